This design comes from an exercise in tuning for small area on the open sky130 flow, not from production work.
At most, simulation tests tie the RTL to the original design; equivalence was not proved.
Order is by start time. A run may have started before the one above it ended, and the first run may already hold edits.
Some runs may be left out. An edit can pass the tests and still lose a function that they never use.
Only the layout flow was run in runs 6 to 9; the RTL was not checked for function there.

**run.sh**
```bash
#!/bin/bash
# synth_recipe.tcl (not shown) runs the flow's synth.tcl, then flattens the netlist and writes it again
# the make line also repeats each setting of config.mk as NAME=value (left out here)
make -C /OpenROAD-flow-scripts/flow DESIGN_CONFIG=/design/flow/config.mk WORK_HOME=/design/flow/orfs CLKGATE_MAP_FILE= SYNTH_SCRIPT=/design/flow/synth_recipe.tcl finish
```
**config.mk**
```make
export PLATFORM = sky130hd
export DESIGN_NAME = board
export DESIGN_NICKNAME = board
export VERILOG_FILES = /design/flow/design.v
export SDC_FILE = /design/flow/constraint.sdc
export NUM_CORES = 4
export LEC_CHECK = 0
export CAP_MARGIN = 20
export CORE_MARGIN = 2
export CORE_UTILIZATION = 40
export SLEW_MARGIN = 20
```
**constraint.sdc**
```tcl
create_clock -name core_clock -period 10.0 [get_ports {clk}]
set_input_delay 2.0000 -clock core_clock [delete_from_list [all_inputs] [get_ports {clk}]]
set_output_delay 2.0000 -clock core_clock [all_outputs]
set_load 0.01 [all_outputs]
```
**design.v**
```verilog
`timescale 1ns / 1ps
module board(
    input clk,
    input rst,
    input [11:0] passSW,
    input T1btn,
    input T0btn,
    input Cbtn,
    output bnkLED,
    output t1LED,
    output t0LED,
    input counterSW,
    input bankSW,
    input chPASS,
    output a,
    output b,
    output c,
    output d,
    output e,
    output f,
    output g,
    output an0,
    output an1,
    output an2,
    output an3,
    output Wait
    );
    wire [4:0] ssd0_pre, ssd1_pre, ssd2_pre, ssd3_pre;
    wire [6:0] ssd0, ssd1, ssd3, ssd2;
    wire  T1btn_c, T0btn_c,  Cbtn_c;
    bankSystem core(.ssd0(ssd0_pre), .ssd1(ssd1_pre), .ssd2(ssd2_pre), .ssd3(ssd3_pre), .passSW(passSW), 
    .Teller1btn(T1btn_c), .Teller0btn(T0btn_c), .bankLed(bnkLED), .Teller1led(t1LED), .Teller0led(t0LED), 
    .rst(rst), .clk(clk), .customerBTN(Cbtn_c),  .counterSW(counterSW), .bankSW(bankSW), .chPASS(chPASS), .Wait(Wait));
    int5bitToHexSSD_bankVer ssd0M(.in(ssd0_pre), .out(ssd0));
    int5bitToHexSSD_bankVer ssd1M(.in(ssd1_pre), .out(ssd1));
    int5bitToHexSSD_bankVer ssd2M(.in(ssd2_pre), .out(ssd2));
    int5bitToHexSSD_bankVer ssd3M(.in(ssd3_pre), .out(ssd3));
    ssd ssdControl(.clk(clk), .rst(rst), .a0(ssd0[0]), .a1(ssd1[0]), .a2(ssd2[0]), .a3(ssd3[0]),
    .b0(ssd0[1]), .b1(ssd1[1]), .b2(ssd2[1]), .b3(ssd3[1]), .c0(ssd0[2]), .c1(ssd1[2]), .c2(ssd2[2]), .c3(ssd3[2]),
    .d0(ssd0[3]), .d1(ssd1[3]), .d2(ssd2[3]), .d3(ssd3[3]), .e0(ssd0[4]), .e1(ssd1[4]), .e2(ssd2[4]), .e3(ssd3[4]),
    .f0(ssd0[5]), .f1(ssd1[5]), .f2(ssd2[5]), .f3(ssd3[5]), .g0(ssd0[6]), .g1(ssd1[6]), .g2(ssd2[6]), .g3(ssd3[6]),
    .a(a), .b(b), .c(c), .d(d), .e(e), .f(f), .g(g), .an0(an0), .an1(an1), .an2(an2), .an3(an3));
    debouncer t0BUT(.clk(clk), .rst(rst), .noisy_in(T0btn), .clean_out(T0btn_c));
    debouncer t1BUT(.clk(clk), .rst(rst), .noisy_in(T1btn), .clean_out(T1btn_c));
    debouncer cBUT(.clk(clk), .rst(rst), .noisy_in(Cbtn), .clean_out(Cbtn_c));
endmodule
`timescale 1ns / 1ps
module bankSystem(ssd0, ssd1, ssd2, ssd3, passSW, Teller1btn, Teller0btn,
  bankLed, Teller1led, Teller0led, rst, clk, customerBTN, counterSW, bankSW, chPASS, Wait);
  input clk, rst;  
  output [4:0] ssd1, ssd2, ssd3, ssd0;  
  input [11:0] passSW;  
  input Teller1btn, Teller0btn;  
  input customerBTN;  
  input counterSW;  
  input bankSW;  
  input chPASS;  
  output reg bankLed, Teller1led, Teller0led;  
  reg [7:0] callingCus, totalCus, teller1call, teller0call;
  reg [11:0] passT1, passT0;  
  reg trigQueNumTake;  
  output reg Wait;  
  reg waitswho;  
  wire blinkOff, queueActive;
  wire [7:0] waitingCus;  
  wire readyForClose;  
  wire [2:0] operation;  
  wire notRdyCls;
  assign notRdyCls = ~readyForClose & bankSW;
  assign operation = {bankSW, counterSW, chPASS};  
  assign readyForClose = (~(Teller1led | Teller0led) & (callingCus == totalCus)) | ~bankLed;
  assign waitingCus = totalCus - callingCus;
  always@(posedge clk or posedge rst)  
    begin
      if(rst)
        begin
          teller1call <= 8'b0;
          teller0call <= 8'b0;
          callingCus <= 8'b0;
        end
      else if((operation == 3'b0) & (waitingCus != 8'b0))
        begin
 if(Teller0btn & Teller0led)
            begin
              teller0call <= callingCus + 8'b1;
              callingCus <= callingCus + 8'b1;
            end
          else if(Teller1btn & Teller1led)
            begin
              teller1call <= callingCus + 8'b1;
              callingCus <= callingCus + 8'b1;
            end
        end
    end
  always@(posedge clk or posedge rst)  
    begin
      if(rst)
        begin
          bankLed <= 0;
          Teller0led <= 0;
          Teller1led <= 0;
          Wait <= 0;
          passT0 <= 12'd0;
          passT1 <= 12'd0;
        end
      else
        case (operation)
          3'b100:  
            begin  
              if(readyForClose)
                begin  
                  if (Wait)  
                      case(waitswho)
                        0: if((passSW == passT0) & Teller0btn)
                            begin  
                              bankLed <= ~bankLed;
                              Wait <= 0;
                            end  
                        1: if((passSW == passT1) & Teller1btn)
                            begin  
                              bankLed <= ~bankLed;
                              Wait <= 0;
                            end  
                      endcase
                  else
                    begin  
                      if((passSW == passT0) & Teller0btn)
                        begin  
                          Wait <= 1;
                          waitswho <= 1;
                        end  
                      else if((passSW == passT1) & Teller1btn)
                        begin  
                          Wait <= 1;
                          waitswho <= 0;
                        end  
                    end  
                  end  
            end  
          3'b010:  
            begin
              if((passSW == passT0) & Teller0btn)
                  Teller0led <= ~Teller0led;
              else if((passSW == passT1) & Teller1btn)
                  Teller1led <= ~Teller1led;
            end
          3'b001:  
            begin
              if (Wait)  
                  case(waitswho)
                    0: if(Teller0btn)
                        passT0 <= passSW;
                    1: if(Teller1btn)
                        passT1 <= passSW;
                  endcase
              else
                begin  
                  if((passSW == passT0) & Teller0btn)
                    begin  
                      Wait <= 1;
                      waitswho <= 0;
                    end  
                  else if((passSW == passT1) & Teller1btn)
                    begin  
                      Wait <= 1;
                      waitswho <= 1;
                    end  
                end  
            end
          default: Wait <= 0;
        endcase
    end
  always@(posedge clk or posedge rst)  
    begin
      if (rst)
        begin
          trigQueNumTake <= 0;
          totalCus <= 8'd0;
        end
      else if(bankLed)
        begin
          if(customerBTN)
            begin
              trigQueNumTake <= 1;
              totalCus <= totalCus + 8'b1;
            end
          else
            begin
              trigQueNumTake <= 0;
            end
        end
      else
        begin
          totalCus <= 8'd0;
          trigQueNumTake <= 0;
        end
    end
  displaySelection ssdSelector(.dig0(ssd0), .dig1(ssd1), .dig2(ssd2), .dig3(ssd3),
      .bankClosed(bankLed), .queueNum(queueActive), .totalCus(totalCus),
      .teller1call(teller1call), .teller0call(teller0call),
      .notRdyCls(notRdyCls), .waitingCus(waitingCus), .blinkOff(blinkOff));
  queueNumTakeProces queuemng(.trigQueNumTake(trigQueNumTake), .clk(clk), .rst(rst),
                                .queueActive(queueActive), .blinkOff(blinkOff));
endmodule
module displaySelection(dig0, dig1, dig2, dig3, bankClosed, queueNum, totalCus,
  teller1call, teller0call, notRdyCls, waitingCus, blinkOff );
  parameter a = 5'd10, b = 5'd11, c = 5'd12, d = 5'd13, h = 5'd19;
  parameter e = 5'd14, f = 5'd15, o = 5'd16, L = 5'd17, p = 5'd18, r = 5'd20;
  output reg [4:0] dig0, dig1, dig2, dig3;
  input bankClosed, notRdyCls;
  input blinkOff, queueNum ;
  input [7:0] totalCus, teller1call, teller0call, waitingCus;
  always@(*)
    if(!bankClosed)  
      begin
        dig3 = c;
        dig2 = L;
        dig1 = 5'd5;  
        dig0 = d;
      end
    else if(blinkOff)  
      begin
        dig3 = 5'b11111;
        dig2 = 5'b11111;
        dig1 = 5'b11111;
        dig0 = 5'b11111;
      end
    else if(queueNum)  
      begin
        dig3 = 5'b11111;
        dig2 = 5'b11111;
        dig1 = {1'b0 ,totalCus[7:4]};
        dig0 = {1'b0 ,totalCus[3:0]};
      end
    else if(notRdyCls)  
      begin
        dig3 = r;
        dig2 = 5'd12;  
        dig1 = {1'b0 ,waitingCus[7:4]};
        dig0 = {1'b0 ,waitingCus[3:0]};
      end
    else
      begin  
        dig3 = {1'b0 ,teller1call[7:4]};
        dig2 = {1'b0 ,teller1call[3:0]};
        dig1 = {1'b0 ,teller0call[7:4]};
        dig0 = {1'b0 ,teller0call[3:0]};
      end
endmodule
module queueNumTakeProces(trigQueNumTake, clk, rst, queueActive, blinkOff);
  input trigQueNumTake, clk, rst;
  output reg queueActive;
  output blinkOff;
  reg [1:0] state;
  wire oneSecSig, quarSecSig, quaTrig, quaTrigRep;
  reg quarSecSig_s;
  quarSecWait quaCount(.start(quaTrig), .rst(rst), .clk(clk), .lastCycle(quarSecSig));
  oneSecWait oneCount(.start(trigQueNumTake), .rst(rst), .clk(clk), .lastCycle(oneSecSig));
  assign quaTrig = trigQueNumTake | quaTrigRep;
  assign blinkOff = state[0];
  always@(posedge clk or posedge rst)  
    begin
      if (rst)
        begin
          state <= 2'b0;
        end
      else
        case (state)
          2'b11: state <= 2'b0;
          default: state <= state + {1'b0, quarSecSig};
        endcase
    end
  always@(posedge clk or posedge rst) 
    if (rst)
        queueActive <= 0;
    else if (oneSecSig)
        queueActive <= 0;
    else if (trigQueNumTake)
        queueActive <= 1;
    assign quaTrigRep = quarSecSig_s & (state != 2'd3);
    always@(posedge clk)
        begin
            quarSecSig_s <= quarSecSig;   
        end
endmodule
`timescale 1ns / 1ps
module oneSecWait(start, rst, clk, lastCycle);
  parameter oneSec = 17'd100000;  
  parameter counterSize = 17;  
  input start, rst, clk;
  output lastCycle;
  reg [(counterSize - 1):0] count;
  assign lastCycle = (count == oneSec);
  always@(posedge clk or posedge rst)
    begin
      if(rst)
        count <= 0;
      else if(count == oneSec)
        count <= 0;
      else if(start)
        count <= 1;
      else if(count != 0)
        count <= count + 1;
      else
        count <= count;
    end
endmodule  
module halfSecWait(start, rst, clk, lastCycle);
  parameter oneSec = (17'd100000 >> 1);  
  parameter counterSize = (17 - 1);  
  input start, rst, clk;
  output lastCycle;
  reg [(counterSize - 1):0] count;
  assign lastCycle = (count == oneSec);
  always@(posedge clk or posedge rst)
    begin
      if(rst)
        count <= 0;
      else if(count == oneSec)
        count <= 0;
      else if(start)
        count <= 1;
      else if(count != 0)
        count <= count + 1;
      else
        count <= count;
    end
endmodule  
module quarSecWait(start, rst, clk, lastCycle);
  parameter oneSec = (17'd100000 >> 2);  
  parameter counterSize = (17 - 2);  
  input start, rst, clk;
  output lastCycle;
  reg [(counterSize - 1):0] count;
  always@(posedge clk or posedge rst)
    begin
      if(rst)
        count <= 0;
      else if(count == oneSec)
        count <= 0;
      else if(start)
        count <= 1;
      else if(count != 0)
        count <= count + 1;
      else
        count <= count;
    end
  assign lastCycle = (count == oneSec);
endmodule  
 `timescale 1ns / 1ps
module int4bitToHexSSD(in, out);
  parameter zero = 7'b0000001, one = 7'b1001111, two = 7'b0010010;
  parameter thr = 7'b0000110, four = 7'b1001100, five = 7'b0100100;
  parameter six = 7'b0100000, svn = 7'b0001111, eght = 7'b0000000;
  parameter nine = 7'b0000100, A = 7'b0001000, B = 7'b1100000;
   parameter C = 7'b0110001, D = 7'b1000010, E = 7'b0110000, F = 7'b0111000;
  input [3:0] in;
  output reg [6:0] out;
  always@(*)
        case (in)
          4'b0: out = zero;
          4'b1: out = one;
          4'b10: out = two;
          4'b11: out = thr;
          4'b100: out = four;
          4'b101: out = five;
          4'b110: out = six;
          4'b111: out = svn;
          4'b1000: out = eght;
          4'b1001: out = nine;
          4'b1010: out = A;
          4'b1011: out = B;
          4'b1100: out = C;
          4'b1101: out = D;
          4'b1110: out = E;
          4'b1111: out = F;
        endcase
endmodule
module int5bitToHexSSD_bankVer(in, out);
  parameter zero = 7'b0000001, one = 7'b1001111, two = 7'b0010010;  
  parameter thr = 7'b0000110, four = 7'b1001100, five = 7'b0100100;  
  parameter six = 7'b0100000, svn = 7'b0001111, eght = 7'b0000000;  
  parameter nine = 7'b0000100, A = 7'b0001000, B = 7'b1100000;  
  parameter C = 7'b0110001, D = 7'b1000010, E = 7'b0110000, F = 7'b0111000;  
  parameter  o = 7'b1100010, L = 7'b1110001, empty = 7'b1111111;  
  parameter  p = 7'b0011000, h = 7'b1101000, r = 7'b1111010;  
  input [4:0] in;
  output reg [6:0] out;
  always@(*)
        case (in)
          5'b0: out = zero;
          5'b1: out = one;
          5'b10: out = two;
          5'b11: out = thr;
          5'b100: out = four;
          5'b101: out = five;
          5'b110: out = six;
          5'b111: out = svn;
          5'b1000: out = eght;
          5'b1001: out = nine;
          5'b1010: out = A;
          5'b1011: out = B;
          5'b1100: out = C;
          5'b1101: out = D;
          5'b1110: out = E;
          5'b1111: out = F;
          5'b10000: out = o;
          5'b10001: out = L;
          5'b10010: out = p;
          5'b10011: out = h;
          5'b10100: out = r;
          default: out = empty;
        endcase
endmodule
`timescale 1ns / 1ps
module debouncer(
	input 		clk,
	input 		rst,
	input 		noisy_in,  
	output reg 	clean_out  
    );
reg noisy_in_reg;
reg clean_out_tmp1;  
reg clean_out_tmp2;  
always@(posedge clk or posedge rst)
begin
	if (rst) 
        begin
            noisy_in_reg <= 0;
            clean_out_tmp1 <= 0;
            clean_out_tmp2 <= 0;   
            clean_out <= 0;
        end
	else 
	   begin
		noisy_in_reg <= noisy_in;  
		clean_out_tmp1 <= noisy_in_reg;
		clean_out_tmp2 <= clean_out_tmp1;
		clean_out <= ~clean_out_tmp2 & clean_out_tmp1;  
	end
end
endmodule
`timescale 1ns / 1ps
module ssd( clk, rst, a0,a1,a2,a3,b0,b1,b2,b3,c0,c1,c2,c3,d0,d1,d2,d3,e0,e1,e2,e3,
f0,f1,f2,f3,g0,g1,g2,g3,a,b,c,d,e,f,g,an0,an1,an2,an3
    );
input clk, rst; 
input a0,a1,a2,a3,b0,b1,b2,b3,c0,c1,c2,c3,d0,d1,d2,d3,e0,e1,e2,e3,f0,f1,f2,f3,g0,g1,g2,g3; 
output reg a,b,c,d,e,f,g,an0,an1,an2,an3; 
reg [2:0] state; 
reg [4:0] counter; 
always @ (posedge clk) begin  
	if(rst) begin	 
		state <= 0;		 
		counter <= 0;
	end else begin  
		if(counter == 5'd24)  
		begin                
			if (state == 3'b100)  
			state <= 1;
			else 						 
			state <= state + 1;
		counter <= 0;		 
		end
		else
		counter <= counter + 1;  
	end
end
always@(posedge clk)
begin
	if(rst) 
	begin
	an0 <= 1;
	an1 <= 1;
	an2 <= 1;
	an3 <= 1;
	a <= 1;
	b <= 1;
	c <= 1;
	d <= 1;
	e <= 1;
	f <= 1;
	g <= 1;
	end
	else if(state == 3'b001)  
	begin
	an0 <= 0;
	an1 <= 1;
	an2 <= 1;
	an3 <= 1;
	a <= a0;
	b <= b0;
	c <= c0;
	d <= d0;
	e <= e0;
	f <= f0;
	g <= g0;
	end
	else if(state == 3'b010)  
	begin
	an0 <= 1;
	an1 <= 0;
	an2 <= 1;
	an3 <= 1;
	a <= a1;
	b <= b1;
	c <= c1;
	d <= d1;
	e <= e1;
	f <= f1;
	g <= g1;
	end
	else if(state == 3'b011)  
	begin
	an0 <= 1;
	an1 <= 1;
	an2 <= 0;
	an3 <= 1;
	a <= a2;
	b <= b2;
	c <= c2;
	d <= d2;
	e <= e2;
	f <= f2;
	g <= g2;
	end
	else if(state == 3'b100)	 
	begin
	an0 <= 1;
	an1 <= 1;
	an2 <= 1;
	an3 <= 0;
	a <= a3;
	b <= b3;
	c <= c3;
	d <= d3;
	e <= e3;
	f <= f3;
	g <= g3;
	end
	else  
	begin
	an0 <= 1;
	an1 <= 1;
	an2 <= 1;
	an3 <= 1;
	a <= 1;
	b <= 1;
	c <= 1;
	d <= 1;
	e <= 1;
	f <= 1;
	g <= 1;
	end
end
endmodule
```
==> results.tsv, run 1 <==
stage	metric	value	unit
finish	top flop regs	core.queuemng.oneCount.count (17), core.queuemng.quaCount.count (15)	
clocking	CTS tree	built	
critical_path	CP peak stage delay	0.70	ns
timing	fmax	196	MHz
global_route	gr busiest metal	met2	
synthesis	Synth Net Count	902	
timing	fin. max-slew vios	0	
critical_path	crit path buf inv count	3	
timing	Fin. Hold Viols	0	
clocking	clock latency (worst-skew pair)	0.42	ns
global_route	vias in the first global route	6035	
timing	Slew headroom	31.7	%
timing	Fin Setup TNS	0	ns
synthesis	Synth Flop Type	dfrtp_1	
critical_path	Critical Path AT	5.41	ns
finish	FILL cells	1849	
die	die extent in y	144	microns
routing	post-route ant nets	0	
synthesis	synthesized cell area	0.00783	sq mm
synthesis	#FFs+latches synth	129	
finish	Finished Cell Area	0.00900	sq mm
finish	layout cells sized above 1	11.1	%
routing	per-cell routed wire length	15.6	microns
synthesis	top cells by area, synth	dfrtp_1 (35%), ha_1 (7.0%), mux2_2 (6.0%)	
critical_path	Worst setup EP type	flip-flop	
critical_path	critical path startpoint category	primary input	
placement	Port Buffers	34	
global_route	grt met2 use	29.1	%
worst_hold_path	HP Class	flip-flop to flip-flop	
synthesis	Mapped Avg Cell Area	9.35	sq um
synthesis	most area-hungry cell type in the Yosys netlist	dfrtp_1	
synthesis	fraction of registers with async set or reset after synthesis	83.7	%
clocking	clk sinks	129	
synthesis	most common library cells after synthesis	dfrtp_1 (108), nor2_1 (87), nand2_1 (76)	
clocking	post_cts resized	0	
die	I/O pins	35	
placement	GPL Wtd Cong	0.858	
critical_path	peak fanout along the critical path	15	
timing	RSZ-0062 raised after global routing	no	
finish	Top reg by flops	core.queuemng.oneCount.count	
finish	number of diodes	0	
synthesis	Ys Warns	8	
finish	Area growth, synth to finish	15.0	%
global_route	first-pass GRT wire length	30000	microns
timing	Tcrit/Tclk final	51.1	%
synthesis	Yosys top cell area share	34.5	%
timing	post-layout minimum cycle time	5.11	ns
timing	Worst Skew	0.0101	ns
finish	Final #Nets	928	
job	Max Cap Viol	0	
synthesis	Seq/Total Area, Yosys	40.0	%
status	status	finished clean	
die	row count	51	
critical_path	Slowest-stage cell, CP	nor2_1	
die	Core ar.	0.0193	sq mm
critical_path	CP top delay family	compound AO/OA/AOI/OAI gates	
timing	fin worst setup slack	4.89	ns
routing	Vias	6158	
critical_path	critical path type	primary input to flip-flop	
synthesis	EDFF count, synth	1	
clocking	clock-pin slew on the worst setup and hold paths	0.06	ns
routing	DRC	0	
timing	setup violators final	0	
synthesis	count leader, synth	dfrtp_1	
synthesis	Mapped Cells	837	
placement	post-place setup slack	4.56	ns
routing	DRT Wirelength	17800	microns
die	Starting Density	40.5	%
global_route	grt met3 use	3.37	%
clocking	Root Buffer	clkbuf_16	
die	Die Span X	144	microns
critical_path	crit-path cells	clkdlybuf4s50_1, o41ai_2, buf_4, nor2_1, nor3b_1, a211o_1, o21ai_0, inv_1, ha_1, mux2_2, a21oi_1, o2bb2ai_1	
global_route	antenna violations before repair	0	
placement	Area after DPL	0.00840	sq mm
routing	vias per cell	5.40	
routing	Initial DRC Count	303	
synthesis	post-synthesis cell type count	76	
clocking	setup repair bufs after CTS	0	
global_route	largest net degree at the start of global routing	79	
global_route	grt total ovfl	0	
clocking	CTS buffer count	17	
finish	Largest register FFs	17	
clocking	maximum clock path buffer count	2	
global_route	GRT Overall Usage	18.2	%
timing	Slew @ Worst Pin	1.02	ns
timing	hold_ws	0.347	ns
clocking	CTS H-tree depth	4	
die	Die Footprint	0.0207	sq mm
placement	DPL Wire Length	12800	microns
global_route	GR Util met1	24.8	%
clocking	# hold bufs at CTS	0	
routing	drt pass-1 iters	5	
critical_path	Required @ worst endpoint	10.30	ns
[through the flow]
stage,std cells,util (%)
finish,1141,46.5
global route,1141,46.5
CTS,1141,46.5
detailed placement,1109,43.4
global placement,1109,43.4
floorplan,837,-
[kinds of logic after synthesis]
kind of cell    share of synthesized area, %
fa+ha+maj                               7.29
buf+inv                                 3.34
xor+xnor                                8.60
mux                                     7.32
compound gates                          14.1
simple gates                            19.3
flops                                   40.0
[metal layers]
metal / vias to the layer above / share of wire [%] / wire (microns)
met5: - / 0 / 0
met4: 0 / 2.1 / 374
met3: 26 / 3.6 / 636
met2: 131 / 46 / 8130
met1: 2960 / 49 / 8630
li1: 3041 / - / -
[layout by cell type (no fill, tap or decap), types with 7 or more instances in the layout]
master             n
dfrtp_1          108
o21ai_0           35
nand4_1           21
nand2_1           76
mux2i_1           10
xor2_1            32
and3_1             8
dfxtp_1           20
a31oi_1            9
inv_1             36
nor2b_1            9
o22ai_1            7
nor3_1            25
clkbuf_16         17
mux2_2            42
nand3_1           33
ha_1              44
nor4_1            10
clkdlybuf4s50_1   34
xnor2_1           43
a21oi_1           35
nor2_1            87
nand2b_1          10
o211ai_1           7
[cell type report]
cell class	instances	area [sq um]	share of cell area, %
Multi-Input combinational cell	641	4430	49.3
Clock buffer	19	443	4.92
Tap cell	265	332	3.69
Sequential cell	129	3130	34.8
Timing Repair Buffer	37	367	4.07
Clock inverter	13	150	1.67
Inverter	37	141	1.57
[worst reg2reg max path: cells and delay by family, from the launching register on]
| family | cells | cell delay (ns) |
|---|---|---|
| AOI/OAI and AO/OA | 5 | 1.35 |
| adders and majority gates | 2 | 0.63 |
| buffers and inverters | 3 | 0.33 |
| DFF | 1 | 0.40 |
| and+or+nand+nor | 6 | 1.32 |
[worst paths after layout]
| path | slack, ns | startpoint | endpoint | cells past startpoint |
|---|---|---|---|---|
| worst min register to register | 0.35 | t0BUT.noisy_in_reg | t0BUT.clean_out_tmp1 | 0 |
| worst max-delay path | 4.89 | bankSW | ssdControl.a | 12 |
| min in group asynchronous | 2.18 | rst | core.bankLed | 2 |
| worst max register to register | 5.91 | core.callingCus[4] | ssdControl.g | 16 |
| worst min-delay path | 0.35 | t0BUT.noisy_in_reg | t0BUT.clean_out_tmp1 | 0 |
| max in group asynchronous | 6.75 | rst | core.totalCus[0] | 3 |
Power of run 1 is not shown: the default activity estimate is doubtful for this run.
==> run 2, diff against run 1 <==
==> design.v (replaced) <==
`timescale 1ns / 1ps
module board(
    input clk,
    input rst,
    input [11:0] passSW,
    input T1btn,
    input T0btn,
    input Cbtn,
    output bnkLED,
    output t1LED,
    output t0LED,
    input counterSW,
    input bankSW,
    input chPASS,
    output a,
    output b,
    output c,
    output d,
    output e,
    output f,
    output g,
    output an0,
    output an1,
    output an2,
    output an3,
    output Wait
    );
  reg n0, n1, nc, T0btn_c, T1btn_c, Cbtn_c;
  reg s0, s1, sc, p0, p1, pc;
  always @(posedge clk or posedge rst)
    if (rst) begin
      n0 <= 1'b0; n1 <= 1'b0; nc <= 1'b0;
      T0btn_c <= 1'b0; T1btn_c <= 1'b0; Cbtn_c <= 1'b0;
    end else begin
      n0 <= T0btn; n1 <= T1btn; nc <= Cbtn;
      T0btn_c <= s0 & ~p0; T1btn_c <= s1 & ~p1; Cbtn_c <= sc & ~pc;
    end
  always @(posedge clk) begin
    s0 <= n0; s1 <= n1; sc <= nc;
    p0 <= s0; p1 <= s1; pc <= sc;
  end
  reg bankLed, T0led, T1led, WaitR, waitswho;
  reg [11:0] passT0, passT1;
  reg [7:0] t0call, t1call, totalCus;
  reg last1, trig;
  assign bnkLED = bankLed;
  assign t0LED = T0led;
  assign t1LED = T1led;
  assign Wait = WaitR;
  wire [2:0] operation = {bankSW, counterSW, chPASS};
  wire [7:0] callingCus = last1 ? t1call : t0call;
  wire [7:0] nextCall = callingCus + 8'd1;
  wire [7:0] waitingCus = totalCus - callingCus;
  wire anyWaiting = (totalCus != callingCus);
  wire readyForClose = (~(T1led | T0led) & ~anyWaiting) | ~bankLed;
  wire notRdyCls = ~readyForClose & bankSW;
  wire eq0 = (passSW == passT0);
  wire eq1 = (passSW == passT1);
  always @(posedge clk or posedge rst)
    if (rst) begin
      t0call <= 8'd0;
      t1call <= 8'd0;
    end else if ((operation == 3'b000) & anyWaiting) begin
      if (T0btn_c & T0led) t0call <= nextCall;
      else if (T1btn_c & T1led) t1call <= nextCall;
    end
  always @(posedge clk)
    if ((operation == 3'b000) & anyWaiting) begin
      if (T0btn_c & T0led) last1 <= 1'b0;
      else if (T1btn_c & T1led) last1 <= 1'b1;
    end
  always @(posedge clk or posedge rst)
    if (rst) begin
      bankLed <= 1'b0;
      T0led <= 1'b0;
      T1led <= 1'b0;
      WaitR <= 1'b0;
      passT0 <= 12'd0;
      passT1 <= 12'd0;
    end else
      case (operation)
        3'b100:
          if (readyForClose) begin
            if (WaitR) begin
              if (waitswho ? (eq1 & T1btn_c) : (eq0 & T0btn_c)) begin
                bankLed <= ~bankLed;
                WaitR <= 1'b0;
              end
            end else if (eq0 & T0btn_c) WaitR <= 1'b1;
            else if (eq1 & T1btn_c) WaitR <= 1'b1;
          end
        3'b010:
          if (eq0 & T0btn_c) T0led <= ~T0led;
          else if (eq1 & T1btn_c) T1led <= ~T1led;
        3'b001:
          if (WaitR) begin
            if (~waitswho & T0btn_c) passT0 <= passSW;
            if (waitswho & T1btn_c) passT1 <= passSW;
          end else if ((eq0 & T0btn_c) | (eq1 & T1btn_c)) WaitR <= 1'b1;
        default: WaitR <= 1'b0;
      endcase
  always @(posedge clk)
    if (~WaitR) begin
      if (operation == 3'b100 & readyForClose) begin
        if (eq0 & T0btn_c) waitswho <= 1'b1;
        else if (eq1 & T1btn_c) waitswho <= 1'b0;
      end else if (operation == 3'b001) begin
        if (eq0 & T0btn_c) waitswho <= 1'b0;
        else if (eq1 & T1btn_c) waitswho <= 1'b1;
      end
    end
  always @(posedge clk) begin
    totalCus <= bankLed ? totalCus + {7'd0, Cbtn_c} : 8'd0;
    trig <= bankLed & Cbtn_c;
  end
  wire queueActive, blinkOff;
  queueTimer qt(.clk(clk), .rst(rst), .trig(trig), .queueActive(queueActive), .blinkOff(blinkOff));
  ssdDrive disp(.clk(clk), .rst(rst), .bankLed(bankLed), .blinkOff(blinkOff),
    .queueActive(queueActive), .notRdyCls(notRdyCls), .totalCus(totalCus),
    .waitingCus(waitingCus), .t0call(t0call), .t1call(t1call),
    .a(a), .b(b), .c(c), .d(d), .e(e), .f(f), .g(g),
    .an0(an0), .an1(an1), .an2(an2), .an3(an3));
endmodule
module queueTimer(clk, rst, trig, queueActive, blinkOff);
  parameter Q = 25000;           
  parameter W = 15;              
  input clk, rst, trig;
  output queueActive, blinkOff;
  reg [W-1:0] B;
  reg [1:0] P, st;
  reg L, cR, qR;
  assign queueActive = cR;
  assign blinkOff = st[0];
  wire bQ = (B == Q);
  wire qsig = qR & bQ;                                      
  wire csig = cR & (P == 2'd3) & (B == (L ? Q - 4 : Q - 3));  
  wire bZ = (B == 0);
  always @(posedge clk or posedge rst)
    if (rst) begin
      st <= 2'd0;
      cR <= 1'b0;
      qR <= 1'b0;
    end else begin
      st <= (st == 2'd3) ? 2'd0 : st + {1'b0, qsig};
      if (csig) cR <= 1'b0;
      else if (trig) cR <= 1'b1;
      if (qsig) qR <= (st != 2'd2);
      else if (trig) qR <= 1'b1;
    end
  always @(posedge clk) begin
    if (trig) begin
      B <= qsig ? {W{1'b0}} : {{(W-1){1'b0}}, 1'b1};
      P <= 2'd0;
      L <= qsig;
    end else if (bQ) begin
      B <= {W{1'b0}};
      P <= P + 2'd1;
    end else if (csig) begin
      B <= {W{1'b0}};
    end else if (bZ) begin
      B <= {{(W-1){1'b0}}, qR | cR};
    end else begin
      B <= B + 1'b1;
    end
  end
endmodule
module ssdDrive(clk, rst, bankLed, blinkOff, queueActive, notRdyCls, totalCus,
  waitingCus, t0call, t1call, a, b, c, d, e, f, g, an0, an1, an2, an3);
  input clk, rst, bankLed, blinkOff, queueActive, notRdyCls;
  input [7:0] totalCus, waitingCus, t0call, t1call;
  output a, b, c, d, e, f, g, an0, an1, an2, an3;
  localparam BL = 5'd31, LL = 5'd17, RR = 5'd20;
  reg [4:0] k;
  reg [3:0] h;       
  reg [4:0] code;
  wire adv = (k == 5'd24);
  wire [3:0] hn = {h[2], h[1], h[0], ~(h[0] | h[1] | h[2])};
  wire [3:0] S = rst ? 4'd0 : (adv ? hn : h);    
  reg [4:0] d0, d1, d2, d3;
  always @(*) begin
    if (!bankLed) begin
      d3 = 5'd12; d2 = LL; d1 = 5'd5; d0 = 5'd13;
    end else if (blinkOff) begin
      d3 = BL; d2 = BL; d1 = BL; d0 = BL;
    end else if (queueActive) begin
      d3 = BL; d2 = BL; d1 = {1'b0, totalCus[7:4]}; d0 = {1'b0, totalCus[3:0]};
    end else if (notRdyCls) begin
      d3 = RR; d2 = 5'd12; d1 = {1'b0, waitingCus[7:4]}; d0 = {1'b0, waitingCus[3:0]};
    end else begin
      d3 = {1'b0, t1call[7:4]}; d2 = {1'b0, t1call[3:0]};
      d1 = {1'b0, t0call[7:4]}; d0 = {1'b0, t0call[3:0]};
    end
  end
  wire [4:0] sel = S[0] ? d0 : S[1] ? d1 : S[2] ? d2 : S[3] ? d3 : BL;
  always @(posedge clk) begin
    k <= rst ? 5'd31 : (adv ? 5'd0 : k + 5'd1);
    h <= S;
    code <= sel;
  end
  assign {an3, an2, an1, an0} = ~h;
  wire [6:0] seg;
  int5bitToHexSSD_bankVer dec(.in(code), .out(seg));
  assign {g, f, e, d, c, b, a} = seg;
endmodule
module int5bitToHexSSD_bankVer(in, out);
  input [4:0] in;
  output reg [6:0] out;
  always @(*)
    case (in)
      5'd0:  out = 7'b0000001;
      5'd1:  out = 7'b1001111;
      5'd2:  out = 7'b0010010;
      5'd3:  out = 7'b0000110;
      5'd4:  out = 7'b1001100;
      5'd5:  out = 7'b0100100;
      5'd6:  out = 7'b0100000;
      5'd7:  out = 7'b0001111;
      5'd8:  out = 7'b0000000;
      5'd9:  out = 7'b0000100;
      5'd10: out = 7'b0001000;
      5'd11: out = 7'b1100000;
      5'd12: out = 7'b0110001;
      5'd13: out = 7'b1000010;
      5'd14: out = 7'b0110000;
      5'd15: out = 7'b0111000;
      5'd17: out = 7'b1110001;
      5'd20: out = 7'b1111010;
      default: out = 7'b1111111;
    endcase
endmodule
--- a/config.mk
+++ b/config.mk
@@ -5,6 +5,7 @@
 export SDC_FILE = /design/flow/constraint.sdc
 export NUM_CORES = 4
 export LEC_CHECK = 0
+export ABC_AREA = 1
 export CAP_MARGIN = 20
 export CORE_MARGIN = 2
 export CORE_UTILIZATION = 40
==> run 2 against run 1 <==
  * Global-route usage decreased by 1.2 points
  * Clock skew about the same
  * Maximum frequency up 16%
  * Hold slack worse by 0.0034 ns
  * Wire length is 28% lower
  * Register-to-register slack better by 0.46 ns
  * Synthesized cell count fell by 7.6%
  * Area after synthesis is 26% lower
==> results.tsv, run 2 <==
stage	metric	value	unit
die	row count	43	
critical_path	Slowest-stage cell, CP	buf_4	
global_route	grt total ovfl	0	
synthesis	Ys Warns	4	
critical_path	Worst setup EP type	flip-flop	
critical_path	CP top delay family	buffers and inverters	
finish	top flop regs	qt.B (15), passT0 (12), passT1 (12)	
finish	Final #Nets	848	
global_route	vias in the first global route	4541	
critical_path	critical path type	primary input to flip-flop	
status	status	finished clean	
critical_path	peak fanout along the critical path	54	
critical_path	Critical Path Stages	19	
synthesis	adder-cell share of the synthesized area	4.45	%
die	Die Span X	124	microns
critical_path	CP peak stage delay	0.59	ns
clocking	# hold bufs at CTS	0	
critical_path	capture point of the worst reg-to-reg path	disp.dec.out[1]	
routing	post-route ant nets	0	
critical_path	crit-path cells	clkdlybuf4s50_1, inv_2, buf_4, nand2_2, o21ai_1, nand2_1, inv_1, nand2_1, nand2_1, nand2_1, nand2_2, nand2_4, ha_1, nand2_1, nand2_1, inv_1, nand2_1, nand3_1, nand2_1	
synthesis	most area-hungry cell type in the Yosys netlist	dfrtp_1	
synthesis	EDFF count, synth	3	
synthesis	Synth Area in Simple Gates	30.6	%
critical_path	critical path startpoint category	primary input	
timing	fin worst setup slack	5.58	ns
synthesis	Synth Flop Type	dfrtp_1	
finish	Largest register FFs	15	
clocking	post_cts resized	0	
critical_path	worst setup path end	disp.dec.out[1]	
synthesis	Synth Net Count	813	
routing	DRC	0	
critical_path	critical path launch point	rst	
synthesis	#FFs+latches synth	105	
global_route	largest net degree at the start of global routing	55	
timing	Worst Skew	0.00983	ns
synthesis	Yosys top cell area share	23.3	%
synthesis	Synth Area in Compound Gates	10.6	%
die	I/O pins	35	
timing	setup violators final	0	
synthesis	multiplexer share of the synthesized area	0	%
critical_path	worst r2r src	last1	
routing	vias per cell	5.00	
placement	DPL Wire Length	9700	microns
finish	layout cells sized above 1	7.63	%
critical_path	crit path buf inv count	5	
timing	post-layout minimum cycle time	4.42	ns
routing	drt pass-1 iters	5	
synthesis	main combinational cell family by area after synthesis	simple AND/OR/NAND/NOR gates	
routing	Vias	4962	
synthesis	fraction of registers with async set or reset after synthesis	51.4	%
timing	fin. max-slew vios	0	
placement	post-place setup slack	5.15	ns
finish	number of diodes	0	
die	Core ar.	0.0140	sq mm
placement	dpl cells	977	
synthesis	top cells by area, synth	dfrtp_1 (23%), dfxtp_1 (17%), nand2_1 (12%)	
finish	Top reg by flops	qt.B	
job	Max Cap Viol	0	
timing	RSZ-0062 raised after global routing	no	
synthesis	count leader, synth	nand2_1	
finish	Area growth, synth to finish	13.7	%
global_route	first-pass GRT wire length	21700	microns
clocking	CTS buffer count	9	
routing	DRT Wirelength	12800	microns
timing	Slew @ Worst Pin	0.952	ns
clocking	Root Buffer	clkbuf_16	
synthesis	Seq/Total Area, Yosys	41.4	%
clocking	clock latency (worst-skew pair)	0.36	ns
critical_path	most numerous cell on the critical path	nand2_1	
die	Die Footprint	0.0155	sq mm
timing	Fin Setup TNS	0	ns
critical_path	Critical Path AT	4.67	ns
timing	Tcrit/Tclk final	44.2	%
routing	per-cell routed wire length	12.9	microns
placement	GPL Wtd Cong	0.883	
clocking	setup repair bufs after CTS	0	
routing	Initial DRC Count	331	
clocking	clock-pin slew on the worst setup and hold paths	0.07	ns
timing	Slew headroom	36.5	%
clocking	clk sinks	105	
global_route	antenna violations before repair	0	
die	Starting Density	41.3	%
critical_path	reg2reg path depth	23	
finish	most frequent cells in the layout	nand2_1 (180), inv_1 (110), nor2_1 (69)	
global_route	GRT Overall Usage	17.1	%
timing	Fin. Hold Viols	0	
critical_path	R2R setup slack	6.37	ns
timing	fmax	226	MHz
finish	most common cell after layout, fill and taps aside	nand2_1	
worst_hold_path	HP Class	flip-flop to flip-flop	
clocking	maximum clock path buffer count	2	
synthesis	synthesized cell area	0.00580	sq mm
synthesis	Synth Area in XOR/XNOR	4.08	%
critical_path	Required @ worst endpoint	10.25	ns
synthesis	Mapped Cells	773	
clocking	CTS tree	built	
worst_hold_path	WHS Path Cells	0	
synthesis	Mapped Avg Cell Area	7.50	sq um
synthesis	most common library cells after synthesis	nand2_1 (180), inv_1 (110), nor2_1 (69)	
finish	non-filler instance count after layout	993	
synthesis	post-synthesis cell type count	49	
placement	Port Buffers	34	
die	die extent in y	124	microns
clocking	CTS H-tree depth	3	
## run 2: cell count changes after synthesis, sizes merged, moves of 10 or more
cell    before  now
dfrtp      108   54
clkbuf      20    9
nand3       33   50
mux2i       10    0
nor2        87   74
inv         36  119
nand2       76  194
xnor2       43    8
nand2b      10    0
dfxtp       20   48
ha          44   19
mux2        42    0
o21ai       36   67
xor2        33   19
## run 2: routing by layer
layer | routed length, microns | global-route usage (%)
met5 | 0 | 0
met4 | 176 | 4.76
met3 | 641 | 4.51
met2 | 5800 | 27.1
met1 | 6220 | 23.0
## run 2: logic make-up after synthesis
group,Yosys count
flip-flops,105
AO/OA/AOI/OAI,109
adder cells (fa/ha/maj),20
buffers and inverters,132
AND/OR/NAND/NOR,380
XOR/XNOR,27
## run 2: final cells by class
| class | count | area [sq um] |
|---|---|---|
| fill | 1408 | 7450 |
| multi-input combinational | 536 | 2880 |
| sequential | 105 | 2400 |
| inverter | 120 | 453 |
| timing repair buffer | 36 | 355 |
| clock buffer | 12 | 246 |
| tap | 180 | 225 |
| clock inverter | 4 | 27.5 |
## run 2: how the worst min path moves through the flow
stage               startpoint  to
CTS                         n1  s1
global route                nc  sc
detailed placement          n0  s0
finish                      nc  sc
floorplan                   n0  s0
global placement            nc  sc
## run 2: stage by stage
stage / util, % / instance area, sq um / hold slack, ns
2_1_floorplan: - / 5800 / 0.324
5_1_grt: 47.0 / 6590 / 0.349
4_1_cts: 47.0 / 6590 / 0.347
6_report: 47.0 / 6590 / 0.344
3_5_place_dp: 45.0 / 6320 / 0.333
3_3_place_gp: 45.0 / 6320 / 0.328
Power of run 2 is not shown: the default activity estimate is doubtful for this run.
==> run 3, diff against run 2 <==
==> design.v (replaced) <==
`timescale 1ns / 1ps
module board(
    input clk,
    input rst,
    input [11:0] passSW,
    input T1btn,
    input T0btn,
    input Cbtn,
    output bnkLED,
    output t1LED,
    output t0LED,
    input counterSW,
    input bankSW,
    input chPASS,
    output a,
    output b,
    output c,
    output d,
    output e,
    output f,
    output g,
    output an0,
    output an1,
    output an2,
    output an3,
    output Wait
    );
  reg n0, n1, nc, T0btn_c, T1btn_c, Cbtn_c;
  reg s0, s1, sc, p0, p1, pc;
  always @(posedge clk or posedge rst)
    if (rst) begin
      n0 <= 1'b0; n1 <= 1'b0; nc <= 1'b0;
      T0btn_c <= 1'b0; T1btn_c <= 1'b0; Cbtn_c <= 1'b0;
    end else begin
      n0 <= T0btn; n1 <= T1btn; nc <= Cbtn;
      T0btn_c <= s0 & ~p0; T1btn_c <= s1 & ~p1; Cbtn_c <= sc & ~pc;
    end
  always @(posedge clk) begin
    s0 <= n0; s1 <= n1; sc <= nc;
    p0 <= s0; p1 <= s1; pc <= sc;
  end
  reg bankLed, T0led, T1led, WaitR, waitswho;
  reg [11:0] passT0, passT1;
  reg [7:0] C, O, totalCus;
  reg last1, trig;
  assign bnkLED = bankLed;
  assign t0LED = T0led;
  assign t1LED = T1led;
  assign Wait = WaitR;
  wire [2:0] operation = {bankSW, counterSW, chPASS};
  wire anyWaiting = (totalCus != C);
  wire readyForClose = (~(T1led | T0led) & ~anyWaiting) | ~bankLed;
  wire notRdyCls = ~readyForClose & bankSW;
  wire eq0 = (passSW == passT0);
  wire eq1 = (passSW == passT1);
  wire callEn = (operation == 3'b000) & anyWaiting;
  wire call0 = callEn & T0btn_c & T0led;
  wire call1 = callEn & ~(T0btn_c & T0led) & T1btn_c & T1led;
  wire callAny = call0 | call1;
  wire swap = call1 ? ~last1 : last1;    
  always @(posedge clk or posedge rst)
    if (rst) begin
      C <= 8'd0;
      O <= 8'd0;
    end else if (callAny) begin
      C <= C + 8'd1;
      if (swap) O <= C;
    end
  always @(posedge clk)
    if (callAny) last1 <= call1;
  always @(posedge clk or posedge rst)
    if (rst) begin
      bankLed <= 1'b0;
      T0led <= 1'b0;
      T1led <= 1'b0;
      WaitR <= 1'b0;
      passT0 <= 12'd0;
      passT1 <= 12'd0;
    end else
      case (operation)
        3'b100:
          if (readyForClose) begin
            if (WaitR) begin
              if (waitswho ? (eq1 & T1btn_c) : (eq0 & T0btn_c)) begin
                bankLed <= ~bankLed;
                WaitR <= 1'b0;
              end
            end else if ((eq0 & T0btn_c) | (eq1 & T1btn_c)) WaitR <= 1'b1;
          end
        3'b010:
          if (eq0 & T0btn_c) T0led <= ~T0led;
          else if (eq1 & T1btn_c) T1led <= ~T1led;
        3'b001:
          if (WaitR) begin
            if (~waitswho & T0btn_c) passT0 <= passSW;
            if (waitswho & T1btn_c) passT1 <= passSW;
          end else if ((eq0 & T0btn_c) | (eq1 & T1btn_c)) WaitR <= 1'b1;
        default: WaitR <= 1'b0;
      endcase
  always @(posedge clk)
    if (~WaitR) begin
      if (operation == 3'b100 & readyForClose) begin
        if (eq0 & T0btn_c) waitswho <= 1'b1;
        else if (eq1 & T1btn_c) waitswho <= 1'b0;
      end else if (operation == 3'b001) begin
        if (eq0 & T0btn_c) waitswho <= 1'b0;
        else if (eq1 & T1btn_c) waitswho <= 1'b1;
      end
    end
  always @(posedge clk) begin
    totalCus <= bankLed ? totalCus + {7'd0, Cbtn_c} : 8'd0;
    trig <= bankLed & Cbtn_c;
  end
  wire queueActive, blinkOff;
  queueTimer qt(.clk(clk), .rst(rst), .trig(trig), .queueActive(queueActive), .blinkOff(blinkOff));
  ssdDrive disp(.clk(clk), .rst(rst), .bankLed(bankLed), .blinkOff(blinkOff),
    .queueActive(queueActive), .notRdyCls(notRdyCls), .totalCus(totalCus),
    .C(C), .O(O), .last1(last1),
    .a(a), .b(b), .c(c), .d(d), .e(e), .f(f), .g(g),
    .an0(an0), .an1(an1), .an2(an2), .an3(an3));
endmodule
module queueTimer(clk, rst, trig, queueActive, blinkOff);
  parameter Q = 25000;           
  parameter W = 15;              
  input clk, rst, trig;
  output queueActive, blinkOff;
  localparam [W-1:0] QM = Q;         
  localparam [W-1:0] EM = Q - 4;     
  localparam [W-1:0] EM1 = Q - 3;    
  reg [W-1:0] B;
  reg [1:0] P, st;
  reg L, cR, qR;
  assign queueActive = cR;
  assign blinkOff = st[0];
  wire bQ = ((B & QM) == QM);
  wire qsig = qR & bQ;                                              
  wire csig = cR & (P == 2'd3) & ((B & EM) == EM) & (B[0] | L);     
  wire run = qR | cR;
  always @(posedge clk or posedge rst)
    if (rst) begin
      st <= 2'd0;
      cR <= 1'b0;
      qR <= 1'b0;
    end else begin
      st <= (st == 2'd3) ? 2'd0 : st + {1'b0, qsig};
      if (csig) cR <= 1'b0;
      else if (trig) cR <= 1'b1;
      if (qsig) qR <= (st != 2'd2);
      else if (trig) qR <= 1'b1;
    end
  always @(posedge clk) begin
    if (trig) begin
      B <= {{(W-1){1'b0}}, ~qsig};
      P <= 2'd0;
      L <= qsig;
    end else if (bQ | csig) begin
      B <= {W{1'b0}};
      P <= P + 2'd1;
    end else begin
      B <= B + {{(W-1){1'b0}}, run};
    end
  end
endmodule
module ssdDrive(clk, rst, bankLed, blinkOff, queueActive, notRdyCls, totalCus,
  C, O, last1, a, b, c, d, e, f, g, an0, an1, an2, an3);
  input clk, rst, bankLed, blinkOff, queueActive, notRdyCls, last1;
  input [7:0] totalCus, C, O;
  output a, b, c, d, e, f, g, an0, an1, an2, an3;
  localparam BL = 5'b11111, LL = 5'b10001, RR = 5'b11010;
  reg [4:0] k;
  reg [3:0] h;       
  reg [4:0] code;
  wire adv = k[4] & k[3] & ~k[0];
  wire [3:0] hn = {h[2], h[1], h[0], ~(h[0] | h[1] | h[2])};
  wire [3:0] S = rst ? 4'd0 : (adv ? hn : h);    
  wire lo = S[0] | S[2];
  wire right = S[0] | S[1];
  wire [3:0] tN = lo ? totalCus[3:0] : totalCus[7:4];
  wire [3:0] cN = lo ? C[3:0] : C[7:4];
  wire [3:0] oN = lo ? O[3:0] : O[7:4];
  wire useO = ~right ^ last1;
  wire showTot = right & (queueActive | notRdyCls);
  wire subC = right & ~queueActive & notRdyCls;
  wire bin = subC & ~lo & (totalCus[3:0] < C[3:0]);
  wire [3:0] p1 = showTot ? tN : (useO ? oN : cN);
  wire [3:0] p2 = subC ? cN : 4'd0;
  wire [3:0] numv = p1 - p2 - {3'd0, bin};
  wire [4:0] num = {1'b0, numv};
  reg [4:0] sel;
  always @(*) begin
    if (S == 4'd0) sel = BL;
    else if (!bankLed) sel = S[0] ? 5'd13 : S[1] ? 5'd5 : S[2] ? LL : 5'd12;
    else if (blinkOff) sel = BL;
    else if (queueActive) sel = right ? num : BL;
    else if (notRdyCls) sel = right ? num : S[2] ? 5'd12 : RR;
    else sel = num;
  end
  always @(posedge clk) begin
    k <= rst ? 5'd31 : (adv ? 5'd0 : k + 5'd1);
    h <= S;
    code <= sel;
  end
  assign {an3, an2, an1, an0} = ~h;
  localparam [111:0] HEX = 112'b0111000011000010000100110001110000000010000000100000000000011110100000010010010011000000110001001010011110000001;
  wire [6:0] hx = HEX[code[3:0]*7 +: 7];
  wire [6:0] seg = code[4] ? {3'b111, code[3:0]} : hx;
  assign {g, f, e, d, c, b, a} = seg;
endmodule
==> run 3 against run 2 <==
  * Critical path depth is 4 lower
  * Die area shrank 4.9%
  * Worst setup slack got worse by 0.80 ns
  * Sequential share of layout area rose by 1.0 points
  * First-iteration DRC count down 41%
  * Wire length is 11% lower
  * Cell area fell by 4.4%
  * Area after synthesis is 5.0% lower
==> results.tsv, run 3 <==
stage	metric	value	unit
routing	per-cell routed wire length	12.3	microns
die	die extent in y	121	microns
routing	vias per cell	4.94	
timing	Tcrit/Tclk final	52.2	%
routing	post-route ant nets	0	
clocking	Root Buffer	clkbuf_16	
critical_path	critical path launch point	rst	
critical_path	Worst setup EP type	flip-flop	
finish	Area growth, synth to finish	14.5	%
die	Die Span X	121	microns
synthesis	fraction of registers with async set or reset after synthesis	52.4	%
timing	Slew headroom	39.0	%
clocking	clock latency (worst-skew pair)	0.35	ns
finish	register area	0.00236	sq mm
placement	GPL Wtd Cong	0.891	
die	Core ar.	0.0133	sq mm
routing	Initial DRC Count	195	
clocking	CTS H-tree depth	3	
die	row count	42	
finish	layout cells sized above 1	6.87	%
finish	top flop regs	qt.B (15), passT0 (12), passT1 (12)	
clocking	CTS buffer count	9	
finish	Largest register FFs	15	
die	Die Footprint	0.0147	sq mm
timing	Worst Skew	0.00923	ns
status	status	finished clean	
finish	Top reg by flops	qt.B	
synthesis	Synth Net Count	760	
global_route	vias in the first global route	4426	
timing	fin. max-slew vios	0	
clocking	# hold bufs at CTS	0	
finish	Final #Nets	794	
worst_hold_path	HP Class	flip-flop to flip-flop	
placement	DPL Wire Length	8610	microns
die	I/O pins	35	
critical_path	worst r2r src	C[3]	
clocking	clk sinks	103	
global_route	GRT Overall Usage	17.3	%
die	Starting Density	41.2	%
routing	met1 WL	5340	microns
routing	drt pass-1 iters	5	
synthesis	count leader, synth	nand2_1	
synthesis	most common library cells after synthesis	nand2_1 (159), inv_1 (103), nor2_1 (77)	
synthesis	Seq/Total Area, Yosys	42.9	%
global_route	grt total ovfl	0	
synthesis	top cells by area, synth	dfrtp_1 (25%), dfxtp_1 (17%), nand2_1 (11%)	
synthesis	Mapped Cells	718	
critical_path	reg2reg path depth	20	
critical_path	capture point of the worst reg-to-reg path	disp.code[2]	
clocking	post_cts resized	0	
timing	setup violators final	0	
timing	Slew @ Worst Pin	0.912	ns
critical_path	worst setup path end	disp.code[2]	
synthesis	Mapped Avg Cell Area	7.67	sq um
finish	most frequent cells in the layout	nand2_1 (159), inv_1 (103), nor2_1 (77)	
finish	FILL cells	1335	
synthesis	Yosys top cell area share	24.5	%
synthesis	post-synthesis cell type count	51	
placement	Port Buffers	34	
routing	DRT Wirelength	11400	microns
timing	Fin Setup TNS	0	ns
clocking	setup repair bufs after CTS	0	
timing	RSZ-0062 raised after global routing	no	
timing	post-layout minimum cycle time	5.22	ns
finish	area of the multi-input gates	0.00267	sq mm
synthesis	EDFF count, synth	3	
global_route	antenna violations before repair	0	
routing	DRC	0	
clocking	maximum clock path buffer count	2	
critical_path	Critical Path AT	5.46	ns
synthesis	#FFs+latches synth	103	
finish	most common cell after layout, fill and taps aside	nand2_1	
synthesis	Ys Warns	3	
routing	Vias	4606	
routing	DR top layer	met4	
job	Max Cap Viol	0	
synthesis	Synth Flop Type	dfrtp_1	
timing	fmax	191	MHz
global_route	largest net degree at the start of global routing	64	
routing	WL met2	5360	microns
clocking	CTS tree	built	
finish	Layout Utilization	47.2	%
clocking	clock-pin slew on the worst setup and hold paths	0.07	ns
routing	met3 wire len	514	microns
synthesis	synthesized cell area	0.00551	sq mm
critical_path	critical path type	primary input to flip-flop	
timing	Fin. Hold Viols	0	
synthesis	most area-hungry cell type in the Yosys netlist	dfrtp_1	
critical_path	critical path startpoint category	primary input	
critical_path	peak fanout along the critical path	63	
finish	number of diodes	0	
global_route	first-pass GRT wire length	20500	microns
critical_path	Required @ worst endpoint	10.24	ns
critical_path	R2R setup slack	6.44	ns
[run 3: metal layers]
metal / up-vias / global-route usage [%]
li1: 2398 / -
met1: 2086 / 21.9
met2: 103 / 28.6
met3: 19 / 3.99
met4: 0 / 6.75
met5: - / 0
[run 3: area by class of cell]
class,count,area share (%)
flip-flops and latches,103,37.5
multi-input cells,495,42.3
well taps,176,3.49
repair buffers,35,5.52
inverters,108,6.43
clock buffers,11,3.85
clock inverters,5,0.913
[run 3: worst min path at each step]
| stage | cells after the start | slack [ns] | endpoint | start |
|---|---|---|---|---|
| 3_5_place_dp | 0 | 0.33 | s0 | n0 |
| 4_1_cts | 0 | 0.34 | s0 | n0 |
| 3_3_place_gp | 0 | 0.32 | s0 | n0 |
| 2_1_floorplan | 0 | 0.32 | s0 | n0 |
| 5_1_grt | 0 | 0.36 | s0 | n0 |
| 6_report | 0 | 0.34 | s0 | n0 |
[run 3: cells by family (layout without fill, tap and decap cells)]
group	after synthesis	after routing	share of synthesized area, %
AND/OR/NAND/NOR	341	341	28.5
flip-flops	103	103	42.9
XOR/XNOR	19	19	3.02
adder cells (fa/ha/maj)	22	22	5.27
AO/OA/AOI/OAI	113	113	11.7
buffers and inverters	120	159	8.59
[run 3: worst max-delay path, stage by stage]
cell and delay [ns]:
clkdlybuf4s50_1 0.41, inv_2 0.05, buf_4 0.63, nand3_4 0.32, nand2_4 0.28, nor2_1 0.07, a211oi_1 0.22, a21oi_1 0.08
fa_1 0.42, fa_1 0.42, xnor2_1 0.14, nor3_1 0.16, nor2_1 0.06, o21ai_1 0.11, nand2_1 0.05
[run 3: per-stage QoR]
stage          std cells  hold slack [ns]  cell area (sq um)  setup WS [ns]
5_1_grt              933            0.357               6310           4.22
4_1_cts              933            0.345               6310           4.71
3_3_place_gp         917            0.324               6010           4.39
6_report             933            0.343               6310           4.78
3_5_place_dp         917            0.328               6010           4.34
2_1_floorplan        718            0.324               5510           4.90
Power of run 3 is not shown: the default activity estimate is doubtful for this run.
==> run 4, diff against run 3 <==
--- a/config.mk
+++ b/config.mk
@@ -8,5 +8,8 @@
 export ABC_AREA = 1
 export CAP_MARGIN = 20
 export CORE_MARGIN = 2
-export CORE_UTILIZATION = 40
+export CORE_UTILIZATION = 60
+export CTS_BUF_LIST = sky130_fd_sc_hd__clkbuf_8
+export CTS_CLUSTER_DIAMETER = 100
+export CTS_CLUSTER_SIZE = 30
 export SLEW_MARGIN = 20
==> run 4 against run 3 <==
  * Core utilization rose by 22 points
  * Global-route usage rose by 7.4 points
  * Maximum frequency rose by 0.29%
  * Worst setup slack improved by 0.015 ns
  * Clock skew is 0.0050 ns higher
  * Clock-buffer cell count down 2
  * Still clean
==> results.tsv, run 4 <==
stage	metric	value	unit
worst_hold_path	Min-Delay Endpoint	sc	
job	Max Cap Viol	0	
routing	post-route ant nets	0	
critical_path	Critical Path AT	5.48	ns
critical_path	reg2reg path depth	20	
clocking	clock latency (worst-skew pair)	0.37	ns
clocking	maximum clock path buffer count	2	
routing	per-cell routed wire length	13.1	microns
clocking	post_cts resized	0	
synthesis	Synth Net Count	760	
routing	drt pass-1 iters	5	
critical_path	Worst setup EP type	flip-flop	
synthesis	post-synthesis cell type count	51	
global_route	grt total ovfl	0	
clocking	CTS H-tree depth	3	
global_route	GR Util met1	30.3	%
critical_path	CP peak stage delay	0.64	ns
critical_path	critical path launch point	rst	
finish	Final #Nets	794	
clocking	clock-pin slew on the worst setup and hold paths	0.10	ns
timing	Slew headroom	40.5	%
synthesis	fraction of registers with async set or reset after synthesis	52.4	%
synthesis	count leader, synth	nand2_1	
critical_path	critical path type	primary input to flip-flop	
timing	fmax	192	MHz
worst_hold_path	Hold Path Origin	nc	
timing	Fin. Hold Viols	0	
placement	Area after DPL	0.00592	sq mm
synthesis	most common library cells after synthesis	nand2_1 (159), inv_1 (103), nor2_1 (77)	
finish	Area growth, synth to finish	10.9	%
finish	top flop regs	qt.B (15), passT0 (12), passT1 (12)	
finish	register area	0.00236	sq mm
timing	fin worst setup slack	4.79	ns
synthesis	Mapped Cells	718	
clocking	Root Buffer	clkbuf_8	
clocking	setup repair bufs after CTS	0	
critical_path	crit-path cells	clkdlybuf4s50_1, inv_2, buf_4, nand3_4, nand2_4, nand2_1, a31oi_1, a21oi_1, fa_1, fa_1, xnor2_1, nor3_1, nor2_1, o21ai_1, nand2_1	
die	row count	34	
critical_path	crit path buf inv count	3	
critical_path	Slowest-stage cell, CP	buf_4	
die	I/O pins	35	
synthesis	most area-hungry cell type in the Yosys netlist	dfrtp_1	
global_route	GRT Overall Usage	24.7	%
timing	post-layout minimum cycle time	5.21	ns
placement	DPL Wire Length	8550	microns
critical_path	Required @ worst endpoint	10.27	ns
finish	most common cell after layout, fill and taps aside	nand2_1	
routing	DRT Wirelength	11400	microns
synthesis	Yosys top cell area share	24.5	%
global_route	grt met3 use	3.41	%
finish	most frequent cells in the layout	nand2_1 (159), inv_1 (103), nor2_1 (77)	
clocking	CTS buffer count	9	
critical_path	critical path startpoint category	primary input	
synthesis	top cells by area, synth	dfrtp_1 (25%), dfxtp_1 (17%), nand2_1 (11%)	
worst_hold_path	HP Class	flip-flop to flip-flop	
global_route	largest net degree at the start of global routing	64	
die	Die Span X	99.8	microns
timing	setup violators final	0	
critical_path	peak fanout along the critical path	63	
timing	RSZ-0062 raised after global routing	no	
finish	layout cells sized above 1	7.00	%
critical_path	worst r2r src	C[3]	
clocking	clk sinks	103	
global_route	antenna violations before repair	0	
synthesis	Mapped Avg Cell Area	7.67	sq um
die	die extent in y	99.8	microns
worst_hold_path	WHS Path Cells	0	
timing	Fin Setup TNS	0	ns
global_route	gr busiest metal	met2	
critical_path	R2R setup slack	6.48	ns
finish	FILL cells	756	
finish	area of the multi-input gates	0.00267	sq mm
synthesis	Ys Warns	3	
timing	fin. max-slew vios	0	
global_route	first-pass GRT wire length	20000	microns
status	status	finished clean	
finish	number of diodes	0	
critical_path	CP top delay family	buffers and inverters	
die	Die Footprint	0.00996	sq mm
synthesis	#FFs+latches synth	103	
synthesis	synthesized cell area	0.00551	sq mm
routing	DRC	0	
critical_path	capture point of the worst reg-to-reg path	disp.code[2]	
placement	GPL Wtd Cong	0.927	
timing	Worst Skew	0.0143	ns
die	Core ar.	0.00881	sq mm
routing	vias per cell	5.40	
routing	Vias	4669	
finish	Largest register FFs	15	
timing	Tcrit/Tclk final	52.1	%
synthesis	Synth Flop Type	dfrtp_1	
finish	Finished Cell Area	0.00611	sq mm
synthesis	EDFF count, synth	3	
clocking	# hold bufs at CTS	0	
timing	Slew @ Worst Pin	0.889	ns
finish	Top reg by flops	qt.B	
placement	post-place setup slack	4.38	ns
global_route	vias in the first global route	4503	
synthesis	Seq/Total Area, Yosys	42.9	%
clocking	CTS tree	built	
global_route	grt met2 use	44.3	%
routing	Initial DRC Count	224	
placement	Port Buffers	34	
die	Starting Density	62.5	%
## run 4: worst max-delay path by stage
| stage | endpoint | slack [ns] | depth (start not counted) |
|---|---|---|---|
| 2_1_floorplan | disp.code[2] | 4.90 | 15 |
| 3_3_place_gp | disp.code[2] | 4.45 | 15 |
| 3_5_place_dp | disp.code[2] | 4.38 | 15 |
| 4_1_cts | disp.code[2] | 4.78 | 15 |
| 5_1_grt | disp.code[2] | 4.48 | 15 |
| 6_report | disp.code[2] | 4.79 | 15 |
## run 4: metrics by stage
stage          std cells  utilization (%)  hold WS (ns)
6_report             865             69.3         0.357
4_1_cts              865             69.3         0.359
2_1_floorplan        718                -         0.324
5_1_grt              865             69.3         0.371
3_3_place_gp         849             67.2         0.325
3_5_place_dp         849             67.2         0.334
## run 4: cell type report
| type | count | share of cell area, % |
|---|---|---|
| multi-input combinational | 495 | 43.7 |
| tap | 108 | 2.21 |
| clock buffer | 9 | 2.03 |
| sequential | 103 | 38.7 |
| inverter | 108 | 6.64 |
| timing repair buffer | 35 | 5.70 |
| clock inverter | 7 | 1.00 |
## run 4: logic make-up after synthesis
logic type	share of synthesized area (%)
xor gates and xnor gates	3.02
and+or+nand+nor	28.5
AOI/OAI and AO/OA	11.7
DFF	42.9
adders and majority gates	5.27
buffers and inverters	8.59
## run 4: layer usage
metal  routed length, microns  vias to the layer above
met5                        0                        -
met4                      186                        0
met3                      309                       16
met2                     5740                       77
met1                     5120                     2178
li1                         -                     2398
Power of run 4 is not shown: the default activity estimate is doubtful for this run.
==> run 5, diff against run 4 <==
--- a/design.v
+++ b/design.v
@@ -66,8 +66,9 @@
       C <= C + 8'd1;
       if (swap) O <= C;
     end
-  always @(posedge clk)
-    if (callAny) last1 <= call1;
+  always @(posedge clk or posedge rst)
+    if (rst) last1 <= 1'b0;
+    else if (callAny) last1 <= call1;
   always @(posedge clk or posedge rst)
     if (rst) begin
       bankLed <= 1'b0;
==> flow/run.sh (new file) <==
#!/bin/bash
# Layout flow: the standard synthesis, then the combinational logic is
# re-mapped for area (registers kept as they are), then the standard ORFS
# layout with small port buffers and a clock tree without dummy loads.
set -euo pipefail
W=$(pwd)
F=$W/flow
R=$W/orfs/results/$FLOW_PLATFORM/board/base
L=$W/orfs/logs/$FLOW_PLATFORM/board/base

# 1. standard synthesis
bash standard.sh synth > $W/1_standard_synth.log 2>&1

# 2. area re-mapping of the combinational logic
cp $R/1_2_yosys.v $W/1_2_yosys_standard.v
DU=$(grep -o -- "-dont_use [A-Za-z0-9_]*" $L/1_2_yosys.log | awk '{print $2}' | sort -u | tr '\n' ' ')
REMAP_IN=$W/1_2_yosys_standard.v REMAP_OUT=$W/1_2_yosys_remap.v \
REMAP_LIB=$FLOW_HOME/platforms/$FLOW_PLATFORM/lib/sky130_fd_sc_hd__tt_025C_1v80.lib \
REMAP_ABC=$F/remap.abc REMAP_DONTUSE="$DU" \
  yosys -c $F/remap.tcl > $W/2_remap.log 2>&1
cp $W/1_2_yosys_remap.v $R/1_2_yosys.v
rm -f $R/1_synth.odb $R/1_synth.sdc
bash standard.sh synth > $W/3_synth_odb.log 2>&1

# 3. the rest of the standard layout
export BUFFER_PORTS_ARGS="-buffer_cell sky130_fd_sc_hd__buf_1"
export CTS_ARGS="-sink_clustering_enable -repair_clock_nets -dont_use_dummy_load -buf_list sky130_fd_sc_hd__clkbuf_8 -sink_clustering_size 30 -sink_clustering_max_diameter 100"
bash standard.sh > $W/4_standard_layout.log 2>&1
==> flow/remap.abc (new file) <==
strash
balance
rewrite
refactor
balance
rewrite -z
refactor -z
rewrite -z
balance
dch
amap
topo
==> flow/remap.tcl (new file) <==
# Re-map the combinational logic of the standard synthesis netlist for area.
# Registers (and tie cells) stay the same instances, with the same names and cells.
# env: REMAP_IN, REMAP_OUT, REMAP_LIB, REMAP_ABC, REMAP_DONTUSE
yosys -import
set lib $::env(REMAP_LIB)
read_liberty -ignore_miss_func $lib
read_verilog $::env(REMAP_IN)
hierarchy -top $::env(FLOW_TOP)
# keep every sequential and tie cell as an instance
foreach m [split [string trim [tee -q -s result.string select -list-mod sky130_fd_sc_hd__*]] "\n"] {
  if {[regexp {__(df|edf|sdf|sedf|dl|conb)} $m]} {
    setattr -mod -set keep_hierarchy 1 $m
  }
}
flatten
opt_clean -purge
set du {}
foreach c $::env(REMAP_DONTUSE) { lappend du -dont_use $c }
abc -liberty $lib {*}$du -script $::env(REMAP_ABC)
opt_clean -purge
hilomap -singleton -hicell sky130_fd_sc_hd__conb_1 HI -locell sky130_fd_sc_hd__conb_1 LO
opt_clean -purge
tee -o $::env(REMAP_OUT).stat stat -liberty $lib
# write only the top module; cells stay references to the library
foreach m [split [string trim [tee -q -s result.string select -list-mod sky130_fd_sc_hd__*]] "\n"] {
  delete $m
}
write_verilog -noattr -noexpr -nohex -nodec $::env(REMAP_OUT)
==> standard.sh (new file) <==
#!/bin/bash
# synth_recipe.tcl (not shown) runs the flow's synth.tcl, then flattens the netlist and writes it again
# the make line also repeats each setting of config.mk as NAME=value (left out here)
make -C /OpenROAD-flow-scripts/flow DESIGN_CONFIG=/design/flow/config.mk WORK_HOME=/design/flow/orfs CLKGATE_MAP_FILE= SYNTH_SCRIPT=/design/flow/synth_recipe.tcl "${@:-finish}"
==> config.mk (replaced) <==
export PLATFORM = sky130hd
export DESIGN_NAME = board
export DESIGN_NICKNAME = board
export VERILOG_FILES = /design/flow/design.v
export SDC_FILE = /design/flow/constraint.sdc
export NUM_CORES = 4
export LEC_CHECK = 0
export CAP_MARGIN = 20
export CORE_MARGIN = 2
export CORE_UTILIZATION = 60
export SLEW_MARGIN = 20
removed: run.sh
==> run 5 against run 4 <==
  * Flip-flop and latch count unchanged
  * Largest cell class is now sequential cells
  * Die area down 14%
  * Hold slack worse by 0.021 ns
  * Clock-buffer cell count unchanged
  * Highest routed layer unchanged
==> results.tsv, run 5 <==
stage	metric	value	unit
status	status	finished clean	
placement	Area after DPL	0.00498	sq mm
timing	Fin. Hold Viols	0	
routing	met3 wire len	418	microns
timing	Fin Setup TNS	0	ns
clocking	clock latency (worst-skew pair)	0.37	ns
finish	Final #Nets	636	
clocking	setup repair bufs after CTS	0	
critical_path	Required @ worst endpoint	10.22	ns
global_route	vias in the first global route	3815	
clocking	clock-pin slew on the worst setup and hold paths	0.11	ns
timing	Slew headroom	37.4	%
routing	DR top layer	met4	
synthesis	Mapped Cells	568	
placement	Port Buffers	34	
synthesis	Mapped Avg Cell Area	8.27	sq um
clocking	# hold bufs at CTS	0	
placement	DPL Wire Length	7650	microns
global_route	grt total ovfl	0	
global_route	antenna violations before repair	0	
routing	met1 WL	4720	microns
clocking	Root Buffer	clkbuf_8	
routing	DRT Wirelength	10200	microns
critical_path	Slowest-stage cell, CP	o22ai_1	
finish	Largest register FFs	15	
timing	fmax	212	MHz
die	I/O pins	35	
finish	layout cells sized above 1	2.12	%
routing	vias per cell	5.78	
critical_path	CP peak stage delay	0.34	ns
clocking	CTS H-tree depth	3	
worst_hold_path	HP Class	flip-flop to flip-flop	
global_route	GRT Overall Usage	25.6	%
critical_path	worst r2r src	disp.k[4]	
critical_path	capture point of the worst reg-to-reg path	disp.code[3]	
die	row count	32	
clocking	CTS tree	built	
critical_path	R2R setup slack	5.68	ns
finish	Top reg by flops	qt.B	
die	Core ar.	0.00765	sq mm
worst_hold_path	Min-Delay Endpoint	s0	
timing	fin. max-slew vios	0	
timing	Worst Skew	0.0433	ns
placement	GPL Wtd Cong	0.891	
finish	top flop regs	qt.B (15), passT0 (12), passT1 (12)	
finish	Area growth, synth to finish	8.55	%
critical_path	crit-path cells	buf_1, a211oi_1, buf_4, clkinv_1, o22ai_1, nand2_1, o21ai_0, o22ai_1, nor3_1, nor2_1, nor2_1, and3_1, o22ai_1, or2_0, nor2_1, a21oi_1, o32a_1	
synthesis	Ys Warns	3	
worst_hold_path	WHS Path Cells	0	
routing	Vias	4138	
worst_hold_path	Hold Path Origin	n0	
critical_path	peak fanout along the critical path	14	
timing	post-layout minimum cycle time	4.71	ns
timing	Tcrit/Tclk final	47.1	%
critical_path	Critical Path AT	4.93	ns
clocking	clk sinks	103	
clocking	post_cts resized	0	
routing	WL met2	4930	microns
global_route	first-pass GRT wire length	17500	microns
die	die extent in y	92.5	microns
critical_path	reg2reg path depth	19	
critical_path	critical path startpoint category	primary input	
routing	Initial DRC Count	273	
synthesis	synthesized cell area	0.00470	sq mm
finish	most common cell after layout, fill and taps aside	clkinv_1	
clocking	CTS buffer count	9	
die	Die Footprint	0.00856	sq mm
global_route	largest net degree at the start of global routing	61	
finish	most frequent cells in the layout	clkinv_1 (85), nor2_1 (80), nand2_1 (61)	
timing	RSZ-0062 raised after global routing	no	
routing	DRC	0	
finish	number of diodes	0	
routing	drt pass-1 iters	4	
finish	Finished Cell Area	0.00510	sq mm
synthesis	Synth Net Count	588	
timing	setup violators final	0	
critical_path	critical path type	primary input to flip-flop	
timing	Slew @ Worst Pin	0.932	ns
die	Die Span X	92.5	microns
job	Max Cap Viol	0	
clocking	maximum clock path buffer count	2	
routing	post-route ant nets	0	
critical_path	Worst setup EP type	flip-flop	
die	Starting Density	61.5	%
routing	per-cell routed wire length	14.3	microns
-- run 5: metal layers --
| layer | vias to the layer above | GRT usage (%) |
|---|---|---|
| li1 | 2114 | - |
| met4 | 0 | 8.08 |
| met3 | 16 | 5.21 |
| met5 | - | 0 |
| met1 | 1894 | 33.7 |
| met2 | 114 | 42.6 |
-- run 5: worst max-delay path by stage --
stage,startpoint,to,slack (ns),cells after the start
floorplan,rst,disp.code[3],4.17,16
finish,rst,disp.code[3],5.29,17
global route,rst,disp.code[3],4.91,17
detailed placement,rst,disp.code[3],4.97,17
global placement,rst,disp.code[3],5.10,17
CTS,rst,disp.code[3],5.32,17
-- run 5: per-stage QoR --
step | hold slack (ns) | setup WS, ns | util [%] | instances
2_1_floorplan | 0.324 | 4.17 | - | 568
3_3_place_gp | 0.325 | 5.10 | 65.1 | 707
3_5_place_dp | 0.331 | 4.97 | 65.1 | 707
4_1_cts | 0.341 | 5.32 | 66.7 | 716
5_1_grt | 0.351 | 4.91 | 66.7 | 716
6_report | 0.336 | 5.29 | 66.7 | 716
-- run 5: cell type report --
type                    count  area (sq um)
repair buffers             37           150
flip-flops and latches    103          2360
clock buffers               9           124
well taps                 102           128
multi-input cells         379          2020
inverters                  86           323
fillers                   663          2550
-- run 5: critical path, delay by kind of cell --
| family | cells | cell delay, ns |
|---|---|---|
| simple gates | 7 | 1.15 |
| compound gates | 7 | 1.07 |
| buf+inv | 3 | 0.71 |
Power of run 5 is not shown: the default activity estimate is doubtful for this run.
==> run 6, diff against run 5 <==
--- a/design.v
+++ b/design.v
@@ -58,14 +58,10 @@
   wire call1 = callEn & ~(T0btn_c & T0led) & T1btn_c & T1led;
   wire callAny = call0 | call1;
   wire swap = call1 ? ~last1 : last1;    
-  always @(posedge clk or posedge rst)
-    if (rst) begin
-      C <= 8'd0;
-      O <= 8'd0;
-    end else if (callAny) begin
-      C <= C + 8'd1;
-      if (swap) O <= C;
-    end
+  always @(posedge clk) begin
+    if (rst | callAny) C <= rst ? 8'd0 : C + 8'd1;
+    if (rst | (callAny & swap)) O <= C;
+  end
   always @(posedge clk or posedge rst)
     if (rst) last1 <= 1'b0;
     else if (callAny) last1 <= call1;
@@ -75,8 +71,6 @@
       T0led <= 1'b0;
       T1led <= 1'b0;
       WaitR <= 1'b0;
-      passT0 <= 12'd0;
-      passT1 <= 12'd0;
     end else
       case (operation)
         3'b100:
@@ -93,11 +87,15 @@
           else if (eq1 & T1btn_c) T1led <= ~T1led;
         3'b001:
           if (WaitR) begin
-            if (~waitswho & T0btn_c) passT0 <= passSW;
-            if (waitswho & T1btn_c) passT1 <= passSW;
           end else if ((eq0 & T0btn_c) | (eq1 & T1btn_c)) WaitR <= 1'b1;
         default: WaitR <= 1'b0;
       endcase
+  wire chWait = (operation == 3'b001) & WaitR;
+  wire [11:0] passIn = passSW & {12{~rst}};
+  always @(posedge clk) begin
+    if (rst | (chWait & ~waitswho & T0btn_c)) passT0 <= passIn;
+    if (rst | (chWait & waitswho & T1btn_c)) passT1 <= passIn;
+  end
   always @(posedge clk)
     if (~WaitR) begin
       if (operation == 3'b100 & readyForClose) begin
--- a/flow/run.sh
+++ b/flow/run.sh
@@ -24,5 +24,5 @@
 
 # 3. the rest of the standard layout
 export BUFFER_PORTS_ARGS="-buffer_cell sky130_fd_sc_hd__buf_1"
-export CTS_ARGS="-sink_clustering_enable -repair_clock_nets -dont_use_dummy_load -buf_list sky130_fd_sc_hd__clkbuf_8 -sink_clustering_size 30 -sink_clustering_max_diameter 100"
+export CTS_ARGS="-sink_clustering_enable -repair_clock_nets -dont_use_dummy_load -buf_list {sky130_fd_sc_hd__clkbuf_4 sky130_fd_sc_hd__clkbuf_8 sky130_fd_sc_hd__clkbuf_16}"
 bash standard.sh > $W/4_standard_layout.log 2>&1
==> run 6 against run 5 <==
  * Still clean on timing, DRC and antenna
  * Clock-buffer cell count unchanged
  * First-iteration DRC count shrank 14%
  * Area after synthesis up 3.5%
  * Wire length grew 4.5%
  * Largest cell class unchanged
==> results.tsv, run 6 <==
stage	metric	value	unit
routing	DRT Wirelength	10700	microns
finish	most common cell after layout, fill and taps aside	nor2_1	
clocking	Root Buffer	clkbuf_8	
finish	Top reg by flops	qt.B	
clocking	post_cts resized	0	
synthesis	Mapped Cells	564	
critical_path	capture point of the worst reg-to-reg path	disp.code[3]	
finish	FILL cells	662	
routing	Initial DRC Count	235	
status	status	finished clean	
global_route	antenna violations before repair	0	
global_route	GRT Overall Usage	26.2	%
finish	Area growth, synth to finish	8.25	%
placement	GPL Wtd Cong	0.880	
finish	layout cells sized above 1	1.97	%
routing	per-cell routed wire length	15.0	microns
die	Die Footprint	0.00885	sq mm
clocking	clock latency (worst-skew pair)	0.38	ns
critical_path	critical path launch point	rst	
critical_path	critical path startpoint category	primary input	
timing	post-layout minimum cycle time	4.62	ns
finish	top flop regs	qt.B (15), passT0 (12), passT1 (12)	
critical_path	worst setup path end	disp.code[3]	
finish	Layout Utilization	67.5	%
routing	vias per cell	5.74	
die	die extent in y	94.1	microns
critical_path	worst r2r src	totalCus[1]	
global_route	first-pass GRT wire length	18200	microns
die	Core ar.	0.00781	sq mm
timing	RSZ-0062 raised after global routing	no	
global_route	largest net degree at the start of global routing	28	
timing	Tcrit/Tclk final	46.2	%
finish	non-filler instance count after layout	712	
routing	drt pass-1 iters	5	
placement	Area after DPL	0.00514	sq mm
routing	DRC	0	
clocking	CTS H-tree depth	3	
timing	Slew headroom	56.9	%
routing	Vias	4085	
clocking	clk sinks	103	
synthesis	Ys Warns	3	
synthesis	Mapped Avg Cell Area	8.63	sq um
clocking	setup repair bufs after CTS	0	
critical_path	peak fanout along the critical path	25	
placement	DPL Wire Length	7970	microns
clocking	CTS buffer count	9	
placement	dpl cells	703	
critical_path	critical path type	primary input to flip-flop	
critical_path	Required @ worst endpoint	10.27	ns
timing	fmax	217	MHz
timing	Worst Skew	0.0452	ns
die	row count	32	
timing	Fin Setup TNS	0	ns
synthesis	Synth Net Count	584	
die	I/O pins	35	
job	Max Cap Viol	0	
clocking	# hold bufs at CTS	0	
critical_path	Worst setup EP type	flip-flop	
finish	number of diodes	0	
finish	most frequent cells in the layout	nor2_1 (129), clkinv_1 (63), nand2_1 (47)	
finish	Largest register FFs	15	
timing	Fin. Hold Viols	0	
clocking	maximum clock path buffer count	2	
worst_hold_path	HP Class	flip-flop to flip-flop	
synthesis	synthesized cell area	0.00487	sq mm
timing	setup violators final	0	
clocking	clock-pin slew on the worst setup and hold paths	0.12	ns
finish	Final #Nets	632	
clocking	CTS tree	built	
critical_path	Critical Path AT	4.89	ns
routing	post-route ant nets	0	
critical_path	R2R setup slack	5.99	ns
finish	register area	0.00256	sq mm
critical_path	reg2reg path depth	16	
die	Starting Density	62.3	%
global_route	grt total ovfl	0	
timing	Slew @ Worst Pin	0.639	ns
finish	area of the multi-input gates	0.00207	sq mm
die	Die Span X	94.1	microns
timing	fin. max-slew vios	0	
global_route	vias in the first global route	3980	
finish	Finished Cell Area	0.00527	sq mm
placement	Port Buffers	34	
## run 6: changes by cell type in the layout (fill, tap and decap cells not counted), sizes merged, moves of 4 or more
cell,before,now
nor2,80,129
dfrtp,55,15
edfxtp,2,42
o21ai,54,31
clkinv,85,63
nand2,61,47
nor2b,6,19
o22ai,29,17
a22oi,11,2
or4,1,10
nand3,3,9
o221ai,7,1
a31oi,6,2
nor3b,0,4
## run 6: area by class of cell
| class | instances | share of cell area (%) |
|---|---|---|
| tap | 102 | 2.42 |
| timing repair buffer | 37 | 2.85 |
| inverter | 63 | 4.49 |
| sequential | 103 | 48.6 |
| multi-input combinational | 398 | 39.3 |
| clock buffer | 9 | 2.35 |
## run 6: worst min path at each step
stage | from | end | slack, ns | cells past startpoint
2_1_floorplan | s0 | p0 | 0.32 | 0
3_3_place_gp | n0 | s0 | 0.33 | 0
3_5_place_dp | n0 | s0 | 0.33 | 0
4_1_cts | n0 | s0 | 0.32 | 0
5_1_grt | n0 | s0 | 0.32 | 0
6_report | n0 | s0 | 0.31 | 0
## run 6: critical path: stages
cell      delay [ns]
buf_1           0.07
buf_4           0.22
a311oi_1        0.28
buf_4           0.23
clkinv_1        0.31
o22a_1          0.26
nor2_1          0.08
a21oi_1         0.05
a22o_1          0.22
o21ai_0         0.36
clkinv_1        0.12
o21ai_0         0.20
nand2_1         0.10
or2_0           0.22
a31oi_1         0.16
## run 6: per-layer routing
layer,vias up,track usage (%),part of all wire (%)
li1,2107,-,-
met1,1860,34.3,45
met2,98,44.8,49
met3,20,3.45,4.3
met4,0,9.30,1.7
met5,-,0,0
## run 6: through the flow
step / hold slack, ns / worst slack [ns]
floorplan: 0.324 / 4.85
global placement: 0.325 / 5.16
detailed placement: 0.329 / 5.06
CTS: 0.319 / 5.41
global route: 0.322 / 4.94
finish: 0.311 / 5.38
Power of run 6 is not shown: the default activity estimate is doubtful for this run.
==> run 7, diff against run 6 <==
--- a/flow/run.sh
+++ b/flow/run.sh
@@ -24,5 +24,5 @@
 
 # 3. the rest of the standard layout
 export BUFFER_PORTS_ARGS="-buffer_cell sky130_fd_sc_hd__buf_1"
-export CTS_ARGS="-sink_clustering_enable -repair_clock_nets -dont_use_dummy_load -buf_list {sky130_fd_sc_hd__clkbuf_4 sky130_fd_sc_hd__clkbuf_8 sky130_fd_sc_hd__clkbuf_16}"
+export CTS_ARGS="-sink_clustering_enable -repair_clock_nets -dont_use_dummy_load -buf_list sky130_fd_sc_hd__clkbuf_16 -sink_clustering_size 50 -sink_clustering_max_diameter 200"
 bash standard.sh > $W/4_standard_layout.log 2>&1
==> run 7 against run 6 <==
  * Critical path depth unchanged
  * Sequential share of layout area is 0.92 points lower
  * Synthesized cell count stayed put
  * Cell area grew 1.9%
  * Flip-flop and latch count unchanged
  * Area after synthesis stayed put
==> results.tsv, run 7 <==
stage	metric	value	unit
timing	RSZ-0062 raised after global routing	no	
job	Max Cap Viol	0	
critical_path	R2R setup slack	6.00	ns
routing	DRC	0	
critical_path	crit-path cells	buf_1, buf_4, a311oi_1, buf_4, clkinv_1, o22a_1, nor2_1, a21oi_1, a22o_1, o21ai_0, clkinv_1, o21ai_0, nand2_1, or2_0, a31oi_1	
worst_hold_path	Min-Delay Endpoint	s0	
routing	Initial DRC Count	217	
timing	fmax	217	MHz
critical_path	Slowest-stage cell, CP	o21ai_0	
finish	number of diodes	0	
timing	Fin Setup TNS	0	ns
die	Die Footprint	0.00885	sq mm
routing	WL met2	5340	microns
routing	per-cell routed wire length	15.2	microns
critical_path	worst r2r src	C[7]	
die	die extent in y	94.1	microns
critical_path	capture point of the worst reg-to-reg path	disp.code[3]	
clocking	CTS tree	built	
status	status	finished clean	
global_route	GRT Overall Usage	26.9	%
placement	GPL Wtd Cong	0.880	
critical_path	CP peak stage delay	0.36	ns
clocking	CTS buffer count	9	
synthesis	Mapped Cells	564	
timing	fin. max-slew vios	0	
placement	DPL Wire Length	7970	microns
routing	Vias	4157	
timing	post-layout minimum cycle time	4.62	ns
placement	Area after DPL	0.00514	sq mm
routing	post-route ant nets	0	
synthesis	Mapped Avg Cell Area	8.63	sq um
finish	Final #Nets	632	
finish	most frequent cells in the layout	nor2_1 (129), clkinv_1 (63), nand2_1 (47)	
timing	Tcrit/Tclk final	46.2	%
synthesis	synthesized cell area	0.00487	sq mm
placement	Port Buffers	34	
finish	Area growth, synth to finish	10.3	%
finish	top flop regs	qt.B (15), passT0 (12), passT1 (12)	
clocking	clock-pin slew on the worst setup and hold paths	0.08	ns
synthesis	Synth Net Count	584	
clocking	clk sinks	103	
timing	Fin. Hold Viols	0	
critical_path	reg2reg path depth	16	
die	I/O pins	35	
timing	Slew @ Worst Pin	0.643	ns
routing	DR top layer	met4	
critical_path	Required @ worst endpoint	10.26	ns
clocking	clock latency (worst-skew pair)	0.35	ns
critical_path	critical path startpoint category	primary input	
worst_hold_path	WHS Path Cells	0	
timing	setup violators final	0	
worst_hold_path	HP Class	flip-flop to flip-flop	
routing	vias per cell	5.84	
global_route	grt total ovfl	0	
finish	Largest register FFs	15	
routing	DRT Wirelength	10800	microns
die	Core ar.	0.00781	sq mm
global_route	antenna violations before repair	0	
global_route	vias in the first global route	4037	
timing	Worst Skew	0.0273	ns
routing	drt pass-1 iters	4	
global_route	first-pass GRT wire length	18500	microns
global_route	largest net degree at the start of global routing	28	
timing	Slew headroom	56.6	%
critical_path	peak fanout along the critical path	25	
clocking	CTS H-tree depth	3	
clocking	post_cts resized	0	
die	Die Span X	94.1	microns
finish	Finished Cell Area	0.00537	sq mm
finish	layout cells sized above 1	1.97	%
finish	FILL cells	644	
routing	met1 WL	4660	microns
critical_path	critical path launch point	rst	
critical_path	Worst setup EP type	flip-flop	
clocking	Root Buffer	clkbuf_16	
worst_hold_path	Hold Path Origin	n0	
routing	met3 wire len	492	microns
clocking	maximum clock path buffer count	2	
die	Starting Density	62.3	%
clocking	setup repair bufs after CTS	0	
critical_path	critical path type	primary input to flip-flop	
finish	most common cell after layout, fill and taps aside	nor2_1	
die	row count	32	
clocking	# hold bufs at CTS	0	
synthesis	Ys Warns	3	
finish	Top reg by flops	qt.B	
critical_path	Critical Path AT	4.88	ns
## run 7: worst max-delay path by stage
stage               depth (start not counted)           end  slack (ns)
floorplan                                  12  disp.code[3]        4.85
global placement                           15  disp.code[3]        5.16
detailed placement                         15  disp.code[3]        5.06
CTS                                        15  disp.code[3]        5.40
global route                               15  disp.code[3]        4.93
finish                                     15  disp.code[3]        5.38
## run 7: per-stage QoR
step                hold slack (ns)  setup WS [ns]  std cells  util (%)
floorplan                     0.324           4.85        564         -
detailed placement            0.329           5.06        703      65.9
global route                  0.329           4.93        712      68.8
global placement              0.325           5.16        703      65.9
CTS                           0.324           5.40        712      68.8
finish                        0.323           5.38        712      68.8
## run 7: worst max-delay path, delay by kind of cell
family / cells / cell delay [ns]
buf+inv: 5 / 0.94
compound gates: 7 / 1.52
simple gates: 3 / 0.40
## run 7: per-layer routing
layer	up-vias	track usage, %
met3	27	4.41
li1	2119	-
met1	1899	34.0
met5	-	0
met4	0	12.2
met2	112	45.5
## run 7: layout make-up
cell class                      instances  area (sq um)  area share [%]
Clock buffer                            9           225            4.19
Inverter                               63           236            4.40
Multi-Input combinational cell        398          2070            38.6
Sequential cell                       103          2560            47.6
Tap cell                              102           128            2.38
Timing Repair Buffer                   37           150            2.80
Power of run 7 is not shown: the default activity estimate is doubtful for this run.
==> run 8, diff against run 7 <==
--- a/design.v
+++ b/design.v
@@ -58,10 +58,11 @@
   wire call1 = callEn & ~(T0btn_c & T0led) & T1btn_c & T1led;
   wire callAny = call0 | call1;
   wire swap = call1 ? ~last1 : last1;    
-  always @(posedge clk) begin
-    if (rst | callAny) C <= rst ? 8'd0 : C + 8'd1;
+  always @(posedge clk or posedge rst)
+    if (rst) C <= 8'd0;
+    else C <= C + {7'd0, callAny};
+  always @(posedge clk)
     if (rst | (callAny & swap)) O <= C;
-  end
   always @(posedge clk or posedge rst)
     if (rst) last1 <= 1'b0;
     else if (callAny) last1 <= call1;
--- a/flow/run.sh
+++ b/flow/run.sh
@@ -16,7 +16,7 @@
 DU=$(grep -o -- "-dont_use [A-Za-z0-9_]*" $L/1_2_yosys.log | awk '{print $2}' | sort -u | tr '\n' ' ')
 REMAP_IN=$W/1_2_yosys_standard.v REMAP_OUT=$W/1_2_yosys_remap.v \
 REMAP_LIB=$FLOW_HOME/platforms/$FLOW_PLATFORM/lib/sky130_fd_sc_hd__tt_025C_1v80.lib \
-REMAP_ABC=$F/remap.abc REMAP_DONTUSE="$DU" \
+REMAP_ABC=$F/abc REMAP_DONTUSE="$DU" \
   yosys -c $F/remap.tcl > $W/2_remap.log 2>&1
 cp $W/1_2_yosys_remap.v $R/1_2_yosys.v
 rm -f $R/1_synth.odb $R/1_synth.sdc
@@ -24,5 +24,5 @@
 
 # 3. the rest of the standard layout
 export BUFFER_PORTS_ARGS="-buffer_cell sky130_fd_sc_hd__buf_1"
-export CTS_ARGS="-sink_clustering_enable -repair_clock_nets -dont_use_dummy_load -buf_list sky130_fd_sc_hd__clkbuf_16 -sink_clustering_size 50 -sink_clustering_max_diameter 200"
+export CTS_ARGS="-sink_clustering_enable -repair_clock_nets -dont_use_dummy_load -buf_list sky130_fd_sc_hd__clkbuf_8 -sink_clustering_size 30 -sink_clustering_max_diameter 100"
 bash standard.sh > $W/4_standard_layout.log 2>&1
==> flow/abc/d0.abc (new file) <==
strash
balance
rewrite
refactor
balance
rewrite -z
refactor -z
rewrite -z
balance
dch
amap
topo
==> flow/abc/d5.abc (new file) <==
strash
dc2
dc2
dch
amap
topo
==> flow/abc/e1.abc (new file) <==
strash
dch
amap
topo
==> flow/abc/e2.abc (new file) <==
strash
dc2
dch
amap
topo
==> flow/abc/e3.abc (new file) <==
strash
balance
rewrite
refactor
balance
rewrite -z
refactor -z
rewrite -z
balance
dch
amap
strash
dch
amap
topo
==> flow/abc/e6.abc (new file) <==
strash
if -K 6
mfs2
strash
dch
amap
topo
==> flow/abc/e7.abc (new file) <==
strash
renode
strash
dch
amap
topo
==> flow/remap.tcl (replaced) <==
# Re-map the combinational logic of the standard synthesis netlist for area:
# several ABC scripts, two rounds, keep the smallest result. Registers (and tie
# cells) stay the same instances, with the same names and cells.
# env: REMAP_IN, REMAP_OUT, REMAP_LIB, REMAP_ABC (folder of *.abc), REMAP_DONTUSE
yosys -import
set lib $::env(REMAP_LIB)
set top $::env(FLOW_TOP)
set du {}
foreach c $::env(REMAP_DONTUSE) { lappend du -dont_use $c }

# read a netlist with the library cells as logic, registers and ties kept as cells
proc load_netlist {file} {
  global lib top
  design -reset
  read_liberty -ignore_miss_func $lib
  read_verilog $file
  hierarchy -top $top
  foreach m [split [string trim [tee -q -s result.string select -list-mod sky130_fd_sc_hd__*]] "\n"] {
    if {[regexp {__(df|edf|sdf|sedf|dl|conb)} $m]} {
      setattr -mod -set keep_hierarchy 1 $m
    }
  }
  flatten
  opt_clean -purge
}
proc top_area {} {
  global lib top
  set s [tee -q -s result.string stat -liberty $lib]
  regexp "Chip area for module '\\\\$top': (\[0-9.\]+)" $s -> a
  return $a
}
proc write_netlist {file} {
  global top
  design -push-copy
  foreach m [split [string trim [tee -q -s result.string select -list-mod sky130_fd_sc_hd__*]] "\n"] {
    delete $m
  }
  write_verilog -noattr -noexpr -nohex -nodec $file
  design -pop
}

set best 1e30
set scripts [lsort [glob $::env(REMAP_ABC)/*.abc]]
set cur $::env(REMAP_IN)
for {set round 1} {$round <= 3} {incr round} {
  set improved 0
  foreach sc $scripts {
    load_netlist $cur
    abc -liberty $lib {*}$du -script $sc
    opt_clean -purge
    set a [top_area]
    puts "REMAP round $round [file tail $sc] area $a"
    if {$a < $best - 0.001} {
      set best $a
      set improved 1
      write_netlist $::env(REMAP_OUT).best.v
    }
  }
  set cur $::env(REMAP_OUT).best.v
  if {!$improved} break
}
puts "REMAP best area $best"
design -reset
read_liberty -lib $lib
read_verilog $cur
hierarchy -top $top
hilomap -singleton -hicell sky130_fd_sc_hd__conb_1 HI -locell sky130_fd_sc_hd__conb_1 LO
opt_clean -purge
tee -o $::env(REMAP_OUT).stat stat -liberty $lib
write_verilog -noattr -noexpr -nohex -nodec $::env(REMAP_OUT)
--- a/config.mk
+++ b/config.mk
@@ -5,6 +5,7 @@
 export SDC_FILE = /design/flow/constraint.sdc
 export NUM_CORES = 4
 export LEC_CHECK = 0
+export ABC_AREA = 1
 export CAP_MARGIN = 20
 export CORE_MARGIN = 2
 export CORE_UTILIZATION = 60
removed: flow/remap.abc
==> run 8 against run 7 <==
  * Die area shrank 6.1%
  * Flip-flop and latch count did not move
  * Worst setup slack worse by 1.3 ns
  * Hold slack gained 0.027 ns
  * Area after synthesis is 6.3% lower
  * Clock-buffer cell count is the same
  * Non-clock buffer count unchanged
  * Wire length down 15%
  * Highest routed layer unchanged
==> results.tsv, run 8 <==
stage	metric	value	unit
timing	setup violators final	0	
clocking	post_cts resized	0	
die	Core ar.	0.00729	sq mm
clocking	clock-pin slew on the worst setup and hold paths	0.09	ns
clocking	clk sinks	103	
critical_path	crit-path cells	buf_1, buf_4, clkinv_1, buf_4, o221ai_1, clkinv_1, nor2_1, clkinv_1, a221o_1, a31oi_1, o21bai_1, nor2_1, nor2_1, nor2_1, nand2_1, nor2_1, a211oi_1, or4_1	
die	die extent in y	91.2	microns
finish	top flop regs	qt.B (15), passT0 (12), passT1 (12)	
finish	layout cells sized above 1	2.16	%
timing	Slew headroom	36.8	%
routing	post-route ant nets	0	
clocking	maximum clock path buffer count	2	
routing	per-cell routed wire length	14.0	microns
finish	Area growth, synth to finish	8.73	%
job	Max Cap Viol	0	
routing	Initial DRC Count	193	
finish	FILL cells	637	
timing	Slew @ Worst Pin	0.940	ns
synthesis	Mapped Cells	510	
routing	DRC	0	
global_route	grt met2 use	38.3	%
global_route	vias in the first global route	3396	
clocking	clock latency (worst-skew pair)	0.36	ns
clocking	CTS buffer count	9	
routing	drt pass-1 iters	4	
critical_path	critical path startpoint category	primary input	
clocking	CTS H-tree depth	3	
routing	vias per cell	5.62	
global_route	first-pass GRT wire length	15200	microns
synthesis	Ys Warns	3	
global_route	grt met3 use	5.31	%
critical_path	reg2reg path depth	17	
critical_path	Required @ worst endpoint	10.22	ns
clocking	CTS tree	built	
timing	RSZ-0062 raised after global routing	no	
critical_path	Worst setup EP type	flip-flop	
clocking	setup repair bufs after CTS	0	
global_route	antenna violations before repair	0	
timing	Tcrit/Tclk final	59.1	%
critical_path	Critical Path AT	6.13	ns
finish	Largest register FFs	15	
die	Die Footprint	0.00831	sq mm
placement	GPL Wtd Cong	0.928	
timing	Fin Setup TNS	0	ns
critical_path	critical path type	primary input to flip-flop	
critical_path	CP peak stage delay	0.75	ns
placement	post-place setup slack	3.86	ns
status	status	finished clean	
finish	Top reg by flops	qt.B	
die	Die Span X	91.2	microns
critical_path	crit path buf inv count	6	
routing	Vias	3683	
finish	most common cell after layout, fill and taps aside	nor2_1	
global_route	gr busiest metal	met2	
timing	Fin. Hold Viols	0	
clocking	Root Buffer	clkbuf_8	
worst_hold_path	WHS Path Cells	0	
worst_hold_path	HP Class	flip-flop to flip-flop	
synthesis	Synth Net Count	530	
timing	post-layout minimum cycle time	5.91	ns
finish	Final #Nets	578	
die	I/O pins	35	
global_route	GRT Overall Usage	22.9	%
critical_path	Slowest-stage cell, CP	nor2_1	
placement	Port Buffers	34	
critical_path	CP top delay family	simple AND/OR/NAND/NOR gates	
timing	fmax	169	MHz
placement	DPL Wire Length	6890	microns
global_route	grt total ovfl	0	
global_route	largest net degree at the start of global routing	33	
synthesis	Mapped Avg Cell Area	8.94	sq um
critical_path	peak fanout along the critical path	32	
die	row count	31	
timing	Worst Skew	0.0195	ns
timing	fin worst setup slack	4.09	ns
timing	fin. max-slew vios	0	
routing	DRT Wirelength	9190	microns
finish	number of diodes	0	
critical_path	Critical Path Stages	18	
finish	most frequent cells in the layout	nor2_1 (104), clkinv_1 (70), dfxtp_1 (46)	
die	Starting Density	62.5	%
synthesis	synthesized cell area	0.00456	sq mm
global_route	GR Util met1	29.2	%
critical_path	most numerous cell on the critical path	nor2_1	
clocking	# hold bufs at CTS	0	
[run 8: changes by cell type in the layout (fill, tap and decap cells not counted), sizes merged, moves of 7 or more]
cell	previous run	this run
nor2	129	104
nor2b	19	6
nand2	47	35
o22ai	17	26
dfrtp	15	23
edfxtp	42	34
clkinv	63	70
or4	10	3
[run 8: area by class of cell]
class	count	area, sq um	share of cell area (%)
sequential	103	2520	50.8
tap	99	124	2.50
clock buffer	9	124	2.50
multi-input combinational	337	1780	35.9
timing repair buffer	37	150	3.03
inverter	70	263	5.30
[run 8: worst reg2reg max path: stages (launching register included)]
cell and delay (ns):
dfxtp_1 0.38, nand2_1 0.11, nor2_1 0.31, clkinv_1 0.27
o221ai_1 0.28, clkinv_1 0.21, nor2_1 0.75, clkinv_1 0.54
a221o_1 0.45, a31oi_1 0.28, o21bai_1 0.12, nor2_1 0.16
nor2_1 0.07, nor2_1 0.11, nand2_1 0.09, nor2_1 0.11
a211oi_1 0.05, or4_1 0.39
[run 8: layer usage]
metal  up-vias  wire (microns)
li1       1902               -
met1      1682            4130
met2        81            4470
met3        18             389
met4         0             195
met5         -               0
[run 8: worst paths after layout]
path                       startpoint           end  slack [ns]
hold / removal                     n1            s1        0.35
setup / recovery                  rst  disp.code[3]        4.09
max in group asynchronous         rst         qt.cR        7.79
setup reg to reg            disp.k[3]  disp.code[3]        5.19
hold reg to reg                    n1            s1        0.35
min in group asynchronous         rst            nc        1.90
[run 8: per-stage QoR]
step | instances | cell area [sq um] | hold WS, ns | util, %
after global routing | 655 | 4960 | 0.361 | 68.0
final | 655 | 4960 | 0.350 | 68.0
after global placement | 646 | 4830 | 0.329 | 66.3
after detailed placement | 646 | 4830 | 0.330 | 66.3
after floorplan | 510 | 4560 | 0.324 | -
after CTS | 655 | 4960 | 0.354 | 68.0
Power of run 8 is not shown: the default activity estimate is doubtful for this run.
==> run 9, diff against run 8 <==
--- a/flow/run.sh
+++ b/flow/run.sh
@@ -24,5 +24,5 @@
 
 # 3. the rest of the standard layout
 export BUFFER_PORTS_ARGS="-buffer_cell sky130_fd_sc_hd__buf_1"
-export CTS_ARGS="-sink_clustering_enable -repair_clock_nets -dont_use_dummy_load -buf_list sky130_fd_sc_hd__clkbuf_8 -sink_clustering_size 30 -sink_clustering_max_diameter 100"
+export CTS_ARGS="-sink_clustering_enable -repair_clock_nets -dont_use_dummy_load -buf_list {sky130_fd_sc_hd__clkbuf_4 sky130_fd_sc_hd__clkbuf_8 sky130_fd_sc_hd__clkbuf_16}"
 bash standard.sh > $W/4_standard_layout.log 2>&1
==> run 9 against run 8 <==
  * First-iteration DRC count did not move
  * Cell count did not move
  * Critical path depth did not move
  * Die area did not move
  * Wire length did not move
  * Non-clock buffer count did not move
  * Via count did not move
  * Sequential share of layout area did not move
  * Flip-flop and latch count did not move
  * Register-to-register slack barely moved
  * Worst setup slack did not move
  * Critical endpoint unchanged
==> results.tsv, run 9 <==
stage	metric	value	unit
status	status	finished clean	
global_route	antenna violations before repair	0	
timing	fin. max-slew vios	0	
finish	layout cells sized above 1	2.16	%
timing	Fin Setup TNS	0	ns
routing	drt pass-1 iters	4	
finish	most frequent cells in the layout	nor2_1 (104), clkinv_1 (70), dfxtp_1 (46)	
finish	top flop regs	qt.B (15), passT0 (12), passT1 (12)	
timing	Tcrit/Tclk final	59.1	%
routing	vias per cell	5.62	
die	row count	31	
clocking	clock-pin slew on the worst setup and hold paths	0.09	ns
job	Max Cap Viol	0	
global_route	gr busiest metal	met2	
critical_path	Slowest-stage cell, CP	nor2_1	
finish	register area	0.00252	sq mm
critical_path	peak fanout along the critical path	32	
finish	most common cell after layout, fill and taps aside	nor2_1	
placement	DPL Wire Length	6890	microns
routing	Initial DRC Count	193	
critical_path	Required @ worst endpoint	10.22	ns
finish	area of the multi-input gates	0.00178	sq mm
timing	Worst Skew	0.0195	ns
timing	setup violators final	0	
routing	Vias	3683	
synthesis	Synth Net Count	530	
finish	Largest register FFs	15	
clocking	CTS H-tree depth	3	
die	Starting Density	62.5	%
placement	Port Buffers	34	
finish	number of diodes	0	
die	Die Span X	91.2	microns
global_route	vias in the first global route	3396	
routing	post-route ant nets	0	
critical_path	most numerous cell on the critical path	nor2_1	
critical_path	crit-path cells	buf_1, buf_4, clkinv_1, buf_4, o221ai_1, clkinv_1, nor2_1, clkinv_1, a221o_1, a31oi_1, o21bai_1, nor2_1, nor2_1, nor2_1, nand2_1, nor2_1, a211oi_1, or4_1	
die	Core ar.	0.00729	sq mm
global_route	grt met3 use	5.31	%
die	Die Footprint	0.00831	sq mm
global_route	largest net degree at the start of global routing	33	
die	I/O pins	35	
critical_path	Worst setup EP type	flip-flop	
clocking	# hold bufs at CTS	0	
clocking	maximum clock path buffer count	2	
timing	fmax	169	MHz
clocking	Root Buffer	clkbuf_8	
global_route	grt total ovfl	0	
clocking	clk sinks	103	
timing	post-layout minimum cycle time	5.91	ns
timing	Slew headroom	36.8	%
global_route	grt met2 use	38.3	%
synthesis	Ys Warns	3	
synthesis	synthesized cell area	0.00456	sq mm
finish	Area growth, synth to finish	8.73	%
clocking	clock latency (worst-skew pair)	0.36	ns
worst_hold_path	HP Class	flip-flop to flip-flop	
placement	dpl cells	646	
routing	per-cell routed wire length	14.0	microns
placement	GPL Wtd Cong	0.928	
synthesis	Mapped Cells	510	
placement	post-place setup slack	3.86	ns
critical_path	Critical Path AT	6.13	ns
clocking	setup repair bufs after CTS	0	
clocking	post_cts resized	0	
timing	fin worst setup slack	4.09	ns
finish	non-filler instance count after layout	655	
critical_path	CP peak stage delay	0.75	ns
global_route	GRT Overall Usage	22.9	%
die	die extent in y	91.2	microns
critical_path	CP top delay family	simple AND/OR/NAND/NOR gates	
critical_path	critical path startpoint category	primary input	
routing	DRC	0	
routing	DRT Wirelength	9190	microns
global_route	GR Util met1	29.2	%
synthesis	Mapped Avg Cell Area	8.94	sq um
timing	Slew @ Worst Pin	0.940	ns
clocking	CTS buffer count	9	
critical_path	critical path type	primary input to flip-flop	
global_route	first-pass GRT wire length	15200	microns
critical_path	crit path buf inv count	6	
timing	RSZ-0062 raised after global routing	no	
timing	Fin. Hold Viols	0	
clocking	CTS tree	built	
finish	Final #Nets	578	
finish	FILL cells	637	
finish	Top reg by flops	qt.B	
[run 9: final timing paths]
kind                                 to  startpoint  slack, ns  cells past startpoint
max reg2reg                disp.code[3]   disp.k[3]       5.19                     17
max in group asynchronous         qt.cR         rst       7.79                      4
max                        disp.code[3]         rst       4.09                     18
min                                  s1          n1       0.35                      0
min reg2reg                          s1          n1       0.35                      0
min in group asynchronous            nc         rst       1.90                      4
[run 9: area by class of cell]
class / count / share of cell area (%)
clock buffers: 9 / 2.50
inverters: 70 / 5.30
multi-input cells: 337 / 35.9
flip-flops and latches: 103 / 50.8
well taps: 99 / 2.50
repair buffers: 37 / 3.03
[run 9: layer usage]
layer	share of wire, %	up-vias
li1	-	1902
met2	49	81
met1	45	1682
met5	0	-
met3	4.2	18
met4	2.1	0
[run 9: through the flow]
stage	utilization (%)	hold slack (ns)	cell area (sq um)
floorplan	-	0.324	4560
global placement	66.3	0.329	4830
detailed placement	66.3	0.330	4830
CTS	68.0	0.354	4960
global route	68.0	0.361	4960
finish	68.0	0.350	4960
Power of run 9 is not shown: the default activity estimate is doubtful for this run.
==> run 10, diff against run 9 <==
--- a/design.v
+++ b/design.v
@@ -120,22 +120,20 @@
     .an0(an0), .an1(an1), .an2(an2), .an3(an3));
 endmodule
 module queueTimer(clk, rst, trig, queueActive, blinkOff);
-  parameter Q = 25000;           
-  parameter W = 15;              
+  parameter [14:0] S1 = 15'h0001, Z = 15'h4000;    
+  parameter [14:0] SQ = 15'h18ca;                  
+  parameter [14:0] SE3 = 15'h6319, SE4 = 15'h318c;  
   input clk, rst, trig;
   output queueActive, blinkOff;
-  localparam [W-1:0] QM = Q;         
-  localparam [W-1:0] EM = Q - 4;     
-  localparam [W-1:0] EM1 = Q - 3;    
-  reg [W-1:0] B;
+  reg [14:0] B;
   reg [1:0] P, st;
   reg L, cR, qR;
   assign queueActive = cR;
   assign blinkOff = st[0];
-  wire bQ = ((B & QM) == QM);
-  wire qsig = qR & bQ;                                              
-  wire csig = cR & (P == 2'd3) & ((B & EM) == EM) & (B[0] | L);     
-  wire run = qR | cR;
+  wire bQ = (B == SQ);
+  wire qsig = qR & bQ;                                           
+  wire csig = cR & (P == 2'd3) & (L ? (B == SE4) : (B == SE3));   
+  wire cont = cR | (qR & (st != 2'd2));      
   always @(posedge clk or posedge rst)
     if (rst) begin
       st <= 2'd0;
@@ -150,14 +148,16 @@
     end
   always @(posedge clk) begin
     if (trig) begin
-      B <= {{(W-1){1'b0}}, ~qsig};
+      B <= qsig ? Z : S1;
       P <= 2'd0;
       L <= qsig;
-    end else if (bQ | csig) begin
-      B <= {W{1'b0}};
+    end else if (bQ) begin
+      B <= cont ? Z : 15'd0;
       P <= P + 2'd1;
+    end else if (csig) begin
+      B <= 15'd0;
     end else begin
-      B <= B + {{(W-1){1'b0}}, run};
+      B <= {B[13:0], B[14] ^ B[13]};
     end
   end
 endmodule
@@ -166,7 +166,7 @@
   input clk, rst, bankLed, blinkOff, queueActive, notRdyCls, last1;
   input [7:0] totalCus, C, O;
   output a, b, c, d, e, f, g, an0, an1, an2, an3;
-  localparam BL = 5'b11111, LL = 5'b10001, RR = 5'b11010;
+  localparam BL = 5'b10001, LL = 5'b10000, RR = 5'b11010;
   reg [4:0] k;
   reg [3:0] h;       
   reg [4:0] code;
@@ -203,6 +203,6 @@
   assign {an3, an2, an1, an0} = ~h;
   localparam [111:0] HEX = 112'b0111000011000010000100110001110000000010000000100000000000011110100000010010010011000000110001001010011110000001;
   wire [6:0] hx = HEX[code[3:0]*7 +: 7];
-  wire [6:0] seg = code[4] ? {3'b111, code[3:0]} : hx;
+  wire [6:0] seg = hx | {{3{code[4]}}, 2'b00, code[4] & code[3], 1'b0};
   assign {g, f, e, d, c, b, a} = seg;
 endmodule
--- a/flow/run.sh
+++ b/flow/run.sh
@@ -24,5 +24,5 @@
 
 # 3. the rest of the standard layout
 export BUFFER_PORTS_ARGS="-buffer_cell sky130_fd_sc_hd__buf_1"
-export CTS_ARGS="-sink_clustering_enable -repair_clock_nets -dont_use_dummy_load -buf_list {sky130_fd_sc_hd__clkbuf_4 sky130_fd_sc_hd__clkbuf_8 sky130_fd_sc_hd__clkbuf_16}"
+export CTS_ARGS="-sink_clustering_enable -repair_clock_nets -dont_use_dummy_load -buf_list sky130_fd_sc_hd__clkbuf_8 -sink_clustering_size 30 -sink_clustering_max_diameter 100"
 bash standard.sh > $W/4_standard_layout.log 2>&1
==> run 10 against run 9 <==
  * First-iteration DRC count increased by 56%
  * Die area down 1.1%
  * Via count up 0.16%
  * Still clean
  * Worst setup slack gained 0.088 ns
  * Highest routed layer unchanged
  * Cell area is 1.2% lower
  * Global-route usage up 2.8 points
  * Maximum frequency grew 1.5%
  * Area after synthesis shrank 1.1%
  * Synthesized cell count shrank 3.3%
  * Clock skew grew 0.0092 ns
==> results.tsv, run 10 <==
stage	metric	value	unit
timing	fmax	172	MHz
synthesis	Synth Net Count	513	
finish	Area growth, synth to finish	8.66	%
routing	per-cell routed wire length	15.5	microns
timing	post-layout minimum cycle time	5.82	ns
clocking	clock-pin slew on the worst setup and hold paths	0.08	ns
finish	most frequent cells in the layout	clkinv_1 (91), nor2_1 (87), dfxtp_1 (46)	
clocking	CTS H-tree depth	3	
routing	drt pass-1 iters	5	
clocking	clk sinks	103	
placement	DPL Wire Length	7470	microns
critical_path	Required @ worst endpoint	10.21	ns
finish	top flop regs	qt.B (15), passT0 (12), passT1 (12)	
die	Die Span X	90.7	microns
finish	Final #Nets	560	
job	Max Cap Viol	0	
timing	setup violators final	0	
timing	RSZ-0062 raised after global routing	no	
clocking	clock latency (worst-skew pair)	0.36	ns
clocking	Root Buffer	clkbuf_8	
timing	Fin Setup TNS	0	ns
routing	DRT Wirelength	9860	microns
finish	Largest register FFs	15	
routing	vias per cell	5.79	
clocking	post_cts resized	0	
die	die extent in y	90.7	microns
routing	Vias	3689	
timing	Worst Skew	0.0287	ns
finish	area of the multi-input gates	0.00165	sq mm
die	I/O pins	35	
finish	number of diodes	0	
critical_path	critical path startpoint category	primary input	
status	status	finished clean	
clocking	setup repair bufs after CTS	0	
routing	Initial DRC Count	302	
timing	Tcrit/Tclk final	58.2	%
placement	GPL Wtd Cong	0.892	
clocking	CTS buffer count	9	
synthesis	Mapped Cells	493	
critical_path	peak fanout along the critical path	16	
timing	Slew @ Worst Pin	0.954	ns
critical_path	critical path type	primary input to flip-flop	
worst_hold_path	HP Class	flip-flop to flip-flop	
die	Core ar.	0.00725	sq mm
die	Die Footprint	0.00822	sq mm
clocking	CTS tree	built	
global_route	antenna violations before repair	0	
finish	FILL cells	604	
critical_path	Critical Path AT	6.03	ns
global_route	vias in the first global route	3522	
global_route	grt total ovfl	0	
clocking	# hold bufs at CTS	0	
timing	Fin. Hold Viols	0	
critical_path	Worst setup EP type	flip-flop	
synthesis	Ys Warns	3	
routing	post-route ant nets	0	
synthesis	Mapped Avg Cell Area	9.14	sq um
die	row count	31	
timing	Slew headroom	35.8	%
finish	Layout Utilization	67.5	%
die	Starting Density	62.1	%
routing	DRC	0	
timing	hold_ws	0.352	ns
synthesis	synthesized cell area	0.00451	sq mm
global_route	GRT Overall Usage	25.8	%
finish	register area	0.00252	sq mm
global_route	first-pass GRT wire length	16800	microns
finish	layout cells sized above 1	2.04	%
global_route	largest net degree at the start of global routing	32	
finish	most common cell after layout, fill and taps aside	clkinv_1	
finish	Top reg by flops	qt.B	
placement	Port Buffers	34	
clocking	maximum clock path buffer count	2	
timing	fin. max-slew vios	0	
==> run 10: cell type report <==
cell class	instances	area share [%]
clock buffer	9	2.53
sequential	103	51.4
multi-input combinational	299	33.6
inverter	91	6.97
timing repair buffer	36	2.91
tap	99	2.53
==> run 10: path summary, 6_finish.rpt <==
kind                                end  slack [ns]  cells past startpoint      start
setup / recovery           disp.code[3]        4.18                     15        rst
hold / removal                       sc        0.35                      0         nc
setup reg to reg           disp.code[3]        5.03                     16  disp.k[3]
hold reg to reg                      sc        0.35                      0         nc
max in group asynchronous         qt.qR        7.66                      3        rst
min in group asynchronous          C[1]        2.04                      3        rst
==> run 10: worst max-delay path: stages <==
cell and delay, ns:
buf_1 0.54, clkinv_1 0.19, o221ai_1 0.14, clkinv_1 0.23, nor2_1 0.76, clkinv_1 0.56, a221o_1 0.45, a31oi_1 0.25
o21bai_1 0.12, nor2_1 0.15, nor2_1 0.06, nor2_1 0.13, nand2_1 0.11, a211oi_1 0.21, o22ai_1 0.11
==> run 10: metal layers <==
| layer | vias to the layer above | share of wire, % | global-route usage, % |
|---|---|---|---|
| met4 | 0 | 2.4 | 11.4 |
| met1 | 1720 | 47 | 36.2 |
| met3 | 17 | 5.1 | 4.76 |
| met5 | - | 0 | 0 |
| li1 | 1848 | - | - |
| met2 | 104 | 45 | 39.2 |
==> run 10: metrics by stage <==
step	instance area, sq um	std cells	worst slack, ns
floorplan	4510	493	4.42
global placement	4770	628	4.06
detailed placement	4770	628	3.92
CTS	4900	637	4.28
global route	4900	637	3.64
finish	4900	637	4.18
Power of run 10 is not shown: the default activity estimate is doubtful for this run.
==> run 11, diff against run 10 <==
--- a/design.v
+++ b/design.v
@@ -170,7 +170,7 @@
   reg [4:0] k;
   reg [3:0] h;       
   reg [4:0] code;
-  wire adv = k[4] & k[3] & ~k[0];
+  wire adv = (k == 5'd29);
   wire [3:0] hn = {h[2], h[1], h[0], ~(h[0] | h[1] | h[2])};
   wire [3:0] S = rst ? 4'd0 : (adv ? hn : h);    
   wire lo = S[0] | S[2];
@@ -196,7 +196,7 @@
     else sel = num;
   end
   always @(posedge clk) begin
-    k <= rst ? 5'd31 : (adv ? 5'd0 : k + 5'd1);
+    k <= rst ? 5'd16 : (adv ? 5'd1 : {k[3:0], k[4] ^ k[2]});
     h <= S;
     code <= sel;
   end
==> run 11 against run 10 <==
  * Largest cell class unchanged
  * Worst setup slack better by 0.48 ns
  * Clock skew up 0.0043 ns
  * Non-clock buffer count fell by 1
  * Core utilization shrank 0.35 points
  * Hold slack better by 0.0019 ns
  * Wire length fell by 7.4%
==> results.tsv, run 11 <==
stage	metric	value	unit
clocking	clock latency (worst-skew pair)	0.37	ns
routing	DRC	0	
die	I/O pins	35	
placement	Port Buffers	34	
finish	most frequent cells in the layout	nor2_1 (99), clkinv_1 (74), dfxtp_1 (46)	
clocking	CTS H-tree depth	3	
timing	setup violators final	0	
critical_path	Worst setup EP type	flip-flop	
finish	FILL cells	604	
critical_path	critical path type	primary input to flip-flop	
clocking	CTS buffer count	9	
clocking	# hold bufs at CTS	0	
routing	vias per cell	5.66	
clocking	Root Buffer	clkbuf_8	
routing	drt pass-1 iters	4	
timing	Fin. Hold Viols	0	
timing	Fin Setup TNS	0	ns
critical_path	Critical Path AT	5.61	ns
routing	Initial DRC Count	211	
routing	Vias	3610	
worst_hold_path	HP Class	flip-flop to flip-flop	
finish	Area growth, synth to finish	8.58	%
timing	Worst Skew	0.0329	ns
clocking	setup repair bufs after CTS	0	
routing	post-route ant nets	0	
critical_path	Required @ worst endpoint	10.27	ns
global_route	first-pass GRT wire length	15700	microns
synthesis	synthesized cell area	0.00446	sq mm
routing	DRT Wirelength	9140	microns
global_route	GRT Overall Usage	23.9	%
job	Max Cap Viol	0	
clocking	clk sinks	103	
status	status	finished clean	
critical_path	critical path startpoint category	primary input	
synthesis	Synth Net Count	515	
critical_path	peak fanout along the critical path	20	
global_route	vias in the first global route	3420	
finish	Final #Nets	561	
finish	most common cell after layout, fill and taps aside	nor2_1	
die	Die Span X	90.2	microns
finish	number of diodes	0	
synthesis	Mapped Avg Cell Area	9.02	sq um
timing	Tcrit/Tclk final	53.4	%
global_route	grt total ovfl	0	
placement	DPL Wire Length	6860	microns
clocking	CTS tree	built	
finish	Top reg by flops	qt.B	
timing	fmax	187	MHz
die	row count	31	
global_route	antenna violations before repair	0	
die	Starting Density	61.9	%
finish	Largest register FFs	15	
global_route	largest net degree at the start of global routing	29	
routing	per-cell routed wire length	14.3	microns
die	die extent in y	90.2	microns
timing	RSZ-0062 raised after global routing	no	
timing	Slew @ Worst Pin	0.900	ns
timing	fin. max-slew vios	0	
finish	layout cells sized above 1	2.04	%
die	Die Footprint	0.00814	sq mm
clocking	post_cts resized	0	
timing	post-layout minimum cycle time	5.34	ns
clocking	maximum clock path buffer count	2	
finish	top flop regs	qt.B (15), passT0 (12), passT1 (12)	
timing	Slew headroom	39.8	%
die	Core ar.	0.00721	sq mm
clocking	clock-pin slew on the worst setup and hold paths	0.11	ns
synthesis	Ys Warns	3	
synthesis	Mapped Cells	495	
placement	GPL Wtd Cong	0.876	
## run 11: critical path, stage by stage
cell and delay, ns:
buf_1 0.07, buf_4 0.24, a211oi_1 0.14, nor2_1 0.72, clkinv_1 0.53, o22ai_1 0.37
clkinv_1 0.15, a21oi_1 0.17, o21ai_0 0.14, nor3_1 0.27, nor2_1 0.09, nor2_1 0.12
and2_0 0.19, nor2_1 0.07, o22a_1 0.19, o21ai_0 0.14
## run 11: cell type report
type                            instances  area, sq um  share of cell area [%]
Sequential cell                       103         2520                    51.9
Tap cell                               99          124                    2.56
Clock buffer                            9          124                    2.56
Multi-Input combinational cell        317         1660                    34.3
Timing Repair Buffer                   35          135                    2.79
Inverter                               75          282                    5.81
## run 11: final timing paths
| kind | start | end | slack [ns] | cells after the start |
|---|---|---|---|---|
| min in group asynchronous | rst | Cbtn_c | 1.91 | 3 |
| worst max-delay path | rst | disp.code[2] | 4.66 | 16 |
| worst min register to register | s0 | p0 | 0.35 | 0 |
| worst max register to register | disp.k[3] | disp.code[2] | 5.56 | 18 |
| worst min-delay path | s0 | p0 | 0.35 | 0 |
| max in group asynchronous | rst | qt.st[1] | 7.66 | 3 |
## run 11: metrics by stage
stage	instance area, sq um	cells	setup slack (ns)	util, %	hold WS [ns]
global route	4850	638	4.26	67.2	0.364
global placement	4720	629	4.63	65.5	0.326
detailed placement	4720	629	4.43	65.5	0.332
floorplan	4460	495	5.39	-	0.324
CTS	4850	638	4.78	67.2	0.354
finish	4850	638	4.66	67.2	0.354
## run 11: layer usage
layer | up-vias | wire length [microns] | track usage, % | share of wire [%]
li1 | 1831 | - | - | -
met1 | 1668 | 4440 | 33.7 | 49
met2 | 101 | 4160 | 38.5 | 46
met3 | 10 | 444 | 4.27 | 4.9
met4 | 0 | 82 | 6.03 | 0.90
met5 | - | 0 | 0 | 0
Power of run 11 is not shown: the default activity estimate is doubtful for this run.
==> run 12, diff against run 11 <==
--- a/design.v
+++ b/design.v
@@ -120,9 +120,9 @@
     .an0(an0), .an1(an1), .an2(an2), .an3(an3));
 endmodule
 module queueTimer(clk, rst, trig, queueActive, blinkOff);
-  parameter [14:0] S1 = 15'h0001, Z = 15'h4000;    
-  parameter [14:0] SQ = 15'h18ca;                  
-  parameter [14:0] SE3 = 15'h6319, SE4 = 15'h318c;  
+  parameter [14:0] S1 = 15'h5003, Z = 15'h2801;    
+  parameter [14:0] SQ = 15'h0010;                  
+  parameter [14:0] SE3 = 15'h0002, SE4 = 15'h0001;  
   input clk, rst, trig;
   output queueActive, blinkOff;
   reg [14:0] B;
--- a/config.mk
+++ b/config.mk
@@ -8,5 +8,5 @@
 export ABC_AREA = 1
 export CAP_MARGIN = 20
 export CORE_MARGIN = 2
-export CORE_UTILIZATION = 60
+export CORE_UTILIZATION = 80
 export SLEW_MARGIN = 20
==> run 12 against run 11 <==
  * Synthesized cell count shrank 3.8%
  * Clock-buffer cell count is the same
  * Maximum frequency shrank 13%
  * Die area shrank 25%
  * Wire length grew 14%
  * Cell count shrank 7.2%
  * Critical path depth grew 2
  * Via count grew 5.6%
  * Core utilization grew 21 points
==> results.tsv, run 12 <==
stage	metric	value	unit
timing	RSZ-0062 raised after global routing	no	
die	Die Span X	78.3	microns
die	Starting Density	81.6	%
timing	setup violators final	0	
routing	drt pass-1 iters	5	
clocking	CTS H-tree depth	3	
finish	number of diodes	0	
global_route	largest net degree at the start of global routing	29	
timing	Slew @ Worst Pin	1.03	ns
clocking	clock latency (worst-skew pair)	0.39	ns
die	Core ar.	0.00541	sq mm
clocking	post_cts resized	0	
clocking	CTS tree	built	
critical_path	peak fanout along the critical path	28	
critical_path	CP peak stage delay	0.72	ns
critical_path	most numerous cell on the critical path	nor2_1	
routing	DRT Wirelength	10400	microns
critical_path	Critical Path AT	6.39	ns
finish	most common cell after layout, fill and taps aside	nor2_1	
job	Max Cap Viol	0	
routing	DRC	0	
timing	fin worst setup slack	3.85	ns
routing	per-cell routed wire length	17.6	microns
timing	Worst Skew	0.0390	ns
routing	post-route ant nets	0	
routing	Vias	3813	
critical_path	critical path startpoint category	primary input	
die	Die Footprint	0.00612	sq mm
synthesis	Ys Warns	3	
critical_path	Slowest-stage cell, CP	nor2_1	
clocking	Root Buffer	clkbuf_8	
status	status	finished clean	
timing	Fin Setup TNS	0	ns
finish	layout cells sized above 1	1.92	%
critical_path	Worst setup EP type	flip-flop	
placement	post-place setup slack	3.67	ns
die	I/O pins	35	
global_route	vias in the first global route	3616	
synthesis	Synth Net Count	496	
synthesis	Mapped Avg Cell Area	9.27	sq um
clocking	clk sinks	103	
clocking	clock-pin slew on the worst setup and hold paths	0.10	ns
global_route	first-pass GRT wire length	16800	microns
timing	fin. max-slew vios	0	
die	row count	27	
timing	Fin. Hold Viols	0	
routing	Initial DRC Count	328	
synthesis	Mapped Cells	476	
critical_path	critical path type	primary input to flip-flop	
timing	Tcrit/Tclk final	61.5	%
timing	fmax	163	MHz
critical_path	crit-path cells	buf_1, clkinv_1, buf_4, nand2_1, o22ai_1, nor2_1, clkinv_1, or3_1, a21o_1, o21bai_1, nor2_1, nor2_1, nor2_1, nand2_1, nor2_1, a21oi_1, a21oi_1, o22ai_1	
critical_path	Required @ worst endpoint	10.25	ns
timing	post-layout minimum cycle time	6.15	ns
worst_hold_path	HP Class	flip-flop to flip-flop	
synthesis	synthesized cell area	0.00441	sq mm
routing	vias per cell	6.44	
clocking	setup repair bufs after CTS	0	
placement	Port Buffers	34	
finish	Largest register FFs	15	
finish	top flop regs	qt.B (15), passT0 (12), passT1 (12)	
clocking	# hold bufs at CTS	0	
placement	DPL Wire Length	7460	microns
finish	Area growth, synth to finish	7.94	%
die	die extent in y	78.3	microns
global_route	grt total ovfl	0	
timing	hold_ws	0.359	ns
finish	FILL cells	274	
global_route	GRT Overall Usage	36.6	%
finish	Final #Nets	542	
clocking	CTS buffer count	9	
clocking	maximum clock path buffer count	2	
finish	Top reg by flops	qt.B	
global_route	antenna violations before repair	0	
finish	most frequent cells in the layout	nor2_1 (86), clkinv_1 (70), dfxtp_1 (46)	
timing	Slew headroom	30.9	%
placement	GPL Wtd Cong	0.912	
-- run 12: final timing paths --
path	cells past startpoint	slack (ns)	from	end
min	0	0.36	sc	pc
min in group asynchronous	3	2.00	rst	C[4]
min reg2reg	0	0.36	sc	pc
max reg2reg	17	5.63	disp.k[1]	disp.code[3]
max	18	3.85	rst	disp.code[3]
max in group asynchronous	3	7.72	rst	last1
-- run 12: layout make-up --
cell class                      instances  area [sq um]  area share [%]
Multi-Input combinational cell        303          1630            34.3
Tap cell                               72          90.1            1.89
Inverter                               70           263            5.52
Clock buffer                            9           124            2.60
Timing Repair Buffer                   35           135            2.84
Sequential cell                       103          2520            52.9
-- run 12: stage by stage --
step | instances | area [sq um] | utilization (%)
after global routing | 592 | 4760 | 88.1
after detailed placement | 583 | 4640 | 85.8
after CTS | 592 | 4760 | 88.1
final | 592 | 4760 | 88.1
after global placement | 583 | 4640 | 85.8
after floorplan | 476 | 4410 | -
-- run 12: critical path, delay by kind of cell --
kind,cells,cell delay [ns]
buffers and inverters,4,1.58
and+or+nand+nor,8,1.98
AOI/OAI and AO/OA,6,0.83
-- run 12: metal layers --
layer	vias to the layer above	part of all wire, %	global-route usage [%]
li1	1781	-	-
met1	1790	38	43.0
met2	200	50	61.8
met3	42	8.1	11.5
met4	0	3.7	16.5
met5	-	0	0
Power of run 12 is not shown: the default activity estimate is doubtful for this run.
==> run 13, diff against run 12 <==
--- a/design.v
+++ b/design.v
@@ -30,14 +30,13 @@
   always @(posedge clk or posedge rst)
     if (rst) begin
       n0 <= 1'b0; n1 <= 1'b0; nc <= 1'b0;
-      T0btn_c <= 1'b0; T1btn_c <= 1'b0; Cbtn_c <= 1'b0;
     end else begin
       n0 <= T0btn; n1 <= T1btn; nc <= Cbtn;
-      T0btn_c <= s0 & ~p0; T1btn_c <= s1 & ~p1; Cbtn_c <= sc & ~pc;
     end
   always @(posedge clk) begin
     s0 <= n0; s1 <= n1; sc <= nc;
     p0 <= s0; p1 <= s1; pc <= sc;
+    T0btn_c <= s0 & ~p0; T1btn_c <= s1 & ~p1; Cbtn_c <= sc & ~pc;
   end
   reg bankLed, T0led, T1led, WaitR, waitswho;
   reg [11:0] passT0, passT1;
@@ -168,7 +167,8 @@
   output a, b, c, d, e, f, g, an0, an1, an2, an3;
   localparam BL = 5'b10001, LL = 5'b10000, RR = 5'b11010;
   reg [4:0] k;
-  reg [3:0] h;       
+  reg [3:0] anr;     
+  wire [3:0] h = ~anr;   
   reg [4:0] code;
   wire adv = (k == 5'd29);
   wire [3:0] hn = {h[2], h[1], h[0], ~(h[0] | h[1] | h[2])};
@@ -197,10 +197,10 @@
   end
   always @(posedge clk) begin
     k <= rst ? 5'd16 : (adv ? 5'd1 : {k[3:0], k[4] ^ k[2]});
-    h <= S;
+    anr <= ~S;
     code <= sel;
   end
-  assign {an3, an2, an1, an0} = ~h;
+  assign {an3, an2, an1, an0} = anr;
   localparam [111:0] HEX = 112'b0111000011000010000100110001110000000010000000100000000000011110100000010010010011000000110001001010011110000001;
   wire [6:0] hx = HEX[code[3:0]*7 +: 7];
   wire [6:0] seg = hx | {{3{code[4]}}, 2'b00, code[4] & code[3], 1'b0};
==> run 13 against run 12 <==
  * Hold slack lost 0.0057 ns
  * Wire length is 1.4% lower
  * First-iteration DRC count is 41% higher
  * Highest routed layer unchanged
  * Synthesized cell count up 0.63%
  * Largest cell class unchanged
  * Global-route usage down 0.53 points
==> results.tsv, run 13 <==
stage	metric	value	unit
clocking	setup repair bufs after CTS	0	
die	I/O pins	35	
synthesis	synthesized cell area	0.00441	sq mm
clocking	post_cts resized	0	
critical_path	Required @ worst endpoint	10.23	ns
global_route	vias in the first global route	3584	
timing	hold_ws	0.353	ns
global_route	GRT Overall Usage	36.0	%
global_route	first-pass GRT wire length	16700	microns
placement	DPL Wire Length	7200	microns
finish	most common cell after layout, fill and taps aside	nor2_1	
timing	Fin Setup TNS	0	ns
timing	RSZ-0062 raised after global routing	no	
routing	Vias	3808	
synthesis	Mapped Avg Cell Area	9.20	sq um
clocking	Root Buffer	clkbuf_8	
placement	GPL Wtd Cong	0.956	
timing	fin. max-slew vios	0	
timing	post-layout minimum cycle time	7.22	ns
routing	drt pass-1 iters	5	
global_route	grt total ovfl	0	
status	status	finished clean	
finish	Largest register FFs	15	
routing	DRT Wirelength	10300	microns
clocking	clock latency (worst-skew pair)	0.37	ns
die	Starting Density	81.5	%
die	die extent in y	78.2	microns
critical_path	peak fanout along the critical path	26	
timing	fmax	138	MHz
clocking	maximum clock path buffer count	2	
timing	Tcrit/Tclk final	72.2	%
finish	top flop regs	qt.B (15), passT0 (12), passT1 (12)	
clocking	clock-pin slew on the worst setup and hold paths	0.10	ns
synthesis	Synth Net Count	499	
placement	post-place setup slack	2.54	ns
timing	setup violators final	0	
die	row count	27	
synthesis	Ys Warns	3	
timing	Worst Skew	0.0270	ns
job	Max Cap Viol	0	
synthesis	Mapped Cells	479	
timing	Slew headroom	35.1	%
clocking	CTS H-tree depth	3	
clocking	CTS tree	built	
clocking	CTS buffer count	9	
critical_path	Slowest-stage cell, CP	clkinv_1	
routing	vias per cell	6.41	
finish	most frequent cells in the layout	nor2_1 (84), clkinv_1 (75), dfxtp_1 (49)	
routing	DRC	0	
placement	Port Buffers	34	
die	Die Footprint	0.00612	sq mm
routing	per-cell routed wire length	17.3	microns
finish	layout cells sized above 1	1.72	%
critical_path	CP peak stage delay	0.91	ns
finish	Area growth, synth to finish	7.75	%
global_route	largest net degree at the start of global routing	27	
die	Die Span X	78.2	microns
critical_path	most numerous cell on the critical path	nor2_1	
critical_path	critical path type	primary input to flip-flop	
critical_path	critical path startpoint category	primary input	
die	Core ar.	0.00541	sq mm
timing	Slew @ Worst Pin	0.964	ns
finish	Final #Nets	544	
worst_hold_path	HP Class	flip-flop to flip-flop	
finish	Top reg by flops	qt.B	
clocking	# hold bufs at CTS	0	
finish	FILL cells	270	
critical_path	crit-path cells	buf_1, clkinv_1, o21ai_0, o22ai_1, nor2_1, clkinv_1, o22ai_1, clkinv_1, o221ai_1, o21a_1, nor2_1, a31oi_1, nor2_1, o21ai_0, nor2_1, a21oi_1, nor2_1, a21oi_1, o21ai_0	
routing	post-route ant nets	0	
critical_path	Critical Path AT	7.46	ns
timing	fin worst setup slack	2.78	ns
critical_path	Worst setup EP type	flip-flop	
timing	Fin. Hold Viols	0	
finish	number of diodes	0	
routing	Initial DRC Count	462	
global_route	antenna violations before repair	0	
clocking	clk sinks	103	
==> run 13: path summary, 6_finish.rpt <==
path                                start      endpoint  slack (ns)  cells past startpoint
worst max-delay path                  rst  disp.code[2]        2.78                     19
worst min-delay path                   n1            s1        0.35                      0
worst max register to register  disp.k[3]  disp.code[2]        5.40                     18
worst min register to register         n1            s1        0.35                      0
max in group asynchronous             rst          C[5]        7.57                      2
min in group asynchronous             rst          C[2]        2.00                      2
==> run 13: worst max-delay path: cells and delay by family <==
kind | cells | cell delay [ns]
AOI/OAI and AO/OA | 10 | 2.40
buffers and inverters | 4 | 2.06
and+or+nand+nor | 5 | 0.98
==> run 13: layout make-up <==
cell class	count	area [sq um]	area share, %
sequential	103	2500	52.7
inverter	75	282	5.93
clock buffer	9	124	2.61
tap	72	90.1	1.90
multi-input combinational	301	1620	34.2
timing repair buffer	34	128	2.69
==> run 13: through the flow <==
step / cells / utilization (%) / cell area [sq um]
2_1_floorplan: 479 / - / 4410
3_3_place_gp: 585 / 85.6 / 4620
3_5_place_dp: 585 / 85.6 / 4620
4_1_cts: 594 / 87.8 / 4750
5_1_grt: 594 / 87.8 / 4750
6_report: 594 / 87.8 / 4750
==> run 13: routing by layer <==
metal	vias to the layer above	share of wire, %	global-route usage (%)
met4	0	4.6	20.0
met1	1700	38	43.3
met5	-	0	0
met3	56	7.2	5.86
li1	1799	-	-
met2	253	50	62.1
Power of run 13 is not shown: the default activity estimate is doubtful for this run.
==> run 14, diff against run 13 <==
--- a/config.mk
+++ b/config.mk
@@ -8,5 +8,5 @@
 export ABC_AREA = 1
 export CAP_MARGIN = 20
 export CORE_MARGIN = 2
-export CORE_UTILIZATION = 80
+export CORE_UTILIZATION = 90
 export SLEW_MARGIN = 20
==> run 14 against run 13 <==
  * The flow now stops in global placement without I/O (3_1_place_gp_skip_io)
  * Area after synthesis did not move
  * Synthesized cell count did not move
==> results.tsv, run 14 <==
stage	metric	value	unit
status	status	did not finish	
status	last flow stage reached	global placement without I/O (3_1_place_gp_skip_io)	
status	error msg	[ERROR GPL-0301] Utilization 104.600 % exceeds 100%.	
synthesis	Ys Warns	3	
die	Starting Density	93.3	%
synthesis	Synth Net Count	499	
die	row count	25	
die	die extent in y	74.0	microns
die	Die Span X	74.0	microns
synthesis	Mapped Avg Cell Area	9.20	sq um
synthesis	Mapped Cells	479	
synthesis	synthesized cell area	0.00441	sq mm
==> run 15, diff against run 14 <==
==> flow/abc/b1.abc (new file) <==
strash
dch
amap
topo
==> flow/abc/c2.abc (new file) <==
strash
balance
rewrite
refactor
balance
rewrite -z
refactor -z
rewrite -z
balance
dch
amap
topo
==> flow/abc/c6.abc (new file) <==
strash
dc2
dch
amap
topo
==> flow/abc/c8.abc (new file) <==
strash
dch
amap -F 2 -A 50
topo
==> flow/abc/f2.abc (new file) <==
strash
balance -l
rewrite -l
refactor -l
balance -l
rewrite -z -l
refactor -z -l
rewrite -z -l
balance -l
dch
amap
topo
==> flow/abc/f4.abc (new file) <==
strash
dc2 -l
dch
amap
topo
==> flow/abc/f5.abc (new file) <==
strash
irw
irws
dch
amap
topo
==> flow/abc/f6.abc (new file) <==
strash
balance
rewrite
refactor
balance
rewrite -z
refactor -z
rewrite -z
balance
refactor -z -N 15
dch
amap
topo
==> flow/abc/f7.abc (new file) <==
strash
multi -m
sop
fx
strash
dch
amap
topo
--- a/config.mk
+++ b/config.mk
@@ -8,5 +8,5 @@
 export ABC_AREA = 1
 export CAP_MARGIN = 20
 export CORE_MARGIN = 2
-export CORE_UTILIZATION = 90
+export CORE_UTILIZATION = 80
 export SLEW_MARGIN = 20
==> run 15 against run 14 <==
  * Now clean on timing, DRC and antenna
  * Synthesized cell count decreased by 1.0%
  * Area after synthesis fell by 0.20%
==> results.tsv, run 15 <==
stage	metric	value	unit
die	I/O pins	35	
global_route	first-pass GRT wire length	18900	microns
placement	Port Buffers	34	
die	Starting Density	84.5	%
critical_path	crit-path cells	buf_1, clkinv_1, buf_4, nand2_1, o22ai_1, nor2_1, clkinv_1, o22ai_1, nor2_1, o32ai_1, o21bai_1, nor2_1, nor2_1, nor2_1, nand2_1, o21ai_0, a21oi_1, o22ai_1	
die	Core ar.	0.00520	sq mm
timing	fin. max-slew vios	0	
finish	Area growth, synth to finish	7.88	%
clocking	clock latency (worst-skew pair)	0.37	ns
finish	Largest register FFs	15	
routing	drt pass-1 iters	11	
finish	number of diodes	0	
die	Die Span X	78.1	microns
critical_path	CP peak stage delay	0.63	ns
die	Die Footprint	0.00611	sq mm
clocking	setup repair bufs after CTS	0	
timing	Slew headroom	35.7	%
finish	non-filler instance count after layout	588	
clocking	# hold bufs at CTS	0	
routing	DRC	0	
clocking	CTS H-tree depth	3	
routing	vias per cell	6.91	
clocking	CTS buffer count	9	
timing	Fin Setup TNS	0	ns
die	row count	26	
critical_path	critical path type	primary input to flip-flop	
finish	FILL cells	215	
global_route	antenna violations before repair	0	
synthesis	Synth Net Count	494	
finish	Final #Nets	540	
critical_path	critical path startpoint category	primary input	
global_route	largest net degree at the start of global routing	28	
synthesis	synthesized cell area	0.00440	sq mm
global_route	GRT Overall Usage	40.1	%
placement	DPL Wire Length	8100	microns
timing	RSZ-0062 raised after global routing	no	
clocking	CTS tree	built	
finish	most frequent cells in the layout	clkinv_1 (76), nor2_1 (70), dfxtp_1 (49)	
critical_path	Critical Path AT	6.50	ns
critical_path	Worst setup EP type	flip-flop	
die	die extent in y	78.1	microns
routing	post-route ant nets	0	
clocking	clock-pin slew on the worst setup and hold paths	0.10	ns
finish	most common cell after layout, fill and taps aside	clkinv_1	
timing	Slew @ Worst Pin	0.956	ns
timing	fmax	160	MHz
global_route	grt total ovfl	0	
timing	Worst Skew	0.0375	ns
global_route	vias in the first global route	3899	
job	Max Cap Viol	0	
placement	post-place setup slack	3.66	ns
finish	Top reg by flops	qt.B	
critical_path	peak fanout along the critical path	27	
finish	layout cells sized above 1	1.93	%
timing	Tcrit/Tclk final	62.3	%
worst_hold_path	HP Class	flip-flop to flip-flop	
finish	top flop regs	qt.B (15), passT0 (12), passT1 (12)	
status	status	finished clean	
timing	fin worst setup slack	3.77	ns
routing	Initial DRC Count	566	
clocking	post_cts resized	0	
finish	Finished Cell Area	0.00474	sq mm
routing	per-cell routed wire length	19.6	microns
clocking	clk sinks	103	
placement	GPL Wtd Cong	0.964	
critical_path	Slowest-stage cell, CP	nor2_1	
synthesis	Ys Warns	3	
timing	setup violators final	0	
critical_path	Required @ worst endpoint	10.27	ns
timing	Fin. Hold Viols	0	
clocking	Root Buffer	clkbuf_8	
clocking	maximum clock path buffer count	2	
routing	Vias	4064	
routing	DRT Wirelength	11500	microns
timing	post-layout minimum cycle time	6.23	ns
synthesis	Mapped Cells	474	
placement	dpl cells	579	
placement	Area after DPL	0.00462	sq mm
critical_path	most numerous cell on the critical path	nor2_1	
synthesis	Mapped Avg Cell Area	9.28	sq um
run 15: critical path, delay by kind of cell:
kind / cells / cell delay [ns]
simple gates: 7 / 1.41
compound gates: 7 / 1.46
buf+inv: 4 / 1.61
run 15: path summary, 6_finish.rpt:
check	startpoint	to	slack [ns]	cells past startpoint
setup / recovery	rst	disp.code[3]	3.77	18
hold / removal	sc	pc	0.36	0
setup reg to reg	totalCus[0]	disp.code[3]	5.51	19
hold reg to reg	sc	pc	0.36	0
max in group asynchronous	rst	qt.cR	7.67	3
min in group asynchronous	rst	n0	2.03	3
run 15: routing by layer:
metal | global-route usage (%) | share of wire (%) | vias to the layer above
met5 | 0 | 0 | -
met1 | 49.8 | 37 | 1857
li1 | - | - | 1788
met3 | 10.1 | 11 | 67
met4 | 16.0 | 3.8 | 0
met2 | 67.6 | 49 | 352
run 15: area by class of cell:
cell class                 instances  area [sq um]  share of cell area [%]
tap                               70          87.6                    1.85
inverter                          76           285                    6.01
timing repair buffer              35           135                    2.85
sequential                       103          2500                    52.7
multi-input combinational        295          1610                    33.9
clock buffer                       9           124                    2.61
run 15: per-stage QoR:
step / hold slack, ns / util, %
global route: 0.367 / 91.2
global placement: 0.330 / 88.8
CTS: 0.359 / 91.2
detailed placement: 0.339 / 88.8
finish: 0.360 / 91.2
floorplan: 0.324 / -
Power of run 15 is not shown: the default activity estimate is doubtful for this run.
==> run 16, diff against run 15 <==
--- a/design.v
+++ b/design.v
@@ -39,7 +39,8 @@
     T0btn_c <= s0 & ~p0; T1btn_c <= s1 & ~p1; Cbtn_c <= sc & ~pc;
   end
   reg bankLed, T0led, T1led, WaitR, waitswho;
-  reg [11:0] passT0, passT1;
+  reg [11:0] passT0n, passT1n;
+  wire [11:0] passT0 = ~passT0n, passT1 = ~passT1n;
   reg [7:0] C, O, totalCus;
   reg last1, trig;
   assign bnkLED = bankLed;
@@ -91,10 +92,10 @@
         default: WaitR <= 1'b0;
       endcase
   wire chWait = (operation == 3'b001) & WaitR;
-  wire [11:0] passIn = passSW & {12{~rst}};
-  always @(posedge clk) begin
-    if (rst | (chWait & ~waitswho & T0btn_c)) passT0 <= passIn;
-    if (rst | (chWait & waitswho & T1btn_c)) passT1 <= passIn;
+  wire [11:0] passInN = ~(passSW & {12{~rst}});
+  always @(posedge clk) begin
+    if (rst | (chWait & ~waitswho & T0btn_c)) passT0n <= passInN;
+    if (rst | (chWait & waitswho & T1btn_c)) passT1n <= passInN;
   end
   always @(posedge clk)
     if (~WaitR) begin
==> run 16 against run 15 <==
  * Still clean on timing, DRC and antenna
  * Global-route usage is 0.10 points higher
  * Wire length is 1.3% lower
  * Synthesized cell count is 1.7% lower
  * Non-clock buffer count stayed put
  * Critical path depth stayed put
  * First-iteration DRC count is 26% lower
  * Flip-flop and latch count stayed put
  * Critical path type unchanged
==> results.tsv, run 16 <==
stage	metric	value	unit
critical_path	CP top delay family	compound AO/OA/AOI/OAI gates	
timing	Fin. Hold Viols	0	
placement	dpl cells	571	
synthesis	Mapped Cells	466	
placement	post-place setup slack	4.02	ns
routing	post-route ant nets	0	
synthesis	Mapped Avg Cell Area	9.38	sq um
finish	Final #Nets	532	
finish	area of the multi-input gates	0.00163	sq mm
finish	number of diodes	0	
clocking	CTS H-tree depth	3	
finish	most frequent cells in the layout	nor2_1 (67), clkinv_1 (63), dfxtp_1 (49)	
die	die extent in y	77.9	microns
critical_path	Critical Path AT	6.01	ns
placement	GPL Wtd Cong	1.06	
clocking	# hold bufs at CTS	0	
timing	Slew @ Worst Pin	0.863	ns
synthesis	Synth Net Count	486	
status	status	finished clean	
finish	non-filler instance count after layout	580	
die	Die Span X	77.9	microns
finish	register area	0.00250	sq mm
critical_path	most numerous cell on the critical path	nor2_1	
timing	hold_ws	0.343	ns
finish	Top reg by flops	qt.B	
clocking	post_cts resized	0	
die	Die Footprint	0.00607	sq mm
die	Core ar.	0.00520	sq mm
finish	layout cells sized above 1	1.96	%
timing	Fin Setup TNS	0	ns
critical_path	critical path type	primary input to flip-flop	
routing	vias per cell	6.82	
clocking	setup repair bufs after CTS	0	
worst_hold_path	HP Class	flip-flop to flip-flop	
synthesis	synthesized cell area	0.00437	sq mm
critical_path	Worst setup EP type	flip-flop	
critical_path	Slowest-stage cell, CP	nor2_1	
die	Starting Density	84.0	%
clocking	maximum clock path buffer count	2	
critical_path	peak fanout along the critical path	38	
finish	FILL cells	221	
timing	fmax	173	MHz
timing	RSZ-0062 raised after global routing	no	
critical_path	critical path startpoint category	primary input	
routing	DRC	0	
die	I/O pins	35	
finish	Area growth, synth to finish	7.93	%
clocking	clock-pin slew on the worst setup and hold paths	0.10	ns
global_route	vias in the first global route	3974	
critical_path	crit-path cells	buf_1, clkinv_1, buf_4, o21ai_0, o22ai_1, nor2_1, clkinv_1, o22ai_1, nand2_1, a31oi_1, nor2_1, nor2_1, nor2_1, nor2_1, a21oi_1, and2_0, a211oi_1, o21ai_0	
global_route	first-pass GRT wire length	18500	microns
timing	fin. max-slew vios	0	
clocking	CTS buffer count	9	
die	row count	26	
timing	post-layout minimum cycle time	5.78	ns
finish	most common cell after layout, fill and taps aside	nor2_1	
routing	Vias	3956	
global_route	antenna violations before repair	0	
placement	DPL Wire Length	8020	microns
critical_path	CP peak stage delay	0.65	ns
job	Max Cap Viol	0	
critical_path	crit path buf inv count	4	
clocking	clk sinks	103	
timing	fin worst setup slack	4.22	ns
routing	DRT Wirelength	11400	microns
clocking	Root Buffer	clkbuf_8	
timing	setup violators final	0	
timing	Worst Skew	0.0352	ns
global_route	largest net degree at the start of global routing	39	
placement	Port Buffers	34	
routing	Initial DRC Count	420	
synthesis	Ys Warns	3	
finish	top flop regs	qt.B (15), passT0n (12), passT1n (12)	
timing	Slew headroom	41.9	%
routing	drt pass-1 iters	6	
critical_path	Required @ worst endpoint	10.23	ns
clocking	CTS tree	built	
timing	Tcrit/Tclk final	57.8	%
routing	per-cell routed wire length	19.6	microns
global_route	grt total ovfl	0	
clocking	clock latency (worst-skew pair)	0.38	ns
global_route	GRT Overall Usage	40.2	%
finish	Largest register FFs	15	
## run 16: stage by stage
| step | utilization [%] | cell area, sq um |
|---|---|---|
| floorplan | - | 4370 |
| global placement | 88.2 | 4590 |
| detailed placement | 88.2 | 4590 |
| CTS | 90.6 | 4720 |
| global route | 90.6 | 4720 |
| finish | 90.6 | 4720 |
## run 16: final timing paths
path / startpoint / endpoint / slack, ns / cells past startpoint
max in group asynchronous: rst / C[4] / 7.93 / 3
min in group asynchronous: rst / T0led / 1.70 / 3
worst max-delay path: rst / disp.code[3] / 4.22 / 18
worst max register to register: disp.k[0] / disp.code[3] / 5.56 / 16
worst min-delay path: s1 / p1 / 0.34 / 0
worst min register to register: s1 / p1 / 0.34 / 0
## run 16: layout make-up
| cell class | instances | share of cell area (%) |
|---|---|---|
| Clock buffer | 9 | 2.63 |
| Inverter | 63 | 5.01 |
| Multi-Input combinational cell | 300 | 34.6 |
| Sequential cell | 103 | 53.1 |
| Tap cell | 70 | 1.86 |
| Timing Repair Buffer | 35 | 2.86 |
## run 16: worst register-to-register path, stage by stage (launching register included)
cell,delay [ns]
dfxtp_1,0.34
nand3_1,0.14
o21ai_0,0.59
o22ai_1,0.25
nor2_1,0.65
clkinv_1,0.54
o22ai_1,0.36
nand2_1,0.09
a31oi_1,0.27
nor2_1,0.08
nor2_1,0.21
nor2_1,0.08
nor2_1,0.14
a21oi_1,0.07
and2_0,0.20
a211oi_1,0.20
o21ai_0,0.09
## run 16: metal layers
layer	vias up	share of wire (%)	GRT usage [%]
met5	-	0	0
met4	0	6.2	22.5
met3	96	9.4	9.77
met2	301	49	68.7
met1	1796	35	46.3
li1	1763	-	-
Power of run 16 is not shown: the default activity estimate is doubtful for this run.
==> run 17, diff against run 16 <==
--- a/design.v
+++ b/design.v
@@ -41,7 +41,9 @@
   reg bankLed, T0led, T1led, WaitR, waitswho;
   reg [11:0] passT0n, passT1n;
   wire [11:0] passT0 = ~passT0n, passT1 = ~passT1n;
-  reg [7:0] C, O, totalCus;
+  reg [7:0] Cn, O, totalCusN;    
+  wire [7:0] totalCus = ~totalCusN;
+  wire [7:0] C = ~Cn;
   reg last1, trig;
   assign bnkLED = bankLed;
   assign t0LED = T0led;
@@ -59,8 +61,8 @@
   wire callAny = call0 | call1;
   wire swap = call1 ? ~last1 : last1;    
   always @(posedge clk or posedge rst)
-    if (rst) C <= 8'd0;
-    else C <= C + {7'd0, callAny};
+    if (rst) Cn <= 8'hff;
+    else Cn <= ~(C + {7'd0, callAny});
   always @(posedge clk)
     if (rst | (callAny & swap)) O <= C;
   always @(posedge clk or posedge rst)
@@ -108,7 +110,7 @@
       end
     end
   always @(posedge clk) begin
-    totalCus <= bankLed ? totalCus + {7'd0, Cbtn_c} : 8'd0;
+    totalCusN <= ~(bankLed ? totalCus + {7'd0, Cbtn_c} : 8'd0);
     trig <= bankLed & Cbtn_c;
   end
   wire queueActive, blinkOff;
==> run 17 against run 16 <==
  * Flip-flop and latch count did not move
  * Still clean on timing, DRC and antenna
  * Cell count fell by 1.7%
  * Critical path depth rose by 3
  * Critical path type unchanged
  * First-iteration DRC count rose by 49%
  * Largest cell class unchanged
==> results.tsv, run 17 <==
stage	metric	value	unit
worst_hold_path	HP Class	flip-flop to flip-flop	
finish	most frequent cells in the layout	nor2_1 (64), clkinv_1 (59), nand2_1 (52)	
global_route	antenna violations before repair	0	
global_route	first-pass GRT wire length	17000	microns
clocking	post_cts resized	0	
die	I/O pins	35	
timing	Worst Skew	0.0269	ns
finish	Finished Cell Area	0.00466	sq mm
clocking	clock-pin slew on the worst setup and hold paths	0.09	ns
timing	fmax	187	MHz
critical_path	crit-path cells	buf_1, clkinv_1, buf_4, nand2_1, o22ai_1, nor2_1, clkinv_1, o21ai_0, clkinv_1, or2_0, o22a_1, o221ai_1, clkinv_1, o21ai_0, o21a_1, o22ai_1, nand2_1, clkinv_1, o21ai_0, o22ai_1, o22ai_1	
finish	Area growth, synth to finish	8.03	%
global_route	grt total ovfl	0	
finish	FILL cells	241	
finish	Final #Nets	522	
job	Max Cap Viol	0	
critical_path	Worst setup EP type	flip-flop	
timing	Slew @ Worst Pin	0.885	ns
routing	DRC	0	
die	Core ar.	0.00517	sq mm
global_route	largest net degree at the start of global routing	40	
clocking	CTS tree	built	
critical_path	CP peak stage delay	0.33	ns
die	Starting Density	83.5	%
critical_path	critical path type	primary input to flip-flop	
die	die extent in y	77.5	microns
placement	Port Buffers	34	
synthesis	synthesized cell area	0.00432	sq mm
timing	hold_ws	0.353	ns
finish	most common cell after layout, fill and taps aside	nor2_1	
critical_path	Slowest-stage cell, CP	or2_0	
placement	Area after DPL	0.00454	sq mm
placement	dpl cells	561	
routing	post-route ant nets	0	
critical_path	crit path buf inv count	7	
die	Die Span X	77.5	microns
routing	DRT Wirelength	10200	microns
finish	non-filler instance count after layout	570	
clocking	Root Buffer	clkbuf_8	
clocking	clock latency (worst-skew pair)	0.36	ns
finish	Largest register FFs	15	
global_route	GRT Overall Usage	36.3	%
clocking	maximum clock path buffer count	2	
timing	Slew headroom	40.5	%
finish	top flop regs	qt.B (15), passT0n (12), passT1n (12)	
critical_path	Critical Path AT	5.61	ns
critical_path	CP top delay family	compound AO/OA/AOI/OAI gates	
synthesis	Ys Warns	3	
timing	fin. max-slew vios	0	
clocking	clk sinks	103	
status	status	finished clean	
synthesis	Synth Net Count	476	
clocking	CTS buffer count	9	
timing	Fin. Hold Viols	0	
global_route	vias in the first global route	3695	
routing	per-cell routed wire length	17.8	microns
critical_path	Required @ worst endpoint	10.27	ns
clocking	setup repair bufs after CTS	0	
finish	number of diodes	0	
clocking	CTS H-tree depth	3	
timing	Tcrit/Tclk final	53.4	%
die	row count	26	
routing	vias per cell	6.58	
timing	Fin Setup TNS	0	ns
timing	post-layout minimum cycle time	5.34	ns
routing	Vias	3752	
timing	setup violators final	0	
routing	Initial DRC Count	625	
synthesis	Mapped Avg Cell Area	9.47	sq um
timing	RSZ-0062 raised after global routing	no	
placement	GPL Wtd Cong	0.937	
die	Die Footprint	0.00600	sq mm
routing	drt pass-1 iters	7	
finish	Top reg by flops	qt.B	
finish	layout cells sized above 1	3.60	%
critical_path	most numerous cell on the critical path	clkinv_1	
critical_path	peak fanout along the critical path	39	
critical_path	critical path startpoint category	primary input	
synthesis	Mapped Cells	456	
placement	DPL Wire Length	7310	microns
clocking	# hold bufs at CTS	0	
==> run 17: area by class of cell <==
cell class,instances,area (sq um),area share (%)
tap,70,87.6,1.88
sequential,103,2510,53.9
timing repair buffer,35,135,2.90
inverter,59,221,4.75
multi-input combinational,294,1580,33.9
clock buffer,9,124,2.66
==> run 17: per-layer routing <==
layer  up-vias  part of all wire (%)  track usage [%]  routed length [microns]
met3        54                   9.1             7.91                      927
met1      1698                    37             45.0                     3750
met4         0                   3.8             14.3                      386
met5         -                     0                0                        0
li1       1727                     -                -                        -
met2       273                    50             62.5                     5110
==> run 17: stage by stage <==
step | worst slack, ns | util, %
after CTS | 4.73 | 90.2
after global routing | 4.34 | 90.2
after floorplan | 4.43 | -
after global placement | 4.67 | 87.8
final | 4.66 | 90.2
after detailed placement | 4.40 | 87.8
==> run 17: worst register-to-register path, stage by stage, from the launching register on <==
cell	delay, ns
dfstp_2	0.52
clkinv_1	0.16
a2111oi_0	0.60
and3_1	0.27
a21oi_1	0.10
clkinv_1	0.07
nor2_1	0.08
o21ai_0	0.25
clkinv_1	0.16
or2_0	0.33
o22a_1	0.24
o221ai_1	0.12
clkinv_1	0.10
o21ai_0	0.29
o21a_1	0.20
o22ai_1	0.09
nand2_1	0.12
clkinv_1	0.10
o21ai_0	0.17
o22ai_1	0.09
o22ai_1	0.11
==> run 17: final timing paths <==
kind | from | to | slack [ns] | cells after the start
worst max-delay path | rst | disp.code[3] | 4.66 | 21
worst min-delay path | sc | pc | 0.35 | 0
worst min register to register | sc | pc | 0.35 | 0
max in group asynchronous | rst | Cn[2] | 7.89 | 3
min in group asynchronous | rst | qt.st[1] | 1.74 | 3
worst max register to register | Cn[2] | disp.code[3] | 5.78 | 20
Power of run 17 is not shown: the default activity estimate is doubtful for this run.

[afterwards: timing with drivers on the ports]
In the flow no input, the clock included, has a driving cell. The finished layouts below were timed again as built, in two steps.
Step 1: set_driving_cell puts a clkbuf_16 on clk and a buf_2 on each other input, an assumption about the parent block.
Step 2 moves the port delays by t, midway between the first and last clock arrival at a register: inputs arrive t later, outputs are due t later. That takes back most of the time a late clock gives input paths.
Three values: no drivers, after step 1, after step 2; two values: the first two.
run	t, ns	slack for setup (ns)	hold WS [ns]	worst setup path after step 2	worst register clock-pin slew, ns
run 1	0.456	4.887 / 4.906 / 4.450	0.347 / 0.347 / 0.347	input to register	0.06 / 0.06
run 2	0.394	5.575 / 5.579 / 5.185	0.344 / 0.344 / 0.344	input to register	0.07 / 0.07
run 3	0.384	4.778 / 4.797 / 4.413	0.343 / 0.343 / 0.343	input to register	0.07 / 0.07
run 4	0.398	4.793 / 4.805 / 4.407	0.357 / 0.357 / 0.357	input to register	0.11 / 0.11
run 5	0.385	5.287 / 5.303 / 4.919	0.336 / 0.336 / 0.336	input to register	0.11 / 0.11
run 6	0.384	5.385 / 5.393 / 5.008	0.311 / 0.311 / 0.311	input to register	0.12 / 0.12
run 7	0.378	5.381 / 5.399 / 5.022	0.323 / 0.323 / 0.323	input to register	0.08 / 0.08
run 8	0.382	4.089 / 4.101 / 3.720	0.350 / 0.350 / 0.350	input to register	0.09 / 0.09
run 9	0.382	4.089 / 4.101 / 3.720	0.350 / 0.350 / 0.350	input to register	0.09 / 0.09
run 10	0.377	4.177 / 4.183 / 3.807	0.352 / 0.352 / 0.352	input to register	0.10 / 0.10
run 11	0.378	4.660 / 4.665 / 4.287	0.354 / 0.354 / 0.354	input to register	0.11 / 0.11
run 12	0.400	3.852 / 3.859 / 3.459	0.359 / 0.359 / 0.359	input to register	0.10 / 0.10
run 13	0.389	2.775 / 2.779 / 2.391	0.353 / 0.353 / 0.353	input to register	0.10 / 0.10
run 15	0.377	3.769 / 3.770 / 3.393	0.360 / 0.360 / 0.360	input to register	0.10 / 0.10
run 16	0.391	4.219 / 4.227 / 3.836	0.343 / 0.343 / 0.343	input to register	0.10 / 0.10
run 17	0.382	4.659 / 4.667 / 4.286	0.353 / 0.353 / 0.353	input to register	0.10 / 0.10
After both steps setup and hold are still met in every run listed. For run 1, which loses most, drivers alone change the setup slack by +0.019 ns; drivers and shift together by -0.437 ns.
